Context: an optimization exercise on an open-source flow, tuned for small area. The choices shown serve that exercise and are no tape-out recipe.
Function was checked by simulation only, so behaviour that the tests miss may differ from the original.
Order is by start time. A run may have started before the one above it ended, and the first run may already hold edits.
Some runs may be left out. An edit can pass the tests and still lose a function that they never use.
Power figures rest on the tool's default switching activity, not on a simulated workload.

===== flow/standard.sh =====
#!/bin/bash
# synth_recipe.tcl (not shown) runs the flow's synth.tcl, then flattens the netlist and writes it again
# the make line also repeats each setting of config.mk as NAME=value (left out here)
make -C /OpenROAD-flow-scripts/flow DESIGN_CONFIG=/design/flow/config.mk WORK_HOME=/design/flow/orfs CLKGATE_MAP_FILE= SYNTH_SCRIPT=/design/flow/synth_recipe.tcl "${@:-finish}"

===== flow/config.mk =====
export PLATFORM = sky130hd
export DESIGN_NAME = DC_DDS_TOP
export DESIGN_NICKNAME = DC_DDS_TOP
export VERILOG_FILES = /design/flow/design.v
export SDC_FILE = /design/flow/constraint.sdc
export NUM_CORES = 4
export LEC_CHECK = 0
export ABC_AREA = 1
export CAP_MARGIN = 20
export CORE_MARGIN = 2
export CORE_UTILIZATION = 55
export PLACE_DENSITY = 0.65
export SLEW_MARGIN = 20
export SYNTH_MEMORY_MAX_BITS = 65536

===== flow/constraint.sdc =====
create_clock -name core_clock -period 10.0 [get_ports {clk}]
set_input_delay 2.0000 -clock core_clock [delete_from_list [all_inputs] [get_ports {clk}]]
set_output_delay 2.0000 -clock core_clock [all_outputs]
set_load 0.01 [all_outputs]

===== flow/flow/area.abc =====
strash
&get -n
&deepsyn -T 240
&put
dch
map -B 0.9
topo

===== flow/design.v =====
module dds_rom_sin (
  input  [7:0] a,
  output [15:0] spo
);
wire n25, n26, n27, n28, n29, n30, n31,
    n32, n33, n34, n35, n36, n37, n38, n39,
    n40, n41, n42, n43, n44, n45, n46, n47,
    n48, n49, n50, n51, n52, n53, n54, n55,
    n56, n57, n58, n59, n60, n61, n62, n63,
    n64, n65, n66, n67, n68, n69, n70, n71,
    n72, n73, n74, n75, n76, n77, n78, n79,
    n80, n81, n82, n83, n84, n85, n86, n87,
    n88, n89, n90, n91, n92, n93, n94, n95,
    n96, n97, n98, n99, n100, n101, n102,
    n103, n104, n105, n106, n107, n108, n109,
    n111, n112, n113, n115, n116, n117, n118,
    n119, n121, n122, n123, n124, n125, n126,
    n128, n129, n130, n131, n132, n133, n134,
    n135, n136, n137, n138, n139, n140, n141,
    n142, n143, n144, n145, n146, n148, n149,
    n150, n151, n152, n153, n154, n155, n156,
    n157, n158, n159, n160, n161, n162, n163,
    n164, n165, n166, n167, n168, n169, n170,
    n171, n172, n173, n174, n175, n176, n177,
    n178, n179, n180, n181, n182, n183, n184,
    n185, n186, n187, n188, n189, n190, n191,
    n192, n193, n194, n195, n196, n197, n198,
    n199, n200, n201, n202, n203, n204, n205,
    n206, n207, n208, n209, n210, n211, n212,
    n213, n214, n215, n216, n217, n218, n219,
    n220, n221, n222, n223, n224, n225, n226,
    n227, n228, n229, n230, n231, n232, n233,
    n234, n235, n236, n237, n238, n239, n240,
    n241, n242, n243, n244, n245, n246, n247,
    n248, n249, n250, n251, n252, n253, n254,
    n255, n256, n257, n258, n259, n260, n261,
    n262, n263, n264, n265, n266, n267, n268,
    n269, n270, n271, n272, n273, n274, n275,
    n276, n277, n278, n279, n280, n281, n282,
    n283, n284, n285, n286, n287, n289, n290,
    n291, n292, n293, n294, n295, n296, n297,
    n298, n300, n301, n302, n303, n304, n305,
    n306, n307, n308, n309, n310, n311, n312,
    n313, n314, n315, n316, n317, n318, n319,
    n320, n321, n322, n323, n324, n325, n326,
    n327, n328, n329, n330, n331, n332, n333,
    n334, n335, n336, n337, n338, n339, n340,
    n341, n342, n343, n344, n345, n346, n347,
    n348, n349, n350, n351, n352, n353, n354,
    n355, n356, n357, n358, n359, n360, n361,
    n362, n363, n364, n365, n366, n367, n368,
    n369, n370, n371, n372, n373, n374, n375,
    n376, n377, n378, n379, n380, n381, n383,
    n384, n385, n386, n387, n388, n389, n390,
    n391, n392, n393, n394, n395, n396, n397,
    n398, n399, n400, n401, n402, n403, n404,
    n405, n406, n407, n408, n409, n410, n411,
    n412, n413, n414, n415, n416, n417, n418,
    n419, n420, n421, n422, n423, n424, n425,
    n426, n427, n428, n429, n430, n431, n432,
    n433, n434, n435, n436, n437, n438, n439,
    n440, n441, n442, n443, n444, n445, n446,
    n447, n448, n449, n450, n451, n452, n454,
    n455, n456, n457, n458, n459, n460, n461,
    n462, n463, n464, n465, n466, n467, n468,
    n469, n470, n471, n472, n473, n474, n475,
    n476, n477, n478, n479, n480, n481, n482,
    n483, n484, n485, n486, n487, n488, n489,
    n490, n491, n492, n493, n494, n495, n496,
    n497, n498, n499, n500, n501, n502, n503,
    n504, n505, n506, n507, n508, n509, n510,
    n511, n512, n513, n515, n516, n517, n518,
    n519, n520, n521, n522, n523, n524, n525,
    n526, n527, n528, n529, n530, n531, n532,
    n533, n534, n535, n536, n537, n538, n539,
    n540, n541, n542, n543, n544, n545, n546,
    n547, n548, n549, n550, n551, n552, n553,
    n554, n555, n556, n557, n558, n559, n560,
    n561, n562, n563, n564, n565, n566, n567,
    n568, n569, n570, n571, n572, n573, n574,
    n575, n576, n577, n578, n579, n580, n581,
    n582, n584, n585, n586, n587, n588, n589,
    n590, n591, n592, n593, n594, n595, n596,
    n597, n598, n599, n600, n601, n602, n603,
    n604, n605, n606, n607, n608, n609, n610,
    n611, n612, n613, n614, n615, n616, n617,
    n618, n619, n620, n621, n622, n623, n624,
    n625, n626, n627, n628, n629, n630, n631,
    n632, n633, n634, n635, n636, n637, n638,
    n639, n640, n641, n642, n643, n644, n645,
    n646, n647, n648, n649, n650, n651, n652,
    n653, n654, n655, n656, n657, n658, n659,
    n661, n662, n663, n664, n665, n666, n667,
    n668, n669, n670, n671, n672, n673, n674,
    n675, n676, n677, n678, n679, n680, n681,
    n682, n683, n684, n685, n686, n687, n688,
    n689, n690, n691, n692, n693, n694, n695,
    n696, n697, n698, n699, n700, n701, n702,
    n703, n704, n705, n706, n707, n708, n709,
    n710, n711, n712, n713, n714, n715, n716,
    n717, n718, n719, n720, n721, n722, n723,
    n724, n725, n726, n727, n728, n729, n730,
    n731, n732, n733, n734, n735, n736, n738,
    n739, n740, n741, n742, n743, n744, n745,
    n746, n747, n748, n749, n750, n751, n752,
    n753, n754, n755, n756, n757, n758, n759,
    n760, n761, n762, n763, n764, n765, n766,
    n767, n768, n769, n770, n771, n772, n773,
    n774, n775, n776, n777, n778, n779, n780,
    n781, n782, n783, n784, n785, n786, n787,
    n788, n789, n790, n791, n792, n793, n794,
    n795, n796, n797, n798, n799, n800, n801,
    n802, n803, n804, n805, n807, n808, n809,
    n810, n811, n812, n813, n814, n815, n816,
    n817, n818, n819, n820, n821, n822, n823,
    n824, n825, n826, n827, n828, n829, n830,
    n831, n832, n833, n834, n835, n836, n837,
    n838, n839, n840, n841, n842, n843, n844,
    n845, n846, n847, n848, n849, n850, n851,
    n852, n853, n854, n855, n856, n857, n858,
    n859, n860, n861, n862, n863, n864, n865,
    n866, n867, n868, n869, n870, n871, n872,
    n873, n874, n875, n876, n878, n879, n880,
    n881, n882, n883, n884, n885, n886, n887,
    n888, n889, n890, n891, n892, n893, n894,
    n895, n896, n897, n898, n899, n900, n901,
    n902, n903, n904, n905, n906, n907, n908,
    n909, n910, n911, n912, n913, n914, n915,
    n916, n917, n918, n919, n920, n921, n922,
    n923, n924, n925, n926, n927, n928, n929,
    n930, n931, n932, n933, n934, n935, n936,
    n937, n938, n939, n940, n941, n942, n943,
    n944;
  assign n25 = a[5] & ~a[4];
  assign n26 = ~a[2] & ~a[1];
  assign n27 = n25 & ~n26;
  assign n28 = ~a[5] & a[2];
  assign n29 = ~a[6] & a[0];
  assign n30 = ~a[4] & ~a[1];
  assign n31 = a[4] & a[1];
  assign n32 = ~n30 & ~n31;
  assign n33 = ~n29 & n32;
  assign n34 = n28 & ~n33;
  assign n35 = ~a[6] & ~a[1];
  assign n36 = ~a[0] & n35;
  assign n37 = ~a[5] & a[4];
  assign n38 = ~a[6] & a[5];
  assign n39 = ~n37 & ~n38;
  assign n40 = ~n36 & n39;
  assign n41 = a[7] & ~a[6];
  assign n42 = a[5] & ~a[2];
  assign n43 = a[4] & n42;
  assign n44 = ~n41 & ~n43;
  assign n45 = ~n40 & n44;
  assign n46 = ~n34 & n45;
  assign n47 = ~n27 & ~n46;
  assign n48 = ~a[3] & ~n47;
  assign n49 = a[7] & a[6];
  assign n50 = ~a[2] & ~n49;
  assign n51 = a[6] & a[4];
  assign n52 = ~a[5] & ~a[3];
  assign n53 = n51 & ~n52;
  assign n54 = a[1] & n53;
  assign n55 = ~a[5] & ~a[1];
  assign n56 = ~a[4] & a[3];
  assign n57 = n55 & n56;
  assign n58 = ~a[6] & a[3];
  assign n59 = n55 & n58;
  assign n60 = ~n57 & ~n59;
  assign n61 = ~n54 & n60;
  assign n62 = n50 & ~n61;
  assign n63 = ~a[2] & ~a[0];
  assign n64 = a[7] & n37;
  assign n65 = a[3] & n64;
  assign n66 = ~n63 & n65;
  assign n67 = a[6] & ~a[4];
  assign n68 = ~a[2] & n56;
  assign n69 = ~n67 & ~n68;
  assign n70 = a[6] & ~a[3];
  assign n71 = a[3] & a[1];
  assign n72 = ~a[6] & n71;
  assign n73 = ~n70 & ~n72;
  assign n74 = a[2] & a[1];
  assign n75 = a[0] & n74;
  assign n76 = n73 & ~n75;
  assign n77 = ~n69 & n76;
  assign n78 = ~n66 & ~n77;
  assign n79 = ~n62 & ~n78;
  assign n80 = a[7] & ~a[4];
  assign n81 = a[5] & ~a[1];
  assign n82 = ~n42 & ~n81;
  assign n83 = n80 & ~n82;
  assign n84 = ~a[4] & ~a[3];
  assign n85 = ~a[4] & ~a[2];
  assign n86 = a[1] & a[0];
  assign n87 = n85 & ~n86;
  assign n88 = ~n84 & ~n87;
  assign n89 = ~a[6] & n88;
  assign n90 = n67 & ~n75;
  assign n91 = a[7] & ~n90;
  assign n92 = ~n89 & n91;
  assign n93 = ~n83 & ~n92;
  assign n94 = ~n79 & n93;
  assign n95 = ~a[6] & a[1];
  assign n96 = a[5] & n95;
  assign n97 = a[2] & a[0];
  assign n98 = n96 & n97;
  assign n99 = ~n25 & ~n87;
  assign n100 = ~n98 & n99;
  assign n101 = n95 & n97;
  assign n102 = n37 & ~n101;
  assign n103 = ~a[7] & n58;
  assign n104 = ~a[7] & a[2];
  assign n105 = a[3] & n104;
  assign n106 = ~n103 & ~n105;
  assign n107 = ~n102 & ~n106;
  assign n108 = n100 & n107;
  assign n109 = n94 & ~n108;
  assign spo[11] = n48 | ~n109;
  assign n111 = ~a[6] & ~n88;
  assign n112 = spo[11] & n111;
  assign n113 = ~a[5] & n112;
  assign spo[15] = a[7] | ~n113;
  assign n115 = a[6] & ~a[5];
  assign n116 = a[4] & ~n48;
  assign n117 = n115 & ~n116;
  assign n118 = ~a[6] & ~n113;
  assign n119 = ~n117 & ~n118;
  assign spo[14] = a[7] | n119;
  assign n121 = a[7] & a[5];
  assign n122 = n112 & ~n121;
  assign n123 = ~a[7] & ~n38;
  assign n124 = n122 & ~n123;
  assign n125 = ~n117 & n123;
  assign n126 = ~n122 & n125;
  assign spo[13] = ~n124 & ~n126;
  assign n128 = ~a[6] & ~a[5];
  assign n129 = ~a[7] & a[5];
  assign n130 = ~a[4] & n129;
  assign n131 = a[6] & ~n130;
  assign n132 = a[5] & a[2];
  assign n133 = ~n121 & ~n132;
  assign n134 = ~spo[11] & ~n133;
  assign n135 = n64 & spo[11];
  assign n136 = ~n134 & ~n135;
  assign n137 = ~n131 & n136;
  assign n138 = ~n128 & ~n137;
  assign n139 = ~a[7] & ~a[5];
  assign n140 = n116 & n139;
  assign n141 = ~a[6] & ~a[4];
  assign n142 = ~a[7] & n141;
  assign n143 = ~n140 & ~n142;
  assign n144 = n138 & n143;
  assign n145 = ~n138 & n140;
  assign n146 = ~n122 & ~n145;
  assign spo[12] = n144 | ~n146;
  assign n148 = n81 & n103;
  assign n149 = a[6] & a[5];
  assign n150 = ~a[2] & a[1];
  assign n151 = a[4] & a[2];
  assign n152 = ~n85 & ~n151;
  assign n153 = ~n128 & ~n152;
  assign n154 = n150 & n153;
  assign n155 = ~n149 & n154;
  assign n156 = a[7] & n151;
  assign n157 = a[5] & n156;
  assign n158 = a[7] & ~a[5];
  assign n159 = n26 & n158;
  assign n160 = ~n157 & ~n159;
  assign n161 = n67 & n132;
  assign n162 = a[1] & n161;
  assign n163 = a[2] & ~a[1];
  assign n164 = ~a[4] & ~n163;
  assign n165 = n49 & ~n164;
  assign n166 = ~n162 & ~n165;
  assign n167 = n160 & n166;
  assign n168 = ~a[4] & n26;
  assign n169 = ~a[7] & n149;
  assign n170 = ~n41 & ~n169;
  assign n171 = n168 & ~n170;
  assign n172 = a[6] & ~a[1];
  assign n173 = a[2] & n172;
  assign n174 = ~n96 & ~n173;
  assign n175 = ~a[4] & a[2];
  assign n176 = n133 & ~n175;
  assign n177 = ~n174 & n176;
  assign n178 = ~n171 & ~n177;
  assign n179 = n167 & n178;
  assign n180 = ~n155 & n179;
  assign n181 = ~a[3] & ~n180;
  assign n182 = ~n148 & ~n181;
  assign n183 = ~n62 & n182;
  assign n184 = a[2] & ~n141;
  assign n185 = ~a[2] & n141;
  assign n186 = ~n184 & ~n185;
  assign n187 = a[4] & a[3];
  assign n188 = ~n84 & ~n187;
  assign n189 = ~a[5] & a[1];
  assign n190 = n188 & n189;
  assign n191 = ~a[1] & ~n25;
  assign n192 = ~n188 & n191;
  assign n193 = ~n158 & ~n192;
  assign n194 = ~n190 & n193;
  assign n195 = ~n186 & n194;
  assign n196 = ~a[7] & ~n67;
  assign n197 = ~n195 & ~n196;
  assign n198 = n128 & n175;
  assign n199 = ~n115 & ~n172;
  assign n200 = a[3] & ~a[1];
  assign n201 = ~a[3] & a[1];
  assign n202 = ~n200 & ~n201;
  assign n203 = n199 & n202;
  assign n204 = a[4] & n173;
  assign n205 = a[4] & ~a[3];
  assign n206 = ~n150 & n205;
  assign n207 = ~n204 & ~n206;
  assign n208 = ~n203 & n207;
  assign n209 = ~n198 & n208;
  assign n210 = ~a[1] & n198;
  assign n211 = ~n209 & ~n210;
  assign n212 = n197 & n211;
  assign n213 = ~spo[13] & n212;
  assign n214 = ~n197 & ~n211;
  assign n215 = ~a[5] & n71;
  assign n216 = n175 & n215;
  assign n217 = ~a[6] & n74;
  assign n218 = n205 & n217;
  assign n219 = a[0] & ~n218;
  assign n220 = ~n216 & n219;
  assign n221 = ~n214 & n220;
  assign n222 = ~n213 & n221;
  assign n223 = ~a[2] & ~n194;
  assign n224 = ~a[6] & n223;
  assign n225 = ~a[7] & ~a[3];
  assign n226 = n74 & ~n225;
  assign n227 = ~n41 & ~n51;
  assign n228 = n226 & n227;
  assign n229 = ~n51 & ~n139;
  assign n230 = ~a[3] & n163;
  assign n231 = ~n229 & n230;
  assign n232 = ~a[0] & ~n231;
  assign n233 = ~n228 & n232;
  assign n234 = ~n224 & n233;
  assign n235 = ~n222 & ~n234;
  assign n236 = n183 & ~n235;
  assign n237 = ~a[5] & ~a[0];
  assign n238 = ~a[6] & ~a[2];
  assign n239 = ~a[7] & a[4];
  assign n240 = n238 & ~n239;
  assign n241 = ~a[6] & a[4];
  assign n242 = n104 & n241;
  assign n243 = ~n240 & ~n242;
  assign n244 = ~a[3] & ~n243;
  assign n245 = ~n237 & n244;
  assign n246 = n136 & ~n245;
  assign n247 = ~n236 & ~n246;
  assign n248 = ~n51 & ~n141;
  assign n249 = a[7] & ~n248;
  assign n250 = ~a[5] & ~n249;
  assign n251 = ~n109 & n250;
  assign n252 = n109 & n249;
  assign n253 = ~n158 & n245;
  assign n254 = n32 & ~n172;
  assign n255 = ~n202 & n254;
  assign n256 = n115 & ~n188;
  assign n257 = ~a[4] & n96;
  assign n258 = ~a[2] & ~n257;
  assign n259 = ~n256 & n258;
  assign n260 = ~n255 & n259;
  assign n261 = a[5] & a[3];
  assign n262 = ~n52 & ~n261;
  assign n263 = n86 & ~n175;
  assign n264 = ~n262 & n263;
  assign n265 = n151 & ~n190;
  assign n266 = ~n264 & n265;
  assign n267 = ~a[7] & ~n266;
  assign n268 = ~n260 & n267;
  assign n269 = ~n253 & ~n268;
  assign n270 = a[3] & ~n86;
  assign n271 = n149 & ~n270;
  assign n272 = a[6] & a[0];
  assign n273 = n55 & ~n272;
  assign n274 = n175 & ~n273;
  assign n275 = ~n271 & n274;
  assign n276 = ~n269 & ~n275;
  assign n277 = ~a[6] & ~a[0];
  assign n278 = n158 & n277;
  assign n279 = n149 & n239;
  assign n280 = ~n278 & ~n279;
  assign n281 = a[3] & a[2];
  assign n282 = ~a[3] & ~a[2];
  assign n283 = ~n281 & ~n282;
  assign n284 = ~n280 & ~n283;
  assign n285 = ~n276 & ~n284;
  assign n286 = ~n252 & n285;
  assign n287 = ~n251 & n286;
  assign spo[10] = ~n247 & n287;
  assign n289 = ~a[7] & n74;
  assign n290 = a[7] & ~a[2];
  assign n291 = a[4] & ~n290;
  assign n292 = ~n289 & n291;
  assign n293 = ~n150 & ~n163;
  assign n294 = ~a[2] & ~n80;
  assign n295 = ~n293 & ~n294;
  assign n296 = ~n292 & n295;
  assign n297 = ~n49 & ~n296;
  assign n298 = n261 & ~n297;
  assign spo[9] = ~n236 | n298;
  assign n300 = ~n222 & n231;
  assign n301 = a[5] & ~a[3];
  assign n302 = a[2] & ~a[0];
  assign n303 = a[7] & ~n302;
  assign n304 = n301 & n303;
  assign n305 = ~n63 & ~n97;
  assign n306 = n139 & ~n248;
  assign n307 = ~n305 & n306;
  assign n308 = ~n304 & ~n307;
  assign n309 = ~n272 & ~n308;
  assign n310 = ~a[7] & a[0];
  assign n311 = a[2] & n310;
  assign n312 = ~n290 & ~n311;
  assign n313 = a[3] & ~n312;
  assign n314 = ~n63 & ~n175;
  assign n315 = ~n313 & n314;
  assign n316 = ~a[2] & n239;
  assign n317 = ~n29 & ~n316;
  assign n318 = ~a[3] & ~n317;
  assign n319 = ~a[7] & ~a[0];
  assign n320 = a[6] & n319;
  assign n321 = n56 & ~n320;
  assign n322 = ~a[3] & n320;
  assign n323 = ~n321 & ~n322;
  assign n324 = ~n318 & n323;
  assign n325 = n315 & n324;
  assign n326 = a[6] & ~n25;
  assign n327 = ~n37 & n326;
  assign n328 = n313 & n327;
  assign n329 = ~a[3] & a[0];
  assign n330 = a[3] & ~a[0];
  assign n331 = ~n329 & ~n330;
  assign n332 = n169 & ~n331;
  assign n333 = ~a[7] & n38;
  assign n334 = n302 & n333;
  assign n335 = a[1] & ~n278;
  assign n336 = ~n334 & n335;
  assign n337 = ~n332 & n336;
  assign n338 = ~n328 & n337;
  assign n339 = ~n325 & n338;
  assign n340 = ~n309 & n339;
  assign n341 = a[7] & a[0];
  assign n342 = n245 & ~n341;
  assign n343 = n187 & n320;
  assign n344 = ~n37 & ~n80;
  assign n345 = ~n237 & ~n261;
  assign n346 = n344 & n345;
  assign n347 = ~n128 & ~n225;
  assign n348 = a[0] & ~n347;
  assign n349 = ~n346 & ~n348;
  assign n350 = ~n343 & n349;
  assign n351 = ~n342 & ~n350;
  assign n352 = ~a[0] & n38;
  assign n353 = ~n244 & n352;
  assign n354 = n26 & ~n353;
  assign n355 = ~n351 & n354;
  assign n356 = n149 & ~n323;
  assign n357 = a[0] & n158;
  assign n358 = ~a[0] & n139;
  assign n359 = ~a[6] & n358;
  assign n360 = ~n357 & ~n359;
  assign n361 = n37 & n272;
  assign n362 = a[3] & n121;
  assign n363 = n163 & ~n362;
  assign n364 = ~n361 & n363;
  assign n365 = n360 & n364;
  assign n366 = ~n356 & n365;
  assign n367 = ~n355 & ~n366;
  assign n368 = ~n340 & n367;
  assign n369 = ~n132 & n188;
  assign n370 = ~n42 & ~n188;
  assign n371 = n49 & ~n370;
  assign n372 = ~n369 & n371;
  assign n373 = ~a[2] & n29;
  assign n374 = n333 & n373;
  assign n375 = n175 & ~n277;
  assign n376 = ~n71 & n237;
  assign n377 = n375 & n376;
  assign n378 = ~n374 & ~n377;
  assign n379 = ~n372 & n378;
  assign n380 = ~n368 & n379;
  assign n381 = spo[15] & n380;
  assign spo[8] = n300 | ~n381;
  assign n383 = ~a[1] & a[0];
  assign n384 = ~a[3] & n139;
  assign n385 = ~n241 & n384;
  assign n386 = n38 & ~n187;
  assign n387 = ~n385 & ~n386;
  assign n388 = a[2] & ~n387;
  assign n389 = n58 & n239;
  assign n390 = a[7] & ~n84;
  assign n391 = n42 & ~n390;
  assign n392 = ~n389 & ~n391;
  assign n393 = ~n388 & n392;
  assign n394 = n383 & ~n393;
  assign n395 = n261 & ~n319;
  assign n396 = ~n25 & ~n395;
  assign n397 = a[7] & n42;
  assign n398 = ~n289 & ~n397;
  assign n399 = n26 & n239;
  assign n400 = ~n151 & ~n399;
  assign n401 = n398 & n400;
  assign n402 = ~n396 & ~n401;
  assign n403 = ~n56 & ~n329;
  assign n404 = n55 & ~n310;
  assign n405 = ~n156 & ~n404;
  assign n406 = ~n403 & ~n405;
  assign n407 = a[7] & n200;
  assign n408 = ~n301 & ~n407;
  assign n409 = a[4] & n302;
  assign n410 = ~n408 & n409;
  assign n411 = ~n406 & ~n410;
  assign n412 = ~n402 & n411;
  assign n413 = a[6] & ~n412;
  assign n414 = n26 & n80;
  assign n415 = n330 & n414;
  assign n416 = a[7] & ~a[0];
  assign n417 = ~n33 & ~n416;
  assign n418 = n128 & ~n417;
  assign n419 = ~n415 & ~n418;
  assign n420 = ~n413 & n419;
  assign n421 = ~n394 & n420;
  assign n422 = ~n84 & ~n416;
  assign n423 = n26 & ~n422;
  assign n424 = n180 & n423;
  assign n425 = ~n30 & ~n215;
  assign n426 = ~n223 & n425;
  assign n427 = ~a[2] & ~n425;
  assign n428 = n320 & ~n427;
  assign n429 = ~n426 & n428;
  assign n430 = a[5] & ~a[0];
  assign n431 = a[0] & n139;
  assign n432 = ~n430 & ~n431;
  assign n433 = ~a[3] & n175;
  assign n434 = n277 & n433;
  assign n435 = n56 & ~n302;
  assign n436 = n241 & n282;
  assign n437 = ~n333 & ~n436;
  assign n438 = ~n435 & n437;
  assign n439 = ~n434 & n438;
  assign n440 = ~n432 & ~n439;
  assign n441 = ~n58 & ~n282;
  assign n442 = a[5] & n341;
  assign n443 = ~n156 & ~n442;
  assign n444 = ~n441 & ~n443;
  assign n445 = ~n281 & ~n319;
  assign n446 = n326 & n445;
  assign n447 = n403 & n446;
  assign n448 = ~n444 & ~n447;
  assign n449 = ~n440 & n448;
  assign n450 = a[1] & ~n449;
  assign n451 = ~n429 & ~n450;
  assign n452 = ~n424 & n451;
  assign spo[7] = ~n421 | ~n452;
  assign n454 = n80 & n293;
  assign n455 = a[7] & a[4];
  assign n456 = ~a[2] & n455;
  assign n457 = ~n454 & ~n456;
  assign n458 = n38 & ~n457;
  assign n459 = ~n163 & ~n238;
  assign n460 = n139 & ~n459;
  assign n461 = a[0] & ~n460;
  assign n462 = ~n458 & n461;
  assign n463 = a[7] & ~n32;
  assign n464 = a[5] & ~n463;
  assign n465 = ~n156 & n277;
  assign n466 = ~n464 & n465;
  assign n467 = ~n462 & ~n466;
  assign n468 = a[4] & ~a[2];
  assign n469 = n169 & n468;
  assign n470 = ~n467 & ~n469;
  assign n471 = a[6] & ~a[0];
  assign n472 = ~n401 & n471;
  assign n473 = ~n470 & ~n472;
  assign n474 = ~a[1] & ~n97;
  assign n475 = n64 & ~n75;
  assign n476 = ~n474 & n475;
  assign n477 = a[3] & ~n476;
  assign n478 = ~n473 & n477;
  assign n479 = ~n310 & ~n416;
  assign n480 = ~n36 & ~n149;
  assign n481 = ~n479 & n480;
  assign n482 = n149 & n319;
  assign n483 = ~n248 & ~n482;
  assign n484 = ~n481 & n483;
  assign n485 = n26 & ~n484;
  assign n486 = n122 & n485;
  assign n487 = ~n293 & n484;
  assign n488 = n31 & n352;
  assign n489 = ~a[3] & ~n488;
  assign n490 = n158 & n185;
  assign n491 = n163 & n442;
  assign n492 = ~n490 & ~n491;
  assign n493 = n489 & n492;
  assign n494 = a[5] & n172;
  assign n495 = ~n95 & ~n241;
  assign n496 = ~n494 & n495;
  assign n497 = n319 & ~n496;
  assign n498 = a[0] & n115;
  assign n499 = a[4] & ~n26;
  assign n500 = ~n289 & n499;
  assign n501 = n498 & ~n500;
  assign n502 = ~n497 & ~n501;
  assign n503 = n493 & n502;
  assign n504 = ~n487 & n503;
  assign n505 = ~n486 & n504;
  assign n506 = ~n478 & ~n505;
  assign n507 = n74 & n248;
  assign n508 = ~a[7] & ~n150;
  assign n509 = a[5] & ~n508;
  assign n510 = ~n507 & ~n509;
  assign n511 = ~n30 & ~n310;
  assign n512 = ~n38 & ~n511;
  assign n513 = ~n510 & n512;
  assign spo[6] = ~n506 & ~n513;
  assign n515 = a[0] & ~n150;
  assign n516 = a[1] & ~a[0];
  assign n517 = ~a[2] & ~n516;
  assign n518 = ~n515 & n517;
  assign n519 = ~n136 & n518;
  assign n520 = ~n104 & ~n150;
  assign n521 = n301 & n520;
  assign n522 = n443 & n521;
  assign n523 = n215 & n303;
  assign n524 = ~a[6] & ~n523;
  assign n525 = n25 & n105;
  assign n526 = a[4] & a[0];
  assign n527 = n28 & ~n526;
  assign n528 = ~n226 & n527;
  assign n529 = ~n525 & ~n528;
  assign n530 = n524 & n529;
  assign n531 = ~n522 & n530;
  assign n532 = n152 & n430;
  assign n533 = a[3] & n345;
  assign n534 = n85 & ~n301;
  assign n535 = ~n533 & ~n534;
  assign n536 = ~n532 & n535;
  assign n537 = n508 & ~n536;
  assign n538 = a[2] & n80;
  assign n539 = n74 & n239;
  assign n540 = ~n538 & ~n539;
  assign n541 = a[5] & ~n516;
  assign n542 = ~n262 & ~n541;
  assign n543 = ~n540 & n542;
  assign n544 = a[6] & ~n264;
  assign n545 = ~n543 & n544;
  assign n546 = n261 & ~n455;
  assign n547 = ~n261 & ~n319;
  assign n548 = n150 & ~n547;
  assign n549 = ~n546 & n548;
  assign n550 = n81 & ~n443;
  assign n551 = ~n549 & ~n550;
  assign n552 = n545 & n551;
  assign n553 = ~n537 & n552;
  assign n554 = ~n531 & ~n553;
  assign n555 = n281 & ~n464;
  assign n556 = ~a[7] & a[6];
  assign n557 = a[1] & n556;
  assign n558 = a[4] & ~n557;
  assign n559 = ~n128 & ~n383;
  assign n560 = a[7] & ~n559;
  assign n561 = n558 & ~n560;
  assign n562 = n555 & n561;
  assign n563 = a[5] & ~n172;
  assign n564 = n290 & ~n563;
  assign n565 = a[2] & ~n115;
  assign n566 = n383 & n565;
  assign n567 = ~n333 & ~n566;
  assign n568 = ~n564 & n567;
  assign n569 = n205 & ~n568;
  assign n570 = ~n95 & ~n150;
  assign n571 = n398 & n570;
  assign n572 = n56 & ~n272;
  assign n573 = n305 & n572;
  assign n574 = ~n571 & n573;
  assign n575 = ~n28 & ~n516;
  assign n576 = n201 & ~n344;
  assign n577 = n575 & n576;
  assign n578 = ~n574 & ~n577;
  assign n579 = ~n569 & n578;
  assign n580 = ~n562 & n579;
  assign n581 = ~n554 & n580;
  assign n582 = spo[15] & n581;
  assign spo[5] = n519 | ~n582;
  assign n584 = ~n28 & ~n42;
  assign n585 = ~a[3] & n584;
  assign n586 = ~a[1] & ~n585;
  assign n587 = n122 & n586;
  assign n588 = n255 & n261;
  assign n589 = ~n173 & ~n201;
  assign n590 = n37 & ~n589;
  assign n591 = ~n201 & ~n281;
  assign n592 = ~n73 & n591;
  assign n593 = ~n58 & n168;
  assign n594 = ~n216 & ~n593;
  assign n595 = ~n592 & n594;
  assign n596 = ~n590 & n595;
  assign n597 = ~n588 & n596;
  assign n598 = ~n319 & ~n597;
  assign n599 = n188 & n431;
  assign n600 = n597 & ~n599;
  assign n601 = ~n598 & ~n600;
  assign n602 = n375 & ~n454;
  assign n603 = ~a[6] & n454;
  assign n604 = n84 & n442;
  assign n605 = ~n26 & ~n80;
  assign n606 = ~a[0] & n261;
  assign n607 = ~n605 & n606;
  assign n608 = ~n604 & ~n607;
  assign n609 = ~n603 & ~n608;
  assign n610 = ~n602 & n609;
  assign n611 = ~n95 & ~n172;
  assign n612 = n82 & n84;
  assign n613 = ~n611 & n612;
  assign n614 = n43 & n71;
  assign n615 = ~n161 & ~n614;
  assign n616 = ~n613 & n615;
  assign n617 = ~a[7] & ~n616;
  assign n618 = ~a[4] & n516;
  assign n619 = ~n49 & ~n132;
  assign n620 = ~a[3] & ~n619;
  assign n621 = ~n284 & ~n620;
  assign n622 = n618 & ~n621;
  assign n623 = ~n617 & ~n622;
  assign n624 = ~n610 & n623;
  assign n625 = a[3] & ~n277;
  assign n626 = n565 & n625;
  assign n627 = a[6] & n74;
  assign n628 = n330 & n627;
  assign n629 = n172 & n329;
  assign n630 = ~n101 & ~n629;
  assign n631 = ~n628 & n630;
  assign n632 = ~n626 & n631;
  assign n633 = ~n96 & ~n277;
  assign n634 = ~n293 & n301;
  assign n635 = ~n633 & n634;
  assign n636 = ~n26 & ~n172;
  assign n637 = ~n217 & n636;
  assign n638 = n52 & ~n637;
  assign n639 = ~n635 & ~n638;
  assign n640 = n632 & n639;
  assign n641 = n455 & ~n640;
  assign n642 = ~n95 & ~n498;
  assign n643 = n187 & ~n642;
  assign n644 = ~n148 & ~n643;
  assign n645 = ~a[2] & ~n644;
  assign n646 = a[4] & n215;
  assign n647 = ~n149 & ~n646;
  assign n648 = n311 & ~n647;
  assign n649 = n341 & ~n584;
  assign n650 = ~n73 & n649;
  assign n651 = ~n63 & n121;
  assign n652 = ~n636 & n651;
  assign n653 = ~n88 & n652;
  assign n654 = ~n650 & ~n653;
  assign n655 = ~n648 & n654;
  assign n656 = ~n645 & n655;
  assign n657 = ~n641 & n656;
  assign n658 = n624 & n657;
  assign n659 = ~n601 & n658;
  assign spo[4] = n587 | ~n659;
  assign n661 = ~n32 & n430;
  assign n662 = ~a[1] & ~n85;
  assign n663 = n149 & ~n662;
  assign n664 = ~n618 & ~n663;
  assign n665 = ~n661 & n664;
  assign n666 = ~n154 & n665;
  assign n667 = ~n129 & ~n241;
  assign n668 = ~n63 & ~n667;
  assign n669 = ~n142 & n618;
  assign n670 = ~n668 & ~n669;
  assign n671 = ~n666 & n670;
  assign n672 = n29 & n156;
  assign n673 = ~n32 & n302;
  assign n674 = n172 & n294;
  assign n675 = ~n673 & ~n674;
  assign n676 = ~n672 & n675;
  assign n677 = ~a[5] & ~n676;
  assign n678 = n333 & n526;
  assign n679 = ~a[5] & n320;
  assign n680 = n51 & n341;
  assign n681 = ~n679 & ~n680;
  assign n682 = ~n678 & n681;
  assign n683 = n163 & ~n682;
  assign n684 = n81 & n152;
  assign n685 = n341 & ~n684;
  assign n686 = ~n29 & ~n158;
  assign n687 = ~n129 & ~n686;
  assign n688 = n468 & n687;
  assign n689 = ~n685 & n688;
  assign n690 = n26 & n333;
  assign n691 = ~a[7] & n163;
  assign n692 = n67 & n691;
  assign n693 = a[3] & ~n692;
  assign n694 = ~n690 & n693;
  assign n695 = ~n689 & n694;
  assign n696 = ~n683 & n695;
  assign n697 = ~n677 & n696;
  assign n698 = ~n671 & n697;
  assign n699 = n129 & n151;
  assign n700 = ~n538 & ~n699;
  assign n701 = ~n383 & ~n700;
  assign n702 = ~n416 & ~n526;
  assign n703 = n199 & n702;
  assign n704 = ~n701 & ~n703;
  assign n705 = n633 & ~n704;
  assign n706 = ~n150 & ~n257;
  assign n707 = ~a[4] & a[0];
  assign n708 = n41 & ~n707;
  assign n709 = ~n706 & n708;
  assign n710 = n248 & n358;
  assign n711 = ~a[3] & ~n710;
  assign n712 = ~n709 & n711;
  assign n713 = ~n705 & n712;
  assign n714 = n32 & ~n35;
  assign n715 = n132 & ~n714;
  assign n716 = ~a[5] & ~a[4];
  assign n717 = n26 & n716;
  assign n718 = ~n715 & ~n717;
  assign n719 = n341 & ~n718;
  assign n720 = ~n30 & ~n416;
  assign n721 = n46 & ~n720;
  assign n722 = ~n719 & ~n721;
  assign n723 = n713 & n722;
  assign n724 = ~n698 & ~n723;
  assign n725 = ~n141 & n158;
  assign n726 = ~n570 & n725;
  assign n727 = ~a[2] & n81;
  assign n728 = ~a[4] & n727;
  assign n729 = ~n726 & ~n728;
  assign n730 = ~a[0] & ~n729;
  assign n731 = n169 & n275;
  assign n732 = n141 & n158;
  assign n733 = ~n469 & ~n732;
  assign n734 = n383 & ~n733;
  assign n735 = ~n731 & ~n734;
  assign n736 = ~n730 & n735;
  assign spo[3] = n724 | ~n736;
  assign n738 = n184 & n208;
  assign n739 = ~a[2] & n80;
  assign n740 = ~n208 & n739;
  assign n741 = ~n738 & ~n740;
  assign n742 = a[0] & ~n741;
  assign n743 = n94 & n742;
  assign n744 = n49 & n302;
  assign n745 = ~n149 & ~n744;
  assign n746 = n80 & ~n745;
  assign n747 = ~n443 & ~n687;
  assign n748 = n37 & n319;
  assign n749 = ~n334 & ~n748;
  assign n750 = ~n747 & n749;
  assign n751 = ~n746 & n750;
  assign n752 = a[1] & ~n751;
  assign n753 = ~n239 & n496;
  assign n754 = ~n25 & n95;
  assign n755 = n63 & ~n754;
  assign n756 = ~n753 & n755;
  assign n757 = ~n352 & ~n357;
  assign n758 = n163 & n667;
  assign n759 = ~n757 & n758;
  assign n760 = n26 & n128;
  assign n761 = ~n707 & n760;
  assign n762 = n693 & ~n761;
  assign n763 = ~n759 & n762;
  assign n764 = ~n756 & n763;
  assign n765 = ~n752 & n764;
  assign n766 = ~n743 & n765;
  assign n767 = ~n67 & n237;
  assign n768 = n481 & n767;
  assign n769 = n168 & n416;
  assign n770 = ~n292 & ~n769;
  assign n771 = n38 & ~n770;
  assign n772 = n149 & ~n293;
  assign n773 = a[7] & ~n518;
  assign n774 = n772 & n773;
  assign n775 = ~n771 & ~n774;
  assign n776 = ~n768 & n775;
  assign n777 = n174 & n515;
  assign n778 = n139 & ~n539;
  assign n779 = ~n777 & ~n778;
  assign n780 = n289 & n498;
  assign n781 = ~n85 & ~n241;
  assign n782 = ~n780 & n781;
  assign n783 = ~n779 & n782;
  assign n784 = a[0] & ~n49;
  assign n785 = n154 & n784;
  assign n786 = ~a[3] & ~n785;
  assign n787 = ~n783 & n786;
  assign n788 = n776 & n787;
  assign n789 = ~n766 & ~n788;
  assign n790 = n150 & ~n682;
  assign n791 = ~n482 & ~n498;
  assign n792 = n360 & n791;
  assign n793 = n168 & ~n792;
  assign n794 = ~n35 & ~n104;
  assign n795 = n707 & ~n794;
  assign n796 = ~n744 & ~n795;
  assign n797 = n464 & ~n796;
  assign n798 = a[7] & n241;
  assign n799 = ~n383 & n798;
  assign n800 = n28 & n516;
  assign n801 = ~n575 & ~n800;
  assign n802 = n799 & n801;
  assign n803 = ~n797 & ~n802;
  assign n804 = ~n793 & n803;
  assign n805 = ~n790 & n804;
  assign spo[2] = n789 | ~n805;
  assign n807 = ~n680 & ~n732;
  assign n808 = n182 & n807;
  assign n809 = n52 & ~n808;
  assign n810 = ~n52 & n808;
  assign n811 = n150 & ~n810;
  assign n812 = ~n809 & n811;
  assign n813 = ~n139 & ~n727;
  assign n814 = a[4] & ~n813;
  assign n815 = ~n414 & ~n814;
  assign n816 = ~n188 & ~n815;
  assign n817 = n29 & ~n816;
  assign n818 = ~n56 & n129;
  assign n819 = ~n152 & n818;
  assign n820 = n272 & ~n819;
  assign n821 = ~n57 & n820;
  assign n822 = ~n817 & ~n821;
  assign n823 = ~n49 & ~n81;
  assign n824 = n175 & ~n823;
  assign n825 = n156 & ~n820;
  assign n826 = ~n824 & ~n825;
  assign n827 = ~a[3] & ~n826;
  assign n828 = ~n822 & ~n827;
  assign n829 = n183 & n717;
  assign n830 = ~n37 & n105;
  assign n831 = ~n59 & ~n161;
  assign n832 = ~n830 & n831;
  assign n833 = ~n163 & ~n832;
  assign n834 = ~n149 & ~n205;
  assign n835 = ~n130 & n834;
  assign n836 = n691 & ~n835;
  assign n837 = ~a[0] & ~n836;
  assign n838 = ~n833 & n837;
  assign n839 = n95 & ~n205;
  assign n840 = a[6] & ~n84;
  assign n841 = ~n71 & n840;
  assign n842 = ~n839 & ~n841;
  assign n843 = ~n201 & ~n261;
  assign n844 = n456 & ~n843;
  assign n845 = ~n130 & ~n384;
  assign n846 = ~n844 & n845;
  assign n847 = ~n842 & ~n846;
  assign n848 = ~n65 & ~n386;
  assign n849 = n507 & ~n848;
  assign n850 = n149 & n205;
  assign n851 = ~n37 & n41;
  assign n852 = ~n205 & n851;
  assign n853 = ~n850 & ~n852;
  assign n854 = n163 & ~n853;
  assign n855 = ~n849 & ~n854;
  assign n856 = ~n847 & n855;
  assign n857 = n838 & n856;
  assign n858 = ~n829 & n857;
  assign n859 = ~n828 & ~n858;
  assign n860 = n152 & n508;
  assign n861 = n211 & n860;
  assign n862 = a[7] & n262;
  assign n863 = a[7] & n153;
  assign n864 = ~a[4] & n384;
  assign n865 = ~n863 & ~n864;
  assign n866 = n86 & ~n865;
  assign n867 = ~n495 & ~n499;
  assign n868 = n243 & n867;
  assign n869 = ~n866 & ~n868;
  assign n870 = ~n862 & ~n869;
  assign n871 = n128 & n188;
  assign n872 = ~n256 & ~n871;
  assign n873 = n163 & ~n872;
  assign n874 = ~n870 & ~n873;
  assign n875 = ~n861 & n874;
  assign n876 = ~n859 & n875;
  assign spo[1] = n812 | ~n876;
  assign n878 = ~n289 & ~n557;
  assign n879 = n56 & ~n878;
  assign n880 = a[2] & ~n201;
  assign n881 = n262 & ~n880;
  assign n882 = n558 & ~n881;
  assign n883 = ~n879 & ~n882;
  assign n884 = ~n128 & ~n883;
  assign n885 = n50 & ~n557;
  assign n886 = ~n627 & ~n885;
  assign n887 = n301 & ~n886;
  assign n888 = a[1] & ~n70;
  assign n889 = ~n103 & n888;
  assign n890 = ~a[2] & n49;
  assign n891 = ~n691 & ~n890;
  assign n892 = ~n889 & n891;
  assign n893 = ~a[5] & ~n892;
  assign n894 = ~n887 & ~n893;
  assign n895 = ~a[4] & ~n894;
  assign n896 = ~n884 & ~n895;
  assign n897 = ~n407 & ~n896;
  assign n898 = ~n61 & n282;
  assign n899 = a[3] & n760;
  assign n900 = ~n570 & n584;
  assign n901 = ~n899 & ~n900;
  assign n902 = a[7] & ~n901;
  assign n903 = n56 & n149;
  assign n904 = n290 & n903;
  assign n905 = ~a[0] & ~n904;
  assign n906 = ~n902 & n905;
  assign n907 = ~n898 & n906;
  assign n908 = ~n897 & n907;
  assign n909 = ~n150 & ~n834;
  assign n910 = ~n841 & n909;
  assign n911 = n37 & n217;
  assign n912 = n25 & n58;
  assign n913 = ~n911 & ~n912;
  assign n914 = n685 & n913;
  assign n915 = ~n910 & n914;
  assign n916 = ~n829 & n915;
  assign n917 = n310 & ~n614;
  assign n918 = n168 & n261;
  assign n919 = ~n899 & ~n918;
  assign n920 = n917 & n919;
  assign n921 = ~n543 & n920;
  assign n922 = ~n58 & n154;
  assign n923 = ~n238 & n613;
  assign n924 = ~n922 & ~n923;
  assign n925 = n921 & n924;
  assign n926 = ~n916 & ~n925;
  assign n927 = n128 & n163;
  assign n928 = ~n494 & ~n927;
  assign n929 = n205 & ~n928;
  assign n930 = n53 & n900;
  assign n931 = ~n37 & n58;
  assign n932 = n163 & n931;
  assign n933 = ~n930 & ~n932;
  assign n934 = ~n929 & n933;
  assign n935 = ~n926 & n934;
  assign n936 = ~n908 & ~n935;
  assign n937 = ~n182 & n772;
  assign n938 = ~n81 & ~n557;
  assign n939 = n555 & ~n938;
  assign n940 = ~n74 & n158;
  assign n941 = ~n591 & n940;
  assign n942 = n714 & n941;
  assign n943 = ~n939 & ~n942;
  assign n944 = ~n937 & n943;
  assign spo[0] = ~n936 & n944;
endmodule
module dds_rom_sqr (
  input  [9:0]  a,
  output [15:0] spo
);
assign spo = a[9] ? 16'h0000 : 16'hfffe;
endmodule
module dds_rom_tri (
  input  [7:0]  j,
  input  [9:0]  a,
  input         mid,
  output [15:0] spo
);
wire up = ~(a[9] ^ a[8]);
assign spo = mid ? 16'h7fff :
             (a == 10'd512) ? 16'hfffe :
             ({1'b0, j, 7'd0} ^ {16{~up}});
endmodule
module dds_rom_harm (
  input  [7:0] a,
  output [15:0] spo
);
wire n25, n26, n27, n28, n29, n30, n31,
    n32, n33, n34, n35, n36, n37, n38, n39,
    n40, n41, n42, n43, n44, n45, n46, n47,
    n48, n49, n50, n51, n52, n53, n54, n55,
    n56, n57, n58, n59, n60, n61, n62, n63,
    n64, n65, n66, n67, n68, n69, n70, n71,
    n72, n73, n74, n75, n76, n77, n78, n79,
    n80, n81, n82, n83, n84, n85, n86, n87,
    n88, n89, n90, n91, n92, n93, n95, n96,
    n97, n98, n99, n100, n101, n102, n103,
    n104, n105, n106, n107, n108, n109, n110,
    n111, n112, n113, n114, n115, n116, n117,
    n118, n119, n120, n122, n123, n124, n125,
    n126, n127, n128, n129, n130, n131, n132,
    n133, n134, n135, n136, n137, n139, n140,
    n141, n142, n144, n145, n146, n147, n148,
    n149, n150, n151, n152, n153, n154, n155,
    n156, n157, n159, n160, n161, n162, n163,
    n164, n165, n166, n167, n168, n169, n170,
    n171, n172, n173, n174, n175, n176, n177,
    n178, n179, n180, n181, n182, n183, n184,
    n185, n186, n187, n188, n189, n190, n191,
    n192, n193, n194, n195, n196, n197, n198,
    n199, n200, n201, n202, n203, n204, n205,
    n206, n207, n208, n209, n210, n211, n212,
    n213, n214, n215, n216, n217, n218, n219,
    n220, n221, n222, n223, n224, n225, n226,
    n227, n228, n229, n230, n231, n232, n233,
    n234, n235, n236, n237, n238, n239, n240,
    n241, n242, n243, n244, n246, n247, n248,
    n249, n250, n251, n252, n253, n254, n255,
    n256, n257, n258, n259, n260, n261, n262,
    n263, n264, n265, n266, n267, n268, n269,
    n270, n271, n272, n273, n274, n275, n276,
    n277, n278, n279, n280, n281, n282, n283,
    n284, n285, n286, n287, n288, n289, n290,
    n291, n292, n293, n295, n296, n297, n298,
    n299, n300, n301, n302, n303, n304, n305,
    n306, n307, n308, n309, n310, n311, n312,
    n313, n314, n315, n316, n317, n318, n319,
    n320, n321, n322, n323, n324, n325, n326,
    n327, n328, n329, n330, n331, n332, n333,
    n334, n335, n336, n337, n338, n339, n340,
    n341, n342, n343, n344, n345, n346, n347,
    n348, n349, n350, n351, n352, n353, n354,
    n355, n356, n357, n358, n359, n360, n361,
    n362, n363, n364, n365, n366, n367, n368,
    n369, n370, n372, n373, n374, n375, n376,
    n377, n378, n379, n380, n381, n382, n383,
    n384, n385, n386, n387, n388, n389, n390,
    n391, n392, n393, n394, n395, n396, n397,
    n398, n399, n400, n401, n402, n403, n404,
    n405, n406, n407, n408, n409, n410, n411,
    n412, n413, n414, n415, n416, n417, n418,
    n419, n420, n421, n422, n423, n424, n425,
    n426, n427, n428, n429, n430, n431, n432,
    n433, n434, n435, n436, n437, n438, n439,
    n440, n441, n442, n443, n444, n445, n446,
    n447, n448, n449, n450, n451, n452, n453,
    n455, n456, n457, n458, n459, n460, n461,
    n462, n463, n464, n465, n466, n467, n468,
    n469, n470, n471, n472, n473, n474, n475,
    n476, n477, n478, n479, n480, n481, n482,
    n483, n484, n485, n486, n487, n488, n489,
    n490, n491, n492, n493, n494, n495, n496,
    n497, n498, n499, n500, n501, n502, n503,
    n504, n505, n506, n507, n508, n509, n510,
    n511, n512, n513, n514, n515, n516, n517,
    n518, n519, n520, n521, n522, n523, n524,
    n525, n526, n527, n528, n529, n530, n531,
    n532, n533, n534, n535, n536, n537, n538,
    n539, n540, n541, n542, n543, n544, n545,
    n546, n547, n548, n549, n550, n551, n552,
    n553, n554, n555, n556, n557, n558, n559,
    n560, n561, n562, n563, n564, n566, n567,
    n568, n569, n570, n571, n572, n573, n574,
    n575, n576, n577, n578, n579, n580, n581,
    n582, n583, n584, n585, n586, n587, n588,
    n589, n590, n591, n592, n593, n594, n595,
    n596, n597, n598, n599, n600, n601, n602,
    n603, n604, n605, n606, n607, n608, n609,
    n610, n611, n612, n613, n614, n615, n616,
    n617, n618, n619, n620, n621, n622, n623,
    n624, n625, n626, n627, n628, n629, n630,
    n631, n632, n633, n634, n635, n636, n637,
    n638, n639, n640, n641, n642, n643, n645,
    n646, n647, n648, n649, n650, n651, n652,
    n653, n654, n655, n656, n657, n658, n659,
    n660, n661, n662, n663, n664, n665, n666,
    n667, n668, n669, n670, n671, n672, n673,
    n674, n675, n676, n677, n678, n679, n680,
    n681, n682, n683, n684, n685, n686, n687,
    n688, n689, n690, n691, n692, n693, n694,
    n695, n696, n697, n698, n699, n700, n701,
    n702, n703, n704, n705, n706, n707, n708,
    n709, n710, n711, n712, n713, n714, n715,
    n716, n717, n718, n719, n721, n722, n723,
    n724, n725, n726, n727, n728, n729, n730,
    n731, n732, n733, n734, n735, n736, n737,
    n738, n739, n740, n741, n742, n743, n744,
    n745, n746, n747, n748, n749, n750, n751,
    n752, n753, n754, n755, n756, n757, n758,
    n759, n760, n761, n762, n763, n764, n765,
    n766, n767, n768, n769, n770, n771, n772,
    n773, n774, n775, n776, n777, n778, n779,
    n780, n781, n782, n783, n784, n785, n786,
    n787, n788, n789, n790, n791, n792, n793,
    n794, n795, n796, n797, n798, n799, n800,
    n801, n803, n804, n805, n806, n807, n808,
    n809, n810, n811, n812, n813, n814, n815,
    n816, n817, n818, n819, n820, n821, n822,
    n823, n824, n825, n826, n827, n828, n829,
    n830, n831, n832, n833, n834, n835, n836,
    n837, n838, n839, n840, n841, n842, n843,
    n844, n845, n846, n847, n848, n849, n850,
    n851, n852, n853, n854, n855, n856, n857,
    n858, n859, n860, n861, n862, n863, n864,
    n865, n866, n867, n868, n869, n871, n872,
    n873, n874, n875, n876, n877, n878, n879,
    n880, n881, n882, n883, n884, n885, n886,
    n887, n888, n889, n890, n891, n892, n893,
    n894, n895, n896, n897, n898, n899, n900,
    n901, n902, n903, n904, n905, n906, n907,
    n908, n909, n910, n911, n912, n913, n914,
    n915, n916, n917, n918, n919, n920, n921,
    n922, n923, n924, n925, n926, n927, n928,
    n929, n930, n931, n932, n933, n934, n935,
    n936, n937, n938, n939, n940, n941, n942,
    n944, n945, n946, n947, n948, n949, n950,
    n951, n952, n953, n954, n955, n956, n957,
    n958, n959, n960, n961, n962, n963, n964,
    n965, n966, n967, n968, n969, n970, n971,
    n972, n973, n974, n975, n976, n977, n978,
    n979, n980, n981, n982, n983, n984, n985,
    n986, n987, n988, n989, n990, n991, n992,
    n993, n994, n995, n996, n997, n998, n999,
    n1000, n1001, n1002, n1003, n1004, n1005,
    n1006, n1007;
  assign n25 = a[6] & ~a[3];
  assign n26 = a[1] & a[0];
  assign n27 = a[4] & ~n26;
  assign n28 = a[2] & ~n27;
  assign n29 = n25 & ~n28;
  assign n30 = a[4] & ~a[0];
  assign n31 = ~a[2] & n30;
  assign n32 = ~a[1] & n31;
  assign n33 = ~a[7] & ~n32;
  assign n34 = ~a[6] & a[4];
  assign n35 = a[6] & ~a[4];
  assign n36 = ~n34 & ~n35;
  assign n37 = a[7] & ~a[4];
  assign n38 = n36 & ~n37;
  assign n39 = ~n33 & ~n38;
  assign n40 = a[3] & ~a[0];
  assign n41 = ~a[2] & a[1];
  assign n42 = a[2] & ~a[1];
  assign n43 = ~a[7] & n42;
  assign n44 = a[6] & n43;
  assign n45 = ~n41 & ~n44;
  assign n46 = n40 & ~n45;
  assign n47 = a[6] & ~a[2];
  assign n48 = ~a[7] & n47;
  assign n49 = a[3] & ~a[2];
  assign n50 = ~a[6] & ~a[1];
  assign n51 = n49 & n50;
  assign n52 = ~n48 & ~n51;
  assign n53 = ~n40 & ~n52;
  assign n54 = a[2] & a[1];
  assign n55 = ~a[6] & a[3];
  assign n56 = n54 & n55;
  assign n57 = ~n53 & ~n56;
  assign n58 = ~n46 & n57;
  assign n59 = ~a[3] & a[2];
  assign n60 = ~a[4] & a[0];
  assign n61 = ~n59 & n60;
  assign n62 = n58 & n61;
  assign n63 = ~n39 & ~n62;
  assign n64 = ~n29 & n63;
  assign n65 = a[6] & a[3];
  assign n66 = a[7] & ~n65;
  assign n67 = a[5] & ~a[3];
  assign n68 = n66 & ~n67;
  assign n69 = ~a[2] & ~a[1];
  assign n70 = a[7] & a[5];
  assign n71 = n69 & ~n70;
  assign n72 = ~n68 & ~n71;
  assign n73 = ~a[6] & ~a[3];
  assign n74 = ~a[4] & ~n54;
  assign n75 = ~a[4] & ~a[0];
  assign n76 = a[5] & n75;
  assign n77 = ~n74 & ~n76;
  assign n78 = n73 & ~n77;
  assign n79 = n72 & n78;
  assign n80 = a[2] & a[0];
  assign n81 = a[5] & a[3];
  assign n82 = n34 & n81;
  assign n83 = a[1] & n82;
  assign n84 = n80 & n83;
  assign n85 = ~n79 & ~n84;
  assign n86 = ~a[5] & a[4];
  assign n87 = n55 & n86;
  assign n88 = ~a[2] & n87;
  assign n89 = n85 & ~n88;
  assign n90 = ~a[4] & ~a[2];
  assign n91 = ~a[5] & ~a[3];
  assign n92 = n90 & n91;
  assign n93 = n89 & n92;
  assign spo[15] = ~n64 | ~n93;
  assign n95 = ~a[4] & ~a[3];
  assign n96 = a[6] & ~n95;
  assign n97 = ~a[5] & ~n64;
  assign n98 = ~a[5] & a[3];
  assign n99 = ~a[4] & a[2];
  assign n100 = n98 & n99;
  assign n101 = ~a[6] & n100;
  assign n102 = n89 & ~n101;
  assign n103 = ~n97 & n102;
  assign n104 = ~a[7] & a[5];
  assign n105 = ~a[1] & ~a[0];
  assign n106 = n73 & ~n105;
  assign n107 = a[2] & n106;
  assign n108 = a[4] & ~n49;
  assign n109 = ~n65 & ~n108;
  assign n110 = ~n107 & ~n109;
  assign n111 = n54 & n60;
  assign n112 = ~n110 & ~n111;
  assign n113 = n104 & ~n112;
  assign n114 = ~a[7] & n54;
  assign n115 = a[4] & a[3];
  assign n116 = a[2] & ~n67;
  assign n117 = ~n115 & n116;
  assign n118 = ~n95 & n117;
  assign n119 = n114 & n118;
  assign n120 = ~n113 & ~n119;
  assign spo[11] = n103 & n120;
  assign n122 = n96 & ~spo[11];
  assign n123 = a[4] & a[1];
  assign n124 = ~n115 & ~n123;
  assign n125 = ~a[3] & ~a[2];
  assign n126 = ~a[7] & ~a[5];
  assign n127 = ~n125 & n126;
  assign n128 = ~n124 & n127;
  assign n129 = a[7] & ~a[6];
  assign n130 = n95 & n104;
  assign n131 = ~n129 & ~n130;
  assign n132 = ~n128 & n131;
  assign n133 = ~n122 & n132;
  assign n134 = a[5] & ~n74;
  assign n135 = n133 & n134;
  assign n136 = ~a[7] & ~a[6];
  assign n137 = spo[15] & n136;
  assign spo[14] = n135 | ~n137;
  assign n139 = ~a[5] & n37;
  assign n140 = n74 & n104;
  assign n141 = ~n139 & ~n140;
  assign n142 = spo[15] & n141;
  assign spo[13] = ~n133 | ~n142;
  assign n144 = a[5] & a[2];
  assign n145 = a[4] & n144;
  assign n146 = a[3] & n145;
  assign n147 = ~a[6] & ~n146;
  assign n148 = ~n103 & ~n147;
  assign n149 = spo[13] & n148;
  assign n150 = ~spo[11] & ~n126;
  assign n151 = n78 & ~spo[11];
  assign n152 = n133 & ~n151;
  assign n153 = ~n150 & ~n152;
  assign n154 = ~n86 & n147;
  assign n155 = n103 & n154;
  assign n156 = ~spo[13] & n155;
  assign n157 = ~n153 & ~n156;
  assign spo[12] = ~n149 & n157;
  assign n159 = a[7] & ~a[5];
  assign n160 = n64 & n159;
  assign n161 = ~a[1] & a[0];
  assign n162 = n25 & n161;
  assign n163 = a[3] & a[2];
  assign n164 = ~n50 & n163;
  assign n165 = ~a[7] & ~n80;
  assign n166 = ~n164 & n165;
  assign n167 = ~n162 & n166;
  assign n168 = a[2] & n26;
  assign n169 = ~n68 & n168;
  assign n170 = ~n98 & ~n126;
  assign n171 = ~n168 & n170;
  assign n172 = ~n169 & ~n171;
  assign n173 = ~n167 & n172;
  assign n174 = ~a[3] & n47;
  assign n175 = a[7] & ~a[2];
  assign n176 = a[6] & a[2];
  assign n177 = n67 & ~n176;
  assign n178 = ~n175 & n177;
  assign n179 = ~n174 & ~n178;
  assign n180 = n105 & ~n179;
  assign n181 = ~a[2] & n55;
  assign n182 = ~n81 & ~n181;
  assign n183 = a[1] & n136;
  assign n184 = ~n182 & n183;
  assign n185 = a[3] & ~a[1];
  assign n186 = ~a[2] & n129;
  assign n187 = n185 & n186;
  assign n188 = a[7] & a[2];
  assign n189 = ~n26 & n188;
  assign n190 = ~n47 & ~n189;
  assign n191 = n67 & ~n190;
  assign n192 = ~n187 & ~n191;
  assign n193 = ~n184 & n192;
  assign n194 = ~n180 & n193;
  assign n195 = ~n173 & n194;
  assign n196 = a[4] & a[2];
  assign n197 = ~n90 & ~n196;
  assign n198 = n73 & ~n126;
  assign n199 = n197 & n198;
  assign n200 = n195 & n199;
  assign n201 = n123 & n126;
  assign n202 = ~n37 & ~n76;
  assign n203 = ~n201 & n202;
  assign n204 = n25 & ~n203;
  assign n205 = a[5] & ~a[4];
  assign n206 = ~n73 & ~n205;
  assign n207 = a[6] & a[5];
  assign n208 = a[3] & n207;
  assign n209 = ~n206 & ~n208;
  assign n210 = ~a[7] & ~a[0];
  assign n211 = a[1] & n210;
  assign n212 = ~n168 & ~n211;
  assign n213 = ~a[6] & a[5];
  assign n214 = ~a[3] & n213;
  assign n215 = ~a[5] & ~a[0];
  assign n216 = n69 & ~n215;
  assign n217 = ~n214 & ~n216;
  assign n218 = n212 & n217;
  assign n219 = n209 & n218;
  assign n220 = ~n204 & ~n219;
  assign n221 = ~n200 & n220;
  assign n222 = ~n160 & n221;
  assign n223 = ~n37 & ~n130;
  assign n224 = ~n72 & ~n223;
  assign n225 = n222 & ~n224;
  assign n226 = ~a[5] & ~a[4];
  assign n227 = n85 & ~n226;
  assign n228 = a[4] & ~n70;
  assign n229 = ~n58 & ~n228;
  assign n230 = ~n227 & n229;
  assign n231 = ~a[0] & n98;
  assign n232 = ~n41 & n231;
  assign n233 = ~a[7] & a[4];
  assign n234 = ~n106 & n233;
  assign n235 = ~n232 & n234;
  assign n236 = ~n125 & ~n163;
  assign n237 = a[3] & ~n213;
  assign n238 = ~n236 & ~n237;
  assign n239 = ~a[6] & ~a[2];
  assign n240 = ~n54 & n98;
  assign n241 = ~n239 & n240;
  assign n242 = ~n238 & ~n241;
  assign n243 = n235 & n242;
  assign n244 = ~n230 & ~n243;
  assign spo[10] = ~n225 | ~n244;
  assign n246 = a[4] & n195;
  assign n247 = ~a[7] & ~a[1];
  assign n248 = a[6] & n91;
  assign n249 = a[3] & n213;
  assign n250 = ~n58 & n249;
  assign n251 = ~n248 & ~n250;
  assign n252 = ~a[2] & ~n251;
  assign n253 = ~a[6] & ~n58;
  assign n254 = a[5] & n163;
  assign n255 = ~n253 & n254;
  assign n256 = ~n252 & ~n255;
  assign n257 = ~n247 & ~n256;
  assign n258 = a[0] & n59;
  assign n259 = n50 & n258;
  assign n260 = ~a[2] & ~n50;
  assign n261 = ~n26 & ~n40;
  assign n262 = n104 & n261;
  assign n263 = ~n260 & n262;
  assign n264 = ~n259 & n263;
  assign n265 = a[7] & a[6];
  assign n266 = ~n91 & ~n265;
  assign n267 = a[2] & ~n266;
  assign n268 = n98 & n267;
  assign n269 = ~a[6] & a[2];
  assign n270 = n126 & n269;
  assign n271 = a[0] & n270;
  assign n272 = ~a[4] & ~n271;
  assign n273 = ~n268 & n272;
  assign n274 = n81 & n175;
  assign n275 = a[7] & ~a[3];
  assign n276 = ~a[7] & a[3];
  assign n277 = ~n275 & ~n276;
  assign n278 = a[6] & ~a[5];
  assign n279 = n105 & n278;
  assign n280 = ~n277 & n279;
  assign n281 = ~n274 & ~n280;
  assign n282 = n273 & n281;
  assign n283 = ~n264 & n282;
  assign n284 = ~n257 & n283;
  assign n285 = ~n246 & ~n284;
  assign n286 = ~n178 & ~n241;
  assign n287 = n26 & ~n286;
  assign n288 = a[1] & n25;
  assign n289 = ~a[2] & ~a[0];
  assign n290 = ~n288 & ~n289;
  assign n291 = ~n47 & n126;
  assign n292 = ~n290 & n291;
  assign n293 = ~n287 & ~n292;
  assign spo[9] = n285 | ~n293;
  assign n295 = a[0] & ~n207;
  assign n296 = ~a[7] & a[6];
  assign n297 = ~a[5] & ~n296;
  assign n298 = n295 & ~n297;
  assign n299 = ~n68 & ~n298;
  assign n300 = ~a[4] & ~n299;
  assign n301 = ~a[0] & n115;
  assign n302 = n126 & n301;
  assign n303 = n54 & ~n302;
  assign n304 = ~n300 & n303;
  assign n305 = a[7] & a[4];
  assign n306 = ~n40 & ~n248;
  assign n307 = n305 & ~n306;
  assign n308 = a[3] & a[0];
  assign n309 = n139 & n308;
  assign n310 = n41 & ~n76;
  assign n311 = a[6] & ~a[0];
  assign n312 = n276 & n311;
  assign n313 = ~n208 & ~n312;
  assign n314 = n310 & n313;
  assign n315 = ~n309 & n314;
  assign n316 = ~n307 & n315;
  assign n317 = ~n304 & ~n316;
  assign n318 = ~n36 & n210;
  assign n319 = n67 & n318;
  assign n320 = ~n317 & ~n319;
  assign n321 = n98 & n197;
  assign n322 = a[7] & ~n208;
  assign n323 = ~n321 & n322;
  assign n324 = a[6] & a[0];
  assign n325 = ~a[7] & ~n324;
  assign n326 = a[5] & ~a[2];
  assign n327 = ~n115 & ~n326;
  assign n328 = ~n258 & n327;
  assign n329 = n325 & ~n328;
  assign n330 = ~n323 & ~n329;
  assign n331 = ~n31 & ~n145;
  assign n332 = a[7] & n73;
  assign n333 = ~n331 & n332;
  assign n334 = ~n330 & ~n333;
  assign n335 = ~a[3] & a[0];
  assign n336 = a[2] & n86;
  assign n337 = ~n335 & n336;
  assign n338 = ~n40 & n296;
  assign n339 = a[0] & n95;
  assign n340 = n338 & ~n339;
  assign n341 = ~n337 & n340;
  assign n342 = ~n334 & ~n341;
  assign n343 = n95 & ~n144;
  assign n344 = ~n210 & n343;
  assign n345 = a[2] & ~a[0];
  assign n346 = a[6] & n345;
  assign n347 = n344 & ~n346;
  assign n348 = ~a[2] & a[0];
  assign n349 = n248 & n348;
  assign n350 = ~a[1] & ~n349;
  assign n351 = ~n292 & n350;
  assign n352 = ~n347 & n351;
  assign n353 = ~n342 & n352;
  assign n354 = ~n320 & ~n353;
  assign n355 = n182 & ~n267;
  assign n356 = ~n26 & ~n264;
  assign n357 = ~n355 & ~n356;
  assign n358 = n67 & n345;
  assign n359 = ~a[6] & n358;
  assign n360 = n207 & ~n236;
  assign n361 = ~n66 & n360;
  assign n362 = ~n359 & ~n361;
  assign n363 = ~n357 & n362;
  assign n364 = a[4] & ~n363;
  assign n365 = n60 & n296;
  assign n366 = n174 & n365;
  assign n367 = n37 & n239;
  assign n368 = ~n366 & ~n367;
  assign n369 = n363 & ~n368;
  assign n370 = ~n364 & ~n369;
  assign spo[8] = n354 | ~n370;
  assign n372 = n43 & ~n73;
  assign n373 = ~a[7] & a[0];
  assign n374 = ~n278 & ~n373;
  assign n375 = a[4] & ~n374;
  assign n376 = ~n26 & n59;
  assign n377 = ~n375 & n376;
  assign n378 = ~n372 & ~n377;
  assign n379 = ~a[0] & ~n91;
  assign n380 = ~n95 & ~n379;
  assign n381 = ~a[5] & ~n75;
  assign n382 = a[6] & ~n76;
  assign n383 = ~n381 & n382;
  assign n384 = ~n380 & ~n383;
  assign n385 = ~n378 & ~n384;
  assign n386 = n25 & n60;
  assign n387 = ~n49 & ~n207;
  assign n388 = ~a[0] & n305;
  assign n389 = n387 & n388;
  assign n390 = ~n386 & ~n389;
  assign n391 = ~n42 & ~n390;
  assign n392 = ~n41 & ~n391;
  assign n393 = ~n385 & n392;
  assign n394 = a[0] & n55;
  assign n395 = a[5] & n115;
  assign n396 = ~n394 & ~n395;
  assign n397 = n213 & n396;
  assign n398 = ~n65 & ~n73;
  assign n399 = ~n40 & n305;
  assign n400 = n398 & n399;
  assign n401 = n41 & ~n400;
  assign n402 = ~n397 & n401;
  assign n403 = ~n393 & ~n402;
  assign n404 = ~a[4] & n163;
  assign n405 = ~n26 & ~n105;
  assign n406 = n98 & n405;
  assign n407 = n311 & n406;
  assign n408 = ~n404 & ~n407;
  assign n409 = n54 & ~n295;
  assign n410 = ~n408 & ~n409;
  assign n411 = ~a[5] & n161;
  assign n412 = n41 & n205;
  assign n413 = a[0] & n412;
  assign n414 = ~n411 & ~n413;
  assign n415 = n65 & ~n414;
  assign n416 = ~a[5] & n56;
  assign n417 = ~a[3] & ~a[0];
  assign n418 = a[5] & n417;
  assign n419 = ~n87 & ~n418;
  assign n420 = a[1] & ~n419;
  assign n421 = ~n416 & ~n420;
  assign n422 = ~n415 & n421;
  assign n423 = ~n410 & n422;
  assign n424 = a[7] & ~n423;
  assign n425 = n69 & n249;
  assign n426 = a[7] & ~n425;
  assign n427 = a[4] & ~a[2];
  assign n428 = ~n417 & n427;
  assign n429 = ~n25 & ~n42;
  assign n430 = n76 & n429;
  assign n431 = ~n428 & ~n430;
  assign n432 = ~n185 & ~n288;
  assign n433 = ~n431 & n432;
  assign n434 = n161 & n249;
  assign n435 = ~n82 & ~n434;
  assign n436 = n60 & ~n65;
  assign n437 = ~n213 & n436;
  assign n438 = n115 & n278;
  assign n439 = n26 & n438;
  assign n440 = ~n437 & ~n439;
  assign n441 = n435 & n440;
  assign n442 = ~n81 & ~n387;
  assign n443 = a[4] & ~a[1];
  assign n444 = ~n308 & n443;
  assign n445 = n442 & n444;
  assign n446 = ~n208 & ~n248;
  assign n447 = n289 & ~n443;
  assign n448 = ~n446 & n447;
  assign n449 = ~n445 & ~n448;
  assign n450 = n441 & n449;
  assign n451 = ~n433 & n450;
  assign n452 = ~n426 & ~n451;
  assign n453 = ~n424 & ~n452;
  assign spo[7] = ~n403 & n453;
  assign n455 = ~a[6] & ~a[5];
  assign n456 = ~a[0] & n455;
  assign n457 = a[5] & n60;
  assign n458 = ~n456 & ~n457;
  assign n459 = n175 & ~n458;
  assign n460 = ~n123 & ~n459;
  assign n461 = a[7] & n41;
  assign n462 = ~n458 & n461;
  assign n463 = ~a[7] & n455;
  assign n464 = ~n207 & ~n463;
  assign n465 = ~n326 & n464;
  assign n466 = ~n295 & ~n465;
  assign n467 = ~n462 & n466;
  assign n468 = ~n460 & n467;
  assign n469 = a[7] & ~n161;
  assign n470 = ~n215 & n469;
  assign n471 = ~a[4] & ~n470;
  assign n472 = a[7] & a[0];
  assign n473 = ~n348 & ~n472;
  assign n474 = n278 & ~n473;
  assign n475 = a[5] & ~a[0];
  assign n476 = n305 & n475;
  assign n477 = a[5] & ~n239;
  assign n478 = ~n476 & ~n477;
  assign n479 = n123 & ~n176;
  assign n480 = ~n278 & n345;
  assign n481 = ~n479 & ~n480;
  assign n482 = n478 & n481;
  assign n483 = ~n474 & n482;
  assign n484 = ~n471 & n483;
  assign n485 = ~a[7] & ~a[2];
  assign n486 = n26 & n455;
  assign n487 = ~n485 & n486;
  assign n488 = ~a[6] & a[0];
  assign n489 = n104 & n488;
  assign n490 = n41 & n311;
  assign n491 = n144 & n161;
  assign n492 = ~n490 & ~n491;
  assign n493 = ~n489 & n492;
  assign n494 = ~n487 & n493;
  assign n495 = ~n233 & ~n494;
  assign n496 = a[7] & ~a[1];
  assign n497 = ~n176 & n247;
  assign n498 = ~n475 & ~n497;
  assign n499 = ~n55 & ~n175;
  assign n500 = ~n498 & n499;
  assign n501 = n496 & n500;
  assign n502 = ~a[1] & n60;
  assign n503 = n176 & n502;
  assign n504 = n26 & n48;
  assign n505 = a[3] & ~n504;
  assign n506 = ~n503 & n505;
  assign n507 = ~n501 & n506;
  assign n508 = ~n495 & n507;
  assign n509 = ~n484 & n508;
  assign n510 = ~n468 & n509;
  assign n511 = ~n213 & n305;
  assign n512 = n37 & n213;
  assign n513 = ~n511 & ~n512;
  assign n514 = a[2] & ~n513;
  assign n515 = a[0] & ~n48;
  assign n516 = ~n514 & n515;
  assign n517 = ~n129 & n326;
  assign n518 = ~a[4] & n517;
  assign n519 = ~n516 & n518;
  assign n520 = n213 & n233;
  assign n521 = ~n517 & ~n520;
  assign n522 = n516 & n521;
  assign n523 = a[1] & ~n522;
  assign n524 = ~n519 & n523;
  assign n525 = a[7] & ~a[0];
  assign n526 = ~a[0] & ~n144;
  assign n527 = ~n525 & ~n526;
  assign n528 = ~n37 & ~n427;
  assign n529 = a[6] & ~n528;
  assign n530 = ~n527 & ~n529;
  assign n531 = n90 & n455;
  assign n532 = ~n161 & ~n270;
  assign n533 = ~n531 & n532;
  assign n534 = n196 & n278;
  assign n535 = ~n512 & ~n520;
  assign n536 = ~n534 & n535;
  assign n537 = ~n533 & n536;
  assign n538 = ~n530 & ~n537;
  assign n539 = ~n524 & n538;
  assign n540 = ~n26 & ~n50;
  assign n541 = ~n278 & n540;
  assign n542 = a[2] & ~n541;
  assign n543 = ~n37 & ~n373;
  assign n544 = ~n295 & n543;
  assign n545 = ~a[7] & ~n41;
  assign n546 = ~a[4] & ~n213;
  assign n547 = ~n461 & ~n546;
  assign n548 = ~n545 & n547;
  assign n549 = n544 & n548;
  assign n550 = ~n542 & n549;
  assign n551 = n43 & n226;
  assign n552 = n99 & n296;
  assign n553 = ~n551 & n552;
  assign n554 = n69 & n139;
  assign n555 = ~a[3] & ~n554;
  assign n556 = ~n553 & n555;
  assign n557 = ~n550 & n556;
  assign n558 = ~n539 & n557;
  assign n559 = ~n510 & ~n558;
  assign n560 = ~n104 & ~n233;
  assign n561 = ~n139 & n560;
  assign n562 = ~n26 & n239;
  assign n563 = ~n475 & n562;
  assign n564 = ~n561 & n563;
  assign spo[6] = ~n559 & ~n564;
  assign n566 = ~a[4] & n26;
  assign n567 = n98 & n566;
  assign n568 = ~a[1] & ~n36;
  assign n569 = ~n129 & ~n305;
  assign n570 = n26 & ~n569;
  assign n571 = ~n568 & ~n570;
  assign n572 = n67 & ~n571;
  assign n573 = ~n567 & ~n572;
  assign n574 = ~n34 & ~n37;
  assign n575 = a[1] & ~n574;
  assign n576 = ~n338 & ~n575;
  assign n577 = ~n95 & ~n214;
  assign n578 = n396 & n577;
  assign n579 = ~n576 & n578;
  assign n580 = n95 & n325;
  assign n581 = n34 & n308;
  assign n582 = ~n580 & ~n581;
  assign n583 = ~a[5] & n443;
  assign n584 = a[5] & ~n443;
  assign n585 = ~n161 & n584;
  assign n586 = ~n583 & ~n585;
  assign n587 = ~n582 & ~n586;
  assign n588 = ~n26 & ~n394;
  assign n589 = ~a[6] & ~n30;
  assign n590 = n588 & n589;
  assign n591 = ~n124 & ~n488;
  assign n592 = n159 & ~n502;
  assign n593 = ~n591 & n592;
  assign n594 = ~n590 & n593;
  assign n595 = ~n587 & ~n594;
  assign n596 = ~n579 & n595;
  assign n597 = n573 & n596;
  assign n598 = ~a[2] & ~n597;
  assign n599 = ~n117 & ~n249;
  assign n600 = n161 & ~n599;
  assign n601 = ~n129 & ~n278;
  assign n602 = ~n584 & n601;
  assign n603 = a[3] & ~n176;
  assign n604 = ~n239 & n603;
  assign n605 = n602 & n604;
  assign n606 = ~n600 & ~n605;
  assign n607 = ~n373 & ~n606;
  assign n608 = ~a[3] & n30;
  assign n609 = ~n386 & ~n608;
  assign n610 = n37 & n40;
  assign n611 = n91 & n233;
  assign n612 = ~n610 & ~n611;
  assign n613 = n609 & n612;
  assign n614 = ~n65 & ~n525;
  assign n615 = a[5] & ~n614;
  assign n616 = ~n130 & ~n365;
  assign n617 = ~n615 & n616;
  assign n618 = n613 & n617;
  assign n619 = ~n305 & n475;
  assign n620 = n96 & n619;
  assign n621 = n54 & ~n620;
  assign n622 = ~n618 & n621;
  assign n623 = n398 & n551;
  assign n624 = ~a[4] & n73;
  assign n625 = n189 & n624;
  assign n626 = ~n623 & ~n625;
  assign n627 = ~n622 & n626;
  assign n628 = ~a[5] & n188;
  assign n629 = ~n619 & ~n628;
  assign n630 = a[4] & ~n629;
  assign n631 = n43 & n475;
  assign n632 = ~n630 & ~n631;
  assign n633 = n65 & ~n632;
  assign n634 = ~a[5] & ~a[2];
  assign n635 = ~a[7] & ~n634;
  assign n636 = ~n91 & n635;
  assign n637 = n30 & ~n636;
  assign n638 = ~n397 & n637;
  assign n639 = ~n295 & n444;
  assign n640 = ~n638 & n639;
  assign n641 = ~n633 & ~n640;
  assign n642 = n627 & n641;
  assign n643 = ~n607 & n642;
  assign spo[5] = ~n598 & n643;
  assign n645 = ~a[5] & a[2];
  assign n646 = n175 & n311;
  assign n647 = ~n269 & ~n646;
  assign n648 = ~n123 & ~n647;
  assign n649 = ~n645 & ~n648;
  assign n650 = a[2] & n455;
  assign n651 = n75 & ~n650;
  assign n652 = ~n74 & n650;
  assign n653 = ~n651 & ~n652;
  assign n654 = ~n649 & n653;
  assign n655 = ~n265 & n521;
  assign n656 = a[5] & n123;
  assign n657 = ~n655 & n656;
  assign n658 = ~n654 & ~n657;
  assign n659 = ~n373 & ~n658;
  assign n660 = a[1] & n196;
  assign n661 = n296 & ~n475;
  assign n662 = n660 & n661;
  assign n663 = ~n136 & ~n662;
  assign n664 = ~a[5] & n168;
  assign n665 = ~n345 & n583;
  assign n666 = ~n412 & ~n660;
  assign n667 = ~n665 & n666;
  assign n668 = ~n664 & n667;
  assign n669 = ~n663 & ~n668;
  assign n670 = n76 & n552;
  assign n671 = ~n631 & ~n670;
  assign n672 = ~n459 & n671;
  assign n673 = ~n669 & n672;
  assign n674 = ~n659 & n673;
  assign n675 = a[3] & ~n674;
  assign n676 = n92 & n161;
  assign n677 = ~n292 & n634;
  assign n678 = a[7] & ~n34;
  assign n679 = n417 & ~n678;
  assign n680 = ~n176 & n205;
  assign n681 = ~a[4] & a[1];
  assign n682 = n278 & n681;
  assign n683 = ~n680 & ~n682;
  assign n684 = n679 & n683;
  assign n685 = ~n677 & n684;
  assign n686 = ~n676 & ~n685;
  assign n687 = n144 & n443;
  assign n688 = ~n686 & ~n687;
  assign n689 = a[5] & ~n496;
  assign n690 = a[5] & n25;
  assign n691 = ~n500 & ~n690;
  assign n692 = ~n689 & ~n691;
  assign n693 = n288 & n628;
  assign n694 = ~n692 & ~n693;
  assign n695 = ~n27 & ~n694;
  assign n696 = a[6] & ~n67;
  assign n697 = n373 & ~n696;
  assign n698 = n258 & ~n697;
  assign n699 = a[7] & n215;
  assign n700 = ~n697 & ~n699;
  assign n701 = ~a[2] & ~n700;
  assign n702 = ~n698 & ~n701;
  assign n703 = a[7] & n25;
  assign n704 = ~n54 & n703;
  assign n705 = ~n568 & n704;
  assign n706 = ~n681 & ~n705;
  assign n707 = ~n702 & ~n706;
  assign n708 = n59 & n689;
  assign n709 = ~n226 & n461;
  assign n710 = ~n708 & ~n709;
  assign n711 = n488 & ~n710;
  assign n712 = ~a[4] & ~n406;
  assign n713 = ~n86 & n296;
  assign n714 = n331 & n713;
  assign n715 = ~n712 & n714;
  assign n716 = ~n711 & ~n715;
  assign n717 = ~n707 & n716;
  assign n718 = ~n695 & n717;
  assign n719 = ~n688 & n718;
  assign spo[4] = n675 | ~n719;
  assign n721 = ~a[3] & ~n464;
  assign n722 = ~a[7] & ~n348;
  assign n723 = n81 & ~n175;
  assign n724 = ~n722 & n723;
  assign n725 = ~n55 & n69;
  assign n726 = ~n71 & ~n725;
  assign n727 = n104 & n417;
  assign n728 = ~n726 & ~n727;
  assign n729 = ~n724 & n728;
  assign n730 = ~n721 & n729;
  assign n731 = n54 & n475;
  assign n732 = n67 & ~n105;
  assign n733 = ~n168 & ~n732;
  assign n734 = ~n406 & n733;
  assign n735 = ~a[7] & ~n734;
  assign n736 = ~n731 & ~n735;
  assign n737 = ~n65 & ~n736;
  assign n738 = ~n54 & n73;
  assign n739 = n525 & n738;
  assign n740 = a[7] & n348;
  assign n741 = n81 & n740;
  assign n742 = ~n69 & ~n312;
  assign n743 = ~n741 & n742;
  assign n744 = ~n739 & n743;
  assign n745 = ~n737 & n744;
  assign n746 = ~n730 & ~n745;
  assign n747 = a[4] & ~n746;
  assign n748 = a[2] & ~n308;
  assign n749 = ~n175 & n213;
  assign n750 = ~n748 & n749;
  assign n751 = a[1] & ~n724;
  assign n752 = ~n750 & n751;
  assign n753 = n237 & n472;
  assign n754 = n278 & n753;
  assign n755 = ~n129 & ~n297;
  assign n756 = n345 & ~n755;
  assign n757 = ~n754 & ~n756;
  assign n758 = n752 & n757;
  assign n759 = n195 & n740;
  assign n760 = ~n188 & ~n603;
  assign n761 = ~n68 & n475;
  assign n762 = ~n760 & n761;
  assign n763 = a[2] & ~n394;
  assign n764 = n55 & n348;
  assign n765 = ~n763 & ~n764;
  assign n766 = n126 & ~n765;
  assign n767 = ~a[3] & n296;
  assign n768 = n175 & n231;
  assign n769 = ~a[1] & ~n768;
  assign n770 = ~n767 & n769;
  assign n771 = ~n766 & n770;
  assign n772 = ~n762 & n771;
  assign n773 = ~n759 & n772;
  assign n774 = ~n758 & ~n773;
  assign n775 = ~a[3] & n324;
  assign n776 = ~n301 & ~n775;
  assign n777 = n126 & ~n776;
  assign n778 = ~a[4] & ~n777;
  assign n779 = ~n774 & n778;
  assign n780 = ~n747 & ~n779;
  assign n781 = n95 & n475;
  assign n782 = ~n438 & ~n781;
  assign n783 = ~n777 & n782;
  assign n784 = n41 & ~n783;
  assign n785 = ~n231 & ~n278;
  assign n786 = n42 & n66;
  assign n787 = ~n339 & n786;
  assign n788 = ~n785 & n787;
  assign n789 = ~a[6] & n496;
  assign n790 = n31 & ~n789;
  assign n791 = ~n111 & ~n211;
  assign n792 = ~n790 & n791;
  assign n793 = n442 & ~n792;
  assign n794 = n275 & n634;
  assign n795 = n60 & n794;
  assign n796 = a[7] & n80;
  assign n797 = n602 & n796;
  assign n798 = ~n795 & ~n797;
  assign n799 = ~n793 & n798;
  assign n800 = ~n788 & n799;
  assign n801 = ~n784 & n800;
  assign spo[3] = ~n780 & n801;
  assign n803 = a[0] & ~n73;
  assign n804 = ~n214 & ~n803;
  assign n805 = ~n87 & ~n804;
  assign n806 = ~n35 & n175;
  assign n807 = ~n100 & ~n332;
  assign n808 = ~n806 & n807;
  assign n809 = ~n360 & n808;
  assign n810 = ~n805 & ~n809;
  assign n811 = ~a[4] & n278;
  assign n812 = ~n30 & ~n339;
  assign n813 = ~n811 & n812;
  assign n814 = ~n91 & n485;
  assign n815 = ~n813 & n814;
  assign n816 = a[1] & ~n815;
  assign n817 = ~n810 & n816;
  assign n818 = ~a[4] & n213;
  assign n819 = ~n67 & ~n818;
  assign n820 = ~n296 & ~n819;
  assign n821 = n373 & n696;
  assign n822 = ~a[2] & ~n30;
  assign n823 = ~n129 & n822;
  assign n824 = ~n231 & n823;
  assign n825 = ~n821 & n824;
  assign n826 = ~n820 & n825;
  assign n827 = a[5] & ~n47;
  assign n828 = n400 & n827;
  assign n829 = n30 & n73;
  assign n830 = n326 & n829;
  assign n831 = n769 & ~n830;
  assign n832 = ~n828 & n831;
  assign n833 = n118 & n650;
  assign n834 = n70 & n269;
  assign n835 = ~a[7] & n289;
  assign n836 = ~n740 & ~n835;
  assign n837 = ~n834 & n836;
  assign n838 = n95 & ~n837;
  assign n839 = ~n833 & ~n838;
  assign n840 = n832 & n839;
  assign n841 = ~n826 & n840;
  assign n842 = ~n817 & ~n841;
  assign n843 = ~n635 & n782;
  assign n844 = a[1] & ~a[0];
  assign n845 = ~a[5] & n73;
  assign n846 = ~n83 & ~n845;
  assign n847 = ~n844 & ~n846;
  assign n848 = a[4] & n185;
  assign n849 = ~n295 & n848;
  assign n850 = ~n847 & ~n849;
  assign n851 = ~n843 & ~n850;
  assign n852 = ~n175 & ~n265;
  assign n853 = ~n43 & n852;
  assign n854 = ~a[0] & ~n25;
  assign n855 = n205 & ~n703;
  assign n856 = ~n854 & n855;
  assign n857 = ~n853 & n856;
  assign n858 = ~n344 & n782;
  assign n859 = n114 & ~n858;
  assign n860 = n75 & ~n175;
  assign n861 = n427 & ~n844;
  assign n862 = ~n860 & ~n861;
  assign n863 = n248 & ~n862;
  assign n864 = ~n610 & ~n775;
  assign n865 = n188 & ~n864;
  assign n866 = ~n863 & ~n865;
  assign n867 = ~n859 & n866;
  assign n868 = ~n857 & n867;
  assign n869 = ~n851 & n868;
  assign spo[2] = n842 | ~n869;
  assign n871 = ~n485 & ~n628;
  assign n872 = ~a[3] & ~n871;
  assign n873 = spo[12] & ~n872;
  assign n874 = ~a[3] & n635;
  assign n875 = ~n181 & ~n186;
  assign n876 = ~n874 & n875;
  assign n877 = ~spo[12] & n876;
  assign n878 = ~n873 & ~n877;
  assign n879 = ~n176 & ~n323;
  assign n880 = n86 & ~n879;
  assign n881 = n26 & ~n274;
  assign n882 = ~n880 & n881;
  assign n883 = ~n878 & n882;
  assign n884 = n196 & ~n696;
  assign n885 = ~n133 & n884;
  assign n886 = n427 & n696;
  assign n887 = ~n794 & n844;
  assign n888 = ~n886 & n887;
  assign n889 = ~n885 & n888;
  assign n890 = ~n237 & n854;
  assign n891 = ~n278 & n526;
  assign n892 = ~n890 & n891;
  assign n893 = n80 & ~n455;
  assign n894 = n446 & n893;
  assign n895 = ~n174 & ~n764;
  assign n896 = ~n894 & n895;
  assign n897 = ~n892 & n896;
  assign n898 = ~n512 & ~n569;
  assign n899 = ~n897 & n898;
  assign n900 = n145 & ~n488;
  assign n901 = n776 & n900;
  assign n902 = ~a[1] & ~n777;
  assign n903 = ~n901 & n902;
  assign n904 = ~n899 & n903;
  assign n905 = ~n889 & ~n904;
  assign n906 = ~n883 & n905;
  assign n907 = n221 & n358;
  assign n908 = a[7] & ~n455;
  assign n909 = ~n463 & ~n908;
  assign n910 = n890 & ~n909;
  assign n911 = ~n753 & ~n910;
  assign n912 = ~n357 & n911;
  assign n913 = ~a[2] & ~n912;
  assign n914 = ~n40 & n601;
  assign n915 = n277 & ~n278;
  assign n916 = ~n914 & n915;
  assign n917 = ~n207 & ~n297;
  assign n918 = ~n775 & ~n917;
  assign n919 = ~n916 & n918;
  assign n920 = n116 & n405;
  assign n921 = ~n919 & n920;
  assign n922 = ~a[3] & ~n909;
  assign n923 = ~n182 & n276;
  assign n924 = ~n922 & ~n923;
  assign n925 = n105 & ~n924;
  assign n926 = n26 & n398;
  assign n927 = ~n725 & ~n926;
  assign n928 = n70 & ~n927;
  assign n929 = ~n925 & ~n928;
  assign n930 = ~n921 & n929;
  assign n931 = ~n913 & n930;
  assign n932 = ~n907 & n931;
  assign n933 = ~a[5] & ~n932;
  assign n934 = n829 & ~n933;
  assign n935 = ~a[4] & ~n932;
  assign n936 = ~n225 & n365;
  assign n937 = n55 & n681;
  assign n938 = ~n425 & ~n937;
  assign n939 = n195 & ~n938;
  assign n940 = ~n936 & ~n939;
  assign n941 = ~n935 & n940;
  assign n942 = ~n934 & n941;
  assign spo[1] = n906 | ~n942;
  assign n944 = ~n60 & n104;
  assign n945 = a[1] & ~n944;
  assign n946 = ~n311 & ~n945;
  assign n947 = n60 & ~n398;
  assign n948 = n116 & ~n231;
  assign n949 = ~n318 & n948;
  assign n950 = ~n947 & n949;
  assign n951 = ~n946 & n950;
  assign n952 = a[6] & n660;
  assign n953 = ~n950 & n952;
  assign n954 = ~n951 & ~n953;
  assign n955 = n222 & ~n954;
  assign n956 = n63 & n65;
  assign n957 = ~n188 & ~n703;
  assign n958 = ~n588 & ~n957;
  assign n959 = ~n956 & ~n958;
  assign n960 = n226 & ~n959;
  assign n961 = ~a[4] & n951;
  assign n962 = n30 & ~n55;
  assign n963 = ~n67 & ~n461;
  assign n964 = n962 & n963;
  assign n965 = ~n43 & ~n964;
  assign n966 = ~n776 & ~n962;
  assign n967 = ~n87 & n545;
  assign n968 = ~n966 & n967;
  assign n969 = ~n965 & ~n968;
  assign n970 = ~n69 & n727;
  assign n971 = ~n60 & n69;
  assign n972 = ~n335 & n971;
  assign n973 = ~n170 & n972;
  assign n974 = ~n970 & ~n973;
  assign n975 = a[6] & ~n974;
  assign n976 = n455 & ~n469;
  assign n977 = ~n413 & ~n976;
  assign n978 = n125 & ~n977;
  assign n979 = ~n975 & ~n978;
  assign n980 = ~n969 & n979;
  assign n981 = ~n961 & n980;
  assign n982 = a[4] & ~n373;
  assign n983 = n55 & ~n982;
  assign n984 = ~n188 & ~n983;
  assign n985 = ~n30 & ~n67;
  assign n986 = ~n475 & ~n985;
  assign n987 = ~n326 & ~n829;
  assign n988 = ~n986 & n987;
  assign n989 = ~n984 & ~n988;
  assign n990 = a[0] & n73;
  assign n991 = n914 & ~n990;
  assign n992 = n273 & n991;
  assign n993 = ~n989 & ~n992;
  assign n994 = ~a[1] & ~n993;
  assign n995 = n196 & n264;
  assign n996 = a[7] & ~n105;
  assign n997 = ~n27 & n996;
  assign n998 = ~n566 & n997;
  assign n999 = ~n995 & ~n998;
  assign n1000 = a[5] & ~n174;
  assign n1001 = a[4] & n634;
  assign n1002 = ~n1000 & ~n1001;
  assign n1003 = ~n249 & ~n1002;
  assign n1004 = ~n999 & n1003;
  assign n1005 = ~n994 & ~n1004;
  assign n1006 = n981 & n1005;
  assign n1007 = ~n960 & n1006;
  assign spo[0] = n955 | ~n1007;
endmodule
module DDS (
    input  [9:0] a,
    input  [1:0] wave_shape,  
    output reg [15:0] dds_out
);
wire       neg  = a[8];
wire [7:0] j    = (a[7:0] ^ {8{neg}}) + neg;  
wire       mid  = neg & (a[7:0] == 8'd0);     
wire [15:0] q_sin, q_harm;
dds_rom_sin  sin_q  (.a(j), .spo(q_sin));
dds_rom_harm harm_q (.a(j), .spo(q_harm));
wire [15:0] sqr_v;
wire [15:0] tri_v;
dds_rom_sqr sqr_f (.a(a), .spo(sqr_v));
dds_rom_tri tri_f (.j(j), .a(a), .mid(mid), .spo(tri_v));
always @(*)begin
    case(wave_shape)
        2'b00: dds_out = mid ? (a[9] ? 16'h0000 : 16'hfffe) : (q_sin ^ {16{a[9]}});
        2'b01: dds_out = sqr_v;
        2'b10: dds_out = tri_v;
        default: dds_out = mid ? (a[9] ? 16'h2667 : 16'hd998) : (q_harm ^ {16{a[9]}});
    endcase
end
endmodule
module DDS_control #(
    parameter PHASE_WIDTH = 32,     
    parameter ADDR_WIDTH = 10,      
    parameter DATA_WIDTH = 16,      
    parameter PERIOD_NUM_WIDTH = 3  
)(
	input clk,
	input rst_n,
    input [1:0] wave_shape,
    input chaotic_valid,                      
    input [PHASE_WIDTH-1:0] frq_prev,         
    input DDS_mod,                            
    input [PERIOD_NUM_WIDTH-1:0] period_num,  
    input [PHASE_WIDTH-1:0] phase_init,       
    input [PHASE_WIDTH-1:0] phase_end,        
    output reg wave_out_valid,
	output [DATA_WIDTH-1:0] wave_out
);
reg  [PHASE_WIDTH-1:0] dds_phase_dly;    
reg  noadd;                              
reg  [PERIOD_NUM_WIDTH-1:0] cnt_period;  
reg  wave_ctrl;                          
reg  [1:0] shape_dly;                    
wire [PHASE_WIDTH:0] acc = {1'b0, dds_phase_dly} + {1'b0, frq_prev & {PHASE_WIDTH{~noadd}}};
wire wrap = acc[PHASE_WIDTH];
wire [PHASE_WIDTH-1:0] dds_phase = acc[PHASE_WIDTH-1:0];
wire last_period = (cnt_period == period_num);
wire [PHASE_WIDTH-1:0] cmp_phase = last_period ? phase_end : phase_init;
wire ge = (dds_phase >= cmp_phase);
wire lt = (dds_phase_dly < cmp_phase);
wire crossed = wrap ? (ge | lt) : (ge & lt);
always @(posedge clk or negedge rst_n)begin
    if(rst_n == 1'b0)begin
        dds_phase_dly <= 'd0;
        noadd <= 1'b1;
        cnt_period <= 'd0;
        wave_ctrl <= 1'b1;
        wave_out_valid <= 1'b0;
    end
    else begin
        dds_phase_dly <= chaotic_valid ? phase_init : dds_phase;
        noadd <= chaotic_valid;
        wave_out_valid <= wave_ctrl;
        if(chaotic_valid || DDS_mod == 1'b0)begin
            cnt_period <= 'd0;
            wave_ctrl <= 1'b1;
        end
        else if(crossed)begin
            if(last_period)begin
                cnt_period <= 'd0;
                wave_ctrl <= 1'b0;
            end
            else begin
                cnt_period <= cnt_period + 1'b1;
            end
        end
    end
end
always @(posedge clk)begin
    shape_dly <= wave_shape;
end
wire [DATA_WIDTH-1:0] dds_out;
DDS DDS_inst(
    .a(dds_phase_dly[PHASE_WIDTH-1:PHASE_WIDTH-ADDR_WIDTH]),
    .wave_shape(shape_dly),
    .dds_out(dds_out)
);
assign wave_out = wave_out_valid ? dds_out : 16'h8000;
endmodule
module DC_DDS_TOP #(
    parameter PHASE_WIDTH = 32,     
    parameter ADDR_WIDTH = 10,      
    parameter DATA_WIDTH = 16,      
    parameter PERIOD_NUM_WIDTH = 3  
)(
	input clk,
	input rst_n,
    input [PHASE_WIDTH-1:0] frq_word   ,  
    input [PHASE_WIDTH-1:0] period_ctrl,  
    input [1:0] CH0_wave_shape,
    input CH0_mod,  
    input CH0_chaotic_valid,  
    input [PHASE_WIDTH-1:0] CH0_chaotic_x,  
    input [PHASE_WIDTH-1:0] CH0_chaotic_y,
    input [PHASE_WIDTH-1:0] CH0_chaotic_z,
    input [1:0] CH1_wave_shape,
    input CH1_mod,  
    input CH1_chaotic_valid,  
    input [PHASE_WIDTH-1:0] CH1_chaotic_x,  
    input [PHASE_WIDTH-1:0] CH1_chaotic_y,
    input [PHASE_WIDTH-1:0] CH1_chaotic_z,
    output reg chaotic_ctrl,  
    output CH0_wave_out_valid,
	output [DATA_WIDTH-1:0] CH0_wave_out,
    output CH1_wave_out_valid,
    output [DATA_WIDTH-1:0] CH1_wave_out
);
reg [PHASE_WIDTH-1:0] cnt_ctrl;
wire [PHASE_WIDTH:0] cnt_c;
wire [PHASE_WIDTH-1:0] cnt_inc;
assign cnt_c[0] = 1'b1;
genvar i;
generate for (i = 0; i < PHASE_WIDTH; i = i + 1) begin : g_inc
    assign cnt_inc[i] = cnt_ctrl[i] ^ cnt_c[i];
    assign cnt_c[i+1] = cnt_ctrl[i] & cnt_c[i];
end endgenerate
wire cnt_hit = (cnt_inc == period_ctrl);
always @(posedge clk or negedge rst_n)begin
    if(rst_n == 1'b0)begin
        chaotic_ctrl <= 1'b0;
        cnt_ctrl <= 'd0;
    end
    else begin
        chaotic_ctrl <= cnt_hit;
        cnt_ctrl <= cnt_inc & {PHASE_WIDTH{~cnt_hit}};
    end
end
reg [PHASE_WIDTH-1:0] frq_prev;
always @(posedge clk)begin
    frq_prev <= frq_word;
end
DDS_control #(
    .PHASE_WIDTH(PHASE_WIDTH),
    .ADDR_WIDTH(ADDR_WIDTH),
    .DATA_WIDTH(DATA_WIDTH),
    .PERIOD_NUM_WIDTH(PERIOD_NUM_WIDTH)
)CH0_DDS(
	.clk(clk),
	.rst_n(rst_n),
    .wave_shape(CH0_wave_shape),
    .chaotic_valid(CH0_chaotic_valid),
    .frq_prev(frq_prev),
    .DDS_mod(CH0_mod),
    .period_num(CH0_chaotic_x[PHASE_WIDTH-1:PHASE_WIDTH-PERIOD_NUM_WIDTH]),
    .phase_init(CH0_chaotic_y),
    .phase_end(CH0_chaotic_z),
    .wave_out_valid(CH0_wave_out_valid),
	.wave_out(CH0_wave_out)
);
DDS_control #(
    .PHASE_WIDTH(PHASE_WIDTH),
    .ADDR_WIDTH(ADDR_WIDTH),
    .DATA_WIDTH(DATA_WIDTH),
    .PERIOD_NUM_WIDTH(PERIOD_NUM_WIDTH)
)CH1_DDS(
	.clk(clk),
	.rst_n(rst_n),
    .wave_shape(CH1_wave_shape),
    .chaotic_valid(CH1_chaotic_valid),
    .frq_prev(frq_prev),
    .DDS_mod(CH1_mod),
    .period_num(CH1_chaotic_x[PHASE_WIDTH-1:PHASE_WIDTH-PERIOD_NUM_WIDTH]),
    .phase_init(CH1_chaotic_y),
    .phase_end(CH1_chaotic_z),
    .wave_out_valid(CH1_wave_out_valid),
	.wave_out(CH1_wave_out)
);
endmodule

===== flow/flow/run.sh =====
#!/bin/bash
# Own flow: the standard layout, with two changes to synthesis only:
#  - no full/half-adder extraction (ADDER_MAP_FILE empty) and Yosys's default
#    adder architecture instead of the Kogge-Stone extra map;
#  - the final ABC mapping runs flow/area.abc (deep AIG resynthesis, then the
#    usual choice computation and mapping) instead of abc_area.script.
# Registers, their names and the rest of the flow are unchanged.
set -euo pipefail
W=$PWD
sed 's#log_cmd abc {\*}\$abc_args#log_cmd abc {*}[lreplace $abc_args 1 1 '"$W"'/flow/area.abc]#' \
    "$FLOW_HOME/scripts/synth.tcl" > "$W/synth_own.tcl"
grep -q "flow/area.abc" "$W/synth_own.tcl"
sed 's#source $::env(SCRIPTS_DIR)/synth.tcl#source '"$W"'/synth_own.tcl#' \
    "$W/synth_recipe.tcl" > "$W/own_synth.tcl"
grep -q "synth_own.tcl" "$W/own_synth.tcl"
bash "$W/standard.sh" SYNTH_SCRIPT="$W/own_synth.tcl" ADDER_MAP_FILE= \
    SYNTH_OPERATIONS_ARGS=-noshare finish > "$W/make.log" 2>&1

==> results.sh, run 1 <==
export IMPL_status="did not finish"
export IMPL_lastStage="5_1_grt"
export IMPL_firstError="[ERROR GRT-0116] Global routing finished with congestion. Check the congestion regions in the DRC Viewer."
export IMPL_ys_seq_area_share_pct=14.9
export IMPL_grt_max_degree=63
export IMPL_yosysMostFrequentCell="nand2_1"
export IMPL_htree_levels=4
export IMPL_dpl_instance_area_um2=27500
export IMPL_cts_resized=5
export IMPL_syn_area_um2=23200
export IMPL_post_cts_setup_buffer_count=0
export IMPL_synthFlopType="dfrtp_1"
export IMPL_synthCells=4256
export IMPL_fp_row_count=75
export IMPL_clk_path_buf_depth=2
export IMPL_synth_top_area_cell="nand2_1"
export IMPL_synth_edff_count=0
export IMPL_cts_buffers_inserted=17
export IMPL_syn_avg_cell_area_um2=5.46
export IMPL_gp_congestion=1.68
export IMPL_synth_async_reset_ratio_pct=75.2
export IMPL_cts_sinks=145
export IMPL_dp_hpwl_um=101000
export IMPL_dp_cells=5193
export IMPL_synthTopCellsByCount="nand2_1, clkinv_1, nor2_1"
export IMPL_ios=301
export IMPL_hold_buffers=0
export IMPL_die_height_um=210
export IMPL_cts_root_buf="clkbuf_16"
export IMPL_yosys_warnings=3
export IMPL_synth_nets=4522
export IMPL_io_buffer_count=242
export IMPL_grt_pass1_vias=39109
export IMPL_start_util_pct=55.5
export IMPL_synth_area_leaders="nand2_1, clkinv_1, nor2_1, dfrtp_1, o21ai_0"
export IMPL_die_x_um=210
export IMPL_synth_top_area_share_pct=14.9
export IMPL_grt_overflow=700
export IMPL_grt_total_usage_pct=81.4
export IMPL_grt_first_pass_wirelength_um=264000
export IMPL_yosys_register_bits=145
export IMPL_synth_cell_types=55
logic make-up after synthesis:
| kind of cell | Yosys count | synth area share [%] |
|---|---|---|
| buffers and inverters | 711 | 11.5 |
| adder cells (fa/ha/maj) | 14 | 0.603 |
| AND/OR/NAND/NOR | 2028 | 35.5 |
| flip-flops | 145 | 14.9 |
| XOR/XNOR | 90 | 3.47 |
| multiplexers | 13 | 0.614 |
| AO/OA/AOI/OAI | 1255 | 33.4 |
power groups by stage:
stage / Clock (mW) / Combinational (mW) / Sequential (mW)
after CTS: 0.681 / 5.56 / 0.708
after detailed placement: 0 / 5.53 / 0.719
after global placement: 0 / 5.56 / 0.718
after floorplan: 0 / 3.22 / 0.711
stage by stage:
step / total power, mW / worst slack (ns) / setup TNS (ns) / hold slack [ns]
after floorplan: 3.94 / 0.0538 / 0 / 0.389
after global placement: 6.28 / 0.0568 / 0 / 0.393
after detailed placement: 6.24 / -0.151 / -0.478 / 0.393
after CTS: 6.94 / 0.0102 / 0 / 0.402
worst max path at each step:
| stage | cells after the start | to |
|---|---|---|
| after floorplan | 38 | CH1_wave_out[1] |
| after global placement | 70 | CH1_DDS.cnt_period[2] |
| after detailed placement | 70 | CH1_DDS.cnt_period[2] |
| after CTS | 70 | CH1_DDS.cnt_period[2] |
per-layer routing:
metal	GRT overflow	GRT usage [%]
met1	131	83.2
met2	268	92.1
met3	170	77.9
met4	107	63.1
met5	24	65.6
==> run 2, diff against run 1 <==
==> flow/run.sh (new file) <==
#!/bin/bash
# synth_recipe.tcl (not shown) runs the flow's synth.tcl, then flattens the netlist and writes it again
# the make line also repeats each setting of config.mk as NAME=value (left out here)
make -C /OpenROAD-flow-scripts/flow DESIGN_CONFIG=/design/flow/config.mk WORK_HOME=/design/flow/orfs CLKGATE_MAP_FILE= SYNTH_SCRIPT=/design/flow/synth_recipe.tcl finish
--- a/flow/config.mk
+++ b/flow/config.mk
@@ -8,7 +8,7 @@
 export ABC_AREA = 1
 export CAP_MARGIN = 20
 export CORE_MARGIN = 2
-export CORE_UTILIZATION = 55
-export PLACE_DENSITY = 0.65
+export CORE_UTILIZATION = 35
+export PLACE_DENSITY = 0.45
 export SLEW_MARGIN = 20
 export SYNTH_MEMORY_MAX_BITS = 65536
removed: flow/flow/run.sh
removed: flow/flow/area.abc
removed: flow/standard.sh
==> results.sh, run 2 <==
export IMPL_cts_root_buf="clkbuf_16"
export IMPL_status="finished clean"
export IMPL_power_leakage_nw=15.8
export IMPL_fillers=9124
export IMPL_route_detailed_drc=0
export IMPL_fp_row_count=105
export IMPL_fin_nets=5483
export IMPL_grt_overflow=0
export IMPL_ys_seq_area_share_pct=11.8
export IMPL_syn_area_um2=29200
export IMPL_ios=301
export IMPL_wire_per_inst_um=32.4
export IMPL_hold_buffers=0
export IMPL_area_growth_pct=14.5
export IMPL_skew_ns=0.0153
export IMPL_dr_pass1_iters=8
export IMPL_clkLatencyLatePin_ns=0.46
export IMPL_final_common_cell="nand2_1"
export IMPL_rsz0062_at_grt="false"
export IMPL_arrival_ns=7.06
export IMPL_synth_area_leaders="ha_1, nand2_1, dfrtp_1, o21ai_0, inv_1"
export IMPL_path_class="reg2out"
export IMPL_io_buffer_count=242
export IMPL_core_area_um2=82400
export IMPL_rr_startpoint="cnt_ctrl[0]"
export IMPL_irDropWorstVdd_v=0.000183
export IMPL_grt_total_usage_pct=43.5
export IMPL_cts_sinks=145
export IMPL_cts_buffers_inserted=17
export IMPL_timing_final_crit_share_pct=90.6
export IMPL_worst_path_max_fanout=37
export IMPL_path_clk_slew_ns=0.07
export IMPL_min_from="CH0_DDS.wave_ctrl"
export IMPL_synth_top_area_cell="ha_1"
export IMPL_grt_max_degree=63
export IMPL_synthTopCellsByCount="nand2_1, inv_1, o21ai_0"
export IMPL_yosysMostFrequentCell="nand2_1"
export IMPL_synthFlopType="dfrtp_1"
export IMPL_synthCells=4698
export IMPL_final_max_slew_viol_count=0
export IMPL_worst_pin_slew_ns=1.26
export IMPL_post_cts_setup_buffer_count=0
export IMPL_crit_required_ns=8.00
export IMPL_synth_edff_count=0
export IMPL_die_height_um=293
export IMPL_r2r_end="cnt_ctrl[23]"
export IMPL_max_cap_violations=0
export IMPL_htree_levels=4
export IMPL_power_density_nw_per_um2=430
export IMPL_critPathLaunchType="register"
export IMPL_drtIter0Drc=5970
export IMPL_design_die_area_um2=85700
export IMPL_gp_congestion=1.12
export IMPL_synth_cell_types=90
export IMPL_r2r_slack_ns=2.60
export IMPL_yosys_warnings=3
export IMPL_clk_path_buf_depth=2
export IMPL_worstSetupEndpointType="output pin"
export IMPL_max_clock_freq_ghz=0.110
export IMPL_synth_top_area_share_pct=15.4
export IMPL_hold_path_class="reg2reg"
export IMPL_worstRegToRegCells=36
export IMPL_slew_headroom_pct=16.0
export IMPL_grt_pass1_vias=36526
export IMPL_dp_hpwl_um=146000
export IMPL_most_common_layout_cells="nand2_1, inv_1, o21ai_0"
export IMPL_synth_nets=5326
export IMPL_finalHoldViolCount=0
export IMPL_wirelength_um=193000
export IMPL_cts_tree="yes"
export IMPL_synth_async_reset_ratio_pct=75.2
export IMPL_timing_setup_tns_ns=0
export IMPL_yosys_register_bits=145
export IMPL_routed_via_count=38722
export IMPL_grt_first_pass_wirelength_um=269000
export IMPL_die_x_um=293
export IMPL_start_util_pct=35.4
export IMPL_vias_per_cell=6.51
export IMPL_total_power_mw=14.4
export IMPL_min_path_cells=0
export IMPL_cts_resized=0
export IMPL_antenna_found_initial=18
export IMPL_postLayoutCoreUtil_pct=40.6
export IMPL_syn_avg_cell_area_um2=6.21
export IMPL_ant_nets=0
export IMPL_drive_gt1_share_pct=7.54
export IMPL_min_period_ns=9.06
export IMPL_min_to="CH0_DDS.wave_out_valid"
export IMPL_setup_violations=0
==> run 2: cell types whose count changed after synthesis, moves of 26 or more <==
cell	before	now
inv_1	0	522
a211oi_1	47	21
inv_2	0	34
nor2_1	701	420
o22ai_1	83	48
clkinv_1	711	10
a21oi_1	295	353
nand2_2	0	43
o21ai_1	0	57
buf_2	0	59
ha_1	0	360
clkbuf_1	0	107
nand4_1	45	89
nand3_1	217	273
==> run 2: logic make-up after synthesis <==
family / count (synthesis) / share of synthesized area (%)
and+or+nand+nor: 2015 / 31.7
AOI/OAI and AO/OA: 1265 / 26.0
buffers and inverters: 790 / 11.2
adders and majority gates: 362 / 15.6
DFF: 145 / 11.8
xor gates and xnor gates: 108 / 3.27
muxes: 13 / 0.446
==> run 2: final cells by class <==
| type | instances | area, µm² | area share [%] |
|---|---|---|---|
| timing repair buffer | 354 | 3310 | 9.89 |
| tap | 1070 | 1340 | 4.01 |
| clock buffer | 20 | 447 | 1.34 |
| inverter | 574 | 2180 | 6.52 |
| antenna | 10 | 25.0 | 0.0749 |
| clock inverter | 12 | 180 | 0.539 |
| multi-input combinational | 3763 | 22500 | 67.3 |
| sequential | 145 | 3450 | 10.3 |
==> run 2: per-layer routing <==
layer / routed length, µm / vias up / track usage, %
met1: 73400 / 17932 / 54.5
met5: 113 / - / 0
met3: 26700 / 905 / 15.6
li1: - / 16580 / -
met4: 15000 / 18 / 27.8
met2: 77400 / 3287 / 62.8
==> run 2: through the flow <==
step           setup slack, ns  cell area, µm²  hold WS, ns  cells
2_1_floorplan             2.96           29200        0.389   4698
3_3_place_gp              1.95           32800        0.393   5905
3_5_place_dp              2.05           32800        0.395   5905
4_1_cts                   1.54           33400        0.406   5937
5_1_grt                  0.897           33400        0.413   5938
6_report                 0.944           33400        0.404   5948
==> run 2: worst max path at each step <==
stage               depth (start not counted)                 startpoint  slack, ns              end
global placement                           23  CH1_DDS.dds_phase_dly[30]       1.95  CH1_wave_out[0]
detailed placement                         23  CH1_DDS.dds_phase_dly[30]       2.05  CH1_wave_out[0]
floorplan                                  36                cnt_ctrl[0]       2.96     cnt_ctrl[10]
global route                               24  CH0_DDS.dds_phase_dly[30]       0.90  CH0_wave_out[1]
finish                                     22  CH0_DDS.dds_phase_dly[30]       0.94  CH0_wave_out[5]
CTS                                        23  CH1_DDS.dds_phase_dly[30]       1.54  CH1_wave_out[0]
==> run 2: where the power goes <==
| group | internal, mW | total [mW] | switching [mW] |
|---|---|---|---|
| Clock | 0.425 | 0.700 | 0.275 |
| Combinational | 3.22 | 12.9 | 9.68 |
| Sequential | 0.659 | 0.763 | 0.104 |
| Total | 4.30 | 14.4 | 10.1 |
==> run 2: worst max-delay path: stages, from the launching register on <==
cell,delay (ns)
dfrtp_1,0.69
inv_2,0.25
nand2_1,0.14
nand2_2,0.14
nor2_8,0.19
nand2_1,0.09
nand2_2,0.11
nand2_8,0.27
inv_4,0.51
ha_1,0.86
inv_1,0.36
o21ai_0,0.29
nand3_1,0.11
nor2_1,0.10
a21oi_1,0.10
nor3_2,0.57
nand3_1,0.25
a21oi_1,0.17
o21ai_1,0.08
nand2_1,0.09
nand2_1,0.09
a21oi_2,0.42
clkdlybuf4s50_1,0.63
==> run 3, diff against run 2 <==
==> flow/design.v (replaced) <==
module dds_rom_sin (
  input  [7:0] a,
  output [15:0] spo
);
wire n25, n26, n27, n28, n29, n30, n31,
    n32, n33, n34, n35, n36, n37, n38, n39,
    n40, n41, n42, n43, n44, n45, n46, n47,
    n48, n49, n50, n51, n52, n53, n54, n55,
    n56, n57, n58, n59, n60, n61, n62, n63,
    n64, n65, n66, n67, n68, n69, n70, n71,
    n72, n73, n74, n75, n76, n77, n78, n79,
    n80, n81, n82, n83, n84, n85, n86, n87,
    n88, n89, n90, n91, n92, n93, n94, n95,
    n96, n97, n98, n99, n100, n101, n102,
    n103, n104, n105, n106, n107, n108, n109,
    n110, n111, n112, n113, n114, n115, n116,
    n117, n118, n119, n120, n121, n122, n123,
    n124, n125, n126, n127, n128, n129, n130,
    n131, n132, n133, n134, n135, n136, n138,
    n139, n140, n142, n143, n144, n145, n147,
    n148, n149, n150, n151, n152, n153, n155,
    n156, n157, n158, n159, n160, n161, n162,
    n163, n164, n165, n166, n167, n168, n169,
    n170, n171, n173, n174, n175, n176, n177,
    n178, n179, n180, n181, n182, n183, n184,
    n185, n186, n187, n188, n189, n190, n191,
    n192, n193, n194, n195, n196, n197, n198,
    n199, n200, n201, n202, n203, n204, n205,
    n206, n207, n208, n209, n210, n211, n212,
    n213, n214, n215, n216, n217, n218, n219,
    n220, n221, n222, n223, n224, n225, n226,
    n227, n228, n229, n230, n231, n232, n233,
    n234, n235, n236, n237, n238, n239, n240,
    n241, n242, n243, n244, n245, n246, n247,
    n248, n249, n250, n251, n252, n253, n254,
    n255, n256, n257, n258, n259, n260, n261,
    n262, n263, n264, n265, n266, n267, n268,
    n269, n270, n272, n273, n274, n275, n276,
    n277, n278, n279, n281, n282, n283, n284,
    n285, n286, n287, n288, n289, n290, n291,
    n292, n293, n294, n295, n296, n297, n298,
    n299, n300, n301, n302, n303, n304, n305,
    n306, n307, n308, n309, n310, n311, n312,
    n313, n314, n315, n316, n317, n318, n319,
    n320, n321, n322, n323, n324, n325, n326,
    n327, n328, n329, n330, n331, n332, n333,
    n334, n335, n336, n337, n338, n339, n340,
    n341, n342, n343, n344, n345, n346, n347,
    n348, n349, n350, n351, n352, n353, n354,
    n355, n356, n357, n358, n359, n360, n361,
    n362, n363, n364, n365, n367, n368, n369,
    n370, n371, n372, n373, n374, n375, n376,
    n377, n378, n379, n380, n381, n382, n383,
    n384, n385, n386, n387, n388, n389, n390,
    n391, n392, n393, n394, n395, n396, n397,
    n398, n399, n400, n401, n402, n403, n404,
    n405, n406, n407, n408, n409, n410, n411,
    n412, n413, n414, n415, n416, n417, n418,
    n420, n421, n422, n423, n424, n425, n426,
    n427, n428, n429, n430, n431, n432, n433,
    n434, n435, n436, n437, n438, n439, n440,
    n441, n442, n443, n444, n445, n446, n447,
    n448, n449, n450, n451, n452, n453, n454,
    n455, n456, n457, n458, n459, n460, n461,
    n462, n463, n464, n465, n466, n467, n468,
    n469, n470, n471, n472, n473, n474, n475,
    n476, n477, n478, n479, n480, n481, n482,
    n483, n484, n485, n486, n487, n488, n489,
    n490, n491, n492, n493, n495, n496, n497,
    n498, n499, n500, n501, n502, n503, n504,
    n505, n506, n507, n508, n509, n510, n511,
    n512, n513, n514, n515, n516, n517, n518,
    n519, n520, n521, n522, n523, n524, n525,
    n526, n527, n528, n529, n530, n531, n532,
    n533, n534, n535, n536, n537, n538, n539,
    n540, n541, n542, n543, n544, n545, n546,
    n547, n548, n549, n550, n551, n552, n553,
    n554, n555, n556, n557, n558, n559, n560,
    n561, n563, n564, n565, n566, n567, n568,
    n569, n570, n571, n572, n573, n574, n575,
    n576, n577, n578, n579, n580, n581, n582,
    n583, n584, n585, n586, n587, n588, n589,
    n590, n591, n592, n593, n594, n595, n596,
    n597, n598, n599, n600, n601, n602, n603,
    n604, n605, n606, n607, n608, n609, n610,
    n611, n612, n613, n614, n615, n616, n617,
    n618, n619, n620, n621, n622, n623, n624,
    n625, n626, n627, n628, n630, n631, n632,
    n633, n634, n635, n636, n637, n638, n639,
    n640, n641, n642, n643, n644, n645, n646,
    n647, n648, n649, n650, n651, n652, n653,
    n654, n655, n656, n657, n658, n659, n660,
    n661, n662, n663, n664, n665, n666, n667,
    n668, n669, n670, n671, n672, n673, n674,
    n675, n676, n677, n678, n679, n680, n681,
    n682, n683, n684, n685, n686, n687, n688,
    n689, n690, n691, n692, n693, n694, n695,
    n697, n698, n699, n700, n701, n702, n703,
    n704, n705, n706, n707, n708, n709, n710,
    n711, n712, n713, n714, n715, n716, n717,
    n718, n719, n720, n721, n722, n723, n724,
    n725, n726, n727, n728, n729, n730, n731,
    n732, n733, n734, n735, n736, n737, n738,
    n739, n740, n741, n742, n743, n744, n745,
    n746, n747, n748, n749, n750, n751, n752,
    n753, n754, n755, n756, n757, n758, n759,
    n761, n762, n763, n764, n765, n766, n767,
    n768, n769, n770, n771, n772, n773, n774,
    n775, n776, n777, n778, n779, n780, n781,
    n782, n783, n784, n785, n786, n787, n788,
    n789, n790, n791, n792, n793, n794, n795,
    n796, n797, n798, n799, n800, n801, n802,
    n803, n804, n805, n806, n807, n808, n809,
    n810, n811, n812, n813, n814, n815, n816,
    n817, n818, n819, n820, n821, n822, n824,
    n825, n826, n827, n828, n829, n830, n831,
    n832, n833, n834, n835, n836, n837, n838,
    n839, n840, n841, n842, n843, n844, n845,
    n846, n847, n848, n849, n850, n851, n852,
    n853, n854, n855, n856, n857, n858, n859,
    n860, n861, n862, n863, n864, n865, n866,
    n867, n868, n869, n870, n871, n872, n873,
    n874, n875, n876, n877, n878, n879, n880,
    n881, n882;
  assign n25 = ~a[5] & a[3];
  assign n26 = a[1] & a[0];
  assign n27 = ~a[2] & ~n26;
  assign n28 = n25 & ~n27;
  assign n29 = ~a[6] & ~a[4];
  assign n30 = a[6] & a[2];
  assign n31 = ~a[7] & ~a[6];
  assign n32 = ~n30 & ~n31;
  assign n33 = a[6] & a[4];
  assign n34 = a[2] & a[1];
  assign n35 = a[5] & ~a[3];
  assign n36 = ~n25 & ~n35;
  assign n37 = n34 & n36;
  assign n38 = a[5] & ~a[0];
  assign n39 = n37 & ~n38;
  assign n40 = ~n33 & n39;
  assign n41 = a[4] & a[2];
  assign n42 = ~a[6] & n41;
  assign n43 = a[5] & ~n29;
  assign n44 = a[4] & ~a[3];
  assign n45 = ~a[4] & ~a[2];
  assign n46 = ~n44 & ~n45;
  assign n47 = n43 & n46;
  assign n48 = ~n42 & ~n47;
  assign n49 = ~n40 & ~n48;
  assign n50 = ~a[4] & n25;
  assign n51 = ~n49 & ~n50;
  assign n52 = ~a[4] & a[2];
  assign n53 = ~a[5] & ~n52;
  assign n54 = ~n26 & n53;
  assign n55 = ~n51 & ~n54;
  assign n56 = ~n32 & n55;
  assign n57 = ~a[6] & a[1];
  assign n58 = ~a[2] & ~n57;
  assign n59 = ~a[4] & a[3];
  assign n60 = n58 & n59;
  assign n61 = a[7] & a[4];
  assign n62 = n28 & n61;
  assign n63 = ~n60 & ~n62;
  assign n64 = a[7] & ~a[5];
  assign n65 = a[4] & ~a[1];
  assign n66 = ~a[5] & a[4];
  assign n67 = ~n65 & ~n66;
  assign n68 = ~a[3] & ~a[1];
  assign n69 = a[3] & a[1];
  assign n70 = ~n68 & ~n69;
  assign n71 = ~n67 & n70;
  assign n72 = ~a[5] & ~a[4];
  assign n73 = ~n70 & n72;
  assign n74 = ~n71 & ~n73;
  assign n75 = ~n64 & n74;
  assign n76 = ~a[4] & ~a[1];
  assign n77 = a[4] & a[1];
  assign n78 = ~n76 & ~n77;
  assign n79 = a[5] & ~a[1];
  assign n80 = n58 & ~n79;
  assign n81 = ~n78 & n80;
  assign n82 = n75 & n81;
  assign n83 = ~n63 & ~n82;
  assign n84 = a[3] & ~n27;
  assign n85 = a[6] & ~a[4];
  assign n86 = ~a[6] & a[4];
  assign n87 = ~n85 & ~n86;
  assign n88 = ~n84 & n87;
  assign n89 = a[5] & ~a[4];
  assign n90 = ~a[2] & ~a[1];
  assign n91 = ~n34 & ~n90;
  assign n92 = n89 & n91;
  assign n93 = a[6] & a[5];
  assign n94 = n26 & n30;
  assign n95 = ~n93 & ~n94;
  assign n96 = ~n92 & n95;
  assign n97 = ~n88 & n96;
  assign n98 = a[7] & ~n97;
  assign n99 = ~n83 & ~n98;
  assign n100 = ~n56 & n99;
  assign n101 = ~a[5] & a[0];
  assign n102 = ~n34 & n101;
  assign n103 = n30 & n102;
  assign n104 = ~n44 & ~n59;
  assign n105 = a[5] & n87;
  assign n106 = ~n104 & ~n105;
  assign n107 = n104 & n105;
  assign n108 = ~a[1] & n45;
  assign n109 = a[6] & ~a[5];
  assign n110 = n108 & ~n109;
  assign n111 = a[4] & ~n58;
  assign n112 = ~n110 & ~n111;
  assign n113 = ~n107 & n112;
  assign n114 = ~n106 & n113;
  assign n115 = n39 & n114;
  assign n116 = ~n39 & ~n114;
  assign n117 = ~a[7] & ~n116;
  assign n118 = ~n115 & n117;
  assign n119 = ~a[5] & ~a[0];
  assign n120 = ~a[7] & a[4];
  assign n121 = ~a[2] & n120;
  assign n122 = ~n119 & ~n121;
  assign n123 = ~a[6] & ~n52;
  assign n124 = ~a[3] & ~n64;
  assign n125 = n123 & n124;
  assign n126 = n122 & n125;
  assign n127 = ~n118 & ~n126;
  assign n128 = ~n103 & ~n127;
  assign n129 = ~a[7] & ~a[3];
  assign n130 = n53 & n129;
  assign n131 = ~n128 & n130;
  assign n132 = n100 & ~n131;
  assign n133 = ~a[4] & ~a[3];
  assign n134 = a[6] & ~a[1];
  assign n135 = a[5] & ~n134;
  assign n136 = n133 & n135;
  assign spo[11] = ~n132 | n136;
  assign n138 = n29 & spo[11];
  assign n139 = ~n28 & n138;
  assign n140 = ~a[7] & ~a[5];
  assign spo[15] = ~n139 | ~n140;
  assign n142 = a[4] & n132;
  assign n143 = n109 & ~n142;
  assign n144 = a[6] & ~n143;
  assign n145 = spo[15] & ~n144;
  assign spo[14] = a[7] | ~n145;
  assign n147 = ~a[7] & a[5];
  assign n148 = ~n64 & ~n147;
  assign n149 = n139 & ~n148;
  assign n150 = ~a[6] & a[5];
  assign n151 = ~a[7] & ~n150;
  assign n152 = ~n143 & n151;
  assign n153 = ~n139 & n152;
  assign spo[13] = ~n149 & ~n153;
  assign n155 = ~a[5] & ~a[3];
  assign n156 = a[7] & n87;
  assign n157 = ~a[5] & ~n156;
  assign n158 = ~n100 & n157;
  assign n159 = ~n128 & ~n158;
  assign n160 = n155 & n159;
  assign n161 = ~a[6] & n147;
  assign n162 = ~n64 & ~n161;
  assign n163 = ~a[7] & ~a[4];
  assign n164 = n162 & ~n163;
  assign n165 = ~n29 & n39;
  assign n166 = ~n164 & ~n165;
  assign n167 = ~n109 & ~n166;
  assign n168 = ~n160 & n167;
  assign n169 = ~n139 & ~n168;
  assign n170 = n139 & n168;
  assign n171 = ~n169 & ~n170;
  assign spo[12] = n143 | n171;
  assign n173 = a[7] & ~a[6];
  assign n174 = ~a[1] & n173;
  assign n175 = n36 & n174;
  assign n176 = ~n59 & n175;
  assign n177 = a[5] & n30;
  assign n178 = n100 & n177;
  assign n179 = ~n176 & ~n178;
  assign n180 = ~a[3] & a[1];
  assign n181 = ~a[7] & a[2];
  assign n182 = ~n180 & n181;
  assign n183 = ~n57 & ~n155;
  assign n184 = n182 & ~n183;
  assign n185 = n78 & n177;
  assign n186 = ~n71 & n185;
  assign n187 = ~a[0] & ~n186;
  assign n188 = a[6] & ~n52;
  assign n189 = a[6] & a[1];
  assign n190 = a[2] & ~n189;
  assign n191 = ~n188 & ~n190;
  assign n192 = ~n75 & n191;
  assign n193 = n187 & ~n192;
  assign n194 = ~n184 & n193;
  assign n195 = a[2] & ~n150;
  assign n196 = n68 & ~n195;
  assign n197 = ~a[6] & ~n155;
  assign n198 = n41 & ~n197;
  assign n199 = ~n69 & ~n198;
  assign n200 = n69 & n198;
  assign n201 = ~n199 & ~n200;
  assign n202 = ~n196 & ~n201;
  assign n203 = ~n37 & n202;
  assign n204 = ~spo[13] & ~n203;
  assign n205 = ~a[7] & ~n85;
  assign n206 = ~a[2] & n29;
  assign n207 = ~n30 & ~n206;
  assign n208 = n75 & ~n207;
  assign n209 = ~n205 & ~n208;
  assign n210 = n202 & ~n209;
  assign n211 = ~n204 & ~n210;
  assign n212 = n204 & ~n209;
  assign n213 = ~n211 & ~n212;
  assign n214 = ~n104 & ~n188;
  assign n215 = a[1] & n214;
  assign n216 = a[2] & n215;
  assign n217 = ~n89 & n216;
  assign n218 = a[0] & ~n217;
  assign n219 = ~n213 & n218;
  assign n220 = ~n194 & ~n219;
  assign n221 = a[7] & ~n45;
  assign n222 = ~a[4] & a[1];
  assign n223 = n221 & ~n222;
  assign n224 = ~n77 & ~n90;
  assign n225 = n53 & n224;
  assign n226 = ~n223 & ~n225;
  assign n227 = a[6] & ~n226;
  assign n228 = n108 & n147;
  assign n229 = ~n150 & ~n228;
  assign n230 = ~n221 & ~n229;
  assign n231 = a[5] & ~a[2];
  assign n232 = ~a[5] & a[2];
  assign n233 = ~n231 & ~n232;
  assign n234 = a[7] & n233;
  assign n235 = ~a[2] & a[1];
  assign n236 = ~n89 & ~n235;
  assign n237 = n234 & n236;
  assign n238 = ~n230 & ~n237;
  assign n239 = ~n227 & n238;
  assign n240 = ~a[7] & ~n134;
  assign n241 = ~n235 & n240;
  assign n242 = ~a[3] & ~n241;
  assign n243 = ~a[7] & a[3];
  assign n244 = ~a[6] & ~a[1];
  assign n245 = n243 & n244;
  assign n246 = ~n242 & ~n245;
  assign n247 = ~n239 & ~n246;
  assign n248 = n80 & n197;
  assign n249 = ~n82 & ~n248;
  assign n250 = ~n247 & n249;
  assign n251 = ~n220 & n250;
  assign n252 = ~n179 & ~n251;
  assign n253 = n99 & n156;
  assign n254 = n159 & ~n253;
  assign n255 = a[3] & ~a[2];
  assign n256 = a[5] & n255;
  assign n257 = ~n129 & ~n256;
  assign n258 = a[7] & a[5];
  assign n259 = ~n25 & n33;
  assign n260 = ~n258 & n259;
  assign n261 = n257 & n260;
  assign n262 = a[7] & ~a[3];
  assign n263 = a[7] & a[0];
  assign n264 = ~a[7] & ~a[0];
  assign n265 = ~n263 & ~n264;
  assign n266 = ~a[6] & ~a[2];
  assign n267 = n265 & n266;
  assign n268 = n262 & n267;
  assign n269 = ~n261 & ~n268;
  assign n270 = n254 & n269;
  assign spo[10] = ~n252 & n270;
  assign n272 = a[7] & a[6];
  assign n273 = a[2] & n76;
  assign n274 = ~n272 & ~n273;
  assign n275 = a[7] & ~a[4];
  assign n276 = n235 & n275;
  assign n277 = n274 & ~n276;
  assign n278 = a[5] & a[3];
  assign n279 = ~n277 & n278;
  assign spo[9] = ~n251 | n279;
  assign n281 = a[2] & ~a[1];
  assign n282 = ~n243 & ~n262;
  assign n283 = a[5] & ~n282;
  assign n284 = n213 & n251;
  assign n285 = ~a[5] & ~n219;
  assign n286 = ~n129 & ~n285;
  assign n287 = ~n213 & ~n251;
  assign n288 = ~n286 & ~n287;
  assign n289 = ~n284 & n288;
  assign n290 = ~n283 & ~n289;
  assign n291 = n281 & ~n290;
  assign n292 = ~n119 & n243;
  assign n293 = n145 & ~n292;
  assign n294 = n108 & ~n213;
  assign n295 = ~a[3] & a[2];
  assign n296 = a[7] & ~n295;
  assign n297 = ~a[1] & ~n52;
  assign n298 = n296 & ~n297;
  assign n299 = ~a[1] & a[0];
  assign n300 = ~n296 & n299;
  assign n301 = ~n298 & ~n300;
  assign n302 = ~n294 & n301;
  assign n303 = a[3] & ~n145;
  assign n304 = ~n302 & n303;
  assign n305 = ~n293 & ~n304;
  assign n306 = n213 & ~n305;
  assign n307 = n291 & n306;
  assign n308 = ~a[0] & ~n160;
  assign n309 = a[0] & n160;
  assign n310 = a[6] & n129;
  assign n311 = ~n309 & n310;
  assign n312 = ~n308 & n311;
  assign n313 = ~a[2] & a[0];
  assign n314 = a[6] & ~a[3];
  assign n315 = ~a[7] & ~n119;
  assign n316 = ~n314 & n315;
  assign n317 = ~n123 & ~n316;
  assign n318 = ~n313 & ~n317;
  assign n319 = a[4] & a[3];
  assign n320 = ~n318 & ~n319;
  assign n321 = ~a[7] & a[0];
  assign n322 = ~a[6] & ~n321;
  assign n323 = ~a[2] & ~n322;
  assign n324 = a[2] & ~a[0];
  assign n325 = ~n72 & ~n324;
  assign n326 = ~a[7] & ~n325;
  assign n327 = ~n323 & ~n326;
  assign n328 = ~n320 & ~n327;
  assign n329 = ~a[6] & n263;
  assign n330 = n52 & ~n329;
  assign n331 = a[3] & n41;
  assign n332 = ~n35 & ~n109;
  assign n333 = ~n331 & n332;
  assign n334 = a[7] & ~n333;
  assign n335 = a[0] & n177;
  assign n336 = ~n334 & ~n335;
  assign n337 = ~n330 & ~n336;
  assign n338 = ~a[6] & n119;
  assign n339 = a[7] & n338;
  assign n340 = ~n337 & ~n339;
  assign n341 = ~n328 & ~n340;
  assign n342 = a[1] & ~n328;
  assign n343 = n340 & ~n342;
  assign n344 = ~n341 & ~n343;
  assign n345 = ~n312 & n344;
  assign n346 = ~n38 & ~n101;
  assign n347 = ~a[6] & ~n346;
  assign n348 = n127 & n347;
  assign n349 = a[6] & n262;
  assign n350 = ~a[3] & a[0];
  assign n351 = ~n29 & n350;
  assign n352 = ~a[1] & ~n351;
  assign n353 = ~n349 & ~n352;
  assign n354 = n27 & ~n353;
  assign n355 = ~n348 & n354;
  assign n356 = ~n305 & n355;
  assign n357 = ~n345 & ~n356;
  assign n358 = ~n291 & n357;
  assign n359 = n161 & n313;
  assign n360 = ~n202 & ~n258;
  assign n361 = ~n119 & n202;
  assign n362 = n30 & ~n361;
  assign n363 = ~n360 & n362;
  assign n364 = ~n359 & ~n363;
  assign n365 = ~n358 & n364;
  assign spo[8] = n307 | ~n365;
  assign n367 = ~a[5] & ~n235;
  assign n368 = a[6] & ~n367;
  assign n369 = ~n291 & ~n368;
  assign n370 = a[3] & ~n264;
  assign n371 = a[4] & n370;
  assign n372 = ~n369 & n371;
  assign n373 = ~n41 & ~n45;
  assign n374 = n258 & ~n373;
  assign n375 = n52 & n147;
  assign n376 = ~n374 & ~n375;
  assign n377 = n85 & ~n376;
  assign n378 = ~n291 & n377;
  assign n379 = ~n70 & n163;
  assign n380 = n290 & n379;
  assign n381 = ~a[3] & ~n275;
  assign n382 = ~n66 & n381;
  assign n383 = a[5] & a[0];
  assign n384 = ~n331 & ~n383;
  assign n385 = ~n382 & n384;
  assign n386 = ~n30 & ~n385;
  assign n387 = ~n302 & n386;
  assign n388 = a[6] & a[3];
  assign n389 = ~a[7] & n388;
  assign n390 = ~n66 & ~n389;
  assign n391 = n213 & ~n390;
  assign n392 = a[6] & ~n119;
  assign n393 = a[2] & n44;
  assign n394 = n392 & n393;
  assign n395 = n50 & n134;
  assign n396 = ~n338 & ~n395;
  assign n397 = ~n394 & n396;
  assign n398 = ~n391 & n397;
  assign n399 = n31 & ~n65;
  assign n400 = ~n321 & ~n399;
  assign n401 = ~n398 & n400;
  assign n402 = a[7] & ~n104;
  assign n403 = n75 & ~n402;
  assign n404 = n267 & ~n403;
  assign n405 = ~a[1] & n232;
  assign n406 = ~n29 & ~n405;
  assign n407 = n162 & n406;
  assign n408 = ~a[0] & ~n296;
  assign n409 = ~n314 & ~n408;
  assign n410 = ~a[1] & ~a[0];
  assign n411 = ~n26 & ~n410;
  assign n412 = ~n409 & n411;
  assign n413 = ~n407 & n412;
  assign n414 = ~n404 & ~n413;
  assign n415 = ~n401 & n414;
  assign n416 = ~n387 & n415;
  assign n417 = ~n380 & n416;
  assign n418 = ~n378 & n417;
  assign spo[7] = n372 | ~n418;
  assign n420 = ~n87 & ~n235;
  assign n421 = n258 & ~n420;
  assign n422 = a[7] & ~a[2];
  assign n423 = a[6] & n65;
  assign n424 = ~n422 & n423;
  assign n425 = ~a[6] & ~a[5];
  assign n426 = a[7] & n41;
  assign n427 = n425 & ~n426;
  assign n428 = n181 & n189;
  assign n429 = ~a[0] & ~n428;
  assign n430 = ~n427 & n429;
  assign n431 = ~n424 & n430;
  assign n432 = a[0] & n33;
  assign n433 = n231 & n432;
  assign n434 = ~n431 & ~n433;
  assign n435 = ~n421 & ~n434;
  assign n436 = n222 & ~n313;
  assign n437 = ~n222 & n313;
  assign n438 = ~n436 & ~n437;
  assign n439 = a[7] & n150;
  assign n440 = ~n438 & n439;
  assign n441 = ~a[2] & n64;
  assign n442 = n77 & n441;
  assign n443 = ~n31 & ~n41;
  assign n444 = n102 & ~n443;
  assign n445 = a[3] & ~n444;
  assign n446 = ~n442 & n445;
  assign n447 = ~n440 & n446;
  assign n448 = ~n435 & n447;
  assign n449 = a[5] & a[2];
  assign n450 = ~n189 & n449;
  assign n451 = ~n82 & ~n450;
  assign n452 = n247 & ~n451;
  assign n453 = n41 & n247;
  assign n454 = n109 & ~n453;
  assign n455 = ~n452 & ~n454;
  assign n456 = n219 & ~n455;
  assign n457 = ~n145 & ~n265;
  assign n458 = n145 & n265;
  assign n459 = n87 & n91;
  assign n460 = ~n458 & n459;
  assign n461 = ~n457 & n460;
  assign n462 = a[6] & ~n79;
  assign n463 = ~n109 & n162;
  assign n464 = a[2] & ~n140;
  assign n465 = a[0] & n76;
  assign n466 = ~n464 & n465;
  assign n467 = ~n463 & n466;
  assign n468 = n76 & ~n324;
  assign n469 = ~n76 & ~n264;
  assign n470 = ~n468 & ~n469;
  assign n471 = n38 & n77;
  assign n472 = n72 & n422;
  assign n473 = ~n471 & ~n472;
  assign n474 = ~n470 & n473;
  assign n475 = ~n467 & n474;
  assign n476 = ~n462 & ~n475;
  assign n477 = ~a[3] & ~n476;
  assign n478 = ~n461 & n477;
  assign n479 = ~n456 & n478;
  assign n480 = ~n448 & ~n479;
  assign n481 = n26 & n41;
  assign n482 = n427 & n481;
  assign n483 = ~n119 & n234;
  assign n484 = n140 & ~n313;
  assign n485 = a[5] & n26;
  assign n486 = ~n324 & ~n485;
  assign n487 = ~n484 & n486;
  assign n488 = ~n483 & n487;
  assign n489 = n321 & n488;
  assign n490 = ~n79 & ~n321;
  assign n491 = n85 & ~n490;
  assign n492 = ~n489 & n491;
  assign n493 = ~n482 & ~n492;
  assign spo[6] = ~n480 & n493;
  assign n495 = ~n181 & ~n252;
  assign n496 = n114 & ~n495;
  assign n497 = a[7] & ~a[0];
  assign n498 = a[1] & n497;
  assign n499 = a[6] & n498;
  assign n500 = ~n329 & ~n499;
  assign n501 = n331 & ~n500;
  assign n502 = ~n422 & ~n501;
  assign n503 = n26 & ~n502;
  assign n504 = n140 & n331;
  assign n505 = ~n405 & ~n504;
  assign n506 = ~n501 & ~n505;
  assign n507 = n64 & n69;
  assign n508 = ~n235 & ~n263;
  assign n509 = n35 & ~n181;
  assign n510 = n508 & n509;
  assign n511 = ~n507 & ~n510;
  assign n512 = ~n41 & ~n511;
  assign n513 = ~a[6] & ~n512;
  assign n514 = ~n506 & n513;
  assign n515 = ~n503 & n514;
  assign n516 = ~n496 & n515;
  assign n517 = ~n202 & ~n451;
  assign n518 = ~n299 & ~n517;
  assign n519 = a[7] & ~n518;
  assign n520 = n202 & n264;
  assign n521 = n93 & ~n520;
  assign n522 = ~n519 & n521;
  assign n523 = ~n275 & n370;
  assign n524 = n508 & n523;
  assign n525 = n52 & n262;
  assign n526 = n109 & ~n481;
  assign n527 = ~n525 & n526;
  assign n528 = ~n524 & n527;
  assign n529 = a[3] & n26;
  assign n530 = ~a[7] & ~a[2];
  assign n531 = ~n65 & n530;
  assign n532 = ~n529 & n531;
  assign n533 = n528 & ~n532;
  assign n534 = ~n522 & ~n533;
  assign n535 = ~n52 & n529;
  assign n536 = ~n528 & n535;
  assign n537 = ~n534 & ~n536;
  assign n538 = ~n516 & ~n537;
  assign n539 = ~spo[12] & n313;
  assign n540 = n59 & ~n539;
  assign n541 = ~a[0] & n34;
  assign n542 = n540 & ~n541;
  assign n543 = a[7] & a[1];
  assign n544 = ~a[0] & ~n41;
  assign n545 = n543 & ~n544;
  assign n546 = n104 & ~n545;
  assign n547 = ~n232 & ~n546;
  assign n548 = ~n31 & n44;
  assign n549 = ~a[5] & ~n26;
  assign n550 = ~n548 & ~n549;
  assign n551 = ~n313 & ~n324;
  assign n552 = n79 & n551;
  assign n553 = ~n64 & ~n552;
  assign n554 = ~n550 & n553;
  assign n555 = ~n547 & ~n554;
  assign n556 = ~n68 & ~n74;
  assign n557 = n232 & n556;
  assign n558 = n554 & ~n557;
  assign n559 = ~n555 & ~n558;
  assign n560 = ~n542 & n559;
  assign n561 = spo[15] & ~n560;
  assign spo[5] = n538 | ~n561;
  assign n563 = ~n251 & n281;
  assign n564 = n235 & n251;
  assign n565 = ~n563 & ~n564;
  assign n566 = a[5] & a[4];
  assign n567 = n193 & n566;
  assign n568 = ~n565 & n567;
  assign n569 = ~n138 & n252;
  assign n570 = ~a[0] & n222;
  assign n571 = n254 & n570;
  assign n572 = ~n213 & n571;
  assign n573 = a[2] & ~n77;
  assign n574 = n64 & n573;
  assign n575 = ~n274 & n574;
  assign n576 = n278 & ~n551;
  assign n577 = n90 & ~n258;
  assign n578 = ~n262 & n577;
  assign n579 = ~n576 & ~n578;
  assign n580 = ~n575 & n579;
  assign n581 = n138 & ~n580;
  assign n582 = ~a[0] & n114;
  assign n583 = ~a[4] & ~n582;
  assign n584 = n135 & n530;
  assign n585 = n272 & n449;
  assign n586 = ~a[2] & n57;
  assign n587 = ~n585 & ~n586;
  assign n588 = ~n584 & n587;
  assign n589 = a[3] & ~n588;
  assign n590 = ~n583 & n589;
  assign n591 = ~n255 & ~n272;
  assign n592 = ~n321 & n591;
  assign n593 = n556 & n592;
  assign n594 = ~n120 & ~n189;
  assign n595 = n381 & n594;
  assign n596 = ~n593 & ~n595;
  assign n597 = ~n147 & ~n543;
  assign n598 = ~n34 & ~n597;
  assign n599 = ~a[0] & n258;
  assign n600 = ~n244 & ~n599;
  assign n601 = ~n598 & n600;
  assign n602 = ~n596 & n601;
  assign n603 = ~n69 & ~n214;
  assign n604 = ~a[7] & ~n215;
  assign n605 = ~n603 & n604;
  assign n606 = a[2] & n349;
  assign n607 = n33 & n255;
  assign n608 = ~n606 & ~n607;
  assign n609 = ~n605 & n608;
  assign n610 = n101 & ~n609;
  assign n611 = n163 & ~n232;
  assign n612 = n257 & ~n611;
  assign n613 = a[6] & n410;
  assign n614 = ~n612 & n613;
  assign n615 = ~n133 & ~n321;
  assign n616 = n177 & ~n615;
  assign n617 = ~n65 & n231;
  assign n618 = ~n69 & n263;
  assign n619 = n617 & n618;
  assign n620 = ~n616 & ~n619;
  assign n621 = ~n501 & n620;
  assign n622 = ~n614 & n621;
  assign n623 = ~n610 & n622;
  assign n624 = ~n602 & n623;
  assign n625 = ~n590 & n624;
  assign n626 = ~n581 & n625;
  assign n627 = ~n572 & n626;
  assign n628 = ~n569 & n627;
  assign spo[4] = n568 | ~n628;
  assign n630 = ~n213 & ~n467;
  assign n631 = n272 & ~n630;
  assign n632 = n55 & n263;
  assign n633 = ~n299 & ~n497;
  assign n634 = n177 & n633;
  assign n635 = ~n586 & ~n634;
  assign n636 = ~n632 & n635;
  assign n637 = spo[15] & n636;
  assign n638 = ~n213 & ~n637;
  assign n639 = n119 & n189;
  assign n640 = n57 & n497;
  assign n641 = ~n57 & ~n497;
  assign n642 = a[5] & ~n641;
  assign n643 = ~n640 & n642;
  assign n644 = a[1] & ~n140;
  assign n645 = n392 & ~n644;
  assign n646 = ~n338 & ~n441;
  assign n647 = ~n645 & n646;
  assign n648 = ~n643 & n647;
  assign n649 = ~n639 & ~n648;
  assign n650 = n133 & ~n649;
  assign n651 = a[7] & ~n180;
  assign n652 = a[3] & ~a[1];
  assign n653 = ~n651 & ~n652;
  assign n654 = n648 & n653;
  assign n655 = ~a[3] & ~n119;
  assign n656 = ~n133 & ~n176;
  assign n657 = ~n655 & n656;
  assign n658 = ~n654 & n657;
  assign n659 = ~n650 & ~n658;
  assign n660 = ~n638 & n659;
  assign n661 = ~n631 & n660;
  assign n662 = ~n109 & ~n163;
  assign n663 = ~n76 & ~n662;
  assign n664 = ~n161 & ~n663;
  assign n665 = ~a[2] & ~n664;
  assign n666 = n30 & n163;
  assign n667 = ~n665 & ~n666;
  assign n668 = ~n26 & ~n667;
  assign n669 = ~n26 & ~n108;
  assign n670 = a[5] & ~n669;
  assign n671 = a[4] & n411;
  assign n672 = ~n313 & n671;
  assign n673 = ~n670 & ~n672;
  assign n674 = n272 & ~n673;
  assign n675 = n86 & n488;
  assign n676 = a[7] & ~n91;
  assign n677 = ~n109 & ~n258;
  assign n678 = ~n232 & n677;
  assign n679 = ~a[4] & ~n551;
  assign n680 = ~n678 & n679;
  assign n681 = ~n676 & n680;
  assign n682 = n109 & n264;
  assign n683 = a[3] & ~n682;
  assign n684 = ~n681 & n683;
  assign n685 = ~n675 & n684;
  assign n686 = ~n674 & n685;
  assign n687 = ~n668 & n686;
  assign n688 = ~n661 & ~n687;
  assign n689 = a[0] & ~n173;
  assign n690 = ~n346 & n468;
  assign n691 = ~n689 & n690;
  assign n692 = ~n93 & ~n331;
  assign n693 = ~n122 & n411;
  assign n694 = ~n692 & n693;
  assign n695 = ~n691 & ~n694;
  assign spo[3] = n688 | ~n695;
  assign n697 = ~a[5] & a[1];
  assign n698 = ~n27 & ~n697;
  assign n699 = ~n437 & ~n698;
  assign n700 = n100 & n699;
  assign n701 = ~n540 & n700;
  assign n702 = ~a[5] & n29;
  assign n703 = ~n43 & ~n702;
  assign n704 = ~a[2] & ~n703;
  assign n705 = n33 & n258;
  assign n706 = ~n411 & ~n705;
  assign n707 = ~n704 & n706;
  assign n708 = a[1] & ~n374;
  assign n709 = ~n299 & ~n708;
  assign n710 = a[2] & n64;
  assign n711 = n86 & ~n231;
  assign n712 = ~n710 & n711;
  assign n713 = ~n575 & ~n712;
  assign n714 = ~n709 & n713;
  assign n715 = ~n707 & ~n714;
  assign n716 = ~a[6] & ~n599;
  assign n717 = ~n272 & ~n411;
  assign n718 = n52 & n717;
  assign n719 = ~n716 & n718;
  assign n720 = a[3] & ~n719;
  assign n721 = ~n715 & n720;
  assign n722 = ~n701 & n721;
  assign n723 = ~n52 & ~n497;
  assign n724 = ~n85 & ~n244;
  assign n725 = ~n723 & n724;
  assign n726 = ~n86 & n182;
  assign n727 = n155 & ~n726;
  assign n728 = ~n725 & n727;
  assign n729 = n45 & ~n241;
  assign n730 = n717 & n729;
  assign n731 = n586 & n671;
  assign n732 = n31 & n65;
  assign n733 = n35 & ~n94;
  assign n734 = ~n732 & n733;
  assign n735 = ~n731 & n734;
  assign n736 = ~n730 & n735;
  assign n737 = n455 & n736;
  assign n738 = ~n728 & ~n737;
  assign n739 = ~n722 & n738;
  assign n740 = ~a[3] & n263;
  assign n741 = n30 & ~n740;
  assign n742 = ~n498 & ~n741;
  assign n743 = ~a[5] & ~n742;
  assign n744 = ~n173 & n436;
  assign n745 = ~a[2] & ~n689;
  assign n746 = a[4] & ~n299;
  assign n747 = ~n449 & n746;
  assign n748 = ~n745 & n747;
  assign n749 = ~n744 & ~n748;
  assign n750 = ~n743 & ~n749;
  assign n751 = ~n312 & ~n750;
  assign n752 = spo[15] & n751;
  assign n753 = spo[13] & ~n752;
  assign n754 = n68 & n373;
  assign n755 = ~n420 & n754;
  assign n756 = ~n375 & ~n755;
  assign n757 = a[0] & ~n756;
  assign n758 = ~n467 & ~n757;
  assign n759 = ~n753 & n758;
  assign spo[2] = n739 | ~n759;
  assign n761 = n277 & n449;
  assign n762 = ~n66 & ~n656;
  assign n763 = ~n761 & ~n762;
  assign n764 = ~n277 & ~n449;
  assign n765 = ~n656 & n761;
  assign n766 = ~n764 & ~n765;
  assign n767 = ~n763 & n766;
  assign n768 = spo[14] & n767;
  assign n769 = n79 & ~n388;
  assign n770 = n209 & ~n769;
  assign n771 = n25 & n86;
  assign n772 = ~n770 & n771;
  assign n773 = a[0] & ~n395;
  assign n774 = ~n772 & n773;
  assign n775 = ~n768 & n774;
  assign n776 = n235 & n261;
  assign n777 = ~n216 & ~n776;
  assign n778 = ~n239 & ~n777;
  assign n779 = ~n248 & ~n375;
  assign n780 = n187 & n779;
  assign n781 = a[5] & n182;
  assign n782 = ~n130 & ~n781;
  assign n783 = ~n30 & ~n68;
  assign n784 = ~n782 & ~n783;
  assign n785 = n69 & n163;
  assign n786 = ~n175 & ~n785;
  assign n787 = a[2] & ~n786;
  assign n788 = ~n148 & ~n373;
  assign n789 = n61 & n231;
  assign n790 = ~n788 & ~n789;
  assign n791 = ~n69 & ~n388;
  assign n792 = ~n189 & ~n791;
  assign n793 = ~n790 & n792;
  assign n794 = ~n787 & ~n793;
  assign n795 = ~n784 & n794;
  assign n796 = n780 & n795;
  assign n797 = ~n778 & n796;
  assign n798 = ~n775 & ~n797;
  assign n799 = ~n36 & n543;
  assign n800 = a[7] & ~n373;
  assign n801 = ~n133 & ~n800;
  assign n802 = n26 & ~n801;
  assign n803 = spo[13] & n802;
  assign n804 = ~n57 & ~n107;
  assign n805 = n52 & ~n804;
  assign n806 = ~a[6] & n104;
  assign n807 = a[6] & ~n104;
  assign n808 = n405 & ~n807;
  assign n809 = ~n806 & n808;
  assign n810 = n65 & ~n388;
  assign n811 = n530 & n810;
  assign n812 = ~n809 & ~n811;
  assign n813 = ~n805 & n812;
  assign n814 = ~n803 & n813;
  assign n815 = ~n799 & ~n814;
  assign n816 = n156 & ~n193;
  assign n817 = ~n247 & ~n816;
  assign n818 = n155 & ~n817;
  assign n819 = ~n155 & n817;
  assign n820 = n235 & ~n819;
  assign n821 = ~n818 & n820;
  assign n822 = ~n815 & ~n821;
  assign spo[1] = n798 | ~n822;
  assign n824 = n78 & n295;
  assign n825 = ~n100 & n824;
  assign n826 = n53 & ~n222;
  assign n827 = ~n72 & n573;
  assign n828 = ~n826 & ~n827;
  assign n829 = n314 & ~n828;
  assign n830 = ~n77 & n221;
  assign n831 = n278 & ~n830;
  assign n832 = ~n41 & ~n69;
  assign n833 = n109 & ~n832;
  assign n834 = ~n831 & ~n833;
  assign n835 = ~n829 & n834;
  assign n836 = ~a[7] & ~n57;
  assign n837 = ~n78 & n836;
  assign n838 = ~n206 & ~n837;
  assign n839 = ~n233 & ~n838;
  assign n840 = n835 & n839;
  assign n841 = ~n835 & n838;
  assign n842 = a[3] & ~n543;
  assign n843 = ~a[4] & ~n842;
  assign n844 = ~n422 & ~n843;
  assign n845 = ~n68 & n425;
  assign n846 = ~n844 & n845;
  assign n847 = ~a[0] & ~n846;
  assign n848 = ~n841 & n847;
  assign n849 = ~n840 & n848;
  assign n850 = ~n825 & n849;
  assign n851 = a[3] & n132;
  assign n852 = n87 & n247;
  assign n853 = ~n770 & ~n852;
  assign n854 = a[7] & ~n793;
  assign n855 = ~n120 & ~n854;
  assign n856 = ~n853 & n855;
  assign n857 = ~n57 & ~n66;
  assign n858 = a[2] & ~n857;
  assign n859 = n132 & n858;
  assign n860 = ~n856 & ~n859;
  assign n861 = ~n851 & ~n860;
  assign n862 = a[4] & n247;
  assign n863 = n770 & ~n862;
  assign n864 = n319 & n617;
  assign n865 = ~a[7] & ~n864;
  assign n866 = ~n248 & n865;
  assign n867 = ~n852 & ~n866;
  assign n868 = ~n863 & n867;
  assign n869 = ~n36 & ~n67;
  assign n870 = n368 & n869;
  assign n871 = ~n66 & n281;
  assign n872 = n783 & n871;
  assign n873 = a[0] & ~n872;
  assign n874 = ~n870 & n873;
  assign n875 = ~n868 & n874;
  assign n876 = ~n861 & n875;
  assign n877 = ~n850 & ~n876;
  assign n878 = n402 & ~n451;
  assign n879 = n189 & n504;
  assign n880 = n180 & n472;
  assign n881 = ~n879 & ~n880;
  assign n882 = ~n878 & n881;
  assign spo[0] = ~n877 & n882;
endmodule
module dds_rom_sqr (
  input  [9:0]  a,
  output [15:0] spo
);
assign spo = a[9] ? 16'h0000 : 16'hfffe;
endmodule
module dds_rom_tri (
  input  [7:0]  j,
  input  [9:0]  a,
  input         mid,
  output [15:0] spo
);
wire up = ~(a[9] ^ a[8]);
assign spo = mid ? 16'h7fff :
             (a == 10'd512) ? 16'hfffe :
             ({1'b0, j, 7'd0} ^ {16{~up}});
endmodule
module dds_rom_harm (
  input  [7:0] a,
  output [15:0] spo
);
wire n25, n26, n27, n28, n29, n30, n31,
    n32, n33, n34, n35, n36, n37, n38, n39,
    n40, n41, n42, n43, n44, n45, n46, n47,
    n48, n49, n50, n51, n52, n53, n54, n55,
    n56, n57, n58, n59, n60, n61, n62, n63,
    n64, n65, n66, n67, n68, n69, n70, n71,
    n72, n73, n74, n75, n76, n77, n78, n79,
    n80, n81, n82, n83, n84, n85, n86, n87,
    n88, n90, n91, n92, n93, n94, n95, n96,
    n97, n98, n99, n100, n101, n102, n103,
    n104, n106, n107, n108, n109, n110, n111,
    n112, n113, n114, n115, n116, n117, n118,
    n119, n120, n121, n122, n123, n124, n125,
    n126, n128, n129, n130, n131, n132, n133,
    n134, n135, n136, n137, n138, n139, n140,
    n141, n142, n143, n144, n145, n146, n147,
    n148, n149, n151, n152, n153, n154, n155,
    n156, n157, n158, n160, n161, n162, n163,
    n164, n165, n166, n167, n168, n169, n170,
    n171, n172, n173, n174, n175, n176, n177,
    n178, n179, n180, n181, n182, n183, n184,
    n185, n186, n187, n188, n189, n190, n191,
    n192, n193, n194, n195, n196, n197, n198,
    n199, n200, n201, n202, n203, n204, n205,
    n206, n207, n208, n209, n210, n211, n212,
    n213, n214, n215, n216, n217, n218, n219,
    n220, n221, n223, n224, n225, n226, n227,
    n228, n229, n230, n231, n232, n233, n234,
    n235, n236, n237, n238, n239, n240, n241,
    n242, n243, n244, n245, n246, n247, n248,
    n249, n250, n251, n252, n253, n254, n255,
    n256, n257, n258, n259, n260, n261, n262,
    n263, n264, n265, n266, n268, n269, n270,
    n271, n272, n273, n274, n275, n276, n277,
    n278, n279, n280, n281, n282, n283, n284,
    n285, n286, n287, n288, n289, n290, n291,
    n292, n293, n294, n295, n296, n297, n298,
    n299, n300, n301, n302, n303, n304, n305,
    n306, n307, n308, n309, n310, n311, n312,
    n313, n314, n315, n316, n317, n318, n319,
    n320, n321, n322, n323, n324, n325, n326,
    n327, n328, n329, n330, n331, n332, n333,
    n334, n335, n336, n337, n338, n339, n340,
    n341, n342, n343, n344, n345, n346, n347,
    n348, n349, n350, n351, n352, n353, n355,
    n356, n357, n358, n359, n360, n361, n362,
    n363, n364, n365, n366, n367, n368, n369,
    n370, n371, n372, n373, n374, n375, n376,
    n377, n378, n379, n380, n381, n382, n383,
    n384, n385, n386, n387, n388, n389, n390,
    n391, n392, n393, n394, n395, n396, n397,
    n398, n399, n400, n401, n402, n403, n404,
    n405, n406, n407, n408, n409, n410, n411,
    n412, n413, n414, n415, n416, n417, n418,
    n419, n420, n421, n422, n423, n424, n425,
    n426, n427, n428, n429, n430, n431, n432,
    n433, n434, n435, n436, n437, n438, n439,
    n441, n442, n443, n444, n445, n446, n447,
    n448, n449, n450, n451, n452, n453, n454,
    n455, n456, n457, n458, n459, n460, n461,
    n462, n463, n464, n465, n466, n467, n468,
    n469, n470, n471, n472, n473, n474, n475,
    n476, n477, n478, n479, n480, n481, n482,
    n483, n484, n485, n486, n487, n488, n489,
    n490, n491, n492, n493, n494, n495, n496,
    n497, n498, n499, n500, n501, n502, n503,
    n504, n505, n506, n507, n508, n509, n510,
    n511, n512, n514, n515, n516, n517, n518,
    n519, n520, n521, n522, n523, n524, n525,
    n526, n527, n528, n529, n530, n531, n532,
    n533, n534, n535, n536, n537, n538, n539,
    n540, n541, n542, n543, n544, n545, n546,
    n547, n548, n549, n550, n551, n552, n553,
    n554, n555, n556, n557, n558, n559, n560,
    n561, n562, n563, n564, n565, n566, n567,
    n568, n569, n570, n571, n572, n573, n574,
    n575, n576, n578, n579, n580, n581, n582,
    n583, n584, n585, n586, n587, n588, n589,
    n590, n591, n592, n593, n594, n595, n596,
    n597, n598, n599, n600, n601, n602, n603,
    n604, n605, n606, n607, n608, n609, n610,
    n611, n612, n613, n614, n615, n616, n617,
    n618, n619, n620, n621, n622, n623, n624,
    n625, n626, n627, n628, n629, n630, n631,
    n632, n633, n634, n635, n636, n637, n638,
    n639, n640, n641, n642, n643, n644, n645,
    n646, n647, n649, n650, n651, n652, n653,
    n654, n655, n656, n657, n658, n659, n660,
    n661, n662, n663, n664, n665, n666, n667,
    n668, n669, n670, n671, n672, n673, n674,
    n675, n676, n677, n678, n679, n680, n681,
    n682, n683, n684, n685, n686, n687, n688,
    n689, n690, n691, n692, n693, n694, n695,
    n696, n697, n698, n699, n700, n701, n702,
    n703, n704, n705, n706, n707, n708, n709,
    n710, n711, n712, n713, n714, n715, n717,
    n718, n719, n720, n721, n722, n723, n724,
    n725, n726, n727, n728, n729, n730, n731,
    n732, n733, n734, n735, n736, n737, n738,
    n739, n740, n741, n742, n743, n744, n745,
    n746, n747, n748, n749, n750, n751, n752,
    n753, n754, n755, n756, n757, n758, n759,
    n760, n761, n762, n763, n764, n765, n766,
    n767, n768, n769, n770, n771, n772, n773,
    n774, n775, n776, n777, n778, n779, n780,
    n781, n782, n783, n784, n785, n786, n787,
    n788, n789, n790, n791, n792, n794, n795,
    n796, n797, n798, n799, n800, n801, n802,
    n803, n804, n805, n806, n807, n808, n809,
    n810, n811, n812, n813, n814, n815, n816,
    n817, n818, n819, n820, n821, n822, n823,
    n824, n825, n826, n827, n828, n829, n830,
    n831, n832, n833, n834, n835, n836, n837,
    n838, n839, n840, n841, n842, n843, n844,
    n845, n846, n847, n848, n849, n850, n851,
    n852, n853, n854, n855, n856, n857, n859,
    n860, n861, n862, n863, n864, n865, n866,
    n867, n868, n869, n870, n871, n872, n873,
    n874, n875, n876, n877, n878, n879, n880,
    n881, n882, n883, n884, n885, n886, n887,
    n888, n889, n890, n891, n892, n893, n894,
    n895, n896, n897, n898, n899, n900, n901,
    n902;
  assign n25 = a[1] & a[0];
  assign n26 = a[2] & n25;
  assign n27 = a[5] & a[3];
  assign n28 = a[7] & ~a[6];
  assign n29 = n27 & n28;
  assign n30 = n26 & n29;
  assign n31 = a[4] & n30;
  assign n32 = a[5] & ~n31;
  assign n33 = a[6] & a[4];
  assign n34 = ~a[2] & ~a[0];
  assign n35 = a[4] & ~a[1];
  assign n36 = n34 & n35;
  assign n37 = ~a[7] & ~n36;
  assign n38 = ~n33 & ~n37;
  assign n39 = ~a[7] & ~a[0];
  assign n40 = a[6] & a[2];
  assign n41 = a[1] & ~n40;
  assign n42 = ~a[1] & n40;
  assign n43 = ~n41 & ~n42;
  assign n44 = n39 & ~n43;
  assign n45 = ~a[2] & ~a[1];
  assign n46 = a[2] & a[1];
  assign n47 = ~n45 & ~n46;
  assign n48 = ~n34 & ~n47;
  assign n49 = ~a[6] & n48;
  assign n50 = ~n44 & ~n49;
  assign n51 = a[3] & ~n50;
  assign n52 = a[3] & ~a[0];
  assign n53 = ~a[7] & a[6];
  assign n54 = ~n52 & n53;
  assign n55 = ~a[2] & n54;
  assign n56 = ~n51 & ~n55;
  assign n57 = ~a[4] & a[0];
  assign n58 = n56 & n57;
  assign n59 = ~a[3] & a[2];
  assign n60 = n58 & ~n59;
  assign n61 = ~n38 & ~n60;
  assign n62 = a[6] & ~a[3];
  assign n63 = ~a[4] & a[2];
  assign n64 = n62 & ~n63;
  assign n65 = ~n26 & n64;
  assign n66 = n61 & ~n65;
  assign n67 = ~n32 & ~n66;
  assign n68 = ~a[6] & ~a[3];
  assign n69 = a[7] & n68;
  assign n70 = ~a[1] & ~n59;
  assign n71 = ~n42 & ~n70;
  assign n72 = ~n69 & ~n71;
  assign n73 = ~a[7] & a[2];
  assign n74 = a[5] & a[0];
  assign n75 = ~a[3] & ~n74;
  assign n76 = n73 & ~n75;
  assign n77 = ~n46 & n68;
  assign n78 = ~a[3] & ~a[0];
  assign n79 = ~a[6] & a[5];
  assign n80 = n78 & n79;
  assign n81 = ~n77 & ~n80;
  assign n82 = ~n76 & n81;
  assign n83 = ~n72 & ~n82;
  assign n84 = ~a[4] & n83;
  assign n85 = ~n67 & ~n84;
  assign n86 = ~a[0] & n85;
  assign n87 = ~a[5] & ~a[3];
  assign n88 = n45 & n87;
  assign spo[15] = ~n86 | ~n88;
  assign n90 = ~a[7] & ~a[5];
  assign n91 = a[5] & ~a[4];
  assign n92 = a[3] & ~a[2];
  assign n93 = ~a[7] & a[5];
  assign n94 = a[7] & ~a[5];
  assign n95 = ~n93 & ~n94;
  assign n96 = n92 & ~n95;
  assign n97 = ~a[7] & ~a[1];
  assign n98 = ~a[7] & ~a[3];
  assign n99 = ~n97 & ~n98;
  assign n100 = ~n87 & ~n99;
  assign n101 = ~n96 & ~n100;
  assign n102 = n91 & ~n101;
  assign n103 = ~n90 & ~n102;
  assign n104 = ~a[6] & ~n103;
  assign spo[14] = ~spo[15] | ~n104;
  assign n106 = ~a[0] & ~n46;
  assign n107 = ~a[6] & n59;
  assign n108 = ~n106 & n107;
  assign n109 = a[6] & a[3];
  assign n110 = a[4] & ~n92;
  assign n111 = ~n109 & ~n110;
  assign n112 = n93 & ~n111;
  assign n113 = ~n108 & n112;
  assign n114 = n85 & ~n113;
  assign n115 = a[6] & n114;
  assign n116 = ~a[4] & ~a[3];
  assign n117 = a[6] & ~n116;
  assign n118 = ~a[7] & ~n117;
  assign n119 = ~n115 & ~n118;
  assign n120 = a[4] & a[3];
  assign n121 = a[4] & a[2];
  assign n122 = a[1] & n121;
  assign n123 = ~n120 & ~n122;
  assign n124 = ~n102 & n123;
  assign n125 = ~n103 & ~n124;
  assign n126 = spo[15] & ~n125;
  assign spo[13] = n119 | ~n126;
  assign n128 = ~a[6] & ~a[5];
  assign n129 = a[7] & n128;
  assign n130 = ~a[6] & ~a[4];
  assign n131 = ~a[4] & a[1];
  assign n132 = ~n53 & ~n131;
  assign n133 = ~n39 & n92;
  assign n134 = ~n132 & n133;
  assign n135 = n130 & ~n134;
  assign n136 = ~a[5] & ~n135;
  assign n137 = ~a[5] & n83;
  assign n138 = a[5] & ~a[3];
  assign n139 = ~a[4] & n138;
  assign n140 = ~a[7] & ~n139;
  assign n141 = ~n137 & n140;
  assign n142 = ~n84 & ~n141;
  assign n143 = ~n136 & ~n142;
  assign n144 = spo[13] & ~n143;
  assign n145 = a[3] & a[2];
  assign n146 = ~n91 & n145;
  assign n147 = n143 & ~n146;
  assign n148 = ~spo[13] & n147;
  assign n149 = ~n144 & ~n148;
  assign spo[12] = n129 | n149;
  assign n151 = ~a[6] & a[2];
  assign n152 = a[3] & n151;
  assign n153 = ~n125 & ~n152;
  assign n154 = ~a[6] & ~a[2];
  assign n155 = ~a[7] & ~n154;
  assign n156 = n120 & n155;
  assign n157 = ~a[5] & ~n156;
  assign n158 = ~n153 & n157;
  assign spo[11] = n114 & ~n158;
  assign n160 = ~a[7] & a[0];
  assign n161 = ~a[4] & ~n109;
  assign n162 = ~n160 & ~n161;
  assign n163 = n142 & ~n162;
  assign n164 = ~n111 & n114;
  assign n165 = ~a[7] & a[4];
  assign n166 = ~n40 & ~n59;
  assign n167 = ~n114 & n166;
  assign n168 = n165 & ~n167;
  assign n169 = ~n164 & n168;
  assign n170 = ~n163 & ~n169;
  assign n171 = n66 & n94;
  assign n172 = a[0] & n97;
  assign n173 = ~a[5] & a[3];
  assign n174 = ~n138 & ~n173;
  assign n175 = ~a[6] & n97;
  assign n176 = ~n174 & ~n175;
  assign n177 = ~n172 & ~n176;
  assign n178 = a[2] & ~n93;
  assign n179 = ~n25 & n178;
  assign n180 = ~a[2] & n94;
  assign n181 = a[6] & ~a[2];
  assign n182 = ~a[3] & n181;
  assign n183 = ~n180 & ~n182;
  assign n184 = ~n179 & n183;
  assign n185 = ~n177 & ~n184;
  assign n186 = a[3] & ~n73;
  assign n187 = ~n177 & ~n186;
  assign n188 = ~a[3] & ~a[1];
  assign n189 = ~n99 & ~n188;
  assign n190 = a[7] & a[1];
  assign n191 = ~a[2] & n190;
  assign n192 = ~n109 & ~n191;
  assign n193 = ~n189 & n192;
  assign n194 = ~n187 & n193;
  assign n195 = n184 & n194;
  assign n196 = ~n185 & ~n195;
  assign n197 = a[4] & ~a[2];
  assign n198 = ~n63 & ~n197;
  assign n199 = a[5] & n198;
  assign n200 = n196 & n199;
  assign n201 = a[1] & n62;
  assign n202 = n90 & ~n201;
  assign n203 = ~n68 & ~n165;
  assign n204 = ~n202 & ~n203;
  assign n205 = ~n196 & n204;
  assign n206 = ~n68 & ~n91;
  assign n207 = a[1] & ~a[0];
  assign n208 = ~n109 & ~n207;
  assign n209 = ~n206 & n208;
  assign n210 = ~n48 & n209;
  assign n211 = ~n204 & ~n210;
  assign n212 = ~n205 & ~n211;
  assign n213 = ~n200 & n212;
  assign n214 = ~n171 & ~n213;
  assign n215 = ~a[5] & ~a[4];
  assign n216 = a[7] & ~a[2];
  assign n217 = ~n25 & n216;
  assign n218 = n56 & ~n217;
  assign n219 = n215 & ~n218;
  assign n220 = ~n30 & ~n219;
  assign n221 = n214 & n220;
  assign spo[10] = ~n170 | ~n221;
  assign n223 = a[4] & n196;
  assign n224 = a[7] & ~n138;
  assign n225 = ~spo[10] & n224;
  assign n226 = ~a[5] & a[0];
  assign n227 = ~a[1] & ~n226;
  assign n228 = a[2] & ~n227;
  assign n229 = ~n53 & n228;
  assign n230 = ~n128 & ~n229;
  assign n231 = ~a[0] & n97;
  assign n232 = n174 & n231;
  assign n233 = ~n59 & n97;
  assign n234 = ~n174 & ~n233;
  assign n235 = ~n232 & ~n234;
  assign n236 = n230 & n235;
  assign n237 = ~a[5] & ~a[0];
  assign n238 = ~n87 & n181;
  assign n239 = ~n237 & n238;
  assign n240 = n236 & ~n239;
  assign n241 = n196 & n240;
  assign n242 = ~n160 & n240;
  assign n243 = ~a[6] & a[0];
  assign n244 = ~n25 & n138;
  assign n245 = ~n243 & ~n244;
  assign n246 = a[5] & n243;
  assign n247 = n73 & ~n246;
  assign n248 = ~n245 & n247;
  assign n249 = ~n242 & ~n248;
  assign n250 = ~a[4] & n249;
  assign n251 = ~n241 & n250;
  assign n252 = ~n225 & n251;
  assign n253 = ~n223 & ~n252;
  assign n254 = n36 & n62;
  assign n255 = a[0] & n173;
  assign n256 = n181 & n255;
  assign n257 = a[0] & ~n40;
  assign n258 = n138 & n257;
  assign n259 = ~n216 & n258;
  assign n260 = ~n256 & ~n259;
  assign n261 = a[1] & ~n260;
  assign n262 = ~n254 & ~n261;
  assign n263 = ~n253 & n262;
  assign n264 = ~n34 & ~n201;
  assign n265 = n90 & ~n181;
  assign n266 = ~n264 & n265;
  assign spo[9] = ~n263 | n266;
  assign n268 = ~n27 & ~n28;
  assign n269 = ~n92 & n268;
  assign n270 = ~n29 & ~n269;
  assign n271 = spo[12] & ~n270;
  assign n272 = n56 & n61;
  assign n273 = n271 & ~n272;
  assign n274 = ~n25 & ~n40;
  assign n275 = n27 & ~n274;
  assign n276 = ~n273 & ~n275;
  assign n277 = a[4] & ~n276;
  assign n278 = ~n80 & ~n109;
  assign n279 = ~n226 & ~n278;
  assign n280 = ~n38 & n279;
  assign n281 = ~n63 & ~n280;
  assign n282 = ~a[0] & n91;
  assign n283 = a[4] & ~a[0];
  assign n284 = ~n62 & ~n283;
  assign n285 = ~n78 & n90;
  assign n286 = ~n284 & n285;
  assign n287 = ~n197 & n286;
  assign n288 = ~n282 & ~n287;
  assign n289 = n281 & n288;
  assign n290 = ~n225 & n289;
  assign n291 = ~n95 & ~n170;
  assign n292 = ~a[4] & ~n138;
  assign n293 = n28 & n292;
  assign n294 = a[6] & ~a[5];
  assign n295 = ~n246 & ~n294;
  assign n296 = n57 & ~n94;
  assign n297 = ~n295 & n296;
  assign n298 = ~n293 & ~n297;
  assign n299 = a[2] & ~n286;
  assign n300 = n298 & n299;
  assign n301 = ~n291 & n300;
  assign n302 = a[1] & ~n301;
  assign n303 = ~n290 & n302;
  assign n304 = ~a[7] & ~n272;
  assign n305 = n154 & n173;
  assign n306 = ~n304 & n305;
  assign n307 = ~n217 & ~n240;
  assign n308 = n120 & ~n242;
  assign n309 = ~n307 & n308;
  assign n310 = a[5] & n121;
  assign n311 = ~n34 & ~n310;
  assign n312 = n207 & n311;
  assign n313 = ~a[1] & ~n39;
  assign n314 = n121 & ~n313;
  assign n315 = ~n312 & n314;
  assign n316 = ~a[1] & n237;
  assign n317 = a[6] & ~n316;
  assign n318 = a[7] & ~a[1];
  assign n319 = n317 & n318;
  assign n320 = ~n172 & ~n319;
  assign n321 = ~n121 & ~n320;
  assign n322 = ~n315 & ~n321;
  assign n323 = a[6] & ~a[0];
  assign n324 = a[5] & n323;
  assign n325 = ~a[0] & ~n324;
  assign n326 = a[5] & ~n325;
  assign n327 = ~a[3] & ~n326;
  assign n328 = ~n322 & n327;
  assign n329 = a[7] & n79;
  assign n330 = ~n258 & ~n329;
  assign n331 = a[2] & ~n330;
  assign n332 = ~a[4] & ~n54;
  assign n333 = n57 & n62;
  assign n334 = ~n332 & ~n333;
  assign n335 = ~n69 & ~n97;
  assign n336 = ~n70 & n335;
  assign n337 = n34 & n93;
  assign n338 = ~n96 & ~n337;
  assign n339 = ~n336 & n338;
  assign n340 = ~n334 & n339;
  assign n341 = ~n331 & n340;
  assign n342 = a[7] & a[4];
  assign n343 = n25 & n342;
  assign n344 = n40 & n343;
  assign n345 = ~n69 & ~n128;
  assign n346 = ~a[1] & ~n311;
  assign n347 = ~n345 & n346;
  assign n348 = ~n344 & ~n347;
  assign n349 = ~n341 & n348;
  assign n350 = ~n328 & n349;
  assign n351 = ~n309 & n350;
  assign n352 = ~n306 & n351;
  assign n353 = ~n303 & n352;
  assign spo[8] = n277 | ~n353;
  assign n355 = ~a[3] & n53;
  assign n356 = ~n324 & n355;
  assign n357 = ~n30 & ~n356;
  assign n358 = n207 & ~n301;
  assign n359 = ~a[1] & a[0];
  assign n360 = a[4] & ~n359;
  assign n361 = ~n358 & n360;
  assign n362 = ~n357 & ~n361;
  assign n363 = ~a[6] & ~n87;
  assign n364 = ~n85 & n363;
  assign n365 = ~n216 & ~n364;
  assign n366 = ~spo[10] & ~n365;
  assign n367 = a[3] & n243;
  assign n368 = ~n57 & ~n367;
  assign n369 = ~n161 & ~n368;
  assign n370 = a[1] & n91;
  assign n371 = n369 & n370;
  assign n372 = n91 & ~n207;
  assign n373 = a[1] & ~n109;
  assign n374 = ~n372 & n373;
  assign n375 = ~n371 & ~n374;
  assign n376 = ~n86 & ~n375;
  assign n377 = n366 & n376;
  assign n378 = a[2] & ~n52;
  assign n379 = ~a[5] & n196;
  assign n380 = ~a[6] & ~n379;
  assign n381 = n378 & ~n380;
  assign n382 = ~n196 & n326;
  assign n383 = ~n381 & ~n382;
  assign n384 = a[6] & n190;
  assign n385 = a[2] & ~a[0];
  assign n386 = ~n257 & ~n385;
  assign n387 = n121 & ~n386;
  assign n388 = ~n384 & ~n387;
  assign n389 = ~n383 & ~n388;
  assign n390 = n40 & n74;
  assign n391 = ~n236 & ~n390;
  assign n392 = ~n389 & n391;
  assign n393 = ~n63 & n236;
  assign n394 = ~n25 & ~n393;
  assign n395 = ~n392 & n394;
  assign n396 = ~n25 & n317;
  assign n397 = ~n63 & ~n396;
  assign n398 = ~a[4] & n337;
  assign n399 = ~n94 & ~n398;
  assign n400 = ~a[4] & ~a[0];
  assign n401 = a[6] & n400;
  assign n402 = n46 & n401;
  assign n403 = a[3] & ~n402;
  assign n404 = ~n399 & n403;
  assign n405 = ~n397 & n404;
  assign n406 = ~n270 & n325;
  assign n407 = n45 & ~n325;
  assign n408 = n270 & n407;
  assign n409 = ~n79 & ~n294;
  assign n410 = n46 & n409;
  assign n411 = n165 & ~n201;
  assign n412 = ~n410 & n411;
  assign n413 = ~n408 & n412;
  assign n414 = ~n406 & n413;
  assign n415 = ~n405 & ~n414;
  assign n416 = ~n59 & ~n415;
  assign n417 = ~n173 & n342;
  assign n418 = n325 & n417;
  assign n419 = ~n109 & ~n116;
  assign n420 = ~n27 & ~n93;
  assign n421 = ~n419 & ~n420;
  assign n422 = n80 & n421;
  assign n423 = ~n333 & ~n422;
  assign n424 = ~n418 & n423;
  assign n425 = ~n47 & ~n424;
  assign n426 = n90 & n130;
  assign n427 = a[0] & n426;
  assign n428 = a[3] & ~n400;
  assign n429 = a[5] & ~a[1];
  assign n430 = n428 & ~n429;
  assign n431 = a[5] & a[1];
  assign n432 = ~n428 & ~n431;
  assign n433 = n154 & ~n432;
  assign n434 = ~n430 & n433;
  assign n435 = ~n427 & ~n434;
  assign n436 = ~n425 & n435;
  assign n437 = ~n416 & n436;
  assign n438 = ~n395 & n437;
  assign n439 = ~n377 & n438;
  assign spo[7] = ~n362 & n439;
  assign n441 = a[3] & n400;
  assign n442 = ~n93 & ~n441;
  assign n443 = ~n39 & ~n442;
  assign n444 = ~n93 & ~n215;
  assign n445 = ~a[7] & ~n120;
  assign n446 = ~n444 & ~n445;
  assign n447 = ~n443 & ~n446;
  assign n448 = n154 & ~n447;
  assign n449 = a[6] & n59;
  assign n450 = n253 & n449;
  assign n451 = ~n448 & ~n450;
  assign n452 = ~n25 & ~n451;
  assign n453 = n26 & ~n132;
  assign n454 = n35 & ~n53;
  assign n455 = ~n453 & ~n454;
  assign n456 = ~n180 & ~n329;
  assign n457 = ~n128 & n456;
  assign n458 = n455 & ~n457;
  assign n459 = ~n455 & n456;
  assign n460 = n53 & n370;
  assign n461 = ~n106 & ~n460;
  assign n462 = ~n459 & n461;
  assign n463 = ~n458 & n462;
  assign n464 = ~n226 & ~n318;
  assign n465 = a[4] & ~n464;
  assign n466 = ~n90 & ~n465;
  assign n467 = a[2] & ~n466;
  assign n468 = ~a[2] & ~n431;
  assign n469 = ~n444 & n468;
  assign n470 = ~n467 & ~n469;
  assign n471 = ~a[6] & ~n470;
  assign n472 = ~n57 & n318;
  assign n473 = ~n370 & ~n472;
  assign n474 = a[7] & n34;
  assign n475 = n473 & n474;
  assign n476 = n53 & n400;
  assign n477 = n40 & n237;
  assign n478 = ~n476 & ~n477;
  assign n479 = ~n475 & n478;
  assign n480 = ~n471 & n479;
  assign n481 = ~n463 & n480;
  assign n482 = ~a[3] & ~n481;
  assign n483 = ~a[5] & a[1];
  assign n484 = ~n152 & ~n483;
  assign n485 = ~a[0] & ~n484;
  assign n486 = ~spo[10] & n485;
  assign n487 = a[7] & a[0];
  assign n488 = n109 & n487;
  assign n489 = n281 & n488;
  assign n490 = ~n98 & n130;
  assign n491 = n45 & ~n237;
  assign n492 = ~n243 & n491;
  assign n493 = ~n63 & ~n243;
  assign n494 = a[1] & ~n493;
  assign n495 = n227 & ~n444;
  assign n496 = ~n494 & ~n495;
  assign n497 = ~n492 & n496;
  assign n498 = a[3] & ~n497;
  assign n499 = ~n490 & ~n498;
  assign n500 = ~n489 & n499;
  assign n501 = ~n486 & n500;
  assign n502 = ~n79 & ~n429;
  assign n503 = n58 & ~n502;
  assign n504 = n137 & n283;
  assign n505 = n131 & n155;
  assign n506 = ~n94 & ~n505;
  assign n507 = a[1] & n243;
  assign n508 = ~n506 & n507;
  assign n509 = ~n504 & ~n508;
  assign n510 = ~n503 & n509;
  assign n511 = ~n501 & n510;
  assign n512 = ~n482 & ~n511;
  assign spo[6] = ~n452 & ~n512;
  assign n514 = a[7] & ~n25;
  assign n515 = ~a[4] & n62;
  assign n516 = ~n514 & ~n515;
  assign n517 = ~n421 & n516;
  assign n518 = n228 & ~n366;
  assign n519 = ~a[4] & ~a[1];
  assign n520 = a[5] & n182;
  assign n521 = n519 & n520;
  assign n522 = n39 & ~n63;
  assign n523 = n63 & n69;
  assign n524 = ~n522 & ~n523;
  assign n525 = ~n521 & n524;
  assign n526 = ~n518 & n525;
  assign n527 = ~n517 & ~n526;
  assign n528 = ~n97 & ~n188;
  assign n529 = ~n181 & n528;
  assign n530 = ~n368 & n529;
  assign n531 = n230 & n530;
  assign n532 = ~n527 & ~n531;
  assign n533 = n134 & ~n204;
  assign n534 = n532 & n533;
  assign n535 = n174 & n401;
  assign n536 = ~n134 & ~n535;
  assign n537 = ~n532 & n536;
  assign n538 = n39 & ~n56;
  assign n539 = n409 & n538;
  assign n540 = a[2] & ~n109;
  assign n541 = ~n71 & n540;
  assign n542 = ~a[2] & ~n25;
  assign n543 = ~n323 & n542;
  assign n544 = n198 & ~n543;
  assign n545 = ~n541 & ~n544;
  assign n546 = ~a[5] & ~n545;
  assign n547 = ~n539 & ~n546;
  assign n548 = ~n109 & n165;
  assign n549 = ~n378 & n548;
  assign n550 = a[7] & ~n540;
  assign n551 = ~a[7] & n63;
  assign n552 = ~n550 & ~n551;
  assign n553 = ~n549 & n552;
  assign n554 = ~n547 & ~n553;
  assign n555 = ~n243 & ~n323;
  assign n556 = n138 & ~n555;
  assign n557 = ~spo[10] & n556;
  assign n558 = a[7] & n210;
  assign n559 = a[5] & ~n151;
  assign n560 = a[1] & ~n559;
  assign n561 = ~n182 & ~n429;
  assign n562 = ~n560 & n561;
  assign n563 = ~n558 & n562;
  assign n564 = n56 & n563;
  assign n565 = ~n28 & ~n160;
  assign n566 = n27 & ~n565;
  assign n567 = a[4] & ~n566;
  assign n568 = a[1] & ~n28;
  assign n569 = ~a[2] & ~n568;
  assign n570 = ~n138 & ~n189;
  assign n571 = ~n569 & n570;
  assign n572 = n567 & ~n571;
  assign n573 = ~n564 & n572;
  assign n574 = ~n557 & n573;
  assign n575 = ~n554 & ~n574;
  assign n576 = ~n537 & n575;
  assign spo[5] = ~n534 & n576;
  assign n578 = ~a[3] & ~n277;
  assign n579 = a[5] & n190;
  assign n580 = a[6] & ~n579;
  assign n581 = ~n312 & n580;
  assign n582 = ~n36 & ~n207;
  assign n583 = n314 & n582;
  assign n584 = a[5] & n197;
  assign n585 = ~n487 & n584;
  assign n586 = ~n232 & n585;
  assign n587 = ~n359 & ~n522;
  assign n588 = n215 & ~n587;
  assign n589 = ~n586 & ~n588;
  assign n590 = ~n583 & n589;
  assign n591 = n581 & n590;
  assign n592 = a[5] & a[2];
  assign n593 = a[2] & n519;
  assign n594 = ~n592 & ~n593;
  assign n595 = ~a[1] & ~n91;
  assign n596 = ~n160 & n595;
  assign n597 = ~n594 & n596;
  assign n598 = ~a[5] & n34;
  assign n599 = n38 & ~n598;
  assign n600 = ~n35 & ~n131;
  assign n601 = n226 & ~n600;
  assign n602 = n34 & n431;
  assign n603 = ~a[6] & ~n122;
  assign n604 = ~n602 & n603;
  assign n605 = ~n601 & n604;
  assign n606 = ~n38 & n605;
  assign n607 = ~n599 & ~n606;
  assign n608 = ~n597 & ~n607;
  assign n609 = ~n591 & ~n608;
  assign n610 = ~n578 & n609;
  assign n611 = a[2] & n237;
  assign n612 = ~n388 & n611;
  assign n613 = spo[10] & n612;
  assign n614 = n98 & ~n594;
  assign n615 = a[7] & n27;
  assign n616 = ~n88 & ~n615;
  assign n617 = ~a[4] & ~n616;
  assign n618 = ~n614 & ~n617;
  assign n619 = a[6] & n618;
  assign n620 = ~n194 & n343;
  assign n621 = ~n85 & ~n90;
  assign n622 = ~a[3] & ~n582;
  assign n623 = ~n621 & n622;
  assign n624 = ~n620 & ~n623;
  assign n625 = ~n619 & ~n624;
  assign n626 = a[7] & ~n246;
  assign n627 = n210 & ~n626;
  assign n628 = ~n286 & ~n487;
  assign n629 = n59 & ~n628;
  assign n630 = n94 & n386;
  assign n631 = ~n519 & ~n630;
  assign n632 = ~n629 & n631;
  assign n633 = ~n627 & n632;
  assign n634 = ~a[0] & n592;
  assign n635 = ~n406 & n634;
  assign n636 = n87 & n565;
  assign n637 = ~n446 & n636;
  assign n638 = a[6] & n318;
  assign n639 = ~n292 & n638;
  assign n640 = ~n131 & ~n639;
  assign n641 = ~n637 & n640;
  assign n642 = ~n635 & n641;
  assign n643 = ~n633 & ~n642;
  assign n644 = n257 & ~n618;
  assign n645 = ~n643 & ~n644;
  assign n646 = ~n625 & n645;
  assign n647 = ~n613 & n646;
  assign spo[4] = n610 | ~n647;
  assign n649 = ~n52 & n263;
  assign n650 = n505 & ~n649;
  assign n651 = ~a[3] & n149;
  assign n652 = a[2] & n249;
  assign n653 = n359 & ~n652;
  assign n654 = n45 & n174;
  assign n655 = n28 & ~n487;
  assign n656 = ~n654 & ~n655;
  assign n657 = ~n653 & n656;
  assign n658 = n567 & ~n657;
  assign n659 = ~n651 & n658;
  assign n660 = ~a[0] & ~n444;
  assign n661 = ~a[6] & n160;
  assign n662 = ~n655 & ~n661;
  assign n663 = ~n660 & n662;
  assign n664 = n46 & ~n663;
  assign n665 = n27 & n216;
  assign n666 = ~a[3] & n93;
  assign n667 = ~n665 & ~n666;
  assign n668 = a[0] & ~n667;
  assign n669 = a[3] & n91;
  assign n670 = ~a[1] & ~n121;
  assign n671 = ~n669 & ~n670;
  assign n672 = ~n668 & n671;
  assign n673 = ~n664 & n672;
  assign n674 = ~n539 & n673;
  assign n675 = ~n659 & ~n674;
  assign n676 = n659 & n674;
  assign n677 = ~n675 & ~n676;
  assign n678 = ~n650 & ~n677;
  assign n679 = ~n78 & n216;
  assign n680 = n196 & n679;
  assign n681 = a[3] & ~n53;
  assign n682 = ~n487 & n681;
  assign n683 = ~n355 & ~n682;
  assign n684 = ~spo[9] & ~n683;
  assign n685 = ~a[1] & ~n684;
  assign n686 = ~n680 & ~n685;
  assign n687 = n73 & ~n149;
  assign n688 = a[7] & n634;
  assign n689 = ~n337 & ~n688;
  assign n690 = n149 & ~n689;
  assign n691 = ~a[1] & n680;
  assign n692 = ~a[4] & ~n691;
  assign n693 = ~n690 & n692;
  assign n694 = ~n687 & n693;
  assign n695 = ~n686 & n694;
  assign n696 = n678 & ~n695;
  assign n697 = ~a[5] & ~n678;
  assign n698 = n695 & n697;
  assign n699 = n57 & n384;
  assign n700 = a[4] & a[1];
  assign n701 = n181 & n700;
  assign n702 = ~n699 & ~n701;
  assign n703 = ~n538 & n702;
  assign n704 = n173 & ~n703;
  assign n705 = n62 & ~n160;
  assign n706 = ~n216 & n705;
  assign n707 = ~n688 & n706;
  assign n708 = ~n473 & n707;
  assign n709 = ~a[0] & ~n63;
  assign n710 = n138 & n709;
  assign n711 = ~n286 & ~n710;
  assign n712 = a[1] & ~n711;
  assign n713 = ~n708 & ~n712;
  assign n714 = ~n704 & n713;
  assign n715 = ~n698 & n714;
  assign spo[3] = ~n696 & n715;
  assign n717 = ~n52 & ~n53;
  assign n718 = ~spo[11] & ~n717;
  assign n719 = spo[11] & n717;
  assign n720 = n253 & n719;
  assign n721 = ~n718 & ~n720;
  assign n722 = ~spo[10] & n721;
  assign n723 = n27 & ~n722;
  assign n724 = ~n151 & n487;
  assign n725 = ~n35 & ~n724;
  assign n726 = n723 & ~n725;
  assign n727 = n63 & ~n74;
  assign n728 = n97 & n727;
  assign n729 = a[2] & n318;
  assign n730 = ~n441 & n729;
  assign n731 = n35 & n378;
  assign n732 = ~n730 & ~n731;
  assign n733 = ~n728 & n732;
  assign n734 = n69 & n91;
  assign n735 = ~n62 & ~n367;
  assign n736 = a[5] & n342;
  assign n737 = ~n735 & n736;
  assign n738 = ~n734 & ~n737;
  assign n739 = ~n733 & n738;
  assign n740 = n68 & n86;
  assign n741 = a[5] & ~n356;
  assign n742 = ~a[5] & ~n705;
  assign n743 = ~n661 & n742;
  assign n744 = ~n741 & ~n743;
  assign n745 = ~n419 & n487;
  assign n746 = n52 & n94;
  assign n747 = n45 & ~n746;
  assign n748 = ~n535 & n747;
  assign n749 = ~n745 & n748;
  assign n750 = ~n744 & n749;
  assign n751 = ~n740 & n750;
  assign n752 = ~n739 & ~n751;
  assign n753 = n63 & n128;
  assign n754 = ~n69 & n753;
  assign n755 = ~n752 & ~n754;
  assign n756 = n114 & n291;
  assign n757 = a[4] & n216;
  assign n758 = n198 & n243;
  assign n759 = n204 & n758;
  assign n760 = ~n757 & ~n759;
  assign n761 = ~n114 & ~n760;
  assign n762 = n109 & n215;
  assign n763 = n61 & n762;
  assign n764 = a[2] & n421;
  assign n765 = a[3] & ~n93;
  assign n766 = ~n198 & n765;
  assign n767 = n93 & n197;
  assign n768 = ~n520 & ~n767;
  assign n769 = ~n766 & n768;
  assign n770 = ~n764 & n769;
  assign n771 = n298 & n770;
  assign n772 = ~a[0] & ~n771;
  assign n773 = ~n116 & ~n120;
  assign n774 = n40 & n90;
  assign n775 = ~n773 & n774;
  assign n776 = a[1] & ~n775;
  assign n777 = ~n772 & n776;
  assign n778 = ~n763 & n777;
  assign n779 = ~n761 & n778;
  assign n780 = ~n756 & n779;
  assign n781 = ~n755 & ~n780;
  assign n782 = ~n142 & ~n160;
  assign n783 = a[6] & n197;
  assign n784 = ~n151 & ~n783;
  assign n785 = n87 & ~n784;
  assign n786 = ~n782 & n785;
  assign n787 = ~n283 & n707;
  assign n788 = n33 & n316;
  assign n789 = ~n707 & n788;
  assign n790 = ~n787 & ~n789;
  assign n791 = ~n786 & n790;
  assign n792 = ~n781 & n791;
  assign spo[2] = n726 | ~n792;
  assign n794 = n97 & n154;
  assign n795 = ~n474 & ~n794;
  assign n796 = n723 & ~n795;
  assign n797 = ~n154 & n272;
  assign n798 = n271 & ~n797;
  assign n799 = n154 & n270;
  assign n800 = ~n272 & ~n799;
  assign n801 = ~spo[12] & ~n800;
  assign n802 = n94 & n110;
  assign n803 = n25 & ~n665;
  assign n804 = ~n802 & n803;
  assign n805 = ~n801 & n804;
  assign n806 = ~n798 & n805;
  assign n807 = a[3] & n378;
  assign n808 = spo[10] & n807;
  assign n809 = ~n33 & ~n91;
  assign n810 = ~a[3] & ~n809;
  assign n811 = ~n324 & ~n810;
  assign n812 = ~n369 & n811;
  assign n813 = n216 & ~n812;
  assign n814 = n597 & n731;
  assign n815 = ~a[6] & n746;
  assign n816 = ~a[1] & ~n286;
  assign n817 = ~n815 & n816;
  assign n818 = ~n814 & n817;
  assign n819 = ~n813 & n818;
  assign n820 = ~n808 & n819;
  assign n821 = ~n100 & ~n128;
  assign n822 = n121 & ~n821;
  assign n823 = ~n138 & n783;
  assign n824 = n28 & ~n59;
  assign n825 = ~n92 & n824;
  assign n826 = n207 & ~n825;
  assign n827 = ~n823 & n826;
  assign n828 = ~n822 & n827;
  assign n829 = ~n820 & ~n828;
  assign n830 = ~n806 & n829;
  assign n831 = ~n240 & n291;
  assign n832 = a[3] & a[1];
  assign n833 = ~n78 & ~n832;
  assign n834 = ~n831 & n833;
  assign n835 = n53 & ~n74;
  assign n836 = ~a[4] & ~n835;
  assign n837 = ~n80 & ~n836;
  assign n838 = a[1] & n378;
  assign n839 = ~n837 & ~n838;
  assign n840 = ~n69 & ~n839;
  assign n841 = n400 & ~n592;
  assign n842 = ~n636 & n841;
  assign n843 = ~n840 & ~n842;
  assign n844 = ~n834 & n843;
  assign n845 = n240 & n255;
  assign n846 = ~a[0] & n27;
  assign n847 = ~n240 & n846;
  assign n848 = ~n845 & ~n847;
  assign n849 = ~n306 & n848;
  assign n850 = n519 & ~n849;
  assign n851 = n131 & n178;
  assign n852 = a[7] & ~n27;
  assign n853 = ~n555 & ~n852;
  assign n854 = n851 & n853;
  assign n855 = ~n850 & ~n854;
  assign n856 = ~n844 & n855;
  assign n857 = ~n830 & n856;
  assign spo[1] = n796 | ~n857;
  assign n859 = ~n190 & ~n426;
  assign n860 = ~n638 & n859;
  assign n861 = n385 & ~n860;
  assign n862 = n25 & ~n93;
  assign n863 = ~n138 & n862;
  assign n864 = n298 & ~n863;
  assign n865 = ~n92 & ~n864;
  assign n866 = n214 & n865;
  assign n867 = ~n861 & ~n866;
  assign n868 = n721 & ~n867;
  assign n869 = n53 & ~n700;
  assign n870 = ~n170 & n869;
  assign n871 = n121 & ~n226;
  assign n872 = n852 & n871;
  assign n873 = n867 & n872;
  assign n874 = ~n270 & n372;
  assign n875 = ~n196 & n874;
  assign n876 = n93 & n154;
  assign n877 = ~n283 & n876;
  assign n878 = ~n57 & n294;
  assign n879 = ~n296 & ~n878;
  assign n880 = ~n877 & n879;
  assign n881 = ~a[1] & ~n880;
  assign n882 = n400 & n579;
  assign n883 = ~n343 & ~n882;
  assign n884 = ~n881 & n883;
  assign n885 = n270 & ~n884;
  assign n886 = n100 & n121;
  assign n887 = n295 & n886;
  assign n888 = ~n87 & ~n317;
  assign n889 = n283 & n528;
  assign n890 = n317 & ~n889;
  assign n891 = a[2] & n87;
  assign n892 = ~a[1] & ~n400;
  assign n893 = n216 & ~n892;
  assign n894 = ~n891 & ~n893;
  assign n895 = ~n890 & n894;
  assign n896 = ~n888 & n895;
  assign n897 = ~n887 & ~n896;
  assign n898 = ~n885 & n897;
  assign n899 = ~n875 & n898;
  assign n900 = ~n763 & n899;
  assign n901 = ~n873 & n900;
  assign n902 = ~n870 & n901;
  assign spo[0] = n868 | ~n902;
endmodule
module DDS (
    input  [9:0] a,
    input  [1:0] wave_shape,  
    output reg [15:0] dds_out
);
wire       neg  = a[8];
wire [7:0] j    = (a[7:0] ^ {8{neg}}) + neg;  
wire       mid  = neg & (a[7:0] == 8'd0);     
wire [15:0] q_sin, q_harm;
dds_rom_sin  sin_q  (.a(j), .spo(q_sin));
dds_rom_harm harm_q (.a(j), .spo(q_harm));
wire [15:0] sqr_v;
wire [15:0] tri_v;
dds_rom_sqr sqr_f (.a(a), .spo(sqr_v));
dds_rom_tri tri_f (.j(j), .a(a), .mid(mid), .spo(tri_v));
always @(*)begin
    case(wave_shape)
        2'b00: dds_out = mid ? (a[9] ? 16'h0000 : 16'hfffe) : (q_sin ^ {16{a[9]}});
        2'b01: dds_out = sqr_v;
        2'b10: dds_out = tri_v;
        default: dds_out = mid ? (a[9] ? 16'h2667 : 16'hd998) : (q_harm ^ {16{a[9]}});
    endcase
end
endmodule
module DDS_control #(
    parameter PHASE_WIDTH = 32,     
    parameter ADDR_WIDTH = 10,      
    parameter DATA_WIDTH = 16,      
    parameter PERIOD_NUM_WIDTH = 3  
)(
	input clk,
	input rst_n,
    input [1:0] wave_shape,
    input chaotic_valid,                      
    input [PHASE_WIDTH-1:0] frq_prev,         
    input DDS_mod,                            
    input [PERIOD_NUM_WIDTH-1:0] period_num,  
    input [PHASE_WIDTH-1:0] phase_init,       
    input [PHASE_WIDTH-1:0] phase_end,        
    output reg wave_out_valid,
	output [DATA_WIDTH-1:0] wave_out
);
reg  [PHASE_WIDTH-1:0] dds_phase_dly;    
reg  add;                                
reg  [PERIOD_NUM_WIDTH-1:0] cnt_period;  
reg  wave_ctrl;                          
reg  [1:0] shape_dly;                    
wire [PHASE_WIDTH:0] acc = {1'b0, dds_phase_dly} + {1'b0, frq_prev & {PHASE_WIDTH{add}}};
wire wrap = acc[PHASE_WIDTH];
wire [PHASE_WIDTH-1:0] dds_phase = acc[PHASE_WIDTH-1:0];
wire last_period = (cnt_period == period_num);
wire [PHASE_WIDTH-1:0] cmp_phase = last_period ? phase_end : phase_init;
wire ge = (dds_phase >= cmp_phase);
wire lt = (dds_phase_dly < cmp_phase);
wire crossed = wrap ? (ge | lt) : (ge & lt);
always @(posedge clk or negedge rst_n)begin
    if(rst_n == 1'b0)begin
        dds_phase_dly <= 'd0;
        add <= 1'b0;
        cnt_period <= 'd0;
        wave_ctrl <= 1'b1;
        wave_out_valid <= 1'b0;
    end
    else begin
        dds_phase_dly <= chaotic_valid ? phase_init : dds_phase;
        add <= ~chaotic_valid;
        wave_out_valid <= wave_ctrl;
        if(chaotic_valid || DDS_mod == 1'b0)begin
            cnt_period <= 'd0;
            wave_ctrl <= 1'b1;
        end
        else if(crossed)begin
            if(last_period)begin
                cnt_period <= 'd0;
                wave_ctrl <= 1'b0;
            end
            else begin
                cnt_period <= cnt_period + 1'b1;
            end
        end
    end
end
always @(posedge clk)begin
    shape_dly <= wave_shape;
end
wire [DATA_WIDTH-1:0] dds_out;
DDS DDS_inst(
    .a(dds_phase_dly[PHASE_WIDTH-1:PHASE_WIDTH-ADDR_WIDTH]),
    .wave_shape(shape_dly),
    .dds_out(dds_out)
);
assign wave_out = wave_out_valid ? dds_out : 16'h8000;
endmodule
module DC_DDS_TOP #(
    parameter PHASE_WIDTH = 32,     
    parameter ADDR_WIDTH = 10,      
    parameter DATA_WIDTH = 16,      
    parameter PERIOD_NUM_WIDTH = 3  
)(
	input clk,
	input rst_n,
    input [PHASE_WIDTH-1:0] frq_word   ,  
    input [PHASE_WIDTH-1:0] period_ctrl,  
    input [1:0] CH0_wave_shape,
    input CH0_mod,  
    input CH0_chaotic_valid,  
    input [PHASE_WIDTH-1:0] CH0_chaotic_x,  
    input [PHASE_WIDTH-1:0] CH0_chaotic_y,
    input [PHASE_WIDTH-1:0] CH0_chaotic_z,
    input [1:0] CH1_wave_shape,
    input CH1_mod,  
    input CH1_chaotic_valid,  
    input [PHASE_WIDTH-1:0] CH1_chaotic_x,  
    input [PHASE_WIDTH-1:0] CH1_chaotic_y,
    input [PHASE_WIDTH-1:0] CH1_chaotic_z,
    output reg chaotic_ctrl,  
    output CH0_wave_out_valid,
	output [DATA_WIDTH-1:0] CH0_wave_out,
    output CH1_wave_out_valid,
    output [DATA_WIDTH-1:0] CH1_wave_out
);
reg [PHASE_WIDTH-1:0] cnt_ctrl;
wire [PHASE_WIDTH:0] cnt_c;
wire [PHASE_WIDTH-1:0] cnt_inc;
assign cnt_c[0] = 1'b1;
genvar i;
generate for (i = 0; i < PHASE_WIDTH; i = i + 1) begin : g_inc
    assign cnt_inc[i] = cnt_ctrl[i] ^ cnt_c[i];
    assign cnt_c[i+1] = cnt_ctrl[i] & cnt_c[i];
end endgenerate
wire cnt_hit = (cnt_inc == period_ctrl);
always @(posedge clk or negedge rst_n)begin
    if(rst_n == 1'b0)begin
        chaotic_ctrl <= 1'b0;
        cnt_ctrl <= 'd0;
    end
    else begin
        chaotic_ctrl <= cnt_hit;
        cnt_ctrl <= cnt_inc & {PHASE_WIDTH{~cnt_hit}};
    end
end
reg [PHASE_WIDTH-1:0] frq_prev;
always @(posedge clk)begin
    frq_prev <= frq_word;
end
DDS_control #(
    .PHASE_WIDTH(PHASE_WIDTH),
    .ADDR_WIDTH(ADDR_WIDTH),
    .DATA_WIDTH(DATA_WIDTH),
    .PERIOD_NUM_WIDTH(PERIOD_NUM_WIDTH)
)CH0_DDS(
	.clk(clk),
	.rst_n(rst_n),
    .wave_shape(CH0_wave_shape),
    .chaotic_valid(CH0_chaotic_valid),
    .frq_prev(frq_prev),
    .DDS_mod(CH0_mod),
    .period_num(CH0_chaotic_x[PHASE_WIDTH-1:PHASE_WIDTH-PERIOD_NUM_WIDTH]),
    .phase_init(CH0_chaotic_y),
    .phase_end(CH0_chaotic_z),
    .wave_out_valid(CH0_wave_out_valid),
	.wave_out(CH0_wave_out)
);
DDS_control #(
    .PHASE_WIDTH(PHASE_WIDTH),
    .ADDR_WIDTH(ADDR_WIDTH),
    .DATA_WIDTH(DATA_WIDTH),
    .PERIOD_NUM_WIDTH(PERIOD_NUM_WIDTH)
)CH1_DDS(
	.clk(clk),
	.rst_n(rst_n),
    .wave_shape(CH1_wave_shape),
    .chaotic_valid(CH1_chaotic_valid),
    .frq_prev(frq_prev),
    .DDS_mod(CH1_mod),
    .period_num(CH1_chaotic_x[PHASE_WIDTH-1:PHASE_WIDTH-PERIOD_NUM_WIDTH]),
    .phase_init(CH1_chaotic_y),
    .phase_end(CH1_chaotic_z),
    .wave_out_valid(CH1_wave_out_valid),
	.wave_out(CH1_wave_out)
);
endmodule
==> flow/flow/run.sh (new file) <==
#!/bin/bash
# Own flow: the standard layout, with two changes to synthesis only:
#  - no full/half-adder extraction (ADDER_MAP_FILE empty) and Yosys's default
#    adder architecture instead of the Kogge-Stone extra map;
#  - the final ABC mapping runs flow/area.abc (deep AIG resynthesis, then the
#    usual choice computation and mapping) instead of abc_area.script.
#  - every port still gets its own buffer, but the smallest buffer cell.
# Registers, their names and the rest of the flow are unchanged.
set -euo pipefail
W=$PWD
sed 's#log_cmd abc {\*}\$abc_args#log_cmd abc {*}[lreplace $abc_args 1 1 '"$W"'/flow/area.abc]#' \
    "$FLOW_HOME/scripts/synth.tcl" > "$W/synth_own.tcl"
grep -q "flow/area.abc" "$W/synth_own.tcl"
sed 's#source $::env(SCRIPTS_DIR)/synth.tcl#source '"$W"'/synth_own.tcl#' \
    "$W/synth_recipe.tcl" > "$W/own_synth.tcl"
grep -q "synth_own.tcl" "$W/own_synth.tcl"
BUFFER_PORTS_ARGS="-buffer_cell sky130_fd_sc_hd__buf_1" \
    bash "$W/standard.sh" SYNTH_SCRIPT="$W/own_synth.tcl" ADDER_MAP_FILE= \
    SYNTH_OPERATIONS_ARGS=-noshare finish > "$W/make.log" 2>&1
==> flow/flow/area.abc (new file) <==
strash
&get -n
&deepsyn -T 240
&put
dch
map -B 0.9
topo
==> flow/standard.sh (new file) <==
#!/bin/bash
# synth_recipe.tcl (not shown) runs the flow's synth.tcl, then flattens the netlist and writes it again
# the make line also repeats each setting of config.mk as NAME=value (left out here)
make -C /OpenROAD-flow-scripts/flow DESIGN_CONFIG=/design/flow/config.mk WORK_HOME=/design/flow/orfs CLKGATE_MAP_FILE= SYNTH_SCRIPT=/design/flow/synth_recipe.tcl "${@:-finish}"
--- a/flow/config.mk
+++ b/flow/config.mk
@@ -8,7 +8,8 @@
 export ABC_AREA = 1
 export CAP_MARGIN = 20
 export CORE_MARGIN = 2
-export CORE_UTILIZATION = 35
-export PLACE_DENSITY = 0.45
+export CORE_UTILIZATION = 30
+export PLACE_DENSITY = 0.35
+export SETUP_SLACK_MARGIN = 0.3
 export SLEW_MARGIN = 20
 export SYNTH_MEMORY_MAX_BITS = 65536
removed: flow/run.sh
==> results.sh, run 3 <==
export IMPL_synth_top_area_share_pct=16.3
export IMPL_r2r_end="CH1_DDS.cnt_period[2]"
export IMPL_cts_tree="yes"
export IMPL_synthCells=4206
export IMPL_fp_row_count=101
export IMPL_min_period_ns=9.57
export IMPL_worstRegToRegCells=71
export IMPL_yosys_register_bits=145
export IMPL_synth_xor_area_share_pct=3.77
export IMPL_wirelength_um=192000
export IMPL_path_clk_slew_ns=0.07
export IMPL_p_sw_mw=6.58
export IMPL_min_path_cells=0
export IMPL_p_int_mw=3.26
export IMPL_irDropWorstVdd_v=0.000199
export IMPL_dr_pass1_iters=8
export IMPL_slew_headroom_pct=14.9
export IMPL_preCtsSetupSlack_ns=0.0102
export IMPL_crit_path_frequent_cell="buf_4"
export IMPL_rsz0062_at_grt="true"
export IMPL_vias_per_cell=6.40
export IMPL_power_leakage_nw=11.8
export IMPL_worstSetupEndpointType="output pin"
export IMPL_finalHoldViolCount=0
export IMPL_area_growth_pct=27.8
export IMPL_grt_total_usage_pct=46.9
export IMPL_crit_required_ns=8.00
export IMPL_gp_congestion=1.20
export IMPL_cts_buffers_inserted=17
export IMPL_path_class="reg2out"
export IMPL_ios=301
export IMPL_grt_first_pass_wirelength_um=259000
export IMPL_grt_max_degree=57
export IMPL_syn_area_um2=22800
export IMPL_route_detailed_drc=0
export IMPL_fin_nets=5092
export IMPL_wire_per_inst_um=33.0
export IMPL_io_buffer_count=242
export IMPL_setup_ws_ns=0.430
export IMPL_hold_ws_ns=0.403
export IMPL_dpl_instance_area_um2=27400
export IMPL_power_density_nw_per_um2=338
export IMPL_status="finished clean"
export IMPL_worst_path_max_fanout=11
export IMPL_syn_avg_cell_area_um2=5.42
export IMPL_synth_area_leaders="nand2_1, clkinv_1, dfrtp_1, o21ai_0, nor2_1"
export IMPL_ys_seq_area_share_pct=15.1
export IMPL_muxShareOfSynthArea_pct=0.225
export IMPL_critPathLaunchType="register"
export IMPL_antenna_found_initial=23
export IMPL_cts_sinks=145
export IMPL_synthFlopType="dfrtp_1"
export IMPL_synth_compound_area_share_pct=31.5
export IMPL_r2r_slack_ns=0.84
export IMPL_synthTopCellsByCount="nand2_1, clkinv_1, nor2_1"
export IMPL_routed_via_count=37315
export IMPL_clkLatencyLatePin_ns=0.46
export IMPL_synth_edff_count=0
export IMPL_drive_gt1_share_pct=12.7
export IMPL_power_frac_comb_pct=85.9
export IMPL_p_sw_share_pct=66.9
export IMPL_final_cell_area_um2=29100
export IMPL_synth_fa_ha_area_share_pct=0.747
export IMPL_synth_top_area_cell="nand2_1"
export IMPL_arrival_ns=7.57
export IMPL_clk_path_buf_depth=2
export IMPL_clkPwrFrac_pct=6.7
export IMPL_start_util_pct=30.2
export IMPL_ant_nets=0
export IMPL_min_from="CH1_DDS.wave_ctrl"
export IMPL_synth_simple_area_share_pct=36.7
export IMPL_max_cap_violations=0
export IMPL_setup_violations=0
export IMPL_synth_cell_types=49
export IMPL_timing_final_crit_share_pct=95.7
export IMPL_yosys_warnings=3
export IMPL_worst_pin_slew_ns=1.24
export IMPL_core_area_um2=75600
export IMPL_grt_pass1_vias=33776
export IMPL_final_max_slew_viol_count=0
export IMPL_crit_path_max_incr_delay_ns=0.48
export IMPL_synth_nets=4472
export IMPL_synth_top_family_by_area="simple AND/OR/NAND/NOR gates"
export IMPL_max_clock_freq_ghz=0.104
export IMPL_most_common_layout_cells="nand2_1, clkinv_1, nor2_1"
export IMPL_seqPwrFrac_pct=7.4
export IMPL_design_die_area_um2=78200
export IMPL_htree_levels=4
export IMPL_min_to="CH1_DDS.wave_out_valid"
export IMPL_dp_hpwl_um=152000
export IMPL_grt_overflow=0
export IMPL_die_x_um=280
export IMPL_final_common_cell="nand2_1"
export IMPL_cts_root_buf="clkbuf_16"
export IMPL_synth_async_reset_ratio_pct=75.2
export IMPL_die_height_um=280
export IMPL_drtIter0Drc=5830
export IMPL_critPathSlowestCell="nor2_1"
export IMPL_skew_ns=0.0161
export IMPL_yosysMostFrequentCell="nand2_1"
export IMPL_hold_buffers=0
export IMPL_rr_startpoint="frq_prev[1]"
export IMPL_fillers=8595
export IMPL_hold_path_class="reg2reg"
[run 3: through the flow]
step / cells / setup TNS, ns / power [mW] / util, %
2_1_floorplan: 4206 / 0 / 4.29 / -
3_3_place_gp: 5750 / 0 / 8.27 / 36.3
3_5_place_dp: 5750 / 0 / 8.11 / 36.3
4_1_cts: 5782 / 0 / 8.83 / 37.2
5_1_grt: 5819 / -0.276 / 9.86 / 38.5
6_report: 5830 / 0 / 9.84 / 38.5
[run 3: critical path, delay by kind of cell, from the launching register on]
kind | cells | cell delay (ns)
buffers and inverters | 14 | 2.84
AND/OR/NAND/NOR | 13 | 1.72
AO/OA/AOI/OAI | 9 | 2.09
flip-flops | 1 | 0.44
[run 3: timing repair]
action / CTS / global route
gates resized for setup: 28 / 201
cloned: 0 / 2
pin swaps: 2 / 41
endpoints found under the setup margin: 21 / 70
buffers inserted: 0 / 32
[run 3: worst max path at each step]
stage                                    from               endpoint  slack (ns)  cells after the start
floorplan           CH0_DDS.dds_phase_dly[22]        CH0_wave_out[7]        0.47                     39
global placement                  frq_prev[0]  CH0_DDS.cnt_period[2]        0.25                     77
detailed placement                frq_prev[0]  CH0_DDS.cnt_period[0]        0.01                     76
CTS                 CH0_DDS.dds_phase_dly[23]        CH0_wave_out[3]        0.31                     35
global route                      CH1_DDS.add  CH1_DDS.cnt_period[2]       -0.11                     72
finish              CH0_DDS.dds_phase_dly[23]        CH0_wave_out[1]        0.43                     36
[run 3: cell type report]
cell class	count	area, µm²	share of cell area (%)
multi-input combinational	3336	17300	59.4
timing repair buffer	601	3760	12.9
sequential	145	3460	11.9
inverter	725	2750	9.44
tap	978	1220	4.20
clock buffer	18	429	1.47
clock inverter	14	155	0.533
antenna	13	32.5	0.112
[run 3: power by group through the flow]
| stage | logic (mW) | registers, mW | clock network [mW] |
|---|---|---|---|
| 3_5_place_dp | 7.38 | 0.734 | 0 |
| 3_3_place_gp | 7.53 | 0.733 | 0 |
| 6_report | 8.46 | 0.730 | 0.657 |
| 4_1_cts | 7.44 | 0.725 | 0.663 |
| 5_1_grt | 8.43 | 0.740 | 0.685 |
| 2_1_floorplan | 3.57 | 0.722 | 0 |
[run 3: cells by family (layout without fill, tap and decap cells)]
group	count (synthesis)	count (layout)
simple gates	2037	2037
other cells	0	13
fa+ha+maj	17	17
xor+xnor	98	98
mux	5	5
flops	145	145
compound gates	1179	1179
buf+inv	725	1358
[run 3: routing by layer]
layer	global-route usage (%)	wire (µm)	share of wire, %	vias to the layer above
li1	-	-	-	15737
met1	57.9	73500	38	17522
met2	62.8	71900	37	3138
met3	26.2	32200	17	902
met4	27.2	14400	7.5	16
met5	0.375	230	0.12	-
==> run 4, diff against run 3 <==
--- a/flow/config.mk
+++ b/flow/config.mk
@@ -9,6 +9,7 @@
 export CAP_MARGIN = 20
 export CORE_MARGIN = 2
 export CORE_UTILIZATION = 30
+export GPL_TIMING_DRIVEN = 0
 export PLACE_DENSITY = 0.35
 export SETUP_SLACK_MARGIN = 0.3
 export SLEW_MARGIN = 20
==> results.sh, run 4 <==
export IMPL_status="finished clean"
export IMPL_yosys_warnings=3
export IMPL_synthTopCellsByCount="nand2_1, clkinv_1, nor2_1"
export IMPL_hold_path_class="reg2reg"
export IMPL_global_route_usage_met2_pct=62.3
export IMPL_multi_input_area_um2=18300
export IMPL_slew_headroom_pct=6.85
export IMPL_skew_ns=0.0127
export IMPL_finalHoldViolCount=0
export IMPL_startpoint="CH0_DDS.dds_phase_dly[23]"
export IMPL_power_leakage_nw=11.4
export IMPL_grt_total_usage_pct=44.3
export IMPL_setup_violations=0
export IMPL_worstSetupEndpointType="output pin"
export IMPL_grt_first_pass_wirelength_um=246000
export IMPL_seqPwrFrac_pct=7.6
export IMPL_start_util_pct=30.2
export IMPL_timing_setup_tns_ns=0
export IMPL_vias_per_cell=6.38
export IMPL_critPathLaunchType="register"
export IMPL_dp_hpwl_um=134000
export IMPL_use_met1_pct=52.7
export IMPL_rr_startpoint="CH1_DDS.add"
export IMPL_drive_gt1_share_pct=14.2
export IMPL_p_int_mw=3.12
export IMPL_synth_top_area_cell="nand2_1"
export IMPL_cts_buffers_inserted=17
export IMPL_cp_depth=32
export IMPL_io_buffer_count=242
export IMPL_die_x_um=280
export IMPL_max_clock_freq_ghz=0.103
export IMPL_irDropWorstVdd_v=0.000101
export IMPL_timing_final_crit_share_pct=97.5
export IMPL_fp_row_count=101
export IMPL_final_cell_area_um2=29500
export IMPL_synth_nets=4472
export IMPL_area_growth_pct=29.5
export IMPL_clkPwrFrac_pct=6.9
export IMPL_min_period_ns=9.75
export IMPL_cts_root_buf="clkbuf_16"
export IMPL_r2r_end="CH1_DDS.cnt_period[0]"
export IMPL_route_detailed_drc=0
export IMPL_wire_per_inst_um=32.0
export IMPL_crit_end="CH0_wave_out[3]"
export IMPL_worstRegToRegCells=71
export IMPL_wirelength_um=181000
export IMPL_fillers=8616
export IMPL_worst_pin_slew_ns=1.39
export IMPL_die_height_um=280
export IMPL_r2r_slack_ns=1.02
export IMPL_met3_usage_pct=23.9
export IMPL_synth_async_reset_ratio_pct=75.2
export IMPL_yosysMostFrequentCell="nand2_1"
export IMPL_arrival_ns=7.75
export IMPL_rsz0062_at_grt="true"
export IMPL_crit_path_max_incr_delay_ns=0.89
export IMPL_final_max_slew_viol_count=0
export IMPL_core_area_um2=75600
export IMPL_syn_area_um2=22800
export IMPL_synth_area_leaders="nand2_1, clkinv_1, dfrtp_1, o21ai_0, nor2_1"
export IMPL_grt_pass1_vias=32747
export IMPL_grt_busiest_layer="met2"
export IMPL_dpl_instance_area_um2=25700
export IMPL_clkLatencyLatePin_ns=0.45
export IMPL_cts_sinks=145
export IMPL_gp_congestion=1.13
export IMPL_most_common_layout_cells="nand2_1, clkinv_1, nor2_1"
export IMPL_hold_buffers=0
export IMPL_grt_overflow=0
export IMPL_clk_path_buf_depth=2
export IMPL_syn_avg_cell_area_um2=5.42
export IMPL_register_area_um2=3480
export IMPL_dr_pass1_iters=10
export IMPL_path_clk_slew_ns=0.07
export IMPL_cts_tree="yes"
export IMPL_htree_levels=4
export IMPL_ios=301
export IMPL_grt_max_degree=42
export IMPL_crit_required_ns=8.00
export IMPL_cpLargestDelayFamily="compound AO/OA/AOI/OAI gates"
export IMPL_p_sw_mw=6.57
export IMPL_critPathSlowestCell="o22ai_1"
export IMPL_fin_nets=4914
export IMPL_yosys_register_bits=145
export IMPL_synth_edff_count=0
export IMPL_synthCells=4206
export IMPL_ys_seq_area_share_pct=15.1
export IMPL_max_cap_violations=0
export IMPL_ant_nets=0
export IMPL_drtIter0Drc=5126
export IMPL_worst_path_max_fanout=23
export IMPL_p_sw_share_pct=67.8
export IMPL_final_common_cell="nand2_1"
export IMPL_routed_via_count=36070
export IMPL_power_frac_comb_pct=85.5
export IMPL_synth_cell_types=49
export IMPL_power_density_nw_per_um2=329
export IMPL_synth_top_area_share_pct=16.3
export IMPL_antenna_found_initial=24
export IMPL_postLayoutCoreUtil_pct=39.0
export IMPL_path_class="reg2out"
export IMPL_synthFlopType="dfrtp_1"
export IMPL_path_buf_inv=6
export IMPL_design_die_area_um2=78200
## run 4: cell counts after synthesis
No cell type changed its count.
## run 4: kinds of logic (layout without fill, tap and decap cells)
kind of cell    after synthesis  in the layout  synth area share (%)
compound gates             1179           1179                  31.5
xor+xnor                     98             98                  3.77
fa+ha+maj                    17             17                 0.747
buf+inv                     725           1176                  11.9
flops                       145            145                  15.1
mux                           5              5                 0.225
other cells                   0             11                     0
simple gates               2037           2041                  36.7
## run 4: metrics by stage
stage          std cells  power, mW  hold slack [ns]  worst slack (ns)
2_1_floorplan       4206       4.29            0.389             0.472
5_1_grt             5640       9.73            0.412            0.0699
6_report            5650       9.69            0.404             0.247
3_3_place_gp        5426       7.40            0.395             -8.27
3_5_place_dp        5455       7.33            0.394             -4.87
4_1_cts             5572       8.63            0.405             0.232
## run 4: how the worst min path moves through the flow
stage	cells past startpoint	endpoint	slack [ns]	startpoint
2_1_floorplan	0	CH0_DDS.wave_out_valid	0.39	CH0_DDS.wave_ctrl
3_3_place_gp	0	CH0_DDS.wave_out_valid	0.40	CH0_DDS.wave_ctrl
3_5_place_dp	0	CH0_DDS.wave_out_valid	0.39	CH0_DDS.wave_ctrl
4_1_cts	0	CH0_DDS.wave_out_valid	0.40	CH0_DDS.wave_ctrl
5_1_grt	0	CH0_DDS.wave_out_valid	0.41	CH0_DDS.wave_ctrl
6_report	0	CH0_DDS.wave_out_valid	0.40	CH0_DDS.wave_ctrl
## run 4: area by class of cell
type	count	area share, %
antenna	11	0.0933
tap	978	4.15
clock buffer	19	1.50
timing repair buffer	417	9.24
sequential	145	11.8
clock inverter	13	0.517
timing repair inverter	2	0.110
multi-input combinational	3340	62.2
inverter	725	10.4
## run 4: worst register-to-register path, delay by kind of cell (launching register included)
kind	cells	cell delay (ns)
simple gates	40	3.55
buf+inv	2	0.12
flops	1	0.46
compound gates	29	4.77
## run 4: timing repair
item	CTS	global route
gates resized for setup	313	238
setup endpoints to repair	42	68
gates cloned	6	2
buffers inserted	79	63
pin swaps	49	98
## run 4: routing by layer
layer,wire length [µm],up-vias
li1,-,15404
met1,66700,16747
met2,70800,2970
met3,29000,907
met4,13700,42
met5,400,-
## run 4: power groups by stage
stage | combinational (mW) | sequential, mW | clock, mW
2_1_floorplan | 3.57 | 0.722 | 0
3_3_place_gp | 6.63 | 0.768 | 0
3_5_place_dp | 6.58 | 0.749 | 0
4_1_cts | 7.21 | 0.732 | 0.683
5_1_grt | 8.29 | 0.747 | 0.701
6_report | 8.29 | 0.736 | 0.670
==> run 5, diff against run 4 <==
==> flow/flow/area.abc (replaced) <==
strash
&get -n
&deepsyn -T 600
&put
dch
map -B 0.9
topo
--- a/flow/config.mk
+++ b/flow/config.mk
@@ -9,7 +9,6 @@
 export CAP_MARGIN = 20
 export CORE_MARGIN = 2
 export CORE_UTILIZATION = 30
-export GPL_TIMING_DRIVEN = 0
 export PLACE_DENSITY = 0.35
 export SETUP_SLACK_MARGIN = 0.3
 export SLEW_MARGIN = 20
==> results.sh, run 5 <==
export IMPL_clk_path_buf_depth=2
export IMPL_irDropWorstVdd_v=0.000199
export IMPL_syn_avg_cell_area_um2=5.42
export IMPL_route_detailed_drc=0
export IMPL_design_die_area_um2=78200
export IMPL_synth_cell_types=49
export IMPL_status="finished clean"
export IMPL_synth_async_reset_ratio_pct=75.2
export IMPL_drive_gt1_share_pct=12.7
export IMPL_setup_violations=0
export IMPL_total_power_mw=9.84
export IMPL_area_growth_pct=27.8
export IMPL_min_from="CH1_DDS.wave_ctrl"
export IMPL_wirelength_um=192000
export IMPL_hold_ws_ns=0.403
export IMPL_max_clock_freq_ghz=0.104
export IMPL_synth_top_area_cell="nand2_1"
export IMPL_worstSetupEndpointType="output pin"
export IMPL_dp_hpwl_um=152000
export IMPL_crit_path_frequent_cell="buf_4"
export IMPL_grt_overflow=0
export IMPL_wire_per_inst_um=33.0
export IMPL_synthFlopType="dfrtp_1"
export IMPL_critPathSlowestCell="nor2_1"
export IMPL_grt_pass1_vias=33776
export IMPL_worst_pin_slew_ns=1.24
export IMPL_ys_seq_area_share_pct=15.1
export IMPL_fin_nets=5092
export IMPL_yosys_register_bits=145
export IMPL_io_buffer_count=242
export IMPL_synthCells=4206
export IMPL_power_density_nw_per_um2=338
export IMPL_ant_nets=0
export IMPL_min_to="CH1_DDS.wave_out_valid"
export IMPL_worst_path_max_fanout=11
export IMPL_dr_pass1_iters=8
export IMPL_grt_first_pass_wirelength_um=259000
export IMPL_htree_levels=4
export IMPL_arrival_ns=7.57
export IMPL_syn_area_um2=22800
export IMPL_hold_buffers=0
export IMPL_die_x_um=280
export IMPL_synth_top_area_share_pct=16.3
export IMPL_synth_nets=4472
export IMPL_skew_ns=0.0161
export IMPL_timing_final_crit_share_pct=95.7
export IMPL_worstRegToRegCells=71
export IMPL_cts_root_buf="clkbuf_16"
export IMPL_antenna_found_initial=23
export IMPL_clkLatencyLatePin_ns=0.46
export IMPL_synth_edff_count=0
export IMPL_final_common_cell="nand2_1"
export IMPL_most_common_layout_cells="nand2_1, clkinv_1, nor2_1"
export IMPL_dpl_instance_area_um2=27400
export IMPL_routed_via_count=37315
export IMPL_min_path_cells=0
export IMPL_path_class="reg2out"
export IMPL_synth_area_leaders="nand2_1, clkinv_1, dfrtp_1, o21ai_0, nor2_1"
export IMPL_cts_tree="yes"
export IMPL_max_cap_violations=0
export IMPL_path_clk_slew_ns=0.07
export IMPL_ios=301
export IMPL_power_leakage_nw=11.8
export IMPL_gp_congestion=1.20
export IMPL_start_util_pct=30.2
export IMPL_yosys_warnings=3
export IMPL_rsz0062_at_grt="true"
export IMPL_fp_row_count=101
export IMPL_r2r_end="CH1_DDS.cnt_period[2]"
export IMPL_synthTopCellsByCount="nand2_1, clkinv_1, nor2_1"
export IMPL_vias_per_cell=6.40
export IMPL_final_max_slew_viol_count=0
export IMPL_cts_sinks=145
export IMPL_crit_required_ns=8.00
export IMPL_hold_path_class="reg2reg"
export IMPL_die_height_um=280
export IMPL_timing_setup_tns_ns=0
export IMPL_final_cell_area_um2=29100
export IMPL_critPathLaunchType="register"
export IMPL_yosysMostFrequentCell="nand2_1"
export IMPL_grt_total_usage_pct=46.9
export IMPL_cts_buffers_inserted=17
export IMPL_crit_path_max_incr_delay_ns=0.48
export IMPL_drtIter0Drc=5830
export IMPL_slew_headroom_pct=14.9
export IMPL_r2r_slack_ns=0.84
export IMPL_grt_max_degree=57
export IMPL_core_area_um2=75600
export IMPL_min_period_ns=9.57
export IMPL_finalHoldViolCount=0
export IMPL_rr_startpoint="frq_prev[1]"
[run 5: cell families after synthesis]
kind of cell	share of synthesized area, %
flops	15.1
xor+xnor	3.77
mux	0.225
simple gates	36.7
fa+ha+maj	0.747
compound gates	31.5
buf+inv	11.9
[run 5: repair_timing]
item,CTS,global route
cloned,0,2
resized for setup,28,201
pin swaps,2,41
buffers inserted,0,32
setup endpoints to repair,21,70
[run 5: metal layers]
metal	share of wire, %	vias to the layer above	GRT usage, %	wire length (µm)
li1	-	15737	-	-
met1	38	17522	57.9	73500
met2	37	3138	62.8	71900
met3	17	902	26.2	32200
met4	7.5	16	27.2	14400
met5	0.12	-	0.375	230
[run 5: per-stage QoR]
| stage | instances | setup WS, ns | util, % |
|---|---|---|---|
| final | 5830 | 0.430 | 38.5 |
| after CTS | 5782 | 0.305 | 37.2 |
| after global routing | 5819 | -0.114 | 38.5 |
| after floorplan | 4206 | 0.472 | - |
| after global placement | 5750 | 0.254 | 36.3 |
| after detailed placement | 5750 | 0.0102 | 36.3 |
[run 5: how the worst max path moves through the flow]
stage                                    from                     to  cells past startpoint
floorplan           CH0_DDS.dds_phase_dly[22]        CH0_wave_out[7]                     39
global placement                  frq_prev[0]  CH0_DDS.cnt_period[2]                     77
detailed placement                frq_prev[0]  CH0_DDS.cnt_period[0]                     76
global route                      CH1_DDS.add  CH1_DDS.cnt_period[2]                     72
CTS                 CH0_DDS.dds_phase_dly[23]        CH0_wave_out[3]                     35
finish              CH0_DDS.dds_phase_dly[23]        CH0_wave_out[1]                     36
[run 5: final cells by class]
type,instances,area [µm²]
antenna,13,32.5
clock buffer,18,429
clock inverter,14,155
fill,8595,46400
inverter,725,2750
multi-input combinational,3336,17300
sequential,145,3460
tap,978,1220
timing repair buffer,601,3760
[run 5: power by group]
part / switching [mW] / internal, mW / total [mW]
clock network: 0.287 / 0.371 / 0.657
registers: 0.0830 / 0.647 / 0.730
logic: 6.21 / 2.24 / 8.46
[run 5: worst max-delay path: cells and delay by family, from the launching register on]
kind	cells	cell delay, ns
simple gates	13	1.72
compound gates	9	2.09
buf+inv	14	2.84
flops	1	0.44
==> run 6, diff against run 5 <==
==> flow/flow/area.abc (replaced) <==
strash
&get -n
&deepsyn -I 2 -T 200
&put
dch
map -B 0.9
topo
--- a/flow/config.mk
+++ b/flow/config.mk
@@ -10,6 +10,6 @@
 export CORE_MARGIN = 2
 export CORE_UTILIZATION = 30
 export PLACE_DENSITY = 0.35
-export SETUP_SLACK_MARGIN = 0.3
+export SETUP_SLACK_MARGIN = 0.6
 export SLEW_MARGIN = 20
 export SYNTH_MEMORY_MAX_BITS = 65536
==> results.sh, run 6 <==
export IMPL_status="finished clean"
export IMPL_yosys_register_bits=145
export IMPL_path_class="reg2reg"
export IMPL_most_common_layout_cells="nand2_1, nor2_1, clkinv_1"
export IMPL_route_detailed_drc=0
export IMPL_rr_startpoint="CH0_DDS.dds_phase_dly[0]"
export IMPL_area_growth_pct=31.8
export IMPL_min_path_cells=0
export IMPL_yosys_warnings=3
export IMPL_multi_input_area_um2=17500
export IMPL_wirelength_um=189000
export IMPL_gp_congestion=1.15
export IMPL_cts_sinks=145
export IMPL_final_max_slew_viol_count=0
export IMPL_grt_pass1_vias=33001
export IMPL_fin_nets=4988
export IMPL_synth_top_area_share_pct=17.1
export IMPL_io_buffer_count=242
export IMPL_timing_final_crit_share_pct=95.1
export IMPL_crit_required_ns=10.33
export IMPL_dr_pass1_iters=10
export IMPL_preCtsSetupSlack_ns=-0.288
export IMPL_die_x_um=276
export IMPL_timing_setup_tns_ns=0
export IMPL_grt_max_degree=78
export IMPL_min_period_ns=9.51
export IMPL_synthCells=4062
export IMPL_worstRegToRegCells=70
export IMPL_synth_edff_count=0
export IMPL_r2r_slack_ns=0.49
export IMPL_irDropWorstVdd_v=0.000155
export IMPL_synth_top_area_cell="nand2_1"
export IMPL_cts_tree="yes"
export IMPL_wire_per_inst_um=33.2
export IMPL_ys_seq_area_share_pct=15.5
export IMPL_rsz0062_at_grt="true"
export IMPL_core_area_um2=73200
export IMPL_yosysMostFrequentCell="nand2_1"
export IMPL_cts_buffers_inserted=17
export IMPL_start_util_pct=30.4
export IMPL_synthTopCellsByCount="nand2_1, nor2_1, clkinv_1"
export IMPL_hold_buffers=0
export IMPL_setup_ws_ns=0.485
export IMPL_cts_root_buf="clkbuf_16"
export IMPL_critPathSlowestCell="dfrtp_1"
export IMPL_arrival_ns=9.85
export IMPL_vias_per_cell=6.41
export IMPL_worst_pin_slew_ns=1.22
export IMPL_synthFlopType="dfrtp_1"
export IMPL_dp_hpwl_um=147000
export IMPL_final_common_cell="nand2_1"
export IMPL_r2r_end="CH0_DDS.cnt_period[0]"
export IMPL_min_to="CH0_DDS.wave_out_valid"
export IMPL_crit_path_max_incr_delay_ns=0.38
export IMPL_setup_violations=0
export IMPL_max_cap_violations=0
export IMPL_drive_gt1_share_pct=15.9
export IMPL_fillers=7984
export IMPL_power_leakage_nw=11.7
export IMPL_min_from="CH0_DDS.wave_ctrl"
export IMPL_fp_row_count=99
export IMPL_max_clock_freq_ghz=0.105
export IMPL_fin_cells=5704
export IMPL_synth_nets=4328
export IMPL_grt_first_pass_wirelength_um=253000
export IMPL_synth_cell_types=51
export IMPL_ios=301
export IMPL_worstSetupEndpointType="register"
export IMPL_path_clk_slew_ns=0.08
export IMPL_die_height_um=276
export IMPL_antenna_found_initial=18
export IMPL_crit_path_frequent_cell="nand2_2"
export IMPL_dp_cells=5590
export IMPL_grt_overflow=0
export IMPL_drtIter0Drc=5829
export IMPL_grt_total_usage_pct=46.6
export IMPL_hold_path_class="reg2reg"
export IMPL_power_density_nw_per_um2=294
export IMPL_finalHoldViolCount=0
export IMPL_final_cell_area_um2=29300
export IMPL_syn_area_um2=22200
export IMPL_hold_ws_ns=0.415
export IMPL_synth_area_leaders="nand2_1, dfrtp_1, nor2_1, clkinv_1, o21ai_0"
export IMPL_dpl_instance_area_um2=26900
export IMPL_clk_path_buf_depth=2
export IMPL_register_area_um2=3460
export IMPL_clkLatencyLatePin_ns=0.45
export IMPL_critPathLaunchType="register"
export IMPL_design_die_area_um2=76300
export IMPL_ant_nets=0
export IMPL_synth_async_reset_ratio_pct=75.2
export IMPL_routed_via_count=36542
export IMPL_htree_levels=4
export IMPL_syn_avg_cell_area_um2=5.47
export IMPL_skew_ns=0.0152
export IMPL_worst_path_max_fanout=6
export IMPL_slew_headroom_pct=18.2
## run 6: cell count changes after synthesis, sizes merged, moves of 5 or more
cell / before / now
xor2: 64 / 59
nand4: 48 / 35
nor2: 581 / 627
nor3: 80 / 73
or2: 20 / 12
nand3: 287 / 191
o311ai: 15 / 25
o221ai: 32 / 27
nand2: 990 / 1011
a2111oi: 8 / 16
clkinv: 725 / 622
xnor2: 34 / 44
o211ai: 62 / 55
o31ai: 34 / 24
## run 6: cell families after synthesis
| kind of cell | share of synthesized area (%) |
|---|---|
| XOR/XNOR | 4.41 |
| AO/OA/AOI/OAI | 32.6 |
| AND/OR/NAND/NOR | 35.9 |
| multiplexers | 0.428 |
| adder cells (fa/ha/maj) | 0.630 |
| flip-flops | 15.5 |
| buffers and inverters | 10.5 |
## run 6: worst max-delay path by stage
stage	slack [ns]	cells past startpoint	endpoint	startpoint
floorplan	0.41	42	CH0_wave_out[7]	CH0_DDS.dds_phase_dly[22]
global placement	-0.05	68	CH0_DDS.wave_ctrl	frq_prev[0]
detailed placement	-0.29	68	CH0_DDS.wave_ctrl	frq_prev[0]
CTS	0.55	46	CH1_wave_out[8]	CH1_DDS.dds_phase_dly[24]
global route	-0.25	71	CH0_DDS.cnt_period[2]	CH0_DDS.dds_phase_dly[0]
finish	0.49	70	CH0_DDS.cnt_period[0]	CH0_DDS.dds_phase_dly[0]
## run 6: power by group
| part | switching (mW) | leakage (nW) | internal, mW |
|---|---|---|---|
| sequential | 0.0774 | 1.67 | 0.640 |
| combinational | 5.27 | 9.78 | 1.98 |
| clock | 0.321 | 0.288 | 0.335 |
## run 6: layer usage
metal	GRT usage [%]	vias to the layer above	part of all wire, %
li1	-	15383	-
met1	57.6	17055	38
met2	63.2	3194	38
met3	25.6	888	17
met4	26.1	22	7.5
met5	1.00	-	0.17
## run 6: timing repair
action,4_1_cts,5_1_grt
endpoints found under the setup margin,29,48
cloned,1,3
resized for setup,102,256
pin swaps,13,106
buffers inserted,13,55
## run 6: metrics by stage
| stage | util (%) | total power, mW |
|---|---|---|
| floorplan | - | 3.71 |
| global placement | 36.8 | 7.12 |
| detailed placement | 36.8 | 6.97 |
| CTS | 38.2 | 7.75 |
| global route | 40.0 | 8.65 |
| finish | 40.0 | 8.63 |
## run 6: layout make-up
class | count | area share, %
diodes | 10 | 0.0854
clock inverters | 15 | 0.559
repair buffers | 641 | 14.1
well taps | 959 | 4.09
flip-flops and latches | 145 | 11.8
clock buffers | 17 | 1.45
multi-input cells | 3295 | 59.8
inverters | 622 | 8.13
## run 6: critical path: cells and delay by family (launching register included)
family          cells  cell delay (ns)
flops               1             0.38
simple gates       36             3.36
compound gates     32             5.53
buf+inv             2             0.12

-- port drivers added, routing unchanged --
No port has a modelled driver above. Below, the same layouts with a new extraction and two added sets of constraints.
Step 1: set_driving_cell puts a clkbuf_16 on clk and a buf_2 on each other input, an assumption about the parent block.
Step 2 times the ports against the registers' clock, not the clock port: input delays grow and output delays shrink by t, the midpoint of the rising clock arrivals with the driver on.
Three values: no drivers, after step 1, after step 2; two values: the first two.
run	shift t [ns]	slack for setup (ns)	worst register clock-pin slew, ns
run 2	0.510	0.944 / 0.885 / 1.395	0.07 / 0.07
run 3	0.504	0.430 / 0.373 / 0.556	0.07 / 0.07
run 4	0.502	0.247 / 0.189 / 0.672	0.07 / 0.07
run 5	0.504	0.430 / 0.373 / 0.556	0.07 / 0.07
run 6	0.500	0.485 / 0.485 / 0.256	0.08 / 0.08
After both steps setup and hold are still met in every run listed. For run 6, which loses most, drivers alone change the setup slack by 0.000 ns; drivers and shift together by -0.229 ns.
